Background: an optimization exercise with open tools, aiming at small area, a short achievable clock period and few clock cycles. Do not read the settings as production practice.
Where RTL was checked, it was by simulation tests only, not by an equivalence proof against the original.
Order is by start time. A run may have started before the one above it ended, and the first run may already hold edits.
Not every run is shown, and edits may drop behaviour that the tests do not exercise.
The RTL of run 3 was laid out without a check of its function.
Power figures rest on the tool's default switching activity, not on a simulated workload.

==> design/flow/design.v <==
`default_nettype none
`timescale 1ns/1ns
module dcr (
    input wire clk,
    input wire reset,
    input wire device_control_write_enable,
    input wire [7:0] device_control_data,
    output wire [7:0] thread_count
);
    reg [7:0] device_conrol_register;
    assign thread_count = device_conrol_register[7:0];
    always @(posedge clk) begin
        if (reset) begin
            device_conrol_register <= 8'b0;
        end else begin
            if (device_control_write_enable) begin 
                device_conrol_register <= device_control_data;
            end
        end
    end
endmodule
`default_nettype none
`timescale 1ns/1ns
module controller #(
    parameter ADDR_BITS = 8,
    parameter DATA_BITS = 16,
    parameter NUM_CONSUMERS = 4,  
    parameter NUM_CHANNELS = 1,   
    parameter WRITE_ENABLE = 1    
) (
    input wire clk,
    input wire reset,
    input wire [NUM_CONSUMERS-1:0] consumer_read_valid,
    input wire [NUM_CONSUMERS-1:0][ADDR_BITS-1:0] consumer_read_address,
    output reg [NUM_CONSUMERS-1:0] consumer_read_ready,
    output reg [NUM_CONSUMERS-1:0][DATA_BITS-1:0] consumer_read_data,
    input wire [NUM_CONSUMERS-1:0] consumer_write_valid,
    input wire [NUM_CONSUMERS-1:0][ADDR_BITS-1:0] consumer_write_address,
    input wire [NUM_CONSUMERS-1:0][DATA_BITS-1:0] consumer_write_data,
    output reg [NUM_CONSUMERS-1:0] consumer_write_ready,
    output reg [NUM_CHANNELS-1:0] mem_read_valid,
    output reg [NUM_CHANNELS-1:0][ADDR_BITS-1:0] mem_read_address,
    input wire [NUM_CHANNELS-1:0] mem_read_ready,
    input wire [NUM_CHANNELS-1:0][DATA_BITS-1:0] mem_read_data,
    output reg [NUM_CHANNELS-1:0] mem_write_valid,
    output reg [NUM_CHANNELS-1:0][ADDR_BITS-1:0] mem_write_address,
    output reg [NUM_CHANNELS-1:0][DATA_BITS-1:0] mem_write_data,
    input wire [NUM_CHANNELS-1:0] mem_write_ready
);
    localparam IDLE = 3'b000, 
        READ_WAITING = 3'b010, 
        WRITE_WAITING = 3'b011,
        READ_RELAYING = 3'b100,
        WRITE_RELAYING = 3'b101;
    reg [NUM_CHANNELS-1:0][2:0] controller_state;
    reg [NUM_CHANNELS-1:0][$clog2(NUM_CONSUMERS)-1:0] current_consumer;
    reg [NUM_CONSUMERS-1:0] consumer_being_served;
    reg [$clog2(NUM_CONSUMERS):0] selected_consumer [NUM_CHANNELS-1:0];
    integer ch, j;
    always @(*) begin
        for (ch = 0; ch < NUM_CHANNELS; ch = ch + 1) begin
            selected_consumer[ch] = NUM_CONSUMERS;  
            for (j = NUM_CONSUMERS - 1; j >= 0; j = j - 1) begin
                if ((j % NUM_CHANNELS) == ch &&
                    (consumer_read_valid[j] || consumer_write_valid[j]) && !consumer_being_served[j]) begin
                    selected_consumer[ch] = j;
                end
            end
        end
    end
    integer i;
    always @(posedge clk) begin
        if (reset) begin 
            mem_read_valid <= 0;
            mem_read_address <= '0;
            mem_write_valid <= 0;
            mem_write_address <= '0;
            mem_write_data <= '0;
            consumer_read_ready <= 0;
            consumer_read_data <= '0;
            consumer_write_ready <= 0;
            current_consumer <= '0;
            controller_state <= '0;
            consumer_being_served <= 0;
        end else begin 
            for (i = 0; i < NUM_CHANNELS; i = i + 1) begin 
                case (controller_state[i])
                    IDLE: begin
                        if (selected_consumer[i] < NUM_CONSUMERS) begin
                            consumer_being_served[selected_consumer[i][$clog2(NUM_CONSUMERS)-1:0]] <= 1;
                            current_consumer[i] <= selected_consumer[i][$clog2(NUM_CONSUMERS)-1:0];
                            if (consumer_read_valid[selected_consumer[i][$clog2(NUM_CONSUMERS)-1:0]]) begin
                                mem_read_valid[i] <= 1;
                                mem_read_address[i] <= consumer_read_address[selected_consumer[i][$clog2(NUM_CONSUMERS)-1:0]];
                                controller_state[i] <= READ_WAITING;
                            end else begin
                                mem_write_valid[i] <= 1;
                                mem_write_address[i] <= consumer_write_address[selected_consumer[i][$clog2(NUM_CONSUMERS)-1:0]];
                                mem_write_data[i] <= consumer_write_data[selected_consumer[i][$clog2(NUM_CONSUMERS)-1:0]];
                                controller_state[i] <= WRITE_WAITING;
                            end
                        end
                    end
                    READ_WAITING: begin
                        if (mem_read_ready[i]) begin 
                            mem_read_valid[i] <= 0;
                            consumer_read_ready[current_consumer[i]] <= 1;
                            consumer_read_data[current_consumer[i]] <= mem_read_data[i];
                            controller_state[i] <= READ_RELAYING;
                        end
                    end
                    WRITE_WAITING: begin 
                        if (mem_write_ready[i]) begin 
                            mem_write_valid[i] <= 0;
                            consumer_write_ready[current_consumer[i]] <= 1;
                            controller_state[i] <= WRITE_RELAYING;
                        end
                    end
                    READ_RELAYING: begin
                        if (!consumer_read_valid[current_consumer[i]]) begin 
                            consumer_being_served[current_consumer[i]] <= 0;
                            consumer_read_ready[current_consumer[i]] <= 0;
                            controller_state[i] <= IDLE;
                        end
                    end
                    WRITE_RELAYING: begin 
                        if (!consumer_write_valid[current_consumer[i]]) begin 
                            consumer_being_served[current_consumer[i]] <= 0;
                            consumer_write_ready[current_consumer[i]] <= 0;
                            controller_state[i] <= IDLE;
                        end
                    end
                endcase
            end
        end
    end
endmodule
`default_nettype none
`timescale 1ns/1ns
module dispatch #(
    parameter NUM_CORES = 2,
    parameter THREADS_PER_BLOCK = 4
) (
    input wire clk,
    input wire reset,
    input wire start,
    input wire [7:0] thread_count,
    input wire [NUM_CORES-1:0] core_done,
    output reg [NUM_CORES-1:0] core_start,
    output reg [NUM_CORES-1:0] core_reset,
    output reg [NUM_CORES-1:0][7:0] core_block_id,
    output reg [NUM_CORES-1:0][$clog2(THREADS_PER_BLOCK):0] core_thread_count,
    output reg done
);
    wire [7:0] total_blocks;
    assign total_blocks = (thread_count + THREADS_PER_BLOCK - 1) / THREADS_PER_BLOCK;
    reg [7:0] blocks_dispatched;
    reg [7:0] blocks_done;
    reg start_execution;
    integer i;
    reg [7:0] cores_completing;
    always @(*) begin
        cores_completing = 0;
        for (i = 0; i < NUM_CORES; i = i + 1) begin
            if (core_start[i] && core_done[i]) begin
                cores_completing = cores_completing + 1;
            end
        end
    end
    reg [NUM_CORES-1:0] should_dispatch;
    reg [7:0] dispatch_block_id [NUM_CORES-1:0];
    reg [7:0] total_dispatching;
    always @(*) begin
        total_dispatching = 0;
        for (i = 0; i < NUM_CORES; i = i + 1) begin
            should_dispatch[i] = 0;
            dispatch_block_id[i] = 0;
            if (core_reset[i] && !core_start[i] && ((blocks_dispatched + total_dispatching) < total_blocks)) begin
                should_dispatch[i] = 1;
                dispatch_block_id[i] = blocks_dispatched + total_dispatching;
                total_dispatching = total_dispatching + 1;
            end
        end
    end
    always @(posedge clk) begin
        if (reset) begin
            done <= 1'b0;
            blocks_dispatched <= 8'b0;
            blocks_done <= 8'b0;
            start_execution <= 1'b0;
            for (i = 0; i < NUM_CORES; i = i + 1) begin
                core_start[i] <= 1'b0;
                core_reset[i] <= 1'b1;
                core_block_id[i] <= 8'b0;
                core_thread_count[i] <= THREADS_PER_BLOCK;
            end
        end else if (start) begin
            if (!start_execution) begin
                start_execution <= 1'b1;
            end
            blocks_done <= blocks_done + cores_completing;
            blocks_dispatched <= blocks_dispatched + total_dispatching;
            for (i = 0; i < NUM_CORES; i = i + 1) begin
                if (should_dispatch[i]) begin
                    core_reset[i] <= 1'b0;
                    core_start[i] <= 1'b1;
                    core_block_id[i] <= dispatch_block_id[i];
                    if (dispatch_block_id[i] == total_blocks - 1) begin
                        core_thread_count[i] <= thread_count - (dispatch_block_id[i] * THREADS_PER_BLOCK);
                    end else begin
                        core_thread_count[i] <= THREADS_PER_BLOCK;
                    end
                end
                else if (core_start[i] && core_done[i]) begin
                    core_reset[i] <= 1'b1;
                    core_start[i] <= 1'b0;
                end
            end
            if ((blocks_done + cores_completing) >= total_blocks && total_blocks > 0) begin
                done <= 1'b1;
            end
        end
    end
endmodule
`default_nettype none
`timescale 1ns/1ns
module alu (
    input wire clk,
    input wire reset,
    input wire enable,  
    input wire [2:0] core_state,
    input wire [1:0] decoded_alu_arithmetic_mux,
    input wire decoded_alu_output_mux,
    input wire [7:0] rs,
    input wire [7:0] rt,
    output wire [7:0] alu_out
);
    localparam ADD = 2'b00,
        SUB = 2'b01,
        MUL = 2'b10,
        DIV = 2'b11;
    reg [7:0] alu_out_reg;
    assign alu_out = alu_out_reg;
    always @(posedge clk) begin 
        if (reset) begin 
            alu_out_reg <= 8'b0;
        end else if (enable) begin
            if (core_state == 3'b101) begin 
                if (decoded_alu_output_mux == 1) begin 
                    alu_out_reg <= {5'b0, (rs > rt), (rs == rt), (rs < rt)};
                end else begin 
                    case (decoded_alu_arithmetic_mux)
                        ADD: begin 
                            alu_out_reg <= rs + rt;
                        end
                        SUB: begin 
                            alu_out_reg <= rs - rt;
                        end
                        MUL: begin 
                            alu_out_reg <= rs * rt;
                        end
                        DIV: begin 
                            alu_out_reg <= (rt == 8'd0) ? 8'hFF : rs / rt;   
                        end
                    endcase
                end
            end
        end
    end
endmodule
`default_nettype none
`timescale 1ns/1ns
module lsu (
    input wire clk,
    input wire reset,
    input wire enable,  
    input wire [2:0] core_state,
    input wire decoded_mem_read_enable,
    input wire decoded_mem_write_enable,
    input wire [7:0] rs,
    input wire [7:0] rt,
    output reg mem_read_valid,
    output reg [7:0] mem_read_address,
    input wire mem_read_ready,
    input wire [7:0] mem_read_data,
    output reg mem_write_valid,
    output reg [7:0] mem_write_address,
    output reg [7:0] mem_write_data,
    input wire mem_write_ready,
    output reg [1:0] lsu_state,
    output reg [7:0] lsu_out
);
    localparam IDLE = 2'b00, REQUESTING = 2'b01, WAITING = 2'b10, DONE = 2'b11;
    always @(posedge clk) begin
        if (reset) begin
            lsu_state <= IDLE;
            lsu_out <= 0;
            mem_read_valid <= 0;
            mem_read_address <= 0;
            mem_write_valid <= 0;
            mem_write_address <= 0;
            mem_write_data <= 0;
        end else if (enable) begin
            if (decoded_mem_read_enable) begin 
                case (lsu_state)
                    IDLE: begin
                        if (core_state == 3'b011) begin 
                            lsu_state <= REQUESTING;
                        end
                    end
                    REQUESTING: begin 
                        mem_read_valid <= 1;
                        mem_read_address <= rs;
                        lsu_state <= WAITING;
                    end
                    WAITING: begin
                        if (mem_read_ready == 1) begin
                            mem_read_valid <= 0;
                            lsu_out <= mem_read_data;
                            lsu_state <= DONE;
                        end
                    end
                    DONE: begin 
                        if (core_state == 3'b110) begin 
                            lsu_state <= IDLE;
                        end
                    end
                endcase
            end
            if (decoded_mem_write_enable) begin 
                case (lsu_state)
                    IDLE: begin
                        if (core_state == 3'b011) begin 
                            lsu_state <= REQUESTING;
                        end
                    end
                    REQUESTING: begin 
                        mem_write_valid <= 1;
                        mem_write_address <= rs;
                        mem_write_data <= rt;
                        lsu_state <= WAITING;
                    end
                    WAITING: begin
                        if (mem_write_ready) begin
                            mem_write_valid <= 0;
                            lsu_state <= DONE;
                        end
                    end
                    DONE: begin 
                        if (core_state == 3'b110) begin 
                            lsu_state <= IDLE;
                        end
                    end
                endcase
            end
        end
    end
endmodule
`default_nettype none
`timescale 1ns/1ns
module pc #(
    parameter DATA_MEM_DATA_BITS = 8,
    parameter PROGRAM_MEM_ADDR_BITS = 8
) (
    input wire clk,
    input wire reset,
    input wire enable,  
    input wire [2:0] core_state,
    input wire [2:0] decoded_nzp,
    input wire [DATA_MEM_DATA_BITS-1:0] decoded_immediate,
    input wire decoded_nzp_write_enable,
    input wire [1:0] decoded_pc_mux,   
    input wire [DATA_MEM_DATA_BITS-1:0] alu_out,
    input wire [DATA_MEM_DATA_BITS-1:0] rs_value,
    input wire [PROGRAM_MEM_ADDR_BITS-1:0] current_pc,
    output reg [PROGRAM_MEM_ADDR_BITS-1:0] next_pc
);
    reg [2:0] nzp;
    always @(posedge clk) begin
        if (reset) begin
            nzp <= 3'b0;
            next_pc <= 0;
        end else if (enable) begin
            if (core_state == 3'b101) begin 
                case (decoded_pc_mux)
                    2'd0: begin
                        next_pc <= current_pc + 1;
                    end
                    2'd1: begin
                        if ((nzp & decoded_nzp) != 3'b0) begin 
                            next_pc <= decoded_immediate;
                        end else begin 
                            next_pc <= current_pc + 1;
                        end
                    end
                    2'd2: begin
                        next_pc <= rs_value;
                    end
                    default: begin
                        next_pc <= current_pc + 1;
                    end
                endcase
            end   
            if (core_state == 3'b110) begin 
                if (decoded_nzp_write_enable) begin
                    nzp[2] <= alu_out[2];
                    nzp[1] <= alu_out[1];
                    nzp[0] <= alu_out[0];
                end
            end      
        end
    end
endmodule
`default_nettype none
`timescale 1ns/1ns
module registers #(
    parameter THREADS_PER_BLOCK = 4,
    parameter THREAD_ID = 0,
    parameter DATA_BITS = 8
) (
    input wire clk,
    input wire reset,
    input wire enable,  
    input wire [7:0] block_id,
    input wire [2:0] core_state,
    input wire [3:0] decoded_rd_address,
    input wire [3:0] decoded_rs_address,
    input wire [3:0] decoded_rt_address,
    input wire decoded_reg_write_enable,
    input wire [1:0] decoded_reg_input_mux,
    input wire [DATA_BITS-1:0] decoded_immediate,
    input wire [DATA_BITS-1:0] alu_out,
    input wire [DATA_BITS-1:0] lsu_out,
    input wire [DATA_BITS-1:0] smem_out,   
    output reg [7:0] rs,
    output reg [7:0] rt
);
    localparam ARITHMETIC = 2'b00,
        MEMORY = 2'b01,
        CONSTANT = 2'b10,
        SMEM = 2'b11;        
    reg [7:0] registers[15:0];
    always @(posedge clk) begin
        if (reset) begin
            rs <= 0;
            rt <= 0;
            registers[0] <= 8'b0;
            registers[1] <= 8'b0;
            registers[2] <= 8'b0;
            registers[3] <= 8'b0;
            registers[4] <= 8'b0;
            registers[5] <= 8'b0;
            registers[6] <= 8'b0;
            registers[7] <= 8'b0;
            registers[8] <= 8'b0;
            registers[9] <= 8'b0;
            registers[10] <= 8'b0;
            registers[11] <= 8'b0;
            registers[12] <= 8'b0;
            registers[13] <= 8'b0;               
            registers[14] <= THREADS_PER_BLOCK;  
            registers[15] <= THREAD_ID;          
        end else if (enable) begin 
            registers[13] <= block_id;  
            if (core_state == 3'b011) begin 
                rs <= registers[decoded_rs_address];
                rt <= registers[decoded_rt_address];
            end
            if (core_state == 3'b110) begin 
                if (decoded_reg_write_enable && decoded_rd_address < 13) begin
                    case (decoded_reg_input_mux)
                        ARITHMETIC: begin 
                            registers[decoded_rd_address] <= alu_out;
                        end
                        MEMORY: begin 
                            registers[decoded_rd_address] <= lsu_out;
                        end
                        CONSTANT: begin 
                            registers[decoded_rd_address] <= decoded_immediate;
                        end
                        SMEM: begin
                            registers[decoded_rd_address] <= smem_out;
                        end
                    endcase
                end
            end
        end
    end
endmodule
`default_nettype none
`timescale 1ns/1ns
module simt_stack #(
    parameter THREADS_PER_BLOCK = 4,
    parameter STACK_DEPTH = 2,
    parameter PC_BITS = 8
) (
    input  wire clk,
    input  wire reset,
    input  wire push,
    input  wire pop,
    input  wire [PC_BITS-1:0]           push_pc,
    input  wire [THREADS_PER_BLOCK-1:0] push_mask,
    input  wire [PC_BITS-1:0]           push_reconvpc,
    output wire [PC_BITS-1:0]           tos_pc,
    output wire [THREADS_PER_BLOCK-1:0] tos_mask,
    output wire [PC_BITS-1:0]           tos_reconvpc,
    output wire empty,
    output wire full
);
    reg [PC_BITS-1:0]           stack_pc      [STACK_DEPTH-1:0];
    reg [THREADS_PER_BLOCK-1:0] stack_mask    [STACK_DEPTH-1:0];
    reg [PC_BITS-1:0]           stack_reconvpc[STACK_DEPTH-1:0];
    reg [$clog2(STACK_DEPTH):0] sp;
    assign empty = (sp == 0);
    assign full  = (sp == STACK_DEPTH);
    assign tos_pc       = empty ? {PC_BITS{1'b0}}           : stack_pc[sp-1];
    assign tos_mask     = empty ? {THREADS_PER_BLOCK{1'b1}} : stack_mask[sp-1];
    assign tos_reconvpc = empty ? {PC_BITS{1'b1}}           : stack_reconvpc[sp-1];
    integer i;
    always @(posedge clk) begin
        if (reset) begin
            sp <= 0;
            for (i = 0; i < STACK_DEPTH; i = i + 1) begin
                stack_pc[i]       <= 0;
                stack_mask[i]     <= {THREADS_PER_BLOCK{1'b1}};
                stack_reconvpc[i] <= {PC_BITS{1'b1}};
            end
        end else begin
            if (push && !full) begin
                stack_pc[sp]       <= push_pc;
                stack_mask[sp]     <= push_mask;
                stack_reconvpc[sp] <= push_reconvpc;
                sp <= sp + 1;
            end else if (pop && !empty) begin
                sp <= sp - 1;
            end
        end
    end
endmodule
`default_nettype none
`timescale 1ns/1ns
module shared_memory #(
    parameter ADDR_BITS = 8,
    parameter DATA_BITS = 8,
    parameter SIZE = 256,   
    parameter THREADS_PER_BLOCK = 4
) (
    input wire clk,
    input wire reset,
    input wire read_enable,
    input wire [ADDR_BITS-1:0] read_addr,
    output reg [DATA_BITS-1:0] read_data,
    input wire write_enable,
    input wire [ADDR_BITS-1:0] write_addr,
    input wire [DATA_BITS-1:0] write_data
);
    reg [DATA_BITS-1:0] mem [SIZE-1:0];
    integer i;
    always @(posedge clk) begin
        if (reset) begin
            for (i = 0; i < SIZE; i = i + 1) begin
                mem[i] <= 0;
            end
            read_data <= 0;
        end else begin
            if (write_enable) begin
                mem[write_addr] <= write_data;
            end
            if (read_enable) begin
                read_data <= mem[read_addr];
            end
        end
    end
endmodule
`default_nettype none
`timescale 1ns/1ns
module icache #(
    parameter CACHE_LINES = 16,
    parameter ADDR_BITS = 8,
    parameter DATA_BITS = 16
) (
    input  wire clk,
    input  wire reset,
    input  wire                  fetch_valid,
    input  wire [ADDR_BITS-1:0]  fetch_pc,
    output reg                   fetch_ready,
    output reg  [DATA_BITS-1:0]  fetch_instruction,
    output reg                   mem_read_valid,
    output reg  [ADDR_BITS-1:0]  mem_read_address,
    input  wire                  mem_read_ready,
    input  wire [DATA_BITS-1:0]  mem_read_data
);
localparam IDLE  = 2'b00;
localparam CHECK = 2'b01;
localparam FETCH = 2'b10;
reg [1:0] state;
reg [DATA_BITS-1:0] cache_data  [CACHE_LINES-1:0];
reg [3:0]           cache_tag   [CACHE_LINES-1:0];
reg                 cache_valid [CACHE_LINES-1:0];
wire [3:0] index = fetch_pc[3:0];
wire [3:0] tag   = fetch_pc[7:4];
wire hit = cache_valid[index] && (cache_tag[index] == tag);  
integer i;
always @(posedge clk) begin
    if (reset) begin
        state <= IDLE;
        fetch_ready <= 0;
        fetch_instruction <= 0;
        mem_read_valid <= 0;
        mem_read_address <= 0;
        for (i = 0; i < CACHE_LINES; i = i + 1) begin
            cache_valid[i] <= 0;
            cache_tag[i] <= 0;
            cache_data[i] <= 0;
        end
    end else begin
        fetch_ready <= 0;
        case (state)
            IDLE: begin
                if (fetch_valid) begin
                    state <= CHECK;
                end
            end
            CHECK: begin
                if (hit) begin
                    fetch_instruction <= cache_data[index];
                    fetch_ready <= 1;
                    state <= IDLE;
                end else begin
                    mem_read_valid <= 1;
                    mem_read_address <= fetch_pc;
                    state <= FETCH; 
                end
            end
            FETCH: begin
                if (mem_read_ready) begin
                    cache_data[index] <= mem_read_data;
                    cache_tag[index] <= tag;
                    cache_valid[index] <= 1;
                    fetch_instruction <= mem_read_data;
                    fetch_ready <= 1;
                    mem_read_valid <= 0;
                    state <= IDLE;
                end
            end
            default: state <= IDLE;
        endcase
    end
end
endmodule
`default_nettype none
`timescale 1ns/1ns
module fetcher #(
    parameter PROGRAM_MEM_ADDR_BITS = 8,
    parameter PROGRAM_MEM_DATA_BITS = 16
) (
    input wire clk,
    input wire reset,
    input wire [2:0] core_state,
    input wire [7:0] current_pc,
    output wire mem_read_valid,
    output wire [PROGRAM_MEM_ADDR_BITS-1:0] mem_read_address,
    input wire mem_read_ready,
    input wire [PROGRAM_MEM_DATA_BITS-1:0] mem_read_data,
    output reg [2:0] fetcher_state,
    output reg [PROGRAM_MEM_DATA_BITS-1:0] instruction
);
    localparam IDLE     = 3'b000;
    localparam FETCHING = 3'b001;
    localparam FETCHED  = 3'b010;
    reg cache_request;
    wire cache_ready;
    wire [PROGRAM_MEM_DATA_BITS-1:0] cache_instruction;
    icache #(
        .CACHE_LINES(16),
        .ADDR_BITS(PROGRAM_MEM_ADDR_BITS),
        .DATA_BITS(PROGRAM_MEM_DATA_BITS)
    ) icache_inst (
        .clk(clk),
        .reset(reset),
        .fetch_valid(cache_request),
        .fetch_pc(current_pc),
        .fetch_ready(cache_ready),
        .fetch_instruction(cache_instruction),
        .mem_read_valid(mem_read_valid),
        .mem_read_address(mem_read_address),
        .mem_read_ready(mem_read_ready),
        .mem_read_data(mem_read_data)
    );
    always @(posedge clk) begin
        if (reset) begin
            fetcher_state <= IDLE;
            cache_request <= 0;
            instruction <= {PROGRAM_MEM_DATA_BITS{1'b0}};
        end else begin
            case (fetcher_state)
                IDLE: begin
                    if (core_state == 3'b001) begin
                        fetcher_state <= FETCHING;
                        cache_request <= 1;
                    end
                end
                FETCHING: begin
                    cache_request <= 0;   
                    if (cache_ready) begin
                        fetcher_state <= FETCHED;
                        instruction <= cache_instruction;
                    end
                end
                FETCHED: begin
                    if (core_state == 3'b010) begin 
                        fetcher_state <= IDLE;
                    end
                end
                default: fetcher_state <= IDLE;
            endcase
        end
    end
endmodule
`default_nettype none
`timescale 1ns/1ns
module decoder (
    input wire clk,
    input wire reset,
    input wire [2:0] core_state,
    input wire [15:0] instruction,
    output reg [3:0] decoded_rd_address,
    output reg [3:0] decoded_rs_address,
    output reg [3:0] decoded_rt_address,
    output reg [2:0] decoded_nzp,
    output reg [7:0] decoded_immediate,
    output reg decoded_reg_write_enable,            
    output reg decoded_mem_read_enable,             
    output reg decoded_mem_write_enable,            
    output reg decoded_nzp_write_enable,            
    output reg [1:0] decoded_reg_input_mux,         
    output reg [1:0] decoded_alu_arithmetic_mux,    
    output reg decoded_alu_output_mux,              
    output reg [1:0] decoded_pc_mux,                
    output reg decoded_smem_read_enable,            
    output reg decoded_smem_write_enable,           
    output reg decoded_ret,
    output reg decoded_reconv
);
    localparam NOP = 4'b0000,
        BRnzp = 4'b0001,
        CMP = 4'b0010,
        ADD = 4'b0011,
        SUB = 4'b0100,
        MUL = 4'b0101,
        DIV = 4'b0110,
        LDR = 4'b0111,
        STR = 4'b1000,
        CONST = 4'b1001,
        JMP = 4'b1010,
        RECONV = 4'b1011,
        LDS = 4'b1100,       
        STS = 4'b1101,       
        RET = 4'b1111;
    always @(posedge clk) begin 
        if (reset) begin 
            decoded_rd_address <= 0;
            decoded_rs_address <= 0;
            decoded_rt_address <= 0;
            decoded_immediate <= 0;
            decoded_nzp <= 0;
            decoded_reg_write_enable <= 0;
            decoded_mem_read_enable <= 0;
            decoded_mem_write_enable <= 0;
            decoded_nzp_write_enable <= 0;
            decoded_reg_input_mux <= 0;
            decoded_alu_arithmetic_mux <= 0;
            decoded_alu_output_mux <= 0;
            decoded_pc_mux <= 0;
            decoded_smem_read_enable <= 0;
            decoded_smem_write_enable <= 0;
            decoded_ret <= 0;
            decoded_reconv <= 0;
        end else begin 
            if (core_state == 3'b010) begin 
                decoded_rd_address <= instruction[11:8];
                decoded_rs_address <= instruction[7:4];
                decoded_rt_address <= instruction[3:0];
                decoded_immediate <= instruction[7:0];
                decoded_nzp <= instruction[11:9];
                decoded_reg_write_enable <= 0;
                decoded_mem_read_enable <= 0;
                decoded_mem_write_enable <= 0;
                decoded_nzp_write_enable <= 0;
                decoded_reg_input_mux <= 0;
                decoded_alu_arithmetic_mux <= 0;
                decoded_alu_output_mux <= 0;
                decoded_pc_mux <= 0;
                decoded_smem_read_enable <= 0;
                decoded_smem_write_enable <= 0;
                decoded_ret <= 0;
                decoded_reconv <= 0;
                case (instruction[15:12])
                    NOP: begin 
                    end
                    BRnzp: begin 
                        decoded_pc_mux <= 1;
                    end
                    CMP: begin 
                        decoded_alu_output_mux <= 1;
                        decoded_nzp_write_enable <= 1;
                    end
                    ADD: begin 
                        decoded_reg_write_enable <= 1;
                        decoded_reg_input_mux <= 2'b00;
                        decoded_alu_arithmetic_mux <= 2'b00;
                    end
                    SUB: begin 
                        decoded_reg_write_enable <= 1;
                        decoded_reg_input_mux <= 2'b00;
                        decoded_alu_arithmetic_mux <= 2'b01;
                    end
                    MUL: begin 
                        decoded_reg_write_enable <= 1;
                        decoded_reg_input_mux <= 2'b00;
                        decoded_alu_arithmetic_mux <= 2'b10;
                    end
                    DIV: begin 
                        decoded_reg_write_enable <= 1;
                        decoded_reg_input_mux <= 2'b00;
                        decoded_alu_arithmetic_mux <= 2'b11;
                    end
                    LDR: begin 
                        decoded_reg_write_enable <= 1;
                        decoded_reg_input_mux <= 2'b01;
                        decoded_mem_read_enable <= 1;
                    end
                    STR: begin 
                        decoded_mem_write_enable <= 1;
                    end
                    CONST: begin 
                        decoded_reg_write_enable <= 1;
                        decoded_reg_input_mux <= 2'b10;
                    end
                    JMP: begin
                        decoded_pc_mux <= 2;   
                    end
                    RET: begin 
                        decoded_ret <= 1;
                    end
                    RECONV: begin
                        decoded_reconv <= 1;
                    end
                    LDS: begin
                        decoded_reg_write_enable <= 1;
                        decoded_reg_input_mux <= 2'b11;   
                        decoded_smem_read_enable <= 1;
                    end
                    STS: begin
                        decoded_smem_write_enable <= 1;
                    end
                endcase
            end
        end
    end
endmodule
`default_nettype none
`timescale 1ns/1ns
module scheduler #(
    parameter THREADS_PER_BLOCK = 4,
    parameter PROGRAM_MEM_ADDR_BITS = 8
) (
    input wire clk,
    input wire reset,
    input wire start,
    input wire [$clog2(THREADS_PER_BLOCK):0] thread_count,
    input wire decoded_mem_read_enable,
    input wire decoded_mem_write_enable,
    input wire decoded_ret,
    input wire [1:0] decoded_pc_mux,  
    input wire decoded_reconv,        
    input wire [2:0] fetcher_state,
    input wire [THREADS_PER_BLOCK-1:0][1:0] lsu_state,
    output reg [PROGRAM_MEM_ADDR_BITS-1:0] current_pc,
    input wire [THREADS_PER_BLOCK-1:0][PROGRAM_MEM_ADDR_BITS-1:0] next_pc,
    output reg [THREADS_PER_BLOCK-1:0] active_mask,
    output reg [2:0] core_state,
    output reg done
);
    localparam IDLE = 3'b000,     
               FETCH = 3'b001,    
               DECODE = 3'b010,   
               REQUEST = 3'b011,  
               WAIT = 3'b100,     
               EXECUTE = 3'b101,  
               UPDATE = 3'b110,   
               DONE = 3'b111;     
    reg simt_push, simt_pop;
    reg [PROGRAM_MEM_ADDR_BITS-1:0] simt_push_pc;
    reg [THREADS_PER_BLOCK-1:0]     simt_push_mask;
    reg [PROGRAM_MEM_ADDR_BITS-1:0] simt_push_reconvpc;
    wire [PROGRAM_MEM_ADDR_BITS-1:0] simt_tos_pc;
    wire [THREADS_PER_BLOCK-1:0]     simt_tos_mask;
    wire [PROGRAM_MEM_ADDR_BITS-1:0] simt_tos_reconvpc;
    wire simt_empty, simt_full;
    simt_stack #(
        .THREADS_PER_BLOCK(THREADS_PER_BLOCK),
        .STACK_DEPTH(2),
        .PC_BITS(PROGRAM_MEM_ADDR_BITS)
    ) stack (
        .clk(clk),
        .reset(reset),
        .push(simt_push),
        .pop(simt_pop),
        .push_pc(simt_push_pc),
        .push_mask(simt_push_mask),
        .push_reconvpc(simt_push_reconvpc),
        .tos_pc(simt_tos_pc),
        .tos_mask(simt_tos_mask),
        .tos_reconvpc(simt_tos_reconvpc),
        .empty(simt_empty),
        .full(simt_full)
    );
    reg [THREADS_PER_BLOCK-1:0] taken_mask;
    reg [THREADS_PER_BLOCK-1:0] not_taken_mask;
    reg [PROGRAM_MEM_ADDR_BITS-1:0] branch_target;
    reg [PROGRAM_MEM_ADDR_BITS-1:0] fallthrough_pc;
    reg is_divergent;
    integer i;
    reg [THREADS_PER_BLOCK-1:0] live_mask;
    always @(*) begin
        for (i = 0; i < THREADS_PER_BLOCK; i = i + 1) begin
            live_mask[i] = active_mask[i] && (i < thread_count);
        end
    end
    always @(*) begin
        taken_mask = {THREADS_PER_BLOCK{1'b0}};
        not_taken_mask = {THREADS_PER_BLOCK{1'b0}};
        branch_target = next_pc[0];
        fallthrough_pc = current_pc + 1;
        is_divergent = 1'b0;
        for (i = 0; i < THREADS_PER_BLOCK; i = i + 1) begin
            if (live_mask[i]) begin
                if (next_pc[i] != fallthrough_pc) begin
                    taken_mask[i] = 1'b1;
                    branch_target = next_pc[i];   
                end else begin
                    not_taken_mask[i] = 1'b1;
                end
            end
        end
        is_divergent = (taken_mask != 0) && (not_taken_mask != 0);
    end
    always @(posedge clk) begin 
        simt_push <= 1'b0;
        simt_pop <= 1'b0;
        if (reset) begin
            current_pc <= 0;
            core_state <= IDLE;
            done <= 0;
            active_mask <= {THREADS_PER_BLOCK{1'b1}};  
        end else begin 
            case (core_state)
                IDLE: begin
                    if (start) begin 
                        core_state <= FETCH;
                        active_mask <= {THREADS_PER_BLOCK{1'b1}};  
                    end
                end
                FETCH: begin 
                    if (fetcher_state == 3'b010) begin 
                        core_state <= DECODE;
                    end
                end
                DECODE: begin
                    core_state <= REQUEST;
                end
                REQUEST: begin 
                    core_state <= WAIT;
                end
                WAIT: begin
                    reg any_lsu_waiting;
                    any_lsu_waiting = 1'b0;
                    for (i = 0; i < THREADS_PER_BLOCK; i = i + 1) begin
                        if (live_mask[i] && (lsu_state[i] == 2'b01 || lsu_state[i] == 2'b10)) begin
                            any_lsu_waiting = 1'b1;
                        end
                    end
                    if (!any_lsu_waiting) begin
                        core_state <= EXECUTE;
                    end
                end
                EXECUTE: begin
                    core_state <= UPDATE;
                end
                UPDATE: begin 
                    if (decoded_ret) begin 
                        if (simt_empty) begin
                            done <= 1;
                            core_state <= DONE;
                        end else begin
                            simt_pop <= 1'b1;
                            current_pc <= simt_tos_pc;
                            active_mask <= simt_tos_mask;
                            core_state <= FETCH;
                        end
                    end else begin
                        if (decoded_pc_mux == 2'd1 && is_divergent && !simt_full) begin
                            simt_push <= 1'b1;
                            simt_push_pc <= fallthrough_pc;
                            simt_push_mask <= not_taken_mask;
                            simt_push_reconvpc <= (branch_target > fallthrough_pc) ? 
                                                  branch_target + 8'd5 : fallthrough_pc + 8'd5;
                            current_pc <= branch_target;
                            active_mask <= taken_mask;
                            core_state <= FETCH;
                        end
                        else if (decoded_reconv) begin
                            if (!simt_empty) begin
                                simt_pop <= 1'b1;
                                current_pc <= simt_tos_pc;   
                                active_mask <= simt_tos_mask;   
                                core_state <= FETCH;
                            end else begin
                                current_pc <= current_pc + 1;
                                active_mask <= {THREADS_PER_BLOCK{1'b1}};   
                                core_state <= FETCH;
                            end
                        end
                        else begin
                            for (i = 0; i < THREADS_PER_BLOCK; i = i + 1) begin
                                if (live_mask[i]) begin
                                    current_pc <= next_pc[i];
                                end
                            end
                            core_state <= FETCH;
                        end
                    end
                end
                DONE: begin 
                end
            endcase
        end
    end
endmodule
`default_nettype none
`timescale 1ns/1ns
module core #(
    parameter DATA_MEM_ADDR_BITS = 8,
    parameter DATA_MEM_DATA_BITS = 8,
    parameter PROGRAM_MEM_ADDR_BITS = 8,
    parameter PROGRAM_MEM_DATA_BITS = 16,
    parameter THREADS_PER_BLOCK = 4
) (
    input wire clk,
    input wire reset,
    input wire start,
    output wire done,
    input wire [7:0] block_id,
    input wire [$clog2(THREADS_PER_BLOCK):0] thread_count,
    output reg program_mem_read_valid,
    output reg [PROGRAM_MEM_ADDR_BITS-1:0] program_mem_read_address,
    input wire program_mem_read_ready,
    input wire [PROGRAM_MEM_DATA_BITS-1:0] program_mem_read_data,
    output reg [THREADS_PER_BLOCK-1:0] data_mem_read_valid,
    output reg [THREADS_PER_BLOCK-1:0][DATA_MEM_ADDR_BITS-1:0] data_mem_read_address,
    input wire [THREADS_PER_BLOCK-1:0] data_mem_read_ready,
    input wire [THREADS_PER_BLOCK-1:0][DATA_MEM_DATA_BITS-1:0] data_mem_read_data,
    output reg [THREADS_PER_BLOCK-1:0] data_mem_write_valid,
    output reg [THREADS_PER_BLOCK-1:0][DATA_MEM_ADDR_BITS-1:0] data_mem_write_address,
    output reg [THREADS_PER_BLOCK-1:0][DATA_MEM_DATA_BITS-1:0] data_mem_write_data,
    input wire [THREADS_PER_BLOCK-1:0] data_mem_write_ready
);
    reg [2:0] core_state;
    reg [2:0] fetcher_state;
    reg [15:0] instruction;
    reg [7:0] current_pc;
    wire [THREADS_PER_BLOCK-1:0][7:0] next_pc;
    wire [THREADS_PER_BLOCK-1:0][7:0] rs;
    wire [THREADS_PER_BLOCK-1:0][7:0] rt;
    wire [THREADS_PER_BLOCK-1:0][1:0] lsu_state;
    wire [THREADS_PER_BLOCK-1:0][7:0] lsu_out;
    wire [THREADS_PER_BLOCK-1:0][7:0] alu_out;
    wire [THREADS_PER_BLOCK-1:0] active_mask;
    wire [THREADS_PER_BLOCK-1:0] thread_enable;
    genvar j;
    generate
        for (j = 0; j < THREADS_PER_BLOCK; j = j + 1) begin : enable_gen
            assign thread_enable[j] = (j < thread_count) && active_mask[j];
        end
    endgenerate
    wire [3:0] decoded_rd_address;
    wire [3:0] decoded_rs_address;
    wire [3:0] decoded_rt_address;
    wire [2:0] decoded_nzp;
    wire [7:0] decoded_immediate;
    wire decoded_reg_write_enable;            
    wire decoded_mem_read_enable;             
    wire decoded_mem_write_enable;            
    wire decoded_nzp_write_enable;            
    wire [1:0] decoded_reg_input_mux;         
    wire [1:0] decoded_alu_arithmetic_mux;    
    wire decoded_alu_output_mux;              
    wire [1:0] decoded_pc_mux;                
    wire decoded_ret;
    wire decoded_reconv;                       
    wire decoded_smem_read_enable;
    wire decoded_smem_write_enable;
    wire [DATA_MEM_DATA_BITS-1:0] smem_read_data;
    wire smem_active = (decoded_smem_read_enable || decoded_smem_write_enable) && 
                       (core_state == 3'b101 || core_state == 3'b110);   
    wire [DATA_MEM_ADDR_BITS-1:0] smem_addr = smem_active ? rs[0] : 8'b0;
    wire [DATA_MEM_DATA_BITS-1:0] smem_wdata = smem_active ? rt[0] : 8'b0;
    fetcher #(
        .PROGRAM_MEM_ADDR_BITS(PROGRAM_MEM_ADDR_BITS),
        .PROGRAM_MEM_DATA_BITS(PROGRAM_MEM_DATA_BITS)
    ) fetcher_instance (
        .clk(clk),
        .reset(reset),
        .core_state(core_state),
        .current_pc(current_pc),
        .mem_read_valid(program_mem_read_valid),
        .mem_read_address(program_mem_read_address),
        .mem_read_ready(program_mem_read_ready),
        .mem_read_data(program_mem_read_data),
        .fetcher_state(fetcher_state),
        .instruction(instruction) 
    );
    decoder decoder_instance (
        .clk(clk),
        .reset(reset),
        .core_state(core_state),
        .instruction(instruction),
        .decoded_rd_address(decoded_rd_address),
        .decoded_rs_address(decoded_rs_address),
        .decoded_rt_address(decoded_rt_address),
        .decoded_nzp(decoded_nzp),
        .decoded_immediate(decoded_immediate),
        .decoded_reg_write_enable(decoded_reg_write_enable),
        .decoded_mem_read_enable(decoded_mem_read_enable),
        .decoded_mem_write_enable(decoded_mem_write_enable),
        .decoded_nzp_write_enable(decoded_nzp_write_enable),
        .decoded_reg_input_mux(decoded_reg_input_mux),
        .decoded_alu_arithmetic_mux(decoded_alu_arithmetic_mux),
        .decoded_alu_output_mux(decoded_alu_output_mux),
        .decoded_pc_mux(decoded_pc_mux),
        .decoded_smem_read_enable(decoded_smem_read_enable),
        .decoded_smem_write_enable(decoded_smem_write_enable),
        .decoded_ret(decoded_ret),
        .decoded_reconv(decoded_reconv)
    );
    shared_memory #(
        .ADDR_BITS(DATA_MEM_ADDR_BITS),
        .DATA_BITS(DATA_MEM_DATA_BITS),
        .SIZE(256),
        .THREADS_PER_BLOCK(THREADS_PER_BLOCK)
    ) shared_memory_instance (
        .clk(clk),
        .reset(reset),
        .read_enable(decoded_smem_read_enable && core_state == 3'b101),   
        .read_addr(smem_addr),
        .read_data(smem_read_data),
        .write_enable(decoded_smem_write_enable && core_state == 3'b110),  
        .write_addr(smem_addr),
        .write_data(smem_wdata)
    );
    scheduler #(
        .THREADS_PER_BLOCK(THREADS_PER_BLOCK),
        .PROGRAM_MEM_ADDR_BITS(PROGRAM_MEM_ADDR_BITS)
    ) scheduler_instance (
        .clk(clk),
        .reset(reset),
        .start(start),
        .thread_count(thread_count),
        .fetcher_state(fetcher_state),
        .core_state(core_state),
        .decoded_mem_read_enable(decoded_mem_read_enable),
        .decoded_mem_write_enable(decoded_mem_write_enable),
        .decoded_ret(decoded_ret),
        .decoded_pc_mux(decoded_pc_mux),
        .decoded_reconv(decoded_reconv),
        .lsu_state(lsu_state),
        .current_pc(current_pc),
        .next_pc(next_pc),
        .active_mask(active_mask),
        .done(done)
    );
    genvar i;
    generate
        for (i = 0; i < THREADS_PER_BLOCK; i = i + 1) begin : threads
            alu alu_instance (
                .clk(clk),
                .reset(reset),
                .enable(thread_enable[i]),
                .core_state(core_state),
                .decoded_alu_arithmetic_mux(decoded_alu_arithmetic_mux),
                .decoded_alu_output_mux(decoded_alu_output_mux),
                .rs(rs[i]),
                .rt(rt[i]),
                .alu_out(alu_out[i])
            );
            lsu lsu_instance (
                .clk(clk),
                .reset(reset),
                .enable(thread_enable[i]),
                .core_state(core_state),
                .decoded_mem_read_enable(decoded_mem_read_enable),
                .decoded_mem_write_enable(decoded_mem_write_enable),
                .mem_read_valid(data_mem_read_valid[i]),
                .mem_read_address(data_mem_read_address[i]),
                .mem_read_ready(data_mem_read_ready[i]),
                .mem_read_data(data_mem_read_data[i]),
                .mem_write_valid(data_mem_write_valid[i]),
                .mem_write_address(data_mem_write_address[i]),
                .mem_write_data(data_mem_write_data[i]),
                .mem_write_ready(data_mem_write_ready[i]),
                .rs(rs[i]),
                .rt(rt[i]),
                .lsu_state(lsu_state[i]),
                .lsu_out(lsu_out[i])
            );
            registers #(
                .THREADS_PER_BLOCK(THREADS_PER_BLOCK),
                .THREAD_ID(i),
                .DATA_BITS(DATA_MEM_DATA_BITS)
            ) register_instance (
                .clk(clk),
                .reset(reset),
                .enable(thread_enable[i]),
                .block_id(block_id),
                .core_state(core_state),
                .decoded_reg_write_enable(decoded_reg_write_enable),
                .decoded_reg_input_mux(decoded_reg_input_mux),
                .decoded_rd_address(decoded_rd_address),
                .decoded_rs_address(decoded_rs_address),
                .decoded_rt_address(decoded_rt_address),
                .decoded_immediate(decoded_immediate),
                .alu_out(alu_out[i]),
                .lsu_out(lsu_out[i]),
                .smem_out(smem_read_data),   
                .rs(rs[i]),
                .rt(rt[i])
            );
            pc #(
                .DATA_MEM_DATA_BITS(DATA_MEM_DATA_BITS),
                .PROGRAM_MEM_ADDR_BITS(PROGRAM_MEM_ADDR_BITS)
            ) pc_instance (
                .clk(clk),
                .reset(reset),
                .enable(thread_enable[i]),
                .core_state(core_state),
                .decoded_nzp(decoded_nzp),
                .decoded_immediate(decoded_immediate),
                .decoded_nzp_write_enable(decoded_nzp_write_enable),
                .decoded_pc_mux(decoded_pc_mux),
                .alu_out(alu_out[i]),
                .rs_value(rs[i]),
                .current_pc(current_pc),
                .next_pc(next_pc[i])
            );
        end
    endgenerate
endmodule
`default_nettype none
`timescale 1ns/1ns
module gpu #(
    parameter DATA_MEM_ADDR_BITS = 8,         
    parameter DATA_MEM_DATA_BITS = 8,         
    parameter DATA_MEM_NUM_CHANNELS = 4,      
    parameter PROGRAM_MEM_ADDR_BITS = 8,      
    parameter PROGRAM_MEM_DATA_BITS = 16,     
    parameter PROGRAM_MEM_NUM_CHANNELS = 1,   
    parameter NUM_CORES = 2,                  
    parameter THREADS_PER_BLOCK = 4           
) (
    input wire clk,
    input wire reset,
    input wire start,
    output wire done,
    input wire device_control_write_enable,
    input wire [7:0] device_control_data,  
    output wire [PROGRAM_MEM_NUM_CHANNELS-1:0] program_mem_read_valid,
    output wire [PROGRAM_MEM_NUM_CHANNELS*PROGRAM_MEM_ADDR_BITS-1:0] program_mem_read_address,
    input wire [PROGRAM_MEM_NUM_CHANNELS-1:0] program_mem_read_ready,
    input wire [PROGRAM_MEM_NUM_CHANNELS*PROGRAM_MEM_DATA_BITS-1:0] program_mem_read_data,
    output wire [DATA_MEM_NUM_CHANNELS-1:0] data_mem_read_valid,
    output wire [DATA_MEM_NUM_CHANNELS*DATA_MEM_ADDR_BITS-1:0] data_mem_read_address,
    input wire [DATA_MEM_NUM_CHANNELS-1:0] data_mem_read_ready,
    input wire [DATA_MEM_NUM_CHANNELS*DATA_MEM_DATA_BITS-1:0] data_mem_read_data,
    output wire [DATA_MEM_NUM_CHANNELS-1:0] data_mem_write_valid,
    output wire [DATA_MEM_NUM_CHANNELS*DATA_MEM_ADDR_BITS-1:0] data_mem_write_address,
    output wire [DATA_MEM_NUM_CHANNELS*DATA_MEM_DATA_BITS-1:0] data_mem_write_data,
    input wire [DATA_MEM_NUM_CHANNELS-1:0] data_mem_write_ready
);
    wire [7:0] thread_count;
    wire [NUM_CORES-1:0] core_start;
    wire [NUM_CORES-1:0] core_reset;
    wire [NUM_CORES-1:0] core_done_w;
    wire [NUM_CORES-1:0][7:0] core_block_id;
    wire [NUM_CORES-1:0][$clog2(THREADS_PER_BLOCK):0] core_thread_count;
    localparam NUM_LSUS = NUM_CORES * THREADS_PER_BLOCK;
    reg [NUM_LSUS-1:0] lsu_read_valid;
    reg [NUM_LSUS-1:0][DATA_MEM_ADDR_BITS-1:0] lsu_read_address;
    wire [NUM_LSUS-1:0] lsu_read_ready;
    wire [NUM_LSUS-1:0][DATA_MEM_DATA_BITS-1:0] lsu_read_data;
    reg [NUM_LSUS-1:0] lsu_write_valid;
    reg [NUM_LSUS-1:0][DATA_MEM_ADDR_BITS-1:0] lsu_write_address;
    reg [NUM_LSUS-1:0][DATA_MEM_DATA_BITS-1:0] lsu_write_data;
    wire [NUM_LSUS-1:0] lsu_write_ready;
    localparam NUM_FETCHERS = NUM_CORES;
    wire [NUM_FETCHERS-1:0] fetcher_read_valid;
    wire [NUM_FETCHERS-1:0][PROGRAM_MEM_ADDR_BITS-1:0] fetcher_read_address;
    wire [NUM_FETCHERS-1:0] fetcher_read_ready;
    wire [NUM_FETCHERS-1:0][PROGRAM_MEM_DATA_BITS-1:0] fetcher_read_data;
    dcr dcr_instance (
        .clk(clk),
        .reset(reset),
        .device_control_write_enable(device_control_write_enable),
        .device_control_data(device_control_data),
        .thread_count(thread_count)
    );
    controller #(
        .ADDR_BITS(DATA_MEM_ADDR_BITS),
        .DATA_BITS(DATA_MEM_DATA_BITS),
        .NUM_CONSUMERS(NUM_LSUS),
        .NUM_CHANNELS(DATA_MEM_NUM_CHANNELS)
    ) data_memory_controller (
        .clk(clk),
        .reset(reset),
        .consumer_read_valid(lsu_read_valid),
        .consumer_read_address(lsu_read_address),
        .consumer_read_ready(lsu_read_ready),
        .consumer_read_data(lsu_read_data),
        .consumer_write_valid(lsu_write_valid),
        .consumer_write_address(lsu_write_address),
        .consumer_write_data(lsu_write_data),
        .consumer_write_ready(lsu_write_ready),
        .mem_read_valid(data_mem_read_valid),
        .mem_read_address(data_mem_read_address),
        .mem_read_ready(data_mem_read_ready),
        .mem_read_data(data_mem_read_data),
        .mem_write_valid(data_mem_write_valid),
        .mem_write_address(data_mem_write_address),
        .mem_write_data(data_mem_write_data),
        .mem_write_ready(data_mem_write_ready)
    );
    controller #(
        .ADDR_BITS(PROGRAM_MEM_ADDR_BITS),
        .DATA_BITS(PROGRAM_MEM_DATA_BITS),
        .NUM_CONSUMERS(NUM_FETCHERS),
        .NUM_CHANNELS(PROGRAM_MEM_NUM_CHANNELS),
        .WRITE_ENABLE(0)
    ) program_memory_controller (
        .clk(clk),
        .reset(reset),
        .consumer_read_valid(fetcher_read_valid),
        .consumer_read_address(fetcher_read_address),
        .consumer_read_ready(fetcher_read_ready),
        .consumer_read_data(fetcher_read_data),
        .mem_read_valid(program_mem_read_valid),
        .mem_read_address(program_mem_read_address),
        .mem_read_ready(program_mem_read_ready),
        .mem_read_data(program_mem_read_data),
        .consumer_write_valid({NUM_FETCHERS{1'b0}}),
        .consumer_write_address({NUM_FETCHERS*PROGRAM_MEM_ADDR_BITS{1'b0}}),
        .consumer_write_data({NUM_FETCHERS*PROGRAM_MEM_DATA_BITS{1'b0}}),
        .consumer_write_ready(),
        .mem_write_valid(),
        .mem_write_address(),
        .mem_write_data(),
        .mem_write_ready({PROGRAM_MEM_NUM_CHANNELS{1'b0}})
    );
    dispatch #(
        .NUM_CORES(NUM_CORES),
        .THREADS_PER_BLOCK(THREADS_PER_BLOCK)
    ) dispatch_instance (
        .clk(clk),
        .reset(reset),
        .start(start),
        .thread_count(thread_count),
        .core_done(core_done_w),
        .core_start(core_start),
        .core_reset(core_reset),
        .core_block_id(core_block_id),
        .core_thread_count(core_thread_count),
        .done(done)
    );
    wire [NUM_LSUS-1:0] core_lsu_read_valid;
    wire [NUM_LSUS*DATA_MEM_ADDR_BITS-1:0] core_lsu_read_address;
    reg [NUM_LSUS-1:0] core_lsu_read_ready;
    reg [NUM_LSUS*DATA_MEM_DATA_BITS-1:0] core_lsu_read_data;
    wire [NUM_LSUS-1:0] core_lsu_write_valid;
    wire [NUM_LSUS*DATA_MEM_ADDR_BITS-1:0] core_lsu_write_address;
    wire [NUM_LSUS*DATA_MEM_DATA_BITS-1:0] core_lsu_write_data;
    reg [NUM_LSUS-1:0] core_lsu_write_ready;
    genvar i;
    generate
        for (i = 0; i < NUM_CORES; i = i + 1) begin : cores
            genvar j;
            for (j = 0; j < THREADS_PER_BLOCK; j = j + 1) begin
                localparam lsu_index = i * THREADS_PER_BLOCK + j;
                always @(posedge clk) begin 
                    lsu_read_valid[lsu_index] <= core_lsu_read_valid[lsu_index];
                    lsu_read_address[lsu_index] <= core_lsu_read_address[lsu_index*DATA_MEM_ADDR_BITS +: DATA_MEM_ADDR_BITS];
                    lsu_write_valid[lsu_index] <= core_lsu_write_valid[lsu_index];
                    lsu_write_address[lsu_index] <= core_lsu_write_address[lsu_index*DATA_MEM_ADDR_BITS +: DATA_MEM_ADDR_BITS];
                    lsu_write_data[lsu_index] <= core_lsu_write_data[lsu_index*DATA_MEM_DATA_BITS +: DATA_MEM_DATA_BITS];
                    core_lsu_read_ready[lsu_index] <= lsu_read_ready[lsu_index];
                    core_lsu_read_data[lsu_index*DATA_MEM_DATA_BITS +: DATA_MEM_DATA_BITS] <= lsu_read_data[lsu_index];
                    core_lsu_write_ready[lsu_index] <= lsu_write_ready[lsu_index];
                end
            end
            core #(
                .DATA_MEM_ADDR_BITS(DATA_MEM_ADDR_BITS),
                .DATA_MEM_DATA_BITS(DATA_MEM_DATA_BITS),
                .PROGRAM_MEM_ADDR_BITS(PROGRAM_MEM_ADDR_BITS),
                .PROGRAM_MEM_DATA_BITS(PROGRAM_MEM_DATA_BITS),
                .THREADS_PER_BLOCK(THREADS_PER_BLOCK)
            ) core_instance (
                .clk(clk),
                .reset(core_reset[i]),
                .start(core_start[i]),
                .done(core_done_w[i]),
                .block_id(core_block_id[i]),
                .thread_count(core_thread_count[i]),
                .program_mem_read_valid(fetcher_read_valid[i]),
                .program_mem_read_address(fetcher_read_address[i]),
                .program_mem_read_ready(fetcher_read_ready[i]),
                .program_mem_read_data(fetcher_read_data[i]),
                .data_mem_read_valid(core_lsu_read_valid[i*THREADS_PER_BLOCK +: THREADS_PER_BLOCK]),
                .data_mem_read_address(core_lsu_read_address[i*THREADS_PER_BLOCK*DATA_MEM_ADDR_BITS +: THREADS_PER_BLOCK*DATA_MEM_ADDR_BITS]),
                .data_mem_read_ready(core_lsu_read_ready[i*THREADS_PER_BLOCK +: THREADS_PER_BLOCK]),
                .data_mem_read_data(core_lsu_read_data[i*THREADS_PER_BLOCK*DATA_MEM_DATA_BITS +: THREADS_PER_BLOCK*DATA_MEM_DATA_BITS]),
                .data_mem_write_valid(core_lsu_write_valid[i*THREADS_PER_BLOCK +: THREADS_PER_BLOCK]),
                .data_mem_write_address(core_lsu_write_address[i*THREADS_PER_BLOCK*DATA_MEM_ADDR_BITS +: THREADS_PER_BLOCK*DATA_MEM_ADDR_BITS]),
                .data_mem_write_data(core_lsu_write_data[i*THREADS_PER_BLOCK*DATA_MEM_DATA_BITS +: THREADS_PER_BLOCK*DATA_MEM_DATA_BITS]),
                .data_mem_write_ready(core_lsu_write_ready[i*THREADS_PER_BLOCK +: THREADS_PER_BLOCK])
            );
        end
    endgenerate
endmodule
==> design/flow/run.sh <==
#!/bin/bash
# synth_recipe.tcl (not shown) runs the flow's synth.tcl, then flattens the netlist and writes it again
# the make line also repeats each setting of config.mk as NAME=value (left out here)
make -C /OpenROAD-flow-scripts/flow DESIGN_CONFIG=/design/flow/config.mk WORK_HOME=/design/flow/orfs CLKGATE_MAP_FILE= SYNTH_SCRIPT=/design/flow/synth_recipe.tcl finish
==> design/flow/config.mk <==
export PLATFORM = sky130hd
export DESIGN_NAME = gpu
export DESIGN_NICKNAME = gpu
export VERILOG_FILES = /design/flow/design.v
export SDC_FILE = /design/flow/constraint.sdc
export NUM_CORES = 8
export LEC_CHECK = 0
export CAP_MARGIN = 20
export CORE_MARGIN = 2
export CORE_UTILIZATION = 30
export SLEW_MARGIN = 20
==> design/flow/constraint.sdc <==
create_clock -name core_clock -period 14.0 [get_ports {clk}]
set_input_delay 2.8000 -clock core_clock [delete_from_list [all_inputs] [get_ports {clk}]]
set_output_delay 2.8000 -clock core_clock [all_outputs]
set_load 0.01 [all_outputs]
==> results.txt, run 1 <==
status=finished clean; met3 Usage GRT=0.0469; Post-route DRC=0; Worst EP required=14.92 ns; vias after detailed routing=262444; WL/cell=27.8 um; Max-slew headroom=0.135; commonest non-fill, non-tap cell in the layout=nor2_1; flops & latches, synth=7241; first-pass GRT wire length=1840000 um; DR iter-0 viols=34472; IO Port Bufs=182; Synth Cell Area=351000 um^2; sequential power share=0.528; met2 GRT Util=0.332; final setup vio count=0; Largest register FFs=4096; ranking of synthesized cells by area=edfxtp_1 (50%), dfxtp_1 (8.0%), nor2_1 (7.5%), mux4_2 (5.8%), mux2i_1 (3.4%); leakage power=133 nW; Worst Setup End Kind=flop; Final Wtd Congestion=0.961; H-tree depth=6; register with the most flip-flops=cores.core_instance.shared_memory_instance.mem; Async SR Flop Fraction=0; Die ar.=1180000 um^2; switching share of power=0.255; post-synthesis sequential area ratio=0.580; Crit path largest cell delay=0.69 ns; GR peak layer=met2; initial antenna violation count=163; Hold Slack=0.305 ns; Num CTS Buffers=760; unique cell type count in the Yosys netlist=116; VDD IR max=106 uV; Clock Latency Late Sink=1.13 ns; fmax=78.0 MHz; hpwl dp=878000 um; EDFF count, synth=5832; pin count of the biggest net entering global routing=168; Tot Pwr=55.1 mW; Final Hold Violating Endpoints=0; cell family with most CP delay=compound AO/OA/AOI/OAI gates; Top FF cell, synth=edfxtp_1; syn avg cell area=11.2 um^2; ratio of cells with drive above 1 in the final layout=0.108; P per Cell Area=139 nW/um^2; Switch Pwr=14.1 mW; Layout area overhead=12.7%; WP data arrival=13.75 ns; Slew Limit Fails=0; CP Buf/Inv Count=2; clock root cell=clkbuf_16; starting density of the core=0.301; critical path peak fanout=11; final wirelength=1310000 um; clock power share=0.370; vias in the first global route=249796; CTS tree=built; CP dominant cell by count=o21a_1; worst-margin pin slew=1.30 ns; die width=1090 um; CP max stage cell=or4_1; # rows=397; routed vias/inst=5.57; GRT Overall Usage=0.213; Yosys top cell by area=edfxtp_1; Routed Antenna Nets=0; Setup Skew=0.120 ns; most frequent cells in the layout=nor2_1 (6956), edfxtp_1 (5832), nand2_1 (2796), a21oi_1 (1967), dfxtp_1 (1365); RSZ-0062 raised after global routing=false; synth warn=21; Post-Syn Instances=31374; Final Cycle Share=0.916; hold_buf cts=0; clk sinks=7241; met1 Resource Use GR=0.268; # IOs=183; CTS max path bufs=5; CORE AREA=1170000 um^2; combinational share of power=0.102; total grt overflow=0; Max-Cap Viols=0; post-synth top area share=0.499; CP startpoint kind=flop; Clk pin slew, worst setup/hold paths=0.07 ns; TritonRoute pass-1 iters=9; HP Class=flop to flop; Pint=41.0 mW; Crit Path Category=flop to flop; Tmin final=12.82 ns; Die Ht=1090 um; nets@finish=31559; setup TNS=0 ns
final timing paths:
| kind | start | to | slack (ns) | cells after the start |
|---|---|---|---|---|
| worst max-delay path | flop | flop | 1.18 | 57 |
| worst min-delay path | flop | lsu_write_address[39] | 0.31 | 0 |
| worst max register to register | flop | flop | 1.18 | 57 |
| worst min register to register | flop | lsu_write_address[39] | 0.31 | 0 |
worst register-to-register path, delay by kind of cell, from the launching register on:
kind,cells,cell delay [ns]
buffers and inverters,2,0.39
AOI/OAI and AO/OA,40,8.00
adders and majority gates,7,2.18
and+or+nand+nor,7,1.37
DFF,1,0.38
muxes,1,0.37
stage by stage:
stage / utilization / area, um^2 / setup WS (ns) / cells
after floorplan: - / 351000 / 2.22 / 31500
after CTS: 0.338 / 394000 / 0.686 / 46865
after global placement: 0.317 / 370000 / 0.738 / 45493
after detailed placement: 0.317 / 370000 / 0.769 / 45497
final: 0.339 / 395000 / 1.18 / 47107
after global routing: 0.339 / 395000 / 0.00281 / 47025
cell usage after synthesis (114+ instances only):
| cell | count |
|---|---|
| a221oi_1 | 325 |
| ha_1 | 664 |
| mux4_2 | 908 |
| o22ai_1 | 122 |
| nand2_1 | 2817 |
| nor3_1 | 466 |
| and3_1 | 233 |
| o221ai_1 | 187 |
| mux2i_1 | 1184 |
| a22oi_1 | 175 |
| nand3_1 | 185 |
| a21o_1 | 204 |
| clkbuf_1 | 1881 |
| dfxtp_1 | 1409 |
| o21a_1 | 192 |
| a21oi_1 | 1991 |
| xor2_1 | 118 |
| fa_1 | 114 |
| buf_1 | 287 |
| a211oi_1 | 635 |
| mux2_2 | 263 |
| o211ai_1 | 175 |
| or3_1 | 144 |
| o21ai_0 | 874 |
| inv_1 | 435 |
| edfxtp_1 | 5832 |
| buf_2 | 290 |
| xnor2_1 | 208 |
| nor2_1 | 7026 |
| and2_1 | 700 |
cell families after synthesis:
family                     Yosys count  synth area share
and+or+nand+nor                  12088             0.144
DFF                               7241             0.580
AOI/OAI and AO/OA                 5629             0.103
buffers and inverters             2931            0.0327
muxes                             2355             0.101
adders and majority gates          779            0.0302
xor gates and xnor gates           349           0.00944
other                                2         0.0000214
power groups by stage:
| stage | clock network (mW) | registers, mW | logic (mW) |
|---|---|---|---|
| 3_5_place_dp | 0 | 29.5 | 5.54 |
| 4_1_cts | 20.5 | 29.1 | 5.56 |
| 5_1_grt | 21.3 | 29.4 | 5.94 |
| 3_3_place_gp | 0 | 29.3 | 5.45 |
| 2_1_floorplan | 0 | 29.0 | 3.70 |
| 6_report | 20.4 | 29.1 | 5.61 |
final cells by class:
cell class	instances	area, um^2
repair buffers	927	7840
diodes	228	571
multi-input cells	21328	138000
clock inverters	399	3870
clock buffers	969	20500
fillers	115206	772000
inverters	454	1740
well taps	15561	19500
flip-flops and latches	7241	203000
repair_timing:
action / 4_1_cts / 5_1_grt
endpoints found under the setup margin: 0 / 3
endpoints found under the hold margin: 0 / 0
gates resized for setup: 0 / 4
buffers inserted: 0 / 6
routing by layer:
metal,vias to the layer above,share of wire
met5,-,0.00032
met3,3219,0.10
met4,66,0.073
met2,15250,0.45
li1,112591,-
met1,131318,0.37
Testbench counts, summed over its fixed seeds: cycles 106,284.
==> run 2: changes to the inputs <==
==> design/flow/design.v (replaced) <==
`default_nettype none
`timescale 1ns/1ns
module dcr (
    input wire clk,
    input wire reset,
    input wire device_control_write_enable,
    input wire [7:0] device_control_data,
    output reg [7:0] thread_count
);
    always @(posedge clk) begin
        if (reset) begin
            thread_count <= 8'b0;
        end else if (device_control_write_enable) begin
            thread_count <= device_control_data;
        end
    end
endmodule
`default_nettype none
`timescale 1ns/1ns
`default_nettype none
`timescale 1ns/1ns
`default_nettype none
`timescale 1ns/1ns
module alu #(
    parameter DIV_STEPS = 2
) (
    input  wire       clk,
    input  wire       div_first,    
    input  wire [7:0] a,
    input  wire [7:0] b,
    output wire [7:0] sum,
    output wire [7:0] diff,
    output wire [7:0] prod,
    output wire [2:0] nzp,          
    output wire [7:0] quot          
);
    assign sum  = a + b;
    assign diff = a - b;
    assign prod = a * b;
    assign nzp  = {a > b, a == b, a < b};
    reg [7:0] r_q, q_q;
    reg [7:0] r_n, q_n;
    reg [8:0] t;
    integer k;
    always @(*) begin
        r_n = div_first ? 8'd0 : r_q;
        q_n = div_first ? a : q_q;
        for (k = 0; k < DIV_STEPS; k = k + 1) begin
            t = {r_n, q_n[7]};
            if (t >= {1'b0, b}) begin
                r_n = t[7:0] - b;
                q_n = {q_n[6:0], 1'b1};
            end else begin
                r_n = t[7:0];
                q_n = {q_n[6:0], 1'b0};
            end
        end
    end
    assign quot = q_n;
    always @(posedge clk) begin
        r_q <= r_n;
        q_q <= q_n;
    end
endmodule
`default_nettype none
`timescale 1ns/1ns
module lsu (
    input  wire       clk,
    input  wire       reset,
    input  wire       issue_read,
    input  wire       issue_write,
    input  wire [7:0] addr,
    input  wire [7:0] wdata,
    output reg        mem_read_valid,
    output reg  [7:0] mem_read_address,
    input  wire       mem_read_ready,
    input  wire [7:0] mem_read_data,
    output reg        mem_write_valid,
    output reg  [7:0] mem_write_address,
    output reg  [7:0] mem_write_data,
    input  wire       mem_write_ready,
    output reg  [7:0] read_data
);
    always @(posedge clk) begin
        if (reset) begin
            mem_read_valid  <= 1'b0;
            mem_write_valid <= 1'b0;
        end else begin
            if (issue_read) begin
                mem_read_valid   <= 1'b1;
                mem_read_address <= addr;
            end else if (mem_read_ready) begin
                mem_read_valid <= 1'b0;
            end
            if (issue_write) begin
                mem_write_valid   <= 1'b1;
                mem_write_address <= addr;
                mem_write_data    <= wdata;
            end else if (mem_write_ready) begin
                mem_write_valid <= 1'b0;
            end
        end
        if (mem_read_valid && mem_read_ready) read_data <= mem_read_data;
    end
endmodule
`default_nettype none
`timescale 1ns/1ns
`default_nettype none
`timescale 1ns/1ns
module registers #(
    parameter THREAD_ID = 0
) (
    input  wire       clk,
    input  wire       clear,
    input  wire       we,
    input  wire [3:0] wa,
    input  wire [7:0] wd,
    input  wire [7:0] block_id,
    input  wire [3:0] ra1,
    input  wire [3:0] ra2,
    output wire [7:0] rd1,
    output wire [7:0] rd2
);
    reg [12:0][7:0] r;
    localparam [7:0] TID = THREAD_ID;
    wire [15:0][7:0] view = {TID, 8'd4, block_id, r};
    assign rd1 = view[ra1];
    assign rd2 = view[ra2];
    genvar i;
    generate
        for (i = 0; i < 13; i = i + 1) begin : regs
            always @(posedge clk) begin
                if (clear || (we && wa == i)) r[i] <= clear ? 8'd0 : wd;
            end
        end
    endgenerate
endmodule
`default_nettype none
`timescale 1ns/1ns
module simt_stack (
    input  wire       clk,
    input  wire       clear,
    input  wire       push,
    input  wire       pop,
    input  wire [7:0] push_pc,
    input  wire [3:0] push_mask,
    output wire [7:0] tos_pc,
    output wire [3:0] tos_mask,
    output wire       empty,
    output wire       full
);
    reg [1:0] sp;
    reg [7:0] pc0, pc1;
    reg [3:0] m0, m1;
    assign empty    = (sp == 2'd0);
    assign full     = sp[1];
    assign tos_pc   = sp[1] ? pc1 : pc0;
    assign tos_mask = sp[1] ? m1 : m0;
    always @(posedge clk) begin
        if (clear) begin
            sp <= 2'd0;
        end else if (push) begin
            if (sp[0]) begin pc1 <= push_pc; m1 <= push_mask; end
            else       begin pc0 <= push_pc; m0 <= push_mask; end
            sp <= sp + 2'd1;
        end else if (pop) begin
            sp <= sp - 2'd1;
        end
    end
endmodule
`default_nettype none
`timescale 1ns/1ns
module shared_memory (
    input  wire       clk,
    input  wire       clear,
    input  wire       we,
    input  wire [7:0] addr,
    input  wire [7:0] wd,
    output wire [7:0] rd
);
    reg [255:0][7:0] m;
    assign rd = m[addr];
    genvar i;
    generate
        for (i = 0; i < 256; i = i + 1) begin : bytes
            always @(posedge clk) begin
                if (clear || (we && addr == i)) m[i] <= clear ? 8'd0 : wd;
            end
        end
    endgenerate
endmodule
`default_nettype none
`timescale 1ns/1ns
module icache #(
    parameter CL = 7,
    parameter PD = 2
) (
    input  wire        clk,
    input  wire        reset,
    input  wire        enable,        
    input  wire [7:0]  fpc,           
    output wire        hit,
    output wire [15:0] word,
    output reg         pm_valid,
    output reg  [7:0]  pm_addr,
    input  wire        pm_ready,
    input  wire [15:0] pm_data
);
    localparam C = 1 << CL;
    reg [C-1:0][15:0]   data;
    reg [C-1:0][7-CL:0] tag;
    reg [C-1:0]         valid;
    reg [15:0] fb_data;
    reg [7:0]  fb_addr;
    reg        fb_v;
    reg        fb_new;
    reg [7:0]  pf;
    wire [CL-1:0] idx = fpc[CL-1:0];
    wire hit_c = valid[idx] && (tag[idx] == fpc[7:CL]);
    wire hit_b = fb_v && (fb_addr == fpc);
    assign hit  = hit_c || hit_b;
    assign word = hit_b ? fb_data : data[idx];
    wire inflight = pm_valid && (pm_addr == fpc);
    wire demand   = enable && !hit && !inflight;
    wire [CL-1:0] pidx = pf[CL-1:0];
    wire pf_have = (valid[pidx] && (tag[pidx] == pf[7:CL])) || (fb_v && (fb_addr == pf)) ||
                   (pm_valid && (pm_addr == pf));
    wire [7:0] pdist = pf - fpc;
    wire pf_in  = (pdist != 8'd0) && (pdist <= PD);
    wire pf_rst = (pdist == 8'd0) || (pdist > 8'd16);
    wire free   = !pm_valid || pm_ready;
    always @(posedge clk) begin
        if (reset) begin
            pm_valid <= 1'b0;
            valid    <= '0;
            fb_v     <= 1'b0;
            fb_new   <= 1'b0;
            pf       <= 8'd1;
        end else begin
            if (fb_new) begin
                data[fb_addr[CL-1:0]]  <= fb_data;
                tag[fb_addr[CL-1:0]]   <= fb_addr[7:CL];
                valid[fb_addr[CL-1:0]] <= 1'b1;
            end
            fb_new <= 1'b0;
            if (pm_valid && pm_ready) begin
                fb_data <= pm_data;
                fb_addr <= pm_addr;
                fb_v    <= 1'b1;
                fb_new  <= 1'b1;
            end
            if (free && demand) begin
                pm_valid <= 1'b1;
                pm_addr  <= fpc;
                pf       <= fpc + 8'd1;
            end else if (enable && pf_rst) begin
                if (free) pm_valid <= 1'b0;
                pf <= fpc + 8'd1;
            end else if (enable && pf_in && !pf_have) begin
                if (free) begin
                    pm_valid <= 1'b1;
                    pm_addr  <= pf;
                    pf       <= pf + 8'd1;
                end
            end else begin
                if (free) pm_valid <= 1'b0;
                if (enable && pf_in && pf_have) pf <= pf + 8'd1;
            end
        end
    end
endmodule
`default_nettype none
`timescale 1ns/1ns
`default_nettype none
`timescale 1ns/1ns
module decoder (
    input  wire [15:0] instruction,
    output wire        is_br,
    output wire        is_cmp,
    output wire        is_div,
    output wire        is_ldr,
    output wire        is_str,
    output wire        is_jmp,
    output wire        is_reconv,
    output wire        is_lds,
    output wire        is_sts,
    output wire        is_ret,
    output wire        reg_write,    
    output wire [2:0]  res_sel       
);
    wire [3:0] op = instruction[15:12];
    assign is_br     = (op == 4'b0001);
    assign is_cmp    = (op == 4'b0010);
    assign is_div    = (op == 4'b0110);
    assign is_ldr    = (op == 4'b0111);
    assign is_str    = (op == 4'b1000);
    assign is_jmp    = (op == 4'b1010);
    assign is_reconv = (op == 4'b1011);
    assign is_lds    = (op == 4'b1100);
    assign is_sts    = (op == 4'b1101);
    assign is_ret    = (op == 4'b1111);
    wire writes = (op == 4'b0011) || (op == 4'b0100) || (op == 4'b0101) || (op == 4'b0110) ||
                  (op == 4'b0111) || (op == 4'b1001) || (op == 4'b1100);
    assign reg_write = writes && (instruction[11:8] < 4'd13);
    assign res_sel = (op == 4'b0011) ? 3'd0 :
                     (op == 4'b0100) ? 3'd1 :
                     (op == 4'b0101) ? 3'd2 :
                     (op == 4'b0110) ? 3'd3 :
                     (op == 4'b0111) ? 3'd4 :
                     (op == 4'b1001) ? 3'd5 : 3'd6;
endmodule
`default_nettype none
`timescale 1ns/1ns
`default_nettype none
`timescale 1ns/1ns
module core #(
    parameter CACHE_LINES_LOG2 = 7,
    parameter DIV_STEPS = 2
) (
    input  wire        clk,
    input  wire        reset,
    input  wire        start,
    input  wire [7:0]  thread_count,
    output reg         done,
    output wire        pm_valid,
    output wire [7:0]  pm_addr,
    input  wire        pm_ready,
    input  wire [15:0] pm_data,
    output wire [3:0]  rd_valid,
    output wire [31:0] rd_addr,
    input  wire [3:0]  rd_ready,
    input  wire [31:0] rd_data,
    output wire [3:0]  wr_valid,
    output wire [31:0] wr_addr,
    output wire [31:0] wr_data,
    input  wire [3:0]  wr_ready
);
    localparam DIV_CYCLES = 8 / DIV_STEPS;
    reg        launched;    
    reg        running;     
    reg        finishing;   
    reg [7:0]  bid;         
    reg [3:0]  present;     
    reg [3:0]  mask;        
    reg [3:0][2:0] nzp;
    reg [7:0]  fpc;
    reg        d_valid;
    reg [15:0] d_ir;
    reg [7:0]  d_pc;
    reg        e_valid;
    reg [7:0]  e_pc;
    reg [3:0]  e_rd;
    reg [7:0]  e_imm;
    reg        e_br, e_cmp, e_div, e_ldr, e_str, e_jmp, e_reconv, e_lds, e_sts, e_ret, e_wen;
    reg [2:0]  e_sel;
    reg [3:0][7:0] e_a;
    reg [3:0][7:0] e_b;
    reg        e_busy;      
    reg [2:0]  e_cnt;       
    reg [7:0]  t0_rs, t0_rt;    
    wire        f_hit;
    wire [15:0] f_word;
    icache #(.CL(CACHE_LINES_LOG2), .PD(2)) icache_instance (
        .clk(clk),
        .reset(reset),
        .enable(running),
        .fpc(fpc),
        .hit(f_hit),
        .word(f_word),
        .pm_valid(pm_valid),
        .pm_addr(pm_addr),
        .pm_ready(pm_ready),
        .pm_data(pm_data)
    );
    wire d_br, d_cmp, d_div, d_ldr, d_str, d_jmp, d_reconv, d_lds, d_sts, d_ret, d_wen;
    wire [2:0] d_sel;
    decoder decoder_instance (
        .instruction(d_ir),
        .is_br(d_br), .is_cmp(d_cmp), .is_div(d_div), .is_ldr(d_ldr), .is_str(d_str),
        .is_jmp(d_jmp), .is_reconv(d_reconv), .is_lds(d_lds), .is_sts(d_sts), .is_ret(d_ret),
        .reg_write(d_wen), .res_sel(d_sel)
    );
    wire [3:0] d_rs = d_ir[7:4];
    wire [3:0] d_rt = d_ir[3:0];
    wire [3:0] live = mask & present;
    wire [1:0] h = live[3] ? 2'd3 : live[2] ? 2'd2 : live[1] ? 2'd1 : 2'd0;
    wire [7:0] pc1 = e_pc + 8'd1;
    wire [3:0][7:0] sum, diff, prod, quot, ldv;
    wire [3:0][2:0] cmp;
    wire [7:0] smem_rd;
    reg  [3:0][7:0] res;
    wire s_empty, s_full;
    wire [7:0] tos_pc;
    wire [3:0] tos_mask;
    wire wr_busy = |wr_valid;
    wire rd_busy = |rd_valid;
    reg e_stall;
    always @(*) begin
        e_stall = 1'b0;
        if (e_ldr)      e_stall = !e_busy || rd_busy;
        else if (e_str) e_stall = wr_busy;
        else if (e_div) e_stall = (e_cnt != 3'(DIV_CYCLES - 1));
    end
    wire e_fire = e_valid && !e_stall;
    wire issue_rd = e_valid && e_ldr && !e_busy && !wr_busy;
    wire issue_wr = e_fire && e_str;
    reg [3:0] cond;
    integer t;
    always @(*) begin
        for (t = 0; t < 4; t = t + 1) cond[t] = |(nzp[t] & e_rd[3:1]);
    end
    wire brt = (e_imm != pc1);
    wire [3:0] taken = live & cond & {4{brt}};
    wire [3:0] ntaken = live & ~(cond & {4{brt}});
    wire divergent = (|taken) && (|ntaken);
    reg [7:0] npc;
    reg       s_push, s_pop, blk_end, set_mask;
    reg [3:0] new_mask;
    always @(*) begin
        npc = pc1;
        s_push = 1'b0;
        s_pop = 1'b0;
        blk_end = 1'b0;
        set_mask = 1'b0;
        new_mask = 4'hF;
        if (e_br) begin
            if (divergent && !s_full) begin
                s_push = 1'b1;
                npc = e_imm;
                set_mask = 1'b1;
                new_mask = taken;
            end else if (cond[h]) begin
                npc = e_imm;
            end
        end else if (e_jmp) begin
            npc = e_a[h];
        end else if (e_reconv || e_ret) begin
            if (!s_empty) begin
                s_pop = 1'b1;
                npc = tos_pc;
                set_mask = 1'b1;
                new_mask = tos_mask;
            end else if (e_ret) begin
                blk_end = 1'b1;
            end else begin
                set_mask = 1'b1;
                new_mask = 4'hF;
            end
        end
    end
    wire redirect = e_fire && (blk_end || (npc != pc1));
    wire       launch   = start && !launched && (thread_count != 8'd0);
    wire [7:0] nbid     = launch ? 8'd0 : bid + 8'd1;
    reg  [3:0] npresent;
    always @(*) begin
        for (t = 0; t < 4; t = t + 1) npresent[t] = ({nbid, 2'b00} + 10'(t)) < {2'b00, thread_count};
    end
    wire next_blk  = e_fire && blk_end && npresent[0];
    wire blk_start = launch || next_blk;
    simt_stack stack_instance (
        .clk(clk),
        .clear(blk_start),
        .push(e_fire && s_push),
        .pop(e_fire && s_pop),
        .push_pc(pc1),
        .push_mask(ntaken),
        .tos_pc(tos_pc),
        .tos_mask(tos_mask),
        .empty(s_empty),
        .full(s_full)
    );
    wire [7:0] sm_addr = live[0] ? e_a[0] : t0_rs;
    wire [7:0] sm_wd   = live[0] ? e_b[0] : t0_rt;
    shared_memory shared_memory_instance (
        .clk(clk),
        .clear(blk_start),
        .we(e_fire && e_sts),
        .addr(sm_addr),
        .wd(sm_wd),
        .rd(smem_rd)
    );
    wire d_adv = running && d_valid && (!e_valid || e_fire) && !redirect;
    wire f_adv = running && f_hit && (!d_valid || d_adv) && !redirect;
    genvar i;
    generate
        for (i = 0; i < 4; i = i + 1) begin : lanes
            wire [7:0] rf1, rf2;
            registers #(.THREAD_ID(i)) register_instance (
                .clk(clk),
                .clear(blk_start),
                .we(e_fire && e_wen && live[i]),
                .wa(e_rd),
                .wd(res[i]),
                .block_id(bid),
                .ra1(d_rs),
                .ra2(d_rt),
                .rd1(rf1),
                .rd2(rf2)
            );
            alu #(.DIV_STEPS(DIV_STEPS)) alu_instance (
                .clk(clk),
                .div_first(e_cnt == 3'd0),
                .a(e_a[i]),
                .b(e_b[i]),
                .sum(sum[i]),
                .diff(diff[i]),
                .prod(prod[i]),
                .nzp(cmp[i]),
                .quot(quot[i])
            );
            lsu lsu_instance (
                .clk(clk),
                .reset(reset),
                .issue_read(issue_rd && live[i]),
                .issue_write(issue_wr && live[i]),
                .addr(e_a[i]),
                .wdata(e_b[i]),
                .mem_read_valid(rd_valid[i]),
                .mem_read_address(rd_addr[i*8 +: 8]),
                .mem_read_ready(rd_ready[i]),
                .mem_read_data(rd_data[i*8 +: 8]),
                .mem_write_valid(wr_valid[i]),
                .mem_write_address(wr_addr[i*8 +: 8]),
                .mem_write_data(wr_data[i*8 +: 8]),
                .mem_write_ready(wr_ready[i]),
                .read_data(ldv[i])
            );
            always @(*) begin
                case (e_sel)
                    3'd0: res[i] = sum[i];
                    3'd1: res[i] = diff[i];
                    3'd2: res[i] = prod[i];
                    3'd3: res[i] = quot[i];
                    3'd4: res[i] = ldv[i];
                    3'd5: res[i] = e_imm;
                    default: res[i] = smem_rd;
                endcase
            end
            wire byp1 = e_valid && e_wen && live[i] && (e_rd == d_rs);
            wire byp2 = e_valid && e_wen && live[i] && (e_rd == d_rt);
            always @(posedge clk) begin
                if (d_adv) begin
                    e_a[i] <= byp1 ? res[i] : rf1;
                    e_b[i] <= byp2 ? res[i] : rf2;
                end
                if (blk_start) nzp[i] <= 3'b000;
                else if (e_fire && e_cmp && live[i]) nzp[i] <= cmp[i];
            end
        end
    endgenerate
    always @(posedge clk) begin
        if (reset) begin
            launched  <= 1'b0;
            running   <= 1'b0;
            finishing <= 1'b0;
            done      <= 1'b0;
            d_valid   <= 1'b0;
            e_valid   <= 1'b0;
            e_busy    <= 1'b0;
            e_cnt     <= 3'd0;
            fpc       <= 8'd0;
            bid       <= 8'd0;
            present   <= 4'd0;
            mask      <= 4'hF;
        end else begin
            if (launch) launched <= 1'b1;
            if (finishing && !wr_busy) done <= 1'b1;
            if (issue_rd) e_busy <= 1'b1;
            if (e_valid && e_div && !e_fire) e_cnt <= e_cnt + 3'd1;
            if (e_fire) begin
                e_busy <= 1'b0;
                e_cnt  <= 3'd0;
                if (set_mask) mask <= new_mask;
                if (live[0]) begin
                    t0_rs <= e_a[0];
                    t0_rt <= e_b[0];
                end
            end
            if (d_adv) begin
                e_valid  <= 1'b1;
                e_pc     <= d_pc;
                e_rd     <= d_ir[11:8];
                e_imm    <= d_ir[7:0];
                e_br     <= d_br;
                e_cmp    <= d_cmp;
                e_div    <= d_div;
                e_ldr    <= d_ldr;
                e_str    <= d_str;
                e_jmp    <= d_jmp;
                e_reconv <= d_reconv;
                e_lds    <= d_lds;
                e_sts    <= d_sts;
                e_ret    <= d_ret;
                e_wen    <= d_wen;
                e_sel    <= d_sel;
            end else if (e_fire) begin
                e_valid <= 1'b0;
            end
            if (f_adv) begin
                d_valid <= 1'b1;
                d_ir    <= f_word;
                d_pc    <= fpc;
                fpc     <= fpc + 8'd1;
            end else if (d_adv || redirect) begin
                d_valid <= 1'b0;
            end
            if (redirect) begin
                fpc     <= npc;
                e_valid <= 1'b0;
            end
            if (e_fire && blk_end && !npresent[0]) begin
                running   <= 1'b0;
                finishing <= 1'b1;
            end
            if (blk_start) begin
                running <= 1'b1;
                bid     <= nbid;
                present <= npresent;
                mask    <= 4'hF;
                fpc     <= 8'd0;
                d_valid <= 1'b0;
                e_valid <= 1'b0;
                t0_rs   <= 8'd0;
                t0_rt   <= 8'd0;
            end
        end
    end
endmodule
`default_nettype none
`timescale 1ns/1ns
module gpu #(
    parameter DATA_MEM_ADDR_BITS = 8,
    parameter DATA_MEM_DATA_BITS = 8,
    parameter DATA_MEM_NUM_CHANNELS = 4,
    parameter PROGRAM_MEM_ADDR_BITS = 8,
    parameter PROGRAM_MEM_DATA_BITS = 16,
    parameter PROGRAM_MEM_NUM_CHANNELS = 1,
    parameter NUM_CORES = 2,
    parameter THREADS_PER_BLOCK = 4
) (
    input wire clk,
    input wire reset,
    input wire start,
    output wire done,
    input wire device_control_write_enable,
    input wire [7:0] device_control_data,  
    output wire [PROGRAM_MEM_NUM_CHANNELS-1:0] program_mem_read_valid,
    output wire [PROGRAM_MEM_NUM_CHANNELS*PROGRAM_MEM_ADDR_BITS-1:0] program_mem_read_address,
    input wire [PROGRAM_MEM_NUM_CHANNELS-1:0] program_mem_read_ready,
    input wire [PROGRAM_MEM_NUM_CHANNELS*PROGRAM_MEM_DATA_BITS-1:0] program_mem_read_data,
    output wire [DATA_MEM_NUM_CHANNELS-1:0] data_mem_read_valid,
    output wire [DATA_MEM_NUM_CHANNELS*DATA_MEM_ADDR_BITS-1:0] data_mem_read_address,
    input wire [DATA_MEM_NUM_CHANNELS-1:0] data_mem_read_ready,
    input wire [DATA_MEM_NUM_CHANNELS*DATA_MEM_DATA_BITS-1:0] data_mem_read_data,
    output wire [DATA_MEM_NUM_CHANNELS-1:0] data_mem_write_valid,
    output wire [DATA_MEM_NUM_CHANNELS*DATA_MEM_ADDR_BITS-1:0] data_mem_write_address,
    output wire [DATA_MEM_NUM_CHANNELS*DATA_MEM_DATA_BITS-1:0] data_mem_write_data,
    input wire [DATA_MEM_NUM_CHANNELS-1:0] data_mem_write_ready
);
    wire [7:0] thread_count;
    dcr dcr_instance (
        .clk(clk),
        .reset(reset),
        .device_control_write_enable(device_control_write_enable),
        .device_control_data(device_control_data),
        .thread_count(thread_count)
    );
    core core_instance (
        .clk(clk),
        .reset(reset),
        .start(start),
        .thread_count(thread_count),
        .done(done),
        .pm_valid(program_mem_read_valid[0]),
        .pm_addr(program_mem_read_address[7:0]),
        .pm_ready(program_mem_read_ready[0]),
        .pm_data(program_mem_read_data[15:0]),
        .rd_valid(data_mem_read_valid),
        .rd_addr(data_mem_read_address),
        .rd_ready(data_mem_read_ready),
        .rd_data(data_mem_read_data),
        .wr_valid(data_mem_write_valid),
        .wr_addr(data_mem_write_address),
        .wr_data(data_mem_write_data),
        .wr_ready(data_mem_write_ready)
    );
endmodule
==> run 2 against run 1 <==
Compared with the run above: still clean; register-to-register slack gained 5.3 ns; cell count shrank 42%; global-route usage decreased by 2.6 points; sequential share of layout area grew 3.7 points; clock power down 28%; area after synthesis decreased by 30%; wire length shrank 38%; first-iteration DRC count is 35% lower; combinational power decreased by 39%; worst setup slack improved by 5.3 ns; via count decreased by 41%.
==> results.txt, run 2 <==
WL/cell=29.6 um; CORE AREA=821000 um^2; die width=911 um; clock root cell=clkbuf_16; vias in the first global route=148243; routed vias/inst=5.64; Clock Latency Late Sink=1.15 ns; CTS tree=built; switching share of power=0.253; starting density of the core=0.301; Die ar.=830000 um^2; ranking of synthesized cells by area=edfxtp_1 (60%), mux4_2 (11%), mux2_2 (8.7%), nand2_1 (2.2%), dfxtp_1 (2.2%); most common library cells after synthesis=edfxtp_1 (4961), mux2_2 (1913), nand2_1 (1476); Worst Setup End Kind=flop; clk sinks=5228; cell family with most CP delay=simple AND/OR/NAND/NOR gates; Crit path largest cell delay=0.90 ns; cell area after placement=262000 um^2; Final Hold Violating Endpoints=0; hpwl dp=497000 um; post-synth top area share=0.604; first-pass GRT wire length=1130000 um; H-tree depth=6; vias after detailed routing=154134; CP max stage cell=a21oi_1; flops & latches, synth=5228; met3 WL post-DR=89300 um; HP Class=flop to flop; clock power share=0.399; Setup Skew=0.0859 ns; fin area=280000 um^2; RSZ-0062 raised after global routing=false; IO Port Bufs=182; Final Wtd Congestion=0.900; CP Buf/Inv Count=2; final setup vio count=0; met1 wire length=323000 um; final wirelength=808000 um; Top FF cell, synth=edfxtp_1; fmax=132 MHz; Highest Signal Layer=met5; post-synthesis sequential area ratio=0.626; Clk pin slew, worst setup/hold paths=0.06 ns; Final Core Density=0.341; DR iter-0 viols=22236; Post-route DRC=0; placed cell count=26263; initial antenna violation count=63; nets@finish=16309; Post-Layout Cell Count=27316; VDD IR max=138 uV; # IOs=183; ratio of cells with drive above 1 in the final layout=0.280; Post-Syn Instances=15920; Crit Path Category=flop to flop; TritonRoute pass-1 iters=10; leakage power=90.4 nW; Async SR Flop Fraction=0; WL met2=360000 um; Final Cycle Share=0.539; Max-Cap Viols=0; # rows=333; worst-margin pin slew=1.27 ns; WP data arrival=8.27 ns; Yosys top cell by area=edfxtp_1; hold_buf cts=0; CTS max path bufs=4; total grt overflow=0; commonest non-fill, non-tap cell in the layout=edfxtp_1; syn avg cell area=15.5 um^2; Synth Cell Area=247000 um^2; CP startpoint kind=flop; status=finished clean; EDFF count, synth=4961; cts repair resizes=0; Num CTS Buffers=562; sequential power share=0.508; unique cell type count in the Yosys netlist=101; GRT Overall Usage=0.186; post-CTS setup buffers=0; Routed Antenna Nets=0; Pint=27.4 mW; Die Ht=911 um; P per Cell Area=131 nW/um^2; synth warn=11; Tmin final=7.55 ns; most frequent cell after synthesis=edfxtp_1; combinational share of power=0.093; Worst EP required=14.72 ns; Slew Limit Fails=0; critical path peak fanout=83; pin count of the biggest net entering global routing=185; Layout area overhead=13.5%; setup TNS=0 ns; Max-slew headroom=0.152; Switch Pwr=9.29 mW; critical-path cell list=nand3_2, nand2_8, buf_12, buf_4, mux2i_1, mux4_2, a2111o_1, nor4b_1, nand4b_1, and2_1, a21oi_1; most frequent cells in the layout=edfxtp_1 (4961), mux2_2 (1912), nand2_1 (1470), mux4_2 (1171), o21ai_0 (747)
-- run 2: worst reg2reg max path, stage by stage (launching register included) --
cell and delay [ns]:
dfxtp_1 0.73, nand3_2 0.29, nand2_8 0.65, buf_12 0.51
buf_4 0.94, mux2i_1 0.22, mux4_2 0.60, a2111o_1 0.60
nor4b_1 0.50, nand4b_1 0.62, and2_1 0.61, a21oi_1 0.91
-- run 2: layer usage --
layer  global-route usage  vias up
met5                    0        -
met4               0.0754       16
met3               0.0441     1632
met2                0.284     9309
met1                0.257    80024
li1                     -    63153
-- run 2: logic make-up after synthesis --
kind of cell | Yosys count | synth area share
compound gates | 2362 | 0.0617
xor+xnor | 215 | 0.00775
fa+ha+maj | 279 | 0.0161
buf+inv | 1455 | 0.0246
flops | 5228 | 0.626
mux | 3546 | 0.213
simple gates | 2835 | 0.0511
-- run 2: final timing paths --
path	depth (start not counted)	slack, ns	to	start
worst max-delay path	11	6.45	core_instance.lanes[0].register_instance.r[23]	core_instance.mask[0]
worst min-delay path	0	0.41	core_instance.e_pc[2]	core_instance.d_pc[2]
worst min register to register	0	0.41	core_instance.e_pc[2]	core_instance.d_pc[2]
worst max register to register	11	6.45	core_instance.lanes[0].register_instance.r[23]	core_instance.mask[0]
-- run 2: area by class of cell --
class | instances | area, um^2
diodes | 22 | 55.1
inverters | 213 | 811
multi-input cells | 9237 | 87100
flip-flops and latches | 5228 | 154000
fillers | 78352 | 541000
clock buffers | 711 | 14900
repair buffers | 719 | 6310
well taps | 10887 | 13600
clock inverters | 299 | 2740
-- run 2: power groups by stage --
stage / registers, mW / logic [mW] / clock network, mW
5_1_grt: 18.7 / 3.54 / 15.4
2_1_floorplan: 18.9 / 2.01 / 0
3_5_place_dp: 19.0 / 3.33 / 0
6_report: 18.7 / 3.40 / 14.7
3_3_place_gp: 19.0 / 3.29 / 0
4_1_cts: 18.7 / 3.33 / 14.8
-- run 2: through the flow --
| step | worst slack [ns] | power [mW] | hold slack [ns] |
|---|---|---|---|
| 2_1_floorplan | 0.676 | 20.9 | 0.400 |
| 3_3_place_gp | 5.25 | 22.3 | 0.405 |
| 3_5_place_dp | 5.33 | 22.3 | 0.405 |
| 4_1_cts | 6.52 | 36.8 | 0.418 |
| 5_1_grt | 6.29 | 37.7 | 0.427 |
| 6_report | 6.45 | 36.7 | 0.411 |
Testbench counts for the RTL of run 2, summed over its fixed seeds: cycles 27,060.
==> run 3: changes to the inputs <==
--- a/design/flow/design.v
+++ b/design/flow/design.v
@@ -193,7 +193,8 @@
 `timescale 1ns/1ns
 module icache #(
     parameter CL = 7,
-    parameter PD = 2
+    parameter PD = 2,
+    parameter NOREPLACE = 1
 ) (
     input  wire        clk,
     input  wire        reset,
@@ -237,7 +238,7 @@
             fb_new   <= 1'b0;
             pf       <= 8'd1;
         end else begin
-            if (fb_new) begin
+            if (fb_new && !(NOREPLACE && valid[fb_addr[CL-1:0]])) begin
                 data[fb_addr[CL-1:0]]  <= fb_data;
                 tag[fb_addr[CL-1:0]]   <= fb_addr[7:CL];
                 valid[fb_addr[CL-1:0]] <= 1'b1;
@@ -314,7 +315,7 @@
 `default_nettype none
 `timescale 1ns/1ns
 module core #(
-    parameter CACHE_LINES_LOG2 = 7,
+    parameter CACHE_LINES_LOG2 = 6,
     parameter DIV_STEPS = 2
 ) (
     input  wire        clk,
@@ -357,6 +358,11 @@
     reg [3:0][7:0] e_b;
     reg        e_busy;      
     reg [2:0]  e_cnt;       
+    reg        e_fwa, e_fwb;    
+    reg [3:0]  w_we;            
+    reg [3:0]  w_rd;
+    reg [3:0][7:0] w_res;
+    reg        clr;             
     reg [7:0]  t0_rs, t0_rt;    
     wire        f_hit;
     wire [15:0] f_word;
@@ -382,6 +388,14 @@
     );
     wire [3:0] d_rs = d_ir[7:4];
     wire [3:0] d_rt = d_ir[3:0];
+    reg [3:0][7:0] a, b;        
+    integer l;
+    always @(*) begin
+        for (l = 0; l < 4; l = l + 1) begin
+            a[l] = (e_fwa && w_we[l]) ? w_res[l] : e_a[l];
+            b[l] = (e_fwb && w_we[l]) ? w_res[l] : e_b[l];
+        end
+    end
     wire [3:0] live = mask & present;
     wire [1:0] h = live[3] ? 2'd3 : live[2] ? 2'd2 : live[1] ? 2'd1 : 2'd0;
     wire [7:0] pc1 = e_pc + 8'd1;
@@ -433,7 +447,7 @@
                 npc = e_imm;
             end
         end else if (e_jmp) begin
-            npc = e_a[h];
+            npc = a[h];
         end else if (e_reconv || e_ret) begin
             if (!s_empty) begin
                 s_pop = 1'b1;
@@ -449,17 +463,20 @@
         end
     end
     wire redirect = e_fire && (blk_end || (npc != pc1));
-    wire       launch   = start && !launched && (thread_count != 8'd0);
-    wire [7:0] nbid     = launch ? 8'd0 : bid + 8'd1;
-    reg  [3:0] npresent;
+    wire       launch = start && !launched && (thread_count != 8'd0);
+    wire [7:0] bid1   = bid + 8'd1;
+    reg  [3:0] p0, pn;          
     always @(*) begin
-        for (t = 0; t < 4; t = t + 1) npresent[t] = ({nbid, 2'b00} + 10'(t)) < {2'b00, thread_count};
+        for (t = 0; t < 4; t = t + 1) begin
+            p0[t] = (8'(t) < thread_count);
+            pn[t] = ({bid1, 2'b00} + 10'(t)) < {2'b00, thread_count};
+        end
     end
-    wire next_blk  = e_fire && blk_end && npresent[0];
+    wire next_blk  = e_fire && blk_end && pn[0];
     wire blk_start = launch || next_blk;
     simt_stack stack_instance (
         .clk(clk),
-        .clear(blk_start),
+        .clear(clr),
         .push(e_fire && s_push),
         .pop(e_fire && s_pop),
         .push_pc(pc1),
@@ -469,11 +486,11 @@
         .empty(s_empty),
         .full(s_full)
     );
-    wire [7:0] sm_addr = live[0] ? e_a[0] : t0_rs;
-    wire [7:0] sm_wd   = live[0] ? e_b[0] : t0_rt;
+    wire [7:0] sm_addr = live[0] ? a[0] : t0_rs;
+    wire [7:0] sm_wd   = live[0] ? b[0] : t0_rt;
     shared_memory shared_memory_instance (
         .clk(clk),
-        .clear(blk_start),
+        .clear(clr),
         .we(e_fire && e_sts),
         .addr(sm_addr),
         .wd(sm_wd),
@@ -487,10 +504,10 @@
             wire [7:0] rf1, rf2;
             registers #(.THREAD_ID(i)) register_instance (
                 .clk(clk),
-                .clear(blk_start),
-                .we(e_fire && e_wen && live[i]),
-                .wa(e_rd),
-                .wd(res[i]),
+                .clear(clr),
+                .we(w_we[i]),
+                .wa(w_rd),
+                .wd(w_res[i]),
                 .block_id(bid),
                 .ra1(d_rs),
                 .ra2(d_rt),
@@ -500,8 +517,8 @@
             alu #(.DIV_STEPS(DIV_STEPS)) alu_instance (
                 .clk(clk),
                 .div_first(e_cnt == 3'd0),
-                .a(e_a[i]),
-                .b(e_b[i]),
+                .a(a[i]),
+                .b(b[i]),
                 .sum(sum[i]),
                 .diff(diff[i]),
                 .prod(prod[i]),
@@ -513,8 +530,8 @@
                 .reset(reset),
                 .issue_read(issue_rd && live[i]),
                 .issue_write(issue_wr && live[i]),
-                .addr(e_a[i]),
-                .wdata(e_b[i]),
+                .addr(a[i]),
+                .wdata(b[i]),
                 .mem_read_valid(rd_valid[i]),
                 .mem_read_address(rd_addr[i*8 +: 8]),
                 .mem_read_ready(rd_ready[i]),
@@ -536,15 +553,19 @@
                     default: res[i] = smem_rd;
                 endcase
             end
-            wire byp1 = e_valid && e_wen && live[i] && (e_rd == d_rs);
-            wire byp2 = e_valid && e_wen && live[i] && (e_rd == d_rt);
+            wire bw1 = w_we[i] && (w_rd == d_rs);
+            wire bw2 = w_we[i] && (w_rd == d_rt);
             always @(posedge clk) begin
                 if (d_adv) begin
-                    e_a[i] <= byp1 ? res[i] : rf1;
-                    e_b[i] <= byp2 ? res[i] : rf2;
+                    e_a[i] <= bw1 ? w_res[i] : rf1;
+                    e_b[i] <= bw2 ? w_res[i] : rf2;
+                end else begin
+                    e_a[i] <= a[i];
+                    e_b[i] <= b[i];
                 end
-                if (blk_start) nzp[i] <= 3'b000;
+                if (clr) nzp[i] <= 3'b000;
                 else if (e_fire && e_cmp && live[i]) nzp[i] <= cmp[i];
+                w_res[i] <= res[i];
             end
         end
     endgenerate
@@ -562,7 +583,16 @@
             bid       <= 8'd0;
             present   <= 4'd0;
             mask      <= 4'hF;
+            w_we      <= 4'd0;
+            clr       <= 1'b0;
+            e_fwa     <= 1'b0;
+            e_fwb     <= 1'b0;
         end else begin
+            clr  <= blk_start;
+            w_we <= (e_fire && e_wen) ? live : 4'd0;
+            w_rd <= e_rd;
+            e_fwa <= d_adv && e_valid && e_wen && (e_rd == d_rs);
+            e_fwb <= d_adv && e_valid && e_wen && (e_rd == d_rt);
             if (launch) launched <= 1'b1;
             if (finishing && !wr_busy) done <= 1'b1;
             if (issue_rd) e_busy <= 1'b1;
@@ -608,14 +638,14 @@
                 fpc     <= npc;
                 e_valid <= 1'b0;
             end
-            if (e_fire && blk_end && !npresent[0]) begin
+            if (e_fire && blk_end && !pn[0]) begin
                 running   <= 1'b0;
                 finishing <= 1'b1;
             end
             if (blk_start) begin
                 running <= 1'b1;
-                bid     <= nbid;
-                present <= npresent;
+                bid     <= launch ? 8'd0 : bid1;
+                present <= launch ? p0 : pn;
                 mask    <= 4'hF;
                 fpc     <= 8'd0;
                 d_valid <= 1'b0;
==> design/flow/flow/run.sh (new file) <==
#!/bin/bash
# Standard layout, unchanged; each tool's output is kept in standard.log
bash standard.sh > standard.log 2>&1
==> design/flow/standard.sh (new file) <==
#!/bin/bash
# synth_recipe.tcl (not shown) runs the flow's synth.tcl, then flattens the netlist and writes it again
# the make line also repeats each setting of config.mk as NAME=value (left out here)
make -C /OpenROAD-flow-scripts/flow DESIGN_CONFIG=/design/flow/config.mk WORK_HOME=/design/flow/orfs CLKGATE_MAP_FILE= SYNTH_SCRIPT=/design/flow/synth_recipe.tcl "${@:-finish}"
removed: design/flow/run.sh
==> run 3 against run 2 <==
Compared with the run above: clock power is 22% lower; design area is 21% lower; still clean; critical path type unchanged; maximum frequency is 12% higher; cell count is 20% lower; global-route usage is 0.081 points lower.
==> results.txt, run 3 <==
status=finished clean; met3 Usage GRT=0.0347; Crit path largest cell delay=0.71 ns; post-CTS setup buffers=0; H-tree depth=5; fmax=149 MHz; Largest register FFs=2048; HP Class=flop to flop; Yosys top cell by area=edfxtp_1; Synth Cell Area=194000 um^2; Hold Slack=0.419 ns; cts repair resizes=0; WP data arrival=7.58 ns; most frequent cells in the layout=edfxtp_1 (3877), nand2_1 (1208), mux2_2 (1008), mux4_2 (933), o21ai_0 (470); Die Ht=808 um; syn avg cell area=15.3 um^2; P per Cell Area=133 nW/um^2; CP Buf/Inv Count=1; most common library cells after synthesis=edfxtp_1 (3877), nand2_1 (1220), mux2_2 (1008); commonest non-fill, non-tap cell in the layout=edfxtp_1; Clock Latency Late Sink=1.09 ns; Num CTS Buffers=432; GRT Overall Usage=0.185; cell family with most CP delay=compound AO/OA/AOI/OAI gates; Layout area overhead=13.8%; VDD IR max=127 uV; worst-margin pin slew=1.35 ns; post-synthesis sequential area ratio=0.631; pin count of the biggest net entering global routing=205; clock root cell=clkbuf_16; adder-cell share of the synthesized area=0.0205; fill cell total of the finished layout=61818; # IOs=183; Final Cycle Share=0.479; Synth Area in XOR/XNOR=0.0104; Post-Syn Instances=12701; CTS tree=built; CP max stage cell=a222oi_1; vias in the first global route=115922; first-pass GRT wire length=892000 um; Crit Path Category=flop to flop; Setup Skew=0.192 ns; flops & latches, synth=4183; Die ar.=654000 um^2; met2 GRT Util=0.284; area of all sequential standard cells=123000 um^2; Async SR Flop Fraction=0; fin area=221000 um^2; TritonRoute pass-1 iters=7; Worst Setup End Kind=flop; leakage power=75.6 nW; starting density of the core=0.301; EDFF count, synth=3877; CP startpoint kind=flop; total grt overflow=0; Final Hold Violating Endpoints=0; Max-Cap Viols=0; register with the most flip-flops=core_instance.shared_memory_instance.m; DR iter-0 viols=17050; most frequent cell after synthesis=edfxtp_1; final wirelength=633000 um; CORE AREA=645000 um^2; clk sinks=4183; routed vias/inst=5.56; main combinational cell family by area after synthesis=multiplexers; final setup vio count=0; vias after detailed routing=121118; Post-route DRC=0; Clk pin slew, worst setup/hold paths=0.06 ns; CTS max path bufs=4; ratio of cells with drive above 1 in the final layout=0.236; IO Port Bufs=182; Final Wtd Congestion=0.891; die width=808 um; cell area after placement=207000 um^2; Worst EP required=14.87 ns; Routed Antenna Nets=0; Synth Area in Compound Gates=0.0646; synth warn=11; met1 Resource Use GR=0.261; RSZ-0062 raised after global routing=false; ranking of synthesized cells by area=edfxtp_1 (60%), mux4_2 (11%), mux2_2 (5.8%), dfxtp_1 (3.2%), mux2i_1 (2.4%); hold_buf cts=0; GR peak layer=met2; nets@finish=13142; hpwl dp=400000 um; Slew Limit Fails=0; # rows=295; critical-path cell list=nand2_1, mux2i_1, inv_1, ha_1, nor2b_1, o21ai_0, a21boi_0, o21ai_0, a21oi_1, o21ai_0, nand2_1, mux2i_1, ha_1, a21o_1, a21o_1, a21oi_1, o21bai_1, nand3_1, nand3_1, a221o_1, a222oi_1, nand3_1; Simple-Gate Fraction of Synth Area=0.0584; area of the multi-input gates=67700 um^2; Max-slew headroom=0.101; initial antenna violation count=27; mux cell area share after synthesis=0.191; post-synth top area share=0.600; critical path peak fanout=17; Top FF cell, synth=edfxtp_1; WL/cell=29.0 um; Tmin final=6.71 ns; unique cell type count in the Yosys netlist=82
-- run 3: changes by cell type after synthesis, sizes merged, moves of 153 or more --
cell    previous run  this run
nand2           1478      1220
a21o              61       358
o21ai            913       481
mux4            1173       933
buf              459       280
edfxtp          4961      3877
mux2            1914      1008
clkbuf           783       630
-- run 3: cell type report --
class | instances | area share
Clock inverter | 269 | 0.0113
Tap cell | 8613 | 0.0488
Clock buffer | 531 | 0.0512
Multi-Input combinational cell | 7366 | 0.307
Inverter | 242 | 0.00414
Timing Repair Buffer | 569 | 0.0229
Antenna cell | 17 | 0.000193
Sequential cell | 4183 | 0.555
-- run 3: cells by family after synthesis --
family / Yosys count
adders and majority gates: 279
DFF: 4183
buffers and inverters: 1152
and+or+nand+nor: 2554
xor gates and xnor gates: 230
AOI/OAI and AO/OA: 1896
muxes: 2407
-- run 3: worst paths after layout --
check                        startpoint                       to  slack [ns]  cells past startpoint
hold / removal    core_instance.d_pc[1]    core_instance.e_pc[1]        0.42                      0
hold reg to reg   core_instance.d_pc[1]    core_instance.e_pc[1]        0.42                      0
setup reg to reg  core_instance.w_we[3]  core_instance.w_res[24]        7.29                     22
setup / recovery  core_instance.w_we[3]  core_instance.w_res[24]        7.29                     22
-- run 3: metal layers --
layer | routed length [um] | share of wire
met5 | 124 | 0.00020
met4 | 28700 | 0.045
met3 | 62000 | 0.098
met2 | 282000 | 0.45
met1 | 260000 | 0.41
-- run 3: per-stage QoR --
step | std cells | util | total power, mW | TNS (ns) | setup slack [ns]
final | 21790 | 0.342 | 29.4 | 0 | 7.29
after global routing | 21776 | 0.342 | 30.1 | 0 | 6.66
after CTS | 21771 | 0.342 | 29.5 | 0 | 7.44
after detailed placement | 20971 | 0.321 | 18.1 | 0 | 7.47
after global placement | 20965 | 0.321 | 18.1 | 0 | 7.06
after floorplan | 12701 | - | 17.0 | -269.60 | -0.334
-- run 3: power breakdown --
part           total (mW)  leakage (nW)  internal [mW]  switching [mW]
registers            14.8          38.5           14.6           0.261
clock network        11.5          6.70           6.33            5.12
logic                3.08          30.5          0.993            2.09
total                29.4          75.6           21.9            7.47
==> run 4: changes to the inputs <==
--- a/design/flow/design.v
+++ b/design/flow/design.v
@@ -337,6 +337,8 @@
     input  wire [3:0]  wr_ready
 );
     localparam DIV_CYCLES = 8 / DIV_STEPS;
+    reg rst;
+    always @(posedge clk) rst <= reset;
     reg        launched;    
     reg        running;     
     reg        finishing;   
@@ -350,6 +352,7 @@
     reg [7:0]  d_pc;
     reg        e_valid;
     reg [7:0]  e_pc;
+    reg [7:0]  e_next;      
     reg [3:0]  e_rd;
     reg [7:0]  e_imm;
     reg        e_br, e_cmp, e_div, e_ldr, e_str, e_jmp, e_reconv, e_lds, e_sts, e_ret, e_wen;
@@ -358,6 +361,7 @@
     reg [3:0][7:0] e_b;
     reg        e_busy;      
     reg [2:0]  e_cnt;       
+    reg        e_first;     
     reg        e_fwa, e_fwb;    
     reg [3:0]  w_we;            
     reg [3:0]  w_rd;
@@ -368,7 +372,7 @@
     wire [15:0] f_word;
     icache #(.CL(CACHE_LINES_LOG2), .PD(2)) icache_instance (
         .clk(clk),
-        .reset(reset),
+        .reset(rst),
         .enable(running),
         .fpc(fpc),
         .hit(f_hit),
@@ -407,11 +411,11 @@
     wire [7:0] tos_pc;
     wire [3:0] tos_mask;
     wire wr_busy = |wr_valid;
-    wire rd_busy = |rd_valid;
+    wire rd_wait = |(rd_valid & ~rd_ready);
     reg e_stall;
     always @(*) begin
         e_stall = 1'b0;
-        if (e_ldr)      e_stall = !e_busy || rd_busy;
+        if (e_ldr)      e_stall = !e_busy || rd_wait;
         else if (e_str) e_stall = wr_busy;
         else if (e_div) e_stall = (e_cnt != 3'(DIV_CYCLES - 1));
     end
@@ -462,7 +466,7 @@
             end
         end
     end
-    wire redirect = e_fire && (blk_end || (npc != pc1));
+    wire redirect = e_fire && (blk_end || (npc != e_next));
     wire       launch = start && !launched && (thread_count != 8'd0);
     wire [7:0] bid1   = bid + 8'd1;
     reg  [3:0] p0, pn;          
@@ -497,7 +501,45 @@
         .rd(smem_rd)
     );
     wire d_adv = running && d_valid && (!e_valid || e_fire) && !redirect;
-    wire f_adv = running && f_hit && (!d_valid || d_adv) && !redirect;
+    wire f_adv = running && f_hit && (!d_valid || d_adv) && !redirect && !d_redirect;
+    wire [3:0] live_next = (e_valid && e_reconv && s_empty) ? present : live;
+    wire e_writes_rs = e_valid && e_wen && (e_rd == d_rs);
+    wire e_slow = (e_sel == 3'd2) || (e_sel == 3'd3) || (e_sel == 3'd6);
+    wire early_rd = d_adv && d_ldr && !wr_busy && !(e_valid && e_str) && !(e_writes_rs && e_slow);
+    wire [1:0] hn = live_next[3] ? 2'd3 : live_next[2] ? 2'd2 : live_next[1] ? 2'd1 : 2'd0;
+    wire [7:0] d_pc1 = d_pc + 8'd1;
+    reg  [3:0] d_cond;
+    reg  [3:0][7:0] d_av;       
+    always @(*) begin
+        for (t = 0; t < 4; t = t + 1) begin
+            d_cond[t] = |(((e_valid && e_cmp && live[t]) ? cmp[t] : nzp[t]) & d_ir[11:9]);
+        end
+    end
+    wire d_brt = (d_ir[7:0] != d_pc1);
+    wire [3:0] d_taken  = live_next & d_cond & {4{d_brt}};
+    wire [3:0] d_ntaken = live_next & ~(d_cond & {4{d_brt}});
+    wire d_div_br = (|d_taken) && (|d_ntaken) && !s_full;
+    reg       d_pred;           
+    reg [7:0] d_npc;
+    always @(*) begin
+        d_pred = 1'b0;
+        d_npc  = d_ir[7:0];
+        if (d_br) begin
+            d_pred = d_div_br || (d_cond[hn] && d_brt);
+        end else if (d_jmp) begin
+            if (e_writes_rs) begin
+                d_npc  = e_imm;
+                d_pred = (e_sel == 3'd5) && live[hn];
+            end else begin
+                d_npc  = d_av[hn];
+                d_pred = 1'b1;
+            end
+        end else if (d_reconv || d_ret) begin
+            d_npc  = tos_pc;
+            d_pred = !s_empty;
+        end
+    end
+    wire d_redirect = d_adv && d_pred && (d_npc != d_pc1);
     genvar i;
     generate
         for (i = 0; i < 4; i = i + 1) begin : lanes
@@ -516,7 +558,7 @@
             );
             alu #(.DIV_STEPS(DIV_STEPS)) alu_instance (
                 .clk(clk),
-                .div_first(e_cnt == 3'd0),
+                .div_first(e_first),
                 .a(a[i]),
                 .b(b[i]),
                 .sum(sum[i]),
@@ -525,12 +567,13 @@
                 .nzp(cmp[i]),
                 .quot(quot[i])
             );
+            wire [7:0] d_a = (e_writes_rs && live[i]) ? res[i] : d_av[i];
             lsu lsu_instance (
                 .clk(clk),
-                .reset(reset),
-                .issue_read(issue_rd && live[i]),
+                .reset(rst),
+                .issue_read((issue_rd && live[i]) || (early_rd && live_next[i])),
                 .issue_write(issue_wr && live[i]),
-                .addr(a[i]),
+                .addr(early_rd ? d_a : a[i]),
                 .wdata(b[i]),
                 .mem_read_valid(rd_valid[i]),
                 .mem_read_address(rd_addr[i*8 +: 8]),
@@ -548,13 +591,14 @@
                     3'd1: res[i] = diff[i];
                     3'd2: res[i] = prod[i];
                     3'd3: res[i] = quot[i];
-                    3'd4: res[i] = ldv[i];
+                    3'd4: res[i] = rd_valid[i] ? rd_data[i*8 +: 8] : ldv[i];
                     3'd5: res[i] = e_imm;
                     default: res[i] = smem_rd;
                 endcase
             end
             wire bw1 = w_we[i] && (w_rd == d_rs);
             wire bw2 = w_we[i] && (w_rd == d_rt);
+            always @(*) d_av[i] = bw1 ? w_res[i] : rf1;
             always @(posedge clk) begin
                 if (d_adv) begin
                     e_a[i] <= bw1 ? w_res[i] : rf1;
@@ -570,7 +614,7 @@
         end
     endgenerate
     always @(posedge clk) begin
-        if (reset) begin
+        if (rst) begin
             launched  <= 1'b0;
             running   <= 1'b0;
             finishing <= 1'b0;
@@ -587,7 +631,9 @@
             clr       <= 1'b0;
             e_fwa     <= 1'b0;
             e_fwb     <= 1'b0;
+            e_first   <= 1'b0;
         end else begin
+            e_first <= d_adv;
             clr  <= blk_start;
             w_we <= (e_fire && e_wen) ? live : 4'd0;
             w_rd <= e_rd;
@@ -607,8 +653,10 @@
                 end
             end
             if (d_adv) begin
+                e_busy   <= early_rd;
                 e_valid  <= 1'b1;
                 e_pc     <= d_pc;
+                e_next   <= d_redirect ? d_npc : d_pc1;
                 e_rd     <= d_ir[11:8];
                 e_imm    <= d_ir[7:0];
                 e_br     <= d_br;
@@ -634,6 +682,7 @@
             end else if (d_adv || redirect) begin
                 d_valid <= 1'b0;
             end
+            if (d_redirect) fpc <= d_npc;
             if (redirect) begin
                 fpc     <= npc;
                 e_valid <= 1'b0;
==> design/flow/flow/run.sh (replaced) <==
#!/bin/bash
set -euo pipefail
bash standard.sh synth > synth.log 2>&1
bash standard.sh SETUP_SLACK_MARGIN=9.5 finish > layout.log 2>&1
--- a/design/flow/config.mk
+++ b/design/flow/config.mk
@@ -7,5 +7,5 @@
 export LEC_CHECK = 0
 export CAP_MARGIN = 20
 export CORE_MARGIN = 2
-export CORE_UTILIZATION = 30
+export CORE_UTILIZATION = 40
 export SLEW_MARGIN = 20
==> run 4 against run 3 <==
Compared with the run above: still clean; core utilization is 14 points higher; clock power is essentially flat; area after synthesis is 0.66% lower; clock-buffer cell count rose by 16; power is 3.5% higher; die area shrank 25%; global-route usage rose by 6.8 points; non-clock buffer count rose by 656; wire length is 2.7% higher; flip-flop and latch count up 10; critical path depth decreased by 2; synthesized cell count shrank 1.5%; critical path type unchanged.
==> results.txt, run 4 <==
Die ar.=488000 um^2; fmax=182 MHz; VDD IR max=112 uV; Post-Syn Instances=12510; Reg-to-Reg Start=core_instance.e_fwa; Die Ht=698 um; GR peak layer=met2; DR iter-0 viols=17563; Worst Slack Setup Final=8.52 ns; min-delay src=core_instance.lanes[3].alu_instance.q_q[5]; clk sinks=4193; critical path peak fanout=5; met2 GRT Util=0.386; register with the most flip-flops=core_instance.shared_memory_instance.m; ranking of synthesized cells by area=edfxtp_1 (60%), mux4_2 (7.4%), mux2_2 (7.3%), dfxtp_1 (3.2%), a221oi_1 (2.1%); Top FF cell, synth=edfxtp_1; Async SR Flop Fraction=0; leakage power=77.4 nW; initial antenna violation count=26; total grt overflow=0; EDFF count, synth=3885; TritonRoute pass-1 iters=9; reg2reg path depth=20; most frequent cells in the layout=edfxtp_1 (3885), mux2_2 (1234), buf_4 (651), mux4_2 (630), clkbuf_16 (462); Layout area overhead=20.5%; final wirelength=650000 um; die width=698 um; most common library cells after synthesis=edfxtp_1 (3885), mux2_2 (1256), clkbuf_1 (734); fin area=232000 um^2; most frequent cell after synthesis=edfxtp_1; H-tree depth=5; Setup Skew=0.115 ns; CORE AREA=481000 um^2; # IOs=183; P per Cell Area=131 nW/um^2; vias after detailed routing=125372; hpwl dp=369000 um; synth warn=11; Max-slew headroom=0.151; commonest non-fill, non-tap cell in the layout=edfxtp_1; RSZ-0062 raised after global routing=true; first-pass GRT wire length=909000 um; CTS max path bufs=4; Tot Pwr=30.4 mW; Num CTS Buffers=440; dpl ws=6.37 ns; Max-Cap Viols=0; CTS tree=built; hold endpoint=core_instance.lanes[3].alu_instance.q_q[7]; Slew Limit Fails=0; post-synthesis sequential area ratio=0.637; Worst Setup End Kind=flop; routed vias/inst=6.27; flops & latches, synth=4193; Post-route DRC=0; Worst EP required=14.78 ns; cell area after placement=203000 um^2; CP startpoint=core_instance.e_fwa; WP data arrival=6.26 ns; syn avg cell area=15.4 um^2; WL/cell=32.5 um; Final Wtd Congestion=0.950; # rows=255; IO Port Bufs=182; Hold Path Cell Cnt=2; hold_buf cts=0; nets@finish=13546; pin count of the biggest net entering global routing=184; Routed Antenna Nets=0; ratio of cells with drive above 1 in the final layout=0.355; Tmin final=5.48 ns; Final Hold Violating Endpoints=0; GRT Overall Usage=0.254; post-synth top area share=0.605; HP Class=flop to flop; clock root cell=clkbuf_16; Crit Path Category=flop to flop; met3 Usage GRT=0.0507; Clock Latency Late Sink=1.06 ns; CP startpoint kind=flop; Final Cycle Share=0.392; worst-margin pin slew=1.26 ns; Clk pin slew, worst setup/hold paths=0.07 ns; status=finished clean; vias in the first global route=120270; Synth Cell Area=193000 um^2; worst reg-to-reg setup slack=8.52 ns; met1 Resource Use GR=0.354; final setup vio count=0; starting density of the core=0.401; Yosys top cell by area=edfxtp_1; setup TNS=0 ns; Hold Slack=0.469 ns; Largest register FFs=2048; unique cell type count in the Yosys netlist=85
run 4: final cells by class:
cell class | instances | area [um^2]
diodes | 14 | 35.0
repair buffers | 1225 | 13700
clock buffers | 547 | 11600
multi-input cells | 7090 | 72800
clock inverters | 261 | 2270
fillers | 40586 | 249000
well taps | 6425 | 8040
inverters | 248 | 998
flip-flops and latches | 4193 | 123000
run 4: metrics by stage:
step / cells / utilization
CTS: 19816 / 0.475
global placement: 18494 / 0.421
global route: 19991 / 0.483
floorplan: 12510 / -
finish: 20003 / 0.483
detailed placement: 18496 / 0.421
run 4: what timing repair did:
action / CTS / global route
resized for setup: 2075 / 444
buffers inserted: 440 / 144
setup endpoints to repair: 3793 / 2680
pin swaps: 260 / 223
cloned: 72 / 26
run 4: worst max-delay path by stage:
stage	to	slack, ns	cells past startpoint
finish	flop	8.52	20
global placement	flop	6.07	14
CTS	flop	8.77	20
detailed placement	flop	6.37	14
floorplan	core_instance.icache_instance.data[0]	-5.65	7
global route	flop	8.47	31
run 4: kinds of logic after synthesis:
logic type	after synthesis	share of synthesized area
adder cells (fa/ha/maj)	279	0.0206
multiplexers	2226	0.165
flip-flops	4193	0.637
XOR/XNOR	252	0.0116
AO/OA/AOI/OAI	2835	0.106
buffers and inverters	1243	0.0249
AND/OR/NAND/NOR	1482	0.0355
run 4: power breakdown:
part           switching (mW)  total (mW)  internal (mW)
clock network            5.11        11.5           6.37
logic                    2.39        3.80           1.41
registers               0.427        15.1           14.7
total                    7.93        30.4           22.4
run 4: routing by layer:
metal,wire length (um),vias up
met2,289000,7305
met5,64,-
met4,34500,12
met3,66300,1449
li1,-,51820
met1,259000,64786
run 4: worst max-delay path: stages (launching register included):
cell and delay (ns):
dfxtp_4 0.36, buf_12 0.13, buf_12 0.13, buf_12 0.13, buf_16 0.13, buf_4 0.14
and3_4 0.16, a21oi_4 0.12, buf_6 0.16, inv_4 0.05, ha_4 0.16, fa_1 0.44
ha_1 0.30, fa_1 0.49, fa_1 0.54, ha_4 0.22, xnor2_1 0.12, a222oi_1 0.85
o211ai_1 0.24, mux2i_1 0.19, a31oi_1 0.14
Testbench counts for the RTL of run 4, summed over its fixed seeds: cycles 28,465.
==> run 5: changes to the inputs <==
--- a/design/flow/design.v
+++ b/design/flow/design.v
@@ -21,13 +21,15 @@
 `timescale 1ns/1ns
 `default_nettype none
 `timescale 1ns/1ns
-module alu #(
-    parameter DIV_STEPS = 2
-) (
+module alu (
     input  wire       clk,
-    input  wire       div_first,    
+    input  wire [1:0] div_cycle,    
     input  wire [7:0] a,
     input  wire [7:0] b,
+    input  wire [7:0] da,           
+    input  wire [7:0] db,
+    input  wire [9:0] b3,           
+    input  wire [8:0] zf,           
     output wire [7:0] sum,
     output wire [7:0] diff,
     output wire [7:0] prod,
@@ -38,28 +40,44 @@
     assign diff = a - b;
     assign prod = a * b;
     assign nzp  = {a > b, a == b, a < b};
-    reg [7:0] r_q, q_q;
-    reg [7:0] r_n, q_n;
-    reg [8:0] t;
-    integer k;
+    wire [9:0] b2 = {1'b0, db, 1'b0};
+    reg [5:0] r_q;         
+    reg [7:0] q_q;         
+    reg [1:0] t1, r1, d1;
+    reg [3:0] t2, r2;
+    reg [1:0] d2;
     always @(*) begin
-        r_n = div_first ? 8'd0 : r_q;
-        q_n = div_first ? a : q_q;
-        for (k = 0; k < DIV_STEPS; k = k + 1) begin
-            t = {r_n, q_n[7]};
-            if (t >= {1'b0, b}) begin
-                r_n = t[7:0] - b;
-                q_n = {q_n[6:0], 1'b1};
-            end else begin
-                r_n = t[7:0];
-                q_n = {q_n[6:0], 1'b0};
-            end
-        end
+        t1 = da[7:6];
+        if (zf[2] && t1 >= b3[1:0])      begin r1 = t1 - b3[1:0];  d1 = 2'd3; end
+        else if (zf[1] && t1 >= b2[1:0]) begin r1 = t1 - b2[1:0];  d1 = 2'd2; end
+        else if (zf[0] && t1 >= db[1:0]) begin r1 = t1 - db[1:0];  d1 = 2'd1; end
+        else                             begin r1 = t1;            d1 = 2'd0; end
+        t2 = {r1, da[5:4]};
+        if (zf[5] && t2 >= b3[3:0])      begin r2 = t2 - b3[3:0];  d2 = 2'd3; end
+        else if (zf[4] && t2 >= b2[3:0]) begin r2 = t2 - b2[3:0];  d2 = 2'd2; end
+        else if (zf[3] && t2 >= db[3:0]) begin r2 = t2 - db[3:0];  d2 = 2'd1; end
+        else                             begin r2 = t2;            d2 = 2'd0; end
     end
-    assign quot = q_n;
+    reg [5:0] t3, r3;
+    reg [1:0] d3;
+    always @(*) begin
+        t3 = {r_q[3:0], q_q[7:6]};
+        if (zf[8] && t3 >= b3[5:0])      begin r3 = t3 - b3[5:0];  d3 = 2'd3; end
+        else if (zf[7] && t3 >= b2[5:0]) begin r3 = t3 - b2[5:0];  d3 = 2'd2; end
+        else if (zf[6] && t3 >= db[5:0]) begin r3 = t3 - db[5:0];  d3 = 2'd1; end
+        else                             begin r3 = t3;            d3 = 2'd0; end
+    end
+    wire [9:0] t4 = {2'b00, r_q, q_q[7:6]};
+    wire [1:0] d4 = (t4 >= b3) ? 2'd3 : (t4 >= b2) ? 2'd2 : (t4 >= {2'b00, db}) ? 2'd1 : 2'd0;
+    assign quot = {q_q[5:0], d4};
     always @(posedge clk) begin
-        r_q <= r_n;
-        q_q <= q_n;
+        if (div_cycle == 2'd0) begin
+            r_q <= {2'b00, r2};
+            q_q <= {da[3:0], d1, d2};
+        end else begin
+            r_q <= r3;
+            q_q <= {q_q[5:0], d3};
+        end
     end
 endmodule
 `default_nettype none
@@ -193,8 +211,8 @@
 `timescale 1ns/1ns
 module icache #(
     parameter CL = 7,
-    parameter PD = 2,
-    parameter NOREPLACE = 1
+    parameter N = 64,
+    parameter PD = 2
 ) (
     input  wire        clk,
     input  wire        reset,
@@ -207,29 +225,37 @@
     input  wire        pm_ready,
     input  wire [15:0] pm_data
 );
-    localparam C = 1 << CL;
-    reg [C-1:0][15:0]   data;
-    reg [C-1:0][7-CL:0] tag;
-    reg [C-1:0]         valid;
+    localparam C = N;
+    reg [C-1:0][15:0] data;
+    reg [C-1:0]       valid;
     reg [15:0] fb_data;
     reg [7:0]  fb_addr;
     reg        fb_v;
     reg        fb_new;
     reg [7:0]  pf;
     wire [CL-1:0] idx = fpc[CL-1:0];
-    wire hit_c = valid[idx] && (tag[idx] == fpc[7:CL]);
+    wire hit_c = valid[idx] && (fpc < C);
     wire hit_b = fb_v && (fb_addr == fpc);
     assign hit  = hit_c || hit_b;
     assign word = hit_b ? fb_data : data[idx];
     wire inflight = pm_valid && (pm_addr == fpc);
     wire demand   = enable && !hit && !inflight;
     wire [CL-1:0] pidx = pf[CL-1:0];
-    wire pf_have = (valid[pidx] && (tag[pidx] == pf[7:CL])) || (fb_v && (fb_addr == pf)) ||
+    wire pf_have = (valid[pidx] && (pf < C)) || (fb_v && (fb_addr == pf)) ||
                    (pm_valid && (pm_addr == pf));
     wire [7:0] pdist = pf - fpc;
     wire pf_in  = (pdist != 8'd0) && (pdist <= PD);
     wire pf_rst = (pdist == 8'd0) || (pdist > 8'd16);
     wire free   = !pm_valid || pm_ready;
+    wire fill = fb_new && (fb_addr < C);
+    genvar g;
+    generate
+        for (g = 0; g < C; g = g + 1) begin : lines
+            always @(posedge clk) begin
+                if (fill && (fb_addr[CL-1:0] == g)) data[g] <= fb_data;
+            end
+        end
+    endgenerate
     always @(posedge clk) begin
         if (reset) begin
             pm_valid <= 1'b0;
@@ -238,11 +264,7 @@
             fb_new   <= 1'b0;
             pf       <= 8'd1;
         end else begin
-            if (fb_new && !(NOREPLACE && valid[fb_addr[CL-1:0]])) begin
-                data[fb_addr[CL-1:0]]  <= fb_data;
-                tag[fb_addr[CL-1:0]]   <= fb_addr[7:CL];
-                valid[fb_addr[CL-1:0]] <= 1'b1;
-            end
+            if (fill) valid[fb_addr[CL-1:0]] <= 1'b1;
             fb_new <= 1'b0;
             if (pm_valid && pm_ready) begin
                 fb_data <= pm_data;
@@ -315,8 +337,7 @@
 `default_nettype none
 `timescale 1ns/1ns
 module core #(
-    parameter CACHE_LINES_LOG2 = 6,
-    parameter DIV_STEPS = 2
+    parameter ICACHE_WORDS = 96
 ) (
     input  wire        clk,
     input  wire        reset,
@@ -336,7 +357,6 @@
     output wire [31:0] wr_data,
     input  wire [3:0]  wr_ready
 );
-    localparam DIV_CYCLES = 8 / DIV_STEPS;
     reg rst;
     always @(posedge clk) rst <= reset;
     reg        launched;    
@@ -353,24 +373,37 @@
     reg        e_valid;
     reg [7:0]  e_pc;
     reg [7:0]  e_next;      
-    reg [3:0]  e_rd;
+    reg [3:0]  e_rd, e_rsf, e_rtf;
     reg [7:0]  e_imm;
     reg        e_br, e_cmp, e_div, e_ldr, e_str, e_jmp, e_reconv, e_lds, e_sts, e_ret, e_wen;
     reg [2:0]  e_sel;
     reg [3:0][7:0] e_a;
     reg [3:0][7:0] e_b;
     reg        e_busy;      
-    reg [2:0]  e_cnt;       
-    reg        e_first;     
+    reg [1:0]  e_cnt;       
+    reg [3:0][9:0] e_b3;    
+    reg [3:0][8:0] e_zf;    
+    reg [5:0]  e_oh;        
+    reg [3:0][2:0] e_cf;    
+    reg        e_cfok;      
     reg        e_fwa, e_fwb;    
     reg [3:0]  w_we;            
     reg [3:0]  w_rd;
     reg [3:0][7:0] w_res;
+    reg        pl_valid;        
+    reg        pl_wr;           
+    reg [3:0]  pl_rd;
+    reg [3:0]  pl_we;
     reg        clr;             
     reg [7:0]  t0_rs, t0_rt;    
+    integer t;
+    function automatic [8:0] zflags(input [7:0] x);
+        zflags = {x < 8'd22, x < 8'd32, x < 8'd64, x < 8'd6, x < 8'd8, x < 8'd16,
+                  x < 8'd2, x < 8'd2, x < 8'd4};
+    endfunction
     wire        f_hit;
     wire [15:0] f_word;
-    icache #(.CL(CACHE_LINES_LOG2), .PD(2)) icache_instance (
+    icache #(.CL($clog2(ICACHE_WORDS)), .N(ICACHE_WORDS), .PD(2)) icache_instance (
         .clk(clk),
         .reset(rst),
         .enable(running),
@@ -393,11 +426,10 @@
     wire [3:0] d_rs = d_ir[7:4];
     wire [3:0] d_rt = d_ir[3:0];
     reg [3:0][7:0] a, b;        
-    integer l;
     always @(*) begin
-        for (l = 0; l < 4; l = l + 1) begin
-            a[l] = (e_fwa && w_we[l]) ? w_res[l] : e_a[l];
-            b[l] = (e_fwb && w_we[l]) ? w_res[l] : e_b[l];
+        for (t = 0; t < 4; t = t + 1) begin
+            a[t] = (e_fwa && w_we[t]) ? w_res[t] : e_a[t];
+            b[t] = (e_fwb && w_we[t]) ? w_res[t] : e_b[t];
         end
     end
     wire [3:0] live = mask & present;
@@ -407,23 +439,29 @@
     wire [3:0][2:0] cmp;
     wire [7:0] smem_rd;
     reg  [3:0][7:0] res;
+    reg  [3:0][7:0] ld_res;
     wire s_empty, s_full;
     wire [7:0] tos_pc;
     wire [3:0] tos_mask;
     wire wr_busy = |wr_valid;
-    wire rd_wait = |(rd_valid & ~rd_ready);
-    reg e_stall;
+    wire sb_hit  = pl_valid && pl_wr &&
+                   ((e_rsf == pl_rd) || (e_rtf == pl_rd) || (e_wen && (e_rd == pl_rd)));
+    wire e_act = e_valid && !sb_hit;
+    wire div_go = e_act && e_div && (e_cnt == 2'd0) && !e_fwa && !e_fwb;
+    reg e_ok;
     always @(*) begin
-        e_stall = 1'b0;
-        if (e_ldr)      e_stall = !e_busy || rd_wait;
-        else if (e_str) e_stall = wr_busy;
-        else if (e_div) e_stall = (e_cnt != 3'(DIV_CYCLES - 1));
-    end
-    wire e_fire = e_valid && !e_stall;
-    wire issue_rd = e_valid && e_ldr && !e_busy && !wr_busy;
+        e_ok = 1'b1;
+        if (e_ldr)      e_ok = e_busy || (!wr_busy && !pl_valid);
+        else if (e_str) e_ok = !wr_busy && !pl_valid;
+        else if (e_div) e_ok = (e_cnt == 2'd2);
+        else if (e_ret) e_ok = !pl_valid;
+    end
+    wire e_fire   = e_act && e_ok;
+    wire e_wb     = e_fire && e_wen && !e_ldr;
+    wire pl_done  = pl_valid && !(|rd_valid) && !e_wb;
+    wire issue_rd = e_act && e_ldr && !e_busy && !wr_busy && !pl_valid;
     wire issue_wr = e_fire && e_str;
     reg [3:0] cond;
-    integer t;
     always @(*) begin
         for (t = 0; t < 4; t = t + 1) cond[t] = |(nzp[t] & e_rd[3:1]);
     end
@@ -502,17 +540,21 @@
     );
     wire d_adv = running && d_valid && (!e_valid || e_fire) && !redirect;
     wire f_adv = running && f_hit && (!d_valid || d_adv) && !redirect && !d_redirect;
+    wire       nw_valid = pl_done ? pl_wr : e_wb;
+    wire [3:0] nw_rd    = pl_done ? pl_rd : e_rd;
     wire [3:0] live_next = (e_valid && e_reconv && s_empty) ? present : live;
-    wire e_writes_rs = e_valid && e_wen && (e_rd == d_rs);
+    wire d_rs_pend = (pl_valid && pl_wr && (pl_rd == d_rs)) || (e_valid && e_ldr && e_wen && (e_rd == d_rs));
+    wire e_writes_rs = e_valid && e_wen && !e_ldr && (e_rd == d_rs);
     wire e_slow = (e_sel == 3'd2) || (e_sel == 3'd3) || (e_sel == 3'd6);
-    wire early_rd = d_adv && d_ldr && !wr_busy && !(e_valid && e_str) && !(e_writes_rs && e_slow);
+    wire early_rd = d_adv && d_ldr && !wr_busy && !pl_valid && !(e_valid && (e_str || e_ldr)) &&
+                    !d_rs_pend && !(e_writes_rs && e_slow);
     wire [1:0] hn = live_next[3] ? 2'd3 : live_next[2] ? 2'd2 : live_next[1] ? 2'd1 : 2'd0;
     wire [7:0] d_pc1 = d_pc + 8'd1;
     reg  [3:0] d_cond;
     reg  [3:0][7:0] d_av;       
     always @(*) begin
         for (t = 0; t < 4; t = t + 1) begin
-            d_cond[t] = |(((e_valid && e_cmp && live[t]) ? cmp[t] : nzp[t]) & d_ir[11:9]);
+            d_cond[t] = |(((e_valid && e_cmp && live[t]) ? e_cf[t] : nzp[t]) & d_ir[11:9]);
         end
     end
     wire d_brt = (d_ir[7:0] != d_pc1);
@@ -525,14 +567,14 @@
         d_pred = 1'b0;
         d_npc  = d_ir[7:0];
         if (d_br) begin
-            d_pred = d_div_br || (d_cond[hn] && d_brt);
+            d_pred = (d_div_br || (d_cond[hn] && d_brt)) && !(e_valid && e_cmp && !e_cfok);
         end else if (d_jmp) begin
             if (e_writes_rs) begin
                 d_npc  = e_imm;
                 d_pred = (e_sel == 3'd5) && live[hn];
             end else begin
                 d_npc  = d_av[hn];
-                d_pred = 1'b1;
+                d_pred = !d_rs_pend;
             end
         end else if (d_reconv || d_ret) begin
             d_npc  = tos_pc;
@@ -556,18 +598,24 @@
                 .rd1(rf1),
                 .rd2(rf2)
             );
-            alu #(.DIV_STEPS(DIV_STEPS)) alu_instance (
+            alu alu_instance (
                 .clk(clk),
-                .div_first(e_first),
+                .div_cycle(e_cnt),
+                .b3(e_b3[i]),
+                .zf(e_zf[i]),
                 .a(a[i]),
                 .b(b[i]),
+                .da(e_a[i]),
+                .db(e_b[i]),
                 .sum(sum[i]),
                 .diff(diff[i]),
                 .prod(prod[i]),
                 .nzp(cmp[i]),
                 .quot(quot[i])
             );
-            wire [7:0] d_a = (e_writes_rs && live[i]) ? res[i] : d_av[i];
+            wire [7:0] res_fast = (e_sel == 3'd0) ? sum[i] :
+                                  (e_sel == 3'd1) ? diff[i] : e_imm;
+            wire [7:0] d_a = (e_writes_rs && live[i]) ? res_fast : d_av[i];
             lsu lsu_instance (
                 .clk(clk),
                 .reset(rst),
@@ -586,30 +634,31 @@
                 .read_data(ldv[i])
             );
             always @(*) begin
-                case (e_sel)
-                    3'd0: res[i] = sum[i];
-                    3'd1: res[i] = diff[i];
-                    3'd2: res[i] = prod[i];
-                    3'd3: res[i] = quot[i];
-                    3'd4: res[i] = rd_valid[i] ? rd_data[i*8 +: 8] : ldv[i];
-                    3'd5: res[i] = e_imm;
-                    default: res[i] = smem_rd;
-                endcase
+                res[i] = ({8{e_oh[0]}} & sum[i]) | ({8{e_oh[1]}} & diff[i]) |
+                         ({8{e_oh[2]}} & prod[i]) | ({8{e_oh[3]}} & quot[i]) |
+                         ({8{e_oh[4]}} & e_imm) | ({8{e_oh[5]}} & smem_rd);
+                ld_res[i] = ldv[i];
             end
             wire bw1 = w_we[i] && (w_rd == d_rs);
             wire bw2 = w_we[i] && (w_rd == d_rt);
             always @(*) d_av[i] = bw1 ? w_res[i] : rf1;
+            wire [7:0] d_bv = bw2 ? w_res[i] : rf2;
             always @(posedge clk) begin
                 if (d_adv) begin
-                    e_a[i] <= bw1 ? w_res[i] : rf1;
-                    e_b[i] <= bw2 ? w_res[i] : rf2;
+                    e_cf[i] <= {d_av[i] > d_bv, d_av[i] == d_bv, d_av[i] < d_bv};
+                    e_a[i] <= d_av[i];
+                    e_b[i] <= d_bv;
+                    e_b3[i] <= {2'b00, d_bv} + {1'b0, d_bv, 1'b0};
+                    e_zf[i] <= zflags(d_bv);
                 end else begin
                     e_a[i] <= a[i];
                     e_b[i] <= b[i];
+                    e_b3[i] <= {2'b00, b[i]} + {1'b0, b[i], 1'b0};
+                    e_zf[i] <= zflags(b[i]);
                 end
                 if (clr) nzp[i] <= 3'b000;
                 else if (e_fire && e_cmp && live[i]) nzp[i] <= cmp[i];
-                w_res[i] <= res[i];
+                w_res[i] <= pl_done ? ld_res[i] : res[i];
             end
         end
     endgenerate
@@ -622,7 +671,7 @@
             d_valid   <= 1'b0;
             e_valid   <= 1'b0;
             e_busy    <= 1'b0;
-            e_cnt     <= 3'd0;
+            e_cnt     <= 2'd0;
             fpc       <= 8'd0;
             bid       <= 8'd0;
             present   <= 4'd0;
@@ -631,25 +680,36 @@
             clr       <= 1'b0;
             e_fwa     <= 1'b0;
             e_fwb     <= 1'b0;
-            e_first   <= 1'b0;
+            pl_valid  <= 1'b0;
         end else begin
-            e_first <= d_adv;
             clr  <= blk_start;
-            w_we <= (e_fire && e_wen) ? live : 4'd0;
-            w_rd <= e_rd;
-            e_fwa <= d_adv && e_valid && e_wen && (e_rd == d_rs);
-            e_fwb <= d_adv && e_valid && e_wen && (e_rd == d_rt);
+            w_we <= pl_done ? pl_we : e_wb ? live : 4'd0;
+            w_rd <= nw_rd;
+            if (d_adv) begin
+                e_fwa <= nw_valid && (nw_rd == d_rs);
+                e_fwb <= nw_valid && (nw_rd == d_rt);
+            end else begin
+                e_fwa <= nw_valid && (nw_rd == e_rsf);
+                e_fwb <= nw_valid && (nw_rd == e_rtf);
+            end
             if (launch) launched <= 1'b1;
             if (finishing && !wr_busy) done <= 1'b1;
+            if (pl_done) pl_valid <= 1'b0;
+            if (e_fire && e_ldr) begin
+                pl_valid <= 1'b1;
+                pl_wr    <= e_wen;
+                pl_rd    <= e_rd;
+                pl_we    <= e_wen ? live : 4'd0;
+            end
             if (issue_rd) e_busy <= 1'b1;
-            if (e_valid && e_div && !e_fire) e_cnt <= e_cnt + 3'd1;
+            if (div_go || (e_cnt == 2'd1)) e_cnt <= e_cnt + 2'd1;
             if (e_fire) begin
                 e_busy <= 1'b0;
-                e_cnt  <= 3'd0;
+                e_cnt  <= 2'd0;
                 if (set_mask) mask <= new_mask;
                 if (live[0]) begin
-                    t0_rs <= e_a[0];
-                    t0_rt <= e_b[0];
+                    t0_rs <= a[0];
+                    t0_rt <= b[0];
                 end
             end
             if (d_adv) begin
@@ -658,6 +718,8 @@
                 e_pc     <= d_pc;
                 e_next   <= d_redirect ? d_npc : d_pc1;
                 e_rd     <= d_ir[11:8];
+                e_rsf    <= d_rs;
+                e_rtf    <= d_rt;
                 e_imm    <= d_ir[7:0];
                 e_br     <= d_br;
                 e_cmp    <= d_cmp;
@@ -671,6 +733,10 @@
                 e_ret    <= d_ret;
                 e_wen    <= d_wen;
                 e_sel    <= d_sel;
+                e_oh     <= {d_sel == 3'd6, d_sel == 3'd5, d_sel == 3'd3, d_sel == 3'd2,
+                             d_sel == 3'd1, d_sel == 3'd0};
+                e_cfok   <= !(e_valid && e_wen && ((e_rd == d_rs) || (e_rd == d_rt))) &&
+                            !(pl_valid && pl_wr && ((pl_rd == d_rs) || (pl_rd == d_rt)));
             end else if (e_fire) begin
                 e_valid <= 1'b0;
             end
==> run 5 against run 4 <==
Compared with the run above: non-clock buffer count decreased by 141; clock-buffer cell count increased by 58; worst hold slack got worse by 0.012 ns; critical path type unchanged; cell count increased by 6.1%; global-route usage decreased by 1.8 points; synthesized cell count increased by 4.2%; die area increased by 8.1%; clock skew increased by 0.047 ns.
==> results.txt, run 5 <==
Routed Antenna Nets=0; sequential power share=0.499; Final Hold Violating Endpoints=0; VDD IR max=122 uV; final wirelength=648000 um; vias after detailed routing=126013; Final Wtd Congestion=0.955; Worst Setup End Kind=flop; first-pass GRT wire length=909000 um; fin area=246000 um^2; Worst EP required=14.90 ns; ratio of cells with drive above 1 in the final layout=0.254; status=finished clean; combinational share of power=0.113; Layout area overhead=18.0%; starting density of the core=0.401; WP data arrival=5.56 ns; reg2reg path depth=23; Pint=24.8 mW; WL/cell=30.6 um; Largest register FFs=2048; Tot Pwr=33.0 mW; commonest non-fill, non-tap cell in the layout=edfxtp_1; die width=726 um; HP Class=flop to flop; P per Cell Area=134 nW/um^2; fmax=214 MHz; Async SR Flop Fraction=0; RSZ-0062 raised after global routing=true; Switch Pwr=8.21 mW; Yosys top cell by area=edfxtp_1; leakage power=85.5 nW; worst-margin pin slew=1.16 ns; final setup vio count=0; Crit Path Category=flop to flop; most common library cells after synthesis=edfxtp_1 (4297), mux4_2 (1245), nand2_1 (1044); ranking of synthesized cells by area=edfxtp_1 (62%), mux4_2 (13%), dfxtp_1 (3.8%), ha_1 (2.7%), nand2_1 (1.9%); total grt overflow=0; Die ar.=527000 um^2; cell area after placement=220000 um^2; synth warn=11; CTS max path bufs=4; switching share of power=0.249; CTS tree=built; vias in the first global route=121986; Post-Syn Instances=13037; IO Port Bufs=182; worst reg-to-reg setup slack=9.34 ns; Synth Cell Area=209000 um^2; most frequent cells in the layout=edfxtp_1 (4297), mux4_2 (1245), nand2_1 (1022), nor2_1 (725), buf_4 (590); critical path peak fanout=6; hold_buf cts=0; Clock Latency Late Sink=1.07 ns; clk sinks=4696; Setup Skew=0.162 ns; Reg-to-Reg Start=core_instance.e_fwa; nets@finish=14459; initial antenna violation count=24; flops & latches, synth=4696; clock power share=0.388; DR iter-0 viols=16019; setup TNS=0 ns; Hold Path Cell Cnt=1; CP startpoint kind=flop; unique cell type count in the Yosys netlist=94; post-synthesis sequential area ratio=0.657; placed cell count=19757; EDFF count, synth=4297; # IOs=183; Top FF cell, synth=edfxtp_1; GRT Overall Usage=0.236; syn avg cell area=16.0 um^2; Max-Cap Viols=0; pin count of the biggest net entering global routing=257; Post-route DRC=0; Num CTS Buffers=485; H-tree depth=5; most frequent cell after synthesis=edfxtp_1; TritonRoute pass-1 iters=8; post-synth top area share=0.619; Tmin final=4.66 ns; Max-slew headroom=0.226; Clk pin slew, worst setup/hold paths=0.07 ns; Post-Layout Cell Count=21215; r2r endpoint=core_instance.w_res[31]; clock root cell=clkbuf_16; hpwl dp=383000 um; Final Cycle Share=0.333; Slew Limit Fails=0; register with the most flip-flops=core_instance.shared_memory_instance.m; # rows=265; routed vias/inst=5.94; CORE AREA=520000 um^2; Die Ht=726 um
-- run 5: logic make-up (layout without fill, tap and decap cells) --
logic type               after synthesis  after routing  share of synthesized area
buffers and inverters               1180           2391                     0.0224
AO/OA/AOI/OAI                       2010           2011                     0.0625
AND/OR/NAND/NOR                     2666           2673                     0.0555
XOR/XNOR                             356            356                     0.0151
flip-flops                          4696           4696                      0.657
adder cells (fa/ha/maj)              551            551                     0.0366
other                                  0             17                          0
multiplexers                        1578           1578                      0.151
-- run 5: critical path, stage by stage, from the launching register on --
cell	delay (ns)
dfxtp_4	0.36
buf_12	0.13
buf_4	0.14
nand2_8	0.12
mux2i_4	0.32
inv_2	0.09
ha_4	0.18
fa_1	0.37
inv_2	0.07
fa_1	0.41
inv_1	0.07
ha_1	0.22
inv_1	0.08
fa_1	0.43
inv_1	0.10
ha_4	0.21
a21o_1	0.19
a21oi_4	0.14
xnor2_2	0.10
xnor2_2	0.15
xnor2_1	0.20
xnor2_1	0.12
a22oi_1	0.20
a31oi_1	0.11
-- run 5: what timing repair did --
| action | 4_1_cts | 5_1_grt |
|---|---|---|
| pin swaps | 102 | 125 |
| endpoints found under the setup margin | 3059 | 2120 |
| setup buffers | 235 | 192 |
| gates resized for setup | 948 | 350 |
| gates cloned | 69 | 32 |
-- run 5: through the flow --
step	hold slack [ns]	utilization	setup slack (ns)
3_3_place_gp	0.454	0.422	6.58
3_5_place_dp	0.453	0.423	6.51
2_1_floorplan	0.406	-	7.78
4_1_cts	0.459	0.465	9.35
5_1_grt	0.470	0.473	9.14
6_report	0.456	0.473	9.34
-- run 5: layer usage --
layer / wire length, um / vias to the layer above / global-route usage / share of wire
li1: - / 52645 / - / -
met2: 296000 / 6664 / 0.367 / 0.46
met1: 261000 / 65217 / 0.330 / 0.40
met3: 61200 / 1477 / 0.0462 / 0.094
met5: 138 / - / 0 / 0.00021
met4: 30600 / 10 / 0.0919 / 0.047
-- run 5: final cells by class --
type | instances | area [um^2]
Fill cell | 43934 | 274000
Sequential cell | 4696 | 137000
Multi-Input combinational cell | 7169 | 70400
Clock buffer | 605 | 12700
Timing Repair Buffer | 1084 | 12500
Tap cell | 6942 | 8690
Clock inverter | 299 | 2870
Inverter | 401 | 1610
Antenna cell | 17 | 42.5
Timing Repair inverter | 2 | 32.5
-- run 5: worst max path at each step --
stage | startpoint | endpoint | cells after the start | slack [ns]
global route | core_instance.e_fwa | core_instance.w_res[31] | 23 | 9.14
global placement | core_instance.w_we[0] | core_instance.w_res[19] | 17 | 6.58
finish | core_instance.e_fwa | core_instance.w_res[31] | 23 | 9.34
CTS | core_instance.icache_instance.pm_addr[7] | program_mem_read_address[7] | 1 | 9.35
detailed placement | core_instance.w_we[0] | core_instance.w_res[3] | 17 | 6.51
floorplan | core_instance.mask[0] | core_instance.shared_memory_instance.m[0] | 7 | 7.78
-- run 5: power by group through the flow --
stage                     Sequential, mW  Clock, mW  Combinational [mW]
after global routing                16.5       13.5                3.92
after CTS                           16.4       13.0                3.56
after floorplan                     16.7          0                2.02
after global placement              16.7          0                3.21
final                               16.4       12.8                3.72
after detailed placement            16.7          0                3.24
Testbench counts for the RTL of run 5, summed over its fixed seeds: cycles 24,217.
==> run 6: changes to the inputs <==
--- a/design/flow/design.v
+++ b/design/flow/design.v
@@ -396,6 +396,7 @@
     reg [3:0]  pl_we;
     reg        clr;             
     reg [7:0]  t0_rs, t0_rt;    
+    reg [7:0]  e_sma, e_smd;    
     integer t;
     function automatic [8:0] zflags(input [7:0] x);
         zflags = {x < 8'd22, x < 8'd32, x < 8'd64, x < 8'd6, x < 8'd8, x < 8'd16,
@@ -455,6 +456,7 @@
         else if (e_str) e_ok = !wr_busy && !pl_valid;
         else if (e_div) e_ok = (e_cnt == 2'd2);
         else if (e_ret) e_ok = !pl_valid;
+        else if (e_lds || e_sts) e_ok = !sm_wait;
     end
     wire e_fire   = e_act && e_ok;
     wire e_wb     = e_fire && e_wen && !e_ldr;
@@ -528,8 +530,9 @@
         .empty(s_empty),
         .full(s_full)
     );
-    wire [7:0] sm_addr = live[0] ? a[0] : t0_rs;
-    wire [7:0] sm_wd   = live[0] ? b[0] : t0_rt;
+    wire [7:0] sm_addr = e_sma;
+    wire [7:0] sm_wd   = e_smd;
+    wire sm_wait = (e_fwa || e_fwb) && w_we[0];
     shared_memory shared_memory_instance (
         .clk(clk),
         .clear(clr),
@@ -552,6 +555,7 @@
     wire [7:0] d_pc1 = d_pc + 8'd1;
     reg  [3:0] d_cond;
     reg  [3:0][7:0] d_av;       
+    reg  [7:0] d_bv0;           
     always @(*) begin
         for (t = 0; t < 4; t = t + 1) begin
             d_cond[t] = |(((e_valid && e_cmp && live[t]) ? e_cf[t] : nzp[t]) & d_ir[11:9]);
@@ -581,7 +585,7 @@
             d_pred = !s_empty;
         end
     end
-    wire d_redirect = d_adv && d_pred && (d_npc != d_pc1);
+    wire d_redirect = d_adv && d_pred;
     genvar i;
     generate
         for (i = 0; i < 4; i = i + 1) begin : lanes
@@ -643,6 +647,9 @@
             wire bw2 = w_we[i] && (w_rd == d_rt);
             always @(*) d_av[i] = bw1 ? w_res[i] : rf1;
             wire [7:0] d_bv = bw2 ? w_res[i] : rf2;
+            if (i == 0) begin : t0
+                always @(*) d_bv0 = d_bv;
+            end
             always @(posedge clk) begin
                 if (d_adv) begin
                     e_cf[i] <= {d_av[i] > d_bv, d_av[i] == d_bv, d_av[i] < d_bv};
@@ -713,6 +720,13 @@
                 end
             end
             if (d_adv) begin
+                e_sma <= live_next[0] ? d_av[0] : (e_fire && live[0]) ? a[0] : t0_rs;
+                e_smd <= live_next[0] ? d_bv0   : (e_fire && live[0]) ? b[0] : t0_rt;
+            end else begin
+                e_sma <= live[0] ? a[0] : t0_rs;
+                e_smd <= live[0] ? b[0] : t0_rt;
+            end
+            if (d_adv) begin
                 e_busy   <= early_rd;
                 e_valid  <= 1'b1;
                 e_pc     <= d_pc;
==> run 6 against run 5 <==
Compared with the run above: combinational power is 25% lower; wire length is 6.1% lower; largest cell class unchanged; power is 3.4% lower; area after synthesis is 0.35% lower; via count is 6.2% lower.
==> results.txt, run 6 <==
Clock Latency Late Sink=1.09 ns; GRT Overall Usage=0.224; initial antenna violation count=21; P per Cell Area=131 nW/um^2; die width=725 um; Synth Cell Area=208000 um^2; HP Class=flop to flop; register with the most flip-flops=core_instance.shared_memory_instance.m; Crit path largest cell delay=0.60 ns; synth warn=11; Clk pin slew, worst setup/hold paths=0.06 ns; nets@finish=13444; Largest register FFs=2048; Yosys top cell by area=edfxtp_1; fin area=244000 um^2; Die ar.=525000 um^2; worst reg-to-reg setup slack=9.32 ns; DR iter-0 viols=14201; Die Ht=725 um; Pint=24.3 mW; Max-slew headroom=0.144; # IOs=183; # rows=264; starting density of the core=0.402; Tmin final=4.68 ns; ranking of synthesized cells by area=edfxtp_1 (62%), mux4_2 (15%), dfxtp_1 (3.8%), ha_1 (2.7%), nor2_1 (1.6%); commonest non-fill, non-tap cell in the layout=edfxtp_1; main combinational cell family by area after synthesis=multiplexers; status=finished clean; placed cell count=18904; clock root cell=clkbuf_16; first-pass GRT wire length=861000 um; Top FF cell, synth=edfxtp_1; Setup Skew=0.136 ns; Synth Area in Compound Gates=0.0567; Worst EP required=14.75 ns; most frequent cells in the layout=edfxtp_1 (4314), mux4_2 (1421), nor2_1 (785), a21oi_1 (568), clkbuf_16 (504); combinational share of power=0.088; pin count of the biggest net entering global routing=217; Crit Path Category=flop to flop; EDFF count, synth=4314; leakage power=82.0 nW; VDD IR max=142 uV; Worst Setup End Kind=flop; H-tree depth=5; Slew Limit Fails=0; setup TNS=0 ns; CORE AREA=517000 um^2; clock power share=0.402; RSZ-0062 raised after global routing=true; Switch Pwr=7.52 mW; Layout area overhead=17.2%; WP data arrival=5.42 ns; critical-path cell list=ha_4, xor2_1, nor2_1, and4_1, and4_4, o21a_4, or4_4, mux2_4, o21a_1, nor4b_4, a41oi_2, or3_4, buf_12, a211oi_4, buf_6, buf_12; post-synth top area share=0.623; Final Wtd Congestion=0.945; Post-Syn Instances=12167; final wirelength=609000 um; most common library cells after synthesis=edfxtp_1 (4314), mux4_2 (1421), nor2_1 (880); most frequent cell after synthesis=edfxtp_1; unique cell type count in the Yosys netlist=95; total grt overflow=0; hold_buf cts=0; Num CTS Buffers=484; routed vias/inst=5.86; CP max stage cell=or4_4; flops & latches, synth=4713; IO Port Bufs=182; Final Core Density=0.471; Synth Area in XOR/XNOR=0.0153; WL/cell=30.2 um; Hold Slack=0.450 ns; final setup vio count=0; CP startpoint kind=flop; vias after detailed routing=118259; post-synthesis sequential area ratio=0.662; cell area after placement=219000 um^2; CP dominant cell by count=buf_12; Final Cycle Share=0.334; CTS max path bufs=4; CTS tree=built; sequential power share=0.511; syn avg cell area=17.1 um^2; Simple-Gate Fraction of Synth Area=0.0404; Post-route DRC=0; vias in the first global route=115341; mux cell area share after synthesis=0.168; Max-Cap Viols=0; Async SR Flop Fraction=0; fmax=214 MHz; TritonRoute pass-1 iters=7; adder-cell share of the synthesized area=0.0367; Post-Layout Cell Count=20165; critical path peak fanout=6; clk sinks=4713; Routed Antenna Nets=0; Final Hold Violating Endpoints=0; hpwl dp=371000 um; ratio of cells with drive above 1 in the final layout=0.281; switching share of power=0.236; worst-margin pin slew=1.28 ns
[run 6: cell count changes after synthesis, sizes merged, moves of 69 or more]
cell / before / now
nand2: 1047 / 473
a21o: 404 / 151
o21bai: 51 / 303
nand3: 299 / 97
mux4: 1245 / 1421
buf: 265 / 187
o21ai: 334 / 265
[run 6: cells by family after synthesis]
kind of cell	count (synthesis)
DFF	4713
and+or+nand+nor	1901
AOI/OAI and AO/OA	1817
muxes	1713
buffers and inverters	1116
adders and majority gates	551
xor gates and xnor gates	356
[run 6: what timing repair did]
item	in CTS	in global routing
buffers inserted	144	134
setup endpoints to repair	2607	1748
pin swaps	33	88
cloned	43	22
resized for setup	1123	369
endpoints found under the hold margin	0	0
[run 6: layout make-up]
class	instances	area [um^2]
clock buffer	604	12700
antenna	12	30.0
timing repair inverter	3	43.8
fill	43576	274000
inverter	407	1590
timing repair buffer	870	9500
tap	6916	8650
sequential	4713	138000
multi-input combinational	6345	70400
clock inverter	295	3000
[run 6: layer usage]
layer | GRT usage | wire length, um | vias to the layer above
li1 | - | - | 49665
met1 | 0.320 | 253000 | 61803
met2 | 0.349 | 279000 | 5672
met3 | 0.0395 | 53300 | 1113
met4 | 0.0717 | 23800 | 6
met5 | 0 | 58 | -
[run 6: power by group through the flow]
| stage | sequential, mW | clock, mW | combinational [mW] |
|---|---|---|---|
| global route | 16.3 | 13.5 | 2.96 |
| detailed placement | 16.6 | 0 | 2.58 |
| floorplan | 16.5 | 0 | 1.62 |
| global placement | 16.6 | 0 | 2.56 |
| finish | 16.3 | 12.8 | 2.80 |
| CTS | 16.3 | 13.0 | 2.76 |
[run 6: metrics by stage]
step / power, mW / worst slack (ns)
floorplan: 18.1 / 8.80
global placement: 19.1 / 7.50
detailed placement: 19.1 / 7.39
CTS: 32.0 / 9.26
global route: 32.8 / 9.16
finish: 31.9 / 9.32
[run 6: worst paths after layout]
kind	start	end	cells after the start
min	core_instance.icache_instance.fb_data[5]	core_instance.icache_instance.data[1381]	0
max reg2reg	core_instance.e_pc[0]	flop	16
min reg2reg	core_instance.icache_instance.fb_data[5]	core_instance.icache_instance.data[1381]	0
max	core_instance.e_pc[0]	flop	16
[run 6: critical path: cells and delay by family (launching register included)]
family | cells | cell delay [ns]
simple gates | 6 | 1.82
mux | 1 | 0.34
flops | 1 | 0.48
compound gates | 4 | 0.86
fa+ha+maj | 1 | 0.33
xor+xnor | 1 | 0.15
buf+inv | 3 | 0.44
Testbench counts for the RTL of run 6, summed over its fixed seeds: cycles 24,298.
==> run 7: changes to the inputs <==
--- a/design/flow/design.v
+++ b/design/flow/design.v
@@ -23,7 +23,6 @@
 `timescale 1ns/1ns
 module alu (
     input  wire       clk,
-    input  wire [1:0] div_cycle,    
     input  wire [7:0] a,
     input  wire [7:0] b,
     input  wire [7:0] da,           
@@ -41,7 +40,7 @@
     assign prod = a * b;
     assign nzp  = {a > b, a == b, a < b};
     wire [9:0] b2 = {1'b0, db, 1'b0};
-    reg [5:0] r_q;         
+    reg [3:0] r_q;         
     reg [7:0] q_q;         
     reg [1:0] t1, r1, d1;
     reg [3:0] t2, r2;
@@ -61,23 +60,18 @@
     reg [5:0] t3, r3;
     reg [1:0] d3;
     always @(*) begin
-        t3 = {r_q[3:0], q_q[7:6]};
+        t3 = {r_q, q_q[7:6]};
         if (zf[8] && t3 >= b3[5:0])      begin r3 = t3 - b3[5:0];  d3 = 2'd3; end
         else if (zf[7] && t3 >= b2[5:0]) begin r3 = t3 - b2[5:0];  d3 = 2'd2; end
         else if (zf[6] && t3 >= db[5:0]) begin r3 = t3 - db[5:0];  d3 = 2'd1; end
         else                             begin r3 = t3;            d3 = 2'd0; end
     end
-    wire [9:0] t4 = {2'b00, r_q, q_q[7:6]};
+    wire [9:0] t4 = {2'b00, r3, q_q[5:4]};
     wire [1:0] d4 = (t4 >= b3) ? 2'd3 : (t4 >= b2) ? 2'd2 : (t4 >= {2'b00, db}) ? 2'd1 : 2'd0;
-    assign quot = {q_q[5:0], d4};
+    assign quot = {q_q[3:0], d3, d4};
     always @(posedge clk) begin
-        if (div_cycle == 2'd0) begin
-            r_q <= {2'b00, r2};
-            q_q <= {da[3:0], d1, d2};
-        end else begin
-            r_q <= r3;
-            q_q <= {q_q[5:0], d3};
-        end
+        r_q <= r2;
+        q_q <= {da[3:0], d1, d2};
     end
 endmodule
 `default_nettype none
@@ -454,7 +448,7 @@
         e_ok = 1'b1;
         if (e_ldr)      e_ok = e_busy || (!wr_busy && !pl_valid);
         else if (e_str) e_ok = !wr_busy && !pl_valid;
-        else if (e_div) e_ok = (e_cnt == 2'd2);
+        else if (e_div) e_ok = (e_cnt == 2'd1);
         else if (e_ret) e_ok = !pl_valid;
         else if (e_lds || e_sts) e_ok = !sm_wait;
     end
@@ -604,7 +598,6 @@
             );
             alu alu_instance (
                 .clk(clk),
-                .div_cycle(e_cnt),
                 .b3(e_b3[i]),
                 .zf(e_zf[i]),
                 .a(a[i]),
@@ -709,7 +702,7 @@
                 pl_we    <= e_wen ? live : 4'd0;
             end
             if (issue_rd) e_busy <= 1'b1;
-            if (div_go || (e_cnt == 2'd1)) e_cnt <= e_cnt + 2'd1;
+            if (div_go) e_cnt <= 2'd1;
             if (e_fire) begin
                 e_busy <= 1'b0;
                 e_cnt  <= 2'd0;
--- a/design/flow/config.mk
+++ b/design/flow/config.mk
@@ -8,4 +8,6 @@
 export CAP_MARGIN = 20
 export CORE_MARGIN = 2
 export CORE_UTILIZATION = 40
+export CTS_CLUSTER_DIAMETER = 100
+export CTS_CLUSTER_SIZE = 20
 export SLEW_MARGIN = 20
==> run 7 against run 6 <==
Compared with the run above: power shrank 15%; via count shrank 1.0%; first-iteration DRC count grew 2.3%; largest power group unchanged; clock skew shrank 0.021 ns; cell count shrank 2.4%; worst setup slack lost 0.057 ns; global-route usage is essentially flat.
==> results.txt, run 7 <==
Die Ht=726 um; P per Cell Area=116 nW/um^2; ranking of synthesized cells by area=edfxtp_1 (62%), mux4_2 (15%), dfxtp_1 (3.7%), ha_1 (3.1%), a21o_1 (1.4%); Max-Cap Viols=0; Hold Path Cell Cnt=0; HP Class=flop to flop; Routed Antenna Nets=0; Layout area overhead=12.1%; routed vias/inst=5.95; Synth Area in XOR/XNOR=0.0152; Tmin final=4.73 ns; most frequent cell after synthesis=edfxtp_1; CP max stage cell=o21ai_0; main combinational cell family by area after synthesis=multiplexers; WP data arrival=5.63 ns; die width=726 um; Simple-Gate Fraction of Synth Area=0.0364; Clk pin slew, worst setup/hold paths=0.09 ns; clock root cell=clkbuf_16; first-pass GRT wire length=858000 um; Setup Skew=0.115 ns; Synth Cell Area=209000 um^2; r2r endpoint=core_instance.fpc[0]; min-delay src=core_instance.e_a[16]; CORE AREA=520000 um^2; pin count of the biggest net entering global routing=257; hold_buf cts=0; IO Port Bufs=182; register with the most flip-flops=core_instance.shared_memory_instance.m; nets@finish=13298; worst reg-to-reg setup slack=9.27 ns; ratio of cells with drive above 1 in the final layout=0.235; Worst Setup End Kind=flop; # rows=265; unique cell type count in the Yosys netlist=93; final wirelength=608000 um; post-synth top area share=0.621; Die ar.=527000 um^2; RSZ-0062 raised after global routing=true; Largest register FFs=2048; Async SR Flop Fraction=0; EDFF count, synth=4314; clk sinks=4704; leakage power=79.0 nW; adder-cell share of the synthesized area=0.0402; post-synthesis sequential area ratio=0.658; Worst Slack Setup Final=9.27 ns; TritonRoute pass-1 iters=9; fill cell total of the finished layout=44568; Worst EP required=14.90 ns; CP dominant cell by count=a21oi_1; H-tree depth=5; starting density of the core=0.401; WL/cell=30.9 um; Tot Pwr=27.0 mW; syn avg cell area=17.1 um^2; # IOs=183; setup TNS=0 ns; fmax=211 MHz; initial antenna violation count=18; Max-slew headroom=0.171; CTS max path bufs=4; CP startpoint=core_instance.d_ir[7]; critical path peak fanout=26; total grt overflow=0; DR iter-0 viols=14529; critical path endpoint=core_instance.fpc[0]; CTS tree=built; dpl ws=7.43 ns; Crit Path Category=flop to flop; final setup vio count=0; critical-path cell list=buf_4, buf_6, nand3b_1, buf_4, a21oi_1, a21oi_1, o211ai_1, o21ai_0, buf_4, o21ai_0, a31oi_1, a21oi_1, nand2_1, a21oi_1, o21ai_0, a21boi_0; Reg-to-Reg Start=core_instance.d_ir[7]; Post-Syn Instances=12195; Final Cycle Share=0.338; Slew Limit Fails=0; Yosys top cell by area=edfxtp_1; Num CTS Buffers=279; commonest non-fill, non-tap cell in the layout=edfxtp_1; VDD IR max=103 uV; hpwl dp=374000 um; CP startpoint kind=flop; vias after detailed routing=117079; most frequent cells in the layout=edfxtp_1 (4314), mux4_2 (1413), nor2_1 (661), a21oi_1 (536), buf_4 (513); flops & latches, synth=4704; most common library cells after synthesis=edfxtp_1 (4314), mux4_2 (1413), nor2_1 (745); synth warn=11; reg2reg path depth=16; GRT Overall Usage=0.224; vias in the first global route=114422; Post-route DRC=0; Top FF cell, synth=edfxtp_1; Clock Latency Late Sink=1.01 ns; Synth Area in Compound Gates=0.0609; Final Wtd Congestion=0.935; Crit path largest cell delay=0.58 ns; mux cell area share after synthesis=0.167; status=finished clean; Final Hold Violating Endpoints=0; Final Core Density=0.450; worst-margin pin slew=1.23 ns
run 7: what timing repair did:
action / CTS / global route
setup endpoints to repair: 1269 / 229
setup buffers: 155 / 75
pin swaps: 65 / 91
gates cloned: 38 / 9
gates resized for setup: 716 / 172
run 7: power by group:
group | switching [mW] | leakage [nW] | total, mW | internal (mW)
Combinational | 1.50 | 32.7 | 2.37 | 0.871
Clock | 4.73 | 3.86 | 8.54 | 3.81
Sequential | 0.169 | 42.5 | 16.1 | 16.0
run 7: how the worst min path moves through the flow:
stage	end	slack [ns]
6_report	core_instance.lanes[2].alu_instance.q_q[4]	0.39
5_1_grt	core_instance.lanes[2].alu_instance.q_q[4]	0.39
4_1_cts	core_instance.lanes[2].alu_instance.q_q[4]	0.40
3_5_place_dp	core_instance.lanes[2].alu_instance.q_q[6]	0.39
3_3_place_gp	core_instance.lanes[2].alu_instance.q_q[5]	0.40
2_1_floorplan	core_instance.lanes[0].alu_instance.q_q[5]	0.32
run 7: logic make-up (layout without fill, tap and decap cells):
logic type	after synthesis	after routing
xor gates and xnor gates	360	360
DFF	4704	4704
and+or+nand+nor	1693	1694
AOI/OAI and AO/OA	1952	1954
muxes	1717	1717
other	0	10
adders and majority gates	612	612
buffers and inverters	1157	1678
run 7: per-layer routing:
metal	wire length, um	GRT usage
met5	49	0
met4	23400	0.0767
met3	50500	0.0379
met2	280000	0.349
met1	254000	0.319
run 7: area by class of cell:
class / instances / area [um^2] / share of cell area
timing repair buffer: 849 / 8980 / 0.0384
sequential: 4704 / 137000 / 0.587
tap: 6942 / 8690 / 0.0371
antenna: 10 / 25.0 / 0.000107
clock inverter: 41 / 647 / 0.00276
clock buffer: 342 / 7330 / 0.0313
inverter: 446 / 1750 / 0.00747
multi-input combinational: 6337 / 69100 / 0.295
run 7: through the flow:
stage	hold WS, ns	cell area, um^2	cells
2_1_floorplan	0.325	209000	12195
3_3_place_gp	0.399	220000	18995
3_5_place_dp	0.388	220000	18997
4_1_cts	0.398	232000	19573
5_1_grt	0.390	234000	19662
6_report	0.392	234000	19671
run 7: worst max-delay path: cells and delay by family (launching register included):
kind	cells	cell delay, ns
AND/OR/NAND/NOR	2	0.24
flip-flops	1	0.35
AO/OA/AOI/OAI	10	2.55
buffers and inverters	4	1.45
Testbench counts for the RTL of run 7, summed over its fixed seeds: cycles 23,706.
==> run 8: changes to the inputs <==
--- a/design/flow/design.v
+++ b/design/flow/design.v
@@ -37,7 +37,7 @@
 );
     assign sum  = a + b;
     assign diff = a - b;
-    assign prod = a * b;
+    assign prod = da * db;          
     assign nzp  = {a > b, a == b, a < b};
     wire [9:0] b2 = {1'b0, db, 1'b0};
     reg [3:0] r_q;         
@@ -81,7 +81,8 @@
     input  wire       reset,
     input  wire       issue_read,
     input  wire       issue_write,
-    input  wire [7:0] addr,
+    input  wire [7:0] raddr,
+    input  wire [7:0] waddr,
     input  wire [7:0] wdata,
     output reg        mem_read_valid,
     output reg  [7:0] mem_read_address,
@@ -100,13 +101,13 @@
         end else begin
             if (issue_read) begin
                 mem_read_valid   <= 1'b1;
-                mem_read_address <= addr;
+                mem_read_address <= raddr;
             end else if (mem_read_ready) begin
                 mem_read_valid <= 1'b0;
             end
             if (issue_write) begin
                 mem_write_valid   <= 1'b1;
-                mem_write_address <= addr;
+                mem_write_address <= waddr;
                 mem_write_data    <= wdata;
             end else if (mem_write_ready) begin
                 mem_write_valid <= 1'b0;
@@ -367,6 +368,7 @@
     reg        e_valid;
     reg [7:0]  e_pc;
     reg [7:0]  e_next;      
+    reg        e_bpred;     
     reg [3:0]  e_rd, e_rsf, e_rtf;
     reg [7:0]  e_imm;
     reg        e_br, e_cmp, e_div, e_ldr, e_str, e_jmp, e_reconv, e_lds, e_sts, e_ret, e_wen;
@@ -451,10 +453,11 @@
         else if (e_div) e_ok = (e_cnt == 2'd1);
         else if (e_ret) e_ok = !pl_valid;
         else if (e_lds || e_sts) e_ok = !sm_wait;
+        else if (e_oh[2]) e_ok = !e_fwa && !e_fwb;    
     end
     wire e_fire   = e_act && e_ok;
     wire e_wb     = e_fire && e_wen && !e_ldr;
-    wire pl_done  = pl_valid && !(|rd_valid) && !e_wb;
+    wire pl_done  = pl_valid && !(|(rd_valid & ~rd_ready)) && !e_wb;
     wire issue_rd = e_act && e_ldr && !e_busy && !wr_busy && !pl_valid;
     wire issue_wr = e_fire && e_str;
     reg [3:0] cond;
@@ -500,7 +503,7 @@
             end
         end
     end
-    wire redirect = e_fire && (blk_end || (npc != e_next));
+    wire redirect = e_fire && (blk_end ? !(e_bpred && pn[0]) : (npc != e_next));
     wire       launch = start && !launched && (thread_count != 8'd0);
     wire [7:0] bid1   = bid + 8'd1;
     reg  [3:0] p0, pn;          
@@ -535,7 +538,7 @@
         .wd(sm_wd),
         .rd(smem_rd)
     );
-    wire d_adv = running && d_valid && (!e_valid || e_fire) && !redirect;
+    wire d_adv = running && d_valid && (!e_valid || e_fire) && !redirect && !(e_fire && blk_end);
     wire f_adv = running && f_hit && (!d_valid || d_adv) && !redirect && !d_redirect;
     wire       nw_valid = pl_done ? pl_wr : e_wb;
     wire [3:0] nw_rd    = pl_done ? pl_rd : e_rd;
@@ -575,11 +578,11 @@
                 d_pred = !d_rs_pend;
             end
         end else if (d_reconv || d_ret) begin
-            d_npc  = tos_pc;
-            d_pred = !s_empty;
+            d_npc  = s_empty ? 8'd0 : tos_pc;
+            d_pred = !s_empty || d_ret;
         end
     end
-    wire d_redirect = d_adv && d_pred;
+    wire d_redirect = d_adv && d_pred && !clr;
     genvar i;
     generate
         for (i = 0; i < 4; i = i + 1) begin : lanes
@@ -618,7 +621,8 @@
                 .reset(rst),
                 .issue_read((issue_rd && live[i]) || (early_rd && live_next[i])),
                 .issue_write(issue_wr && live[i]),
-                .addr(early_rd ? d_a : a[i]),
+                .raddr((e_valid && e_ldr && !e_busy) ? a[i] : d_a),
+                .waddr(a[i]),
                 .wdata(b[i]),
                 .mem_read_valid(rd_valid[i]),
                 .mem_read_address(rd_addr[i*8 +: 8]),
@@ -634,12 +638,13 @@
                 res[i] = ({8{e_oh[0]}} & sum[i]) | ({8{e_oh[1]}} & diff[i]) |
                          ({8{e_oh[2]}} & prod[i]) | ({8{e_oh[3]}} & quot[i]) |
                          ({8{e_oh[4]}} & e_imm) | ({8{e_oh[5]}} & smem_rd);
-                ld_res[i] = ldv[i];
+                ld_res[i] = rd_valid[i] ? rd_data[i*8 +: 8] : ldv[i];
             end
             wire bw1 = w_we[i] && (w_rd == d_rs);
             wire bw2 = w_we[i] && (w_rd == d_rt);
-            always @(*) d_av[i] = bw1 ? w_res[i] : rf1;
-            wire [7:0] d_bv = bw2 ? w_res[i] : rf2;
+            always @(*) d_av[i] = (clr && d_rs < 4'd13) ? 8'd0 : bw1 ? w_res[i] : rf1;
+            wire [7:0] d_bv = (clr && d_rt < 4'd13) ? 8'd0 : bw2 ? w_res[i] : rf2;
+            wire [7:0] nb = d_adv ? d_bv : b[i];    
             if (i == 0) begin : t0
                 always @(*) d_bv0 = d_bv;
             end
@@ -647,15 +652,12 @@
                 if (d_adv) begin
                     e_cf[i] <= {d_av[i] > d_bv, d_av[i] == d_bv, d_av[i] < d_bv};
                     e_a[i] <= d_av[i];
-                    e_b[i] <= d_bv;
-                    e_b3[i] <= {2'b00, d_bv} + {1'b0, d_bv, 1'b0};
-                    e_zf[i] <= zflags(d_bv);
                 end else begin
                     e_a[i] <= a[i];
-                    e_b[i] <= b[i];
-                    e_b3[i] <= {2'b00, b[i]} + {1'b0, b[i], 1'b0};
-                    e_zf[i] <= zflags(b[i]);
                 end
+                e_b[i]  <= nb;
+                e_b3[i] <= d_adv ? {2'b00, d_bv} + {1'b0, d_bv, 1'b0} : {2'b00, b[i]} + {1'b0, b[i], 1'b0};
+                e_zf[i] <= d_adv ? zflags(d_bv) : zflags(b[i]);
                 if (clr) nzp[i] <= 3'b000;
                 else if (e_fire && e_cmp && live[i]) nzp[i] <= cmp[i];
                 w_res[i] <= pl_done ? ld_res[i] : res[i];
@@ -724,6 +726,7 @@
                 e_valid  <= 1'b1;
                 e_pc     <= d_pc;
                 e_next   <= d_redirect ? d_npc : d_pc1;
+                e_bpred  <= d_redirect && d_ret && s_empty;
                 e_rd     <= d_ir[11:8];
                 e_rsf    <= d_rs;
                 e_rtf    <= d_rt;
@@ -769,8 +772,10 @@
                 bid     <= launch ? 8'd0 : bid1;
                 present <= launch ? p0 : pn;
                 mask    <= 4'hF;
-                fpc     <= 8'd0;
-                d_valid <= 1'b0;
+                if (launch || !e_bpred) begin
+                    fpc     <= 8'd0;
+                    d_valid <= 1'b0;
+                end
                 e_valid <= 1'b0;
                 t0_rs   <= 8'd0;
                 t0_rt   <= 8'd0;
==> run 8 against run 7 <==
Compared with the run above: cell count is 2.6% higher; power is 12% higher; first-iteration DRC count increased by 0.36%; global-route usage is 0.15 points higher; non-clock buffer count down 87; worst hold slack better by 0.074 ns; worst setup slack better by 0.078 ns; clock skew fell by 0.0017 ns; largest power group unchanged.
==> results.txt, run 8 <==
Final Core Density=0.448; Worst Setup End Kind=flop; GRT Overall Usage=0.225; Layout area overhead=11.8%; WP data arrival=5.35 ns; Routed Antenna Nets=0; Setup Skew=0.113 ns; flops & latches, synth=4705; setup TNS=0 ns; Max-Cap Viols=0; Largest register FFs=2048; Final Hold Violating Endpoints=0; critical path peak fanout=27; CTS tree=built; clk sinks=4705; Synth Area in Compound Gates=0.0484; Worst Slack Setup Final=9.35 ns; met2 GRT Util=0.355; dpl ws=7.47 ns; post-synthesis sequential area ratio=0.654; Die ar.=531000 um^2; most common library cells after synthesis=edfxtp_1 (4315), mux4_2 (1374), nand2_1 (1220); worst-margin pin slew=1.35 ns; # IOs=183; ranking of synthesized cells by area=edfxtp_1 (62%), mux4_2 (15%), dfxtp_1 (3.7%), ha_1 (3.2%), nand2_1 (2.2%); met1 Resource Use GR=0.319; routed vias/inst=5.91; Post-route DRC=0; IO Port Bufs=182; CP startpoint kind=flop; ratio of cells with drive above 1 in the final layout=0.223; WL/cell=30.7 um; pin count of the biggest net entering global routing=256; commonest non-fill, non-tap cell in the layout=edfxtp_1; clock root cell=clkbuf_16; initial antenna violation count=22; Die Ht=729 um; RSZ-0062 raised after global routing=true; Yosys top cell by area=edfxtp_1; GR peak layer=met2; nets@finish=13805; Worst EP required=14.70 ns; HP Class=flop to flop; status=finished clean; Max-slew headroom=0.100; Synth Cell Area=210000 um^2; Tmin final=4.65 ns; CORE AREA=524000 um^2; worst reg-to-reg setup slack=9.35 ns; unique cell type count in the Yosys netlist=102; Slew Limit Fails=0; fmax=215 MHz; Final Wtd Congestion=0.956; CTS max path bufs=4; vias in the first global route=114614; starting density of the core=0.401; met3 Usage GRT=0.0331; hold_buf cts=0; EDFF count, synth=4315; Clock Latency Late Sink=1.00 ns; syn avg cell area=16.5 um^2; DR iter-0 viols=14582; P per Cell Area=129 nW/um^2; Num CTS Buffers=279; Simple-Gate Fraction of Synth Area=0.0507; leakage power=79.2 nW; synth warn=11; Post-Syn Instances=12764; adder-cell share of the synthesized area=0.0413; most frequent cells in the layout=edfxtp_1 (4315), mux4_2 (1374), nand2_1 (1189), nor2_1 (553), ha_1 (536); Final Cycle Share=0.332; mux cell area share after synthesis=0.169; post-synth top area share=0.616; Clk pin slew, worst setup/hold paths=0.09 ns; main combinational cell family by area after synthesis=multiplexers; most frequent cell after synthesis=edfxtp_1; Tot Pwr=30.2 mW; final wirelength=620000 um; TritonRoute pass-1 iters=9; Crit Path Category=flop to flop; # rows=266; Top FF cell, synth=edfxtp_1; hpwl dp=385000 um; first-pass GRT wire length=867000 um; H-tree depth=5; total grt overflow=0; VDD IR max=113 uV; final setup vio count=0; die width=729 um; register with the most flip-flops=core_instance.shared_memory_instance.m; vias after detailed routing=119157; Async SR Flop Fraction=0; Synth Area in XOR/XNOR=0.0158
## run 8: metrics by stage
stage | hold WS, ns | cell area (um^2) | cells
after floorplan | 0.380 | 210000 | 12764
after global placement | 0.444 | 221000 | 19510
after detailed placement | 0.456 | 221000 | 19513
after CTS | 0.469 | 232000 | 20038
after global routing | 0.490 | 235000 | 20164
final | 0.467 | 235000 | 20178
## run 8: final cells by class
| class | count | area [um^2] |
|---|---|---|
| diodes | 15 | 37.5 |
| clock buffers | 337 | 7390 |
| clock inverters | 39 | 514 |
| fillers | 45233 | 289000 |
| inverters | 424 | 1670 |
| multi-input cells | 6925 | 70400 |
| flip-flops and latches | 4705 | 138000 |
| well taps | 6968 | 8720 |
| repair buffers | 762 | 8700 |
| repair inverters | 3 | 26.3 |
## run 8: power by group
group	switching [mW]	internal (mW)
clock network	4.67	3.84
registers	0.355	16.2
logic	3.15	2.02
## run 8: what timing repair did
action / CTS / global route
gates resized for setup: 747 / 254
setup endpoints to repair: 2565 / 720
setup buffers: 109 / 90
pin swaps: 49 / 68
gates cloned: 40 / 23
## run 8: worst paths after layout
check | to | from | cells past startpoint
max | core_instance.e_sma[0] | core_instance.stack_instance.sp[1] | 16
min | core_instance.e_cnt[0] | core_instance.e_cnt[0] | 2
max reg2reg | core_instance.e_sma[0] | core_instance.stack_instance.sp[1] | 16
min reg2reg | core_instance.e_cnt[0] | core_instance.e_cnt[0] | 2
## run 8: layer usage
layer / wire [um] / vias up
met5: 69 / -
met3: 50700 / 999
li1: - / 50358
met2: 286000 / 5391
met4: 28000 / 10
met1: 255000 / 62399
## run 8: worst max-delay path, cell delays in order (launching register included)
cell       delay, ns
dfxtp_1         0.38
buf_4           0.36
nor2_2          0.17
nor2_4          0.27
nor2_1          0.07
a211oi_1        0.66
a31oi_1         0.27
o21ai_0         0.29
o2bb2ai_2       0.19
xnor2_1         0.17
nand4_1         0.18
o31a_4          0.42
buf_16          0.17
clkinv_16       0.08
nor2_4          0.06
buf_12          0.16
a221oi_4        0.45
## run 8: logic make-up after synthesis
| logic type | after synthesis |
|---|---|
| flops | 4705 |
| simple gates | 2477 |
| mux | 1813 |
| compound gates | 1627 |
| buf+inv | 1135 |
| fa+ha+maj | 636 |
| xor+xnor | 371 |
Testbench counts for the RTL of run 8, summed over its fixed seeds: cycles 23,099.
==> run 9: changes to the inputs <==
--- a/design/flow/design.v
+++ b/design/flow/design.v
@@ -94,21 +94,30 @@
     input  wire       mem_write_ready,
     output reg  [7:0] read_data
 );
+    reg  [7:0] ra_hn, wa_hn, wd_hn;
+    wire [7:0] ra_n = issue_read  ? raddr : ~ra_hn;
+    wire [7:0] wa_n = issue_write ? waddr : ~wa_hn;
+    wire [7:0] wd_n = issue_write ? wdata : ~wd_hn;
+    always @(posedge clk) begin
+        ra_hn <= ~ra_n;
+        wa_hn <= ~wa_n;
+        wd_hn <= ~wd_n;
+        mem_read_address  <= ra_n;
+        mem_write_address <= wa_n;
+        mem_write_data    <= wd_n;
+    end
     always @(posedge clk) begin
         if (reset) begin
             mem_read_valid  <= 1'b0;
             mem_write_valid <= 1'b0;
         end else begin
             if (issue_read) begin
-                mem_read_valid   <= 1'b1;
-                mem_read_address <= raddr;
+                mem_read_valid <= 1'b1;
             end else if (mem_read_ready) begin
                 mem_read_valid <= 1'b0;
             end
             if (issue_write) begin
-                mem_write_valid   <= 1'b1;
-                mem_write_address <= waddr;
-                mem_write_data    <= wdata;
+                mem_write_valid <= 1'b1;
             end else if (mem_write_ready) begin
                 mem_write_valid <= 1'b0;
             end
@@ -187,17 +196,18 @@
     input  wire       clk,
     input  wire       clear,
     input  wire       we,
-    input  wire [7:0] addr,
+    input  wire [7:0] waddr,
     input  wire [7:0] wd,
-    output wire [7:0] rd
+    input  wire [7:0] raddr,
+    output reg  [7:0] rd
 );
     reg [255:0][7:0] m;
-    assign rd = m[addr];
+    always @(posedge clk) rd <= m[raddr];
     genvar i;
     generate
         for (i = 0; i < 256; i = i + 1) begin : bytes
             always @(posedge clk) begin
-                if (clear || (we && addr == i)) m[i] <= clear ? 8'd0 : wd;
+                if (clear || (we && waddr == i)) m[i] <= clear ? 8'd0 : wd;
             end
         end
     endgenerate
@@ -251,6 +261,34 @@
             end
         end
     endgenerate
+    reg       req;              
+    reg [7:0] req_addr;
+    reg [7:0] pf_n;
+    always @(*) begin
+        req = 1'b0;
+        req_addr = pf;
+        pf_n = pf;
+        if (demand) begin
+            req = 1'b1;
+            req_addr = fpc;
+            pf_n = fpc + 8'd1;
+        end else if (enable && pf_rst) begin
+            pf_n = fpc + 8'd1;
+        end else if (enable && pf_in && !pf_have) begin
+            req = 1'b1;
+            req_addr = pf;
+            pf_n = pf + 8'd1;
+        end else if (enable && pf_in && pf_have) begin
+            pf_n = pf + 8'd1;
+        end
+    end
+    wire issue = free && req;
+    reg  [7:0] pa_hn;
+    wire [7:0] pa_n = issue ? req_addr : ~pa_hn;
+    always @(posedge clk) begin
+        pa_hn   <= ~pa_n;
+        pm_addr <= pa_n;
+    end
     always @(posedge clk) begin
         if (reset) begin
             pm_valid <= 1'b0;
@@ -267,23 +305,8 @@
                 fb_v    <= 1'b1;
                 fb_new  <= 1'b1;
             end
-            if (free && demand) begin
-                pm_valid <= 1'b1;
-                pm_addr  <= fpc;
-                pf       <= fpc + 8'd1;
-            end else if (enable && pf_rst) begin
-                if (free) pm_valid <= 1'b0;
-                pf <= fpc + 8'd1;
-            end else if (enable && pf_in && !pf_have) begin
-                if (free) begin
-                    pm_valid <= 1'b1;
-                    pm_addr  <= pf;
-                    pf       <= pf + 8'd1;
-                end
-            end else begin
-                if (free) pm_valid <= 1'b0;
-                if (enable && pf_in && pf_have) pf <= pf + 8'd1;
-            end
+            if (free) pm_valid <= req;
+            if (!(req && !free && !demand)) pf <= pf_n;
         end
     end
 endmodule
@@ -366,7 +389,8 @@
     reg [15:0] d_ir;
     reg [7:0]  d_pc;
     reg        e_valid;
-    reg [7:0]  e_pc;
+    reg [7:0]  e_pc1;       
+    reg        e_brt;       
     reg [7:0]  e_next;      
     reg        e_bpred;     
     reg [3:0]  e_rd, e_rsf, e_rtf;
@@ -377,6 +401,8 @@
     reg [3:0][7:0] e_b;
     reg        e_busy;      
     reg [1:0]  e_cnt;       
+    reg        sts_pend;    
+    reg [7:0]  sts_a, sts_d;
     reg [3:0][9:0] e_b3;    
     reg [3:0][8:0] e_zf;    
     reg [5:0]  e_oh;        
@@ -431,7 +457,7 @@
     end
     wire [3:0] live = mask & present;
     wire [1:0] h = live[3] ? 2'd3 : live[2] ? 2'd2 : live[1] ? 2'd1 : 2'd0;
-    wire [7:0] pc1 = e_pc + 8'd1;
+    wire [7:0] pc1 = e_pc1;
     wire [3:0][7:0] sum, diff, prod, quot, ldv;
     wire [3:0][2:0] cmp;
     wire [7:0] smem_rd;
@@ -440,11 +466,12 @@
     wire s_empty, s_full;
     wire [7:0] tos_pc;
     wire [3:0] tos_mask;
-    wire wr_busy = |wr_valid;
+    reg  wr_busy;
     wire sb_hit  = pl_valid && pl_wr &&
                    ((e_rsf == pl_rd) || (e_rtf == pl_rd) || (e_wen && (e_rd == pl_rd)));
     wire e_act = e_valid && !sb_hit;
     wire div_go = e_act && e_div && (e_cnt == 2'd0) && !e_fwa && !e_fwb;
+    wire lds_go = e_act && e_lds && (e_cnt == 2'd0) && !sm_wait && !sts_pend;
     reg e_ok;
     always @(*) begin
         e_ok = 1'b1;
@@ -452,7 +479,8 @@
         else if (e_str) e_ok = !wr_busy && !pl_valid;
         else if (e_div) e_ok = (e_cnt == 2'd1);
         else if (e_ret) e_ok = !pl_valid;
-        else if (e_lds || e_sts) e_ok = !sm_wait;
+        else if (e_lds) e_ok = (e_cnt == 2'd1);
+        else if (e_sts) e_ok = !sm_wait;
         else if (e_oh[2]) e_ok = !e_fwa && !e_fwb;    
     end
     wire e_fire   = e_act && e_ok;
@@ -464,7 +492,7 @@
     always @(*) begin
         for (t = 0; t < 4; t = t + 1) cond[t] = |(nzp[t] & e_rd[3:1]);
     end
-    wire brt = (e_imm != pc1);
+    wire brt = e_brt;
     wire [3:0] taken = live & cond & {4{brt}};
     wire [3:0] ntaken = live & ~(cond & {4{brt}});
     wire divergent = (|taken) && (|ntaken);
@@ -533,9 +561,10 @@
     shared_memory shared_memory_instance (
         .clk(clk),
         .clear(clr),
-        .we(e_fire && e_sts),
-        .addr(sm_addr),
-        .wd(sm_wd),
+        .we(sts_pend),
+        .waddr(sts_a),
+        .wd(sts_d),
+        .raddr(sm_addr),
         .rd(smem_rd)
     );
     wire d_adv = running && d_valid && (!e_valid || e_fire) && !redirect && !(e_fire && blk_end);
@@ -545,7 +574,7 @@
     wire [3:0] live_next = (e_valid && e_reconv && s_empty) ? present : live;
     wire d_rs_pend = (pl_valid && pl_wr && (pl_rd == d_rs)) || (e_valid && e_ldr && e_wen && (e_rd == d_rs));
     wire e_writes_rs = e_valid && e_wen && !e_ldr && (e_rd == d_rs);
-    wire e_slow = (e_sel == 3'd2) || (e_sel == 3'd3) || (e_sel == 3'd6);
+    wire e_slow = !e_oh[4];
     wire early_rd = d_adv && d_ldr && !wr_busy && !pl_valid && !(e_valid && (e_str || e_ldr)) &&
                     !d_rs_pend && !(e_writes_rs && e_slow);
     wire [1:0] hn = live_next[3] ? 2'd3 : live_next[2] ? 2'd2 : live_next[1] ? 2'd1 : 2'd0;
@@ -613,9 +642,7 @@
                 .nzp(cmp[i]),
                 .quot(quot[i])
             );
-            wire [7:0] res_fast = (e_sel == 3'd0) ? sum[i] :
-                                  (e_sel == 3'd1) ? diff[i] : e_imm;
-            wire [7:0] d_a = (e_writes_rs && live[i]) ? res_fast : d_av[i];
+            wire [7:0] d_a = (e_writes_rs && live[i]) ? e_imm : d_av[i];
             lsu lsu_instance (
                 .clk(clk),
                 .reset(rst),
@@ -674,6 +701,8 @@
             e_valid   <= 1'b0;
             e_busy    <= 1'b0;
             e_cnt     <= 2'd0;
+            sts_pend  <= 1'b0;
+            wr_busy   <= 1'b0;
             fpc       <= 8'd0;
             bid       <= 8'd0;
             present   <= 4'd0;
@@ -704,7 +733,11 @@
                 pl_we    <= e_wen ? live : 4'd0;
             end
             if (issue_rd) e_busy <= 1'b1;
-            if (div_go) e_cnt <= 2'd1;
+            if (div_go || lds_go) e_cnt <= 2'd1;
+            sts_pend <= e_fire && e_sts;
+            wr_busy  <= (issue_wr && (|live)) || (|(wr_valid & ~wr_ready));
+            sts_a    <= sm_addr;
+            sts_d    <= sm_wd;
             if (e_fire) begin
                 e_busy <= 1'b0;
                 e_cnt  <= 2'd0;
@@ -724,7 +757,8 @@
             if (d_adv) begin
                 e_busy   <= early_rd;
                 e_valid  <= 1'b1;
-                e_pc     <= d_pc;
+                e_pc1    <= d_pc1;
+                e_brt    <= d_brt;
                 e_next   <= d_redirect ? d_npc : d_pc1;
                 e_bpred  <= d_redirect && d_ret && s_empty;
                 e_rd     <= d_ir[11:8];
==> run 9 against run 8 <==
Compared with the run above: still clean on timing, DRC and antenna; maximum frequency grew 2.2%; worst setup slack better by 0.098 ns; clock-buffer cell count increased by 37; via count fell by 0.30%; sequential power barely moved; largest power group unchanged.
==> results.txt, run 9 <==
WL/cell=29.6 um; vias in the first global route=116196; Worst Setup End Kind=flop; register with the most flip-flops=core_instance.shared_memory_instance.m; Clk pin slew, worst setup/hold paths=0.09 ns; die width=733 um; CP startpoint kind=flop; flops & latches, synth=4836; commonest non-fill, non-tap cell in the layout=edfxtp_1; clk sinks=4836; EDFF count, synth=4260; most frequent cells in the layout=edfxtp_1 (4260), mux4_2 (1394), nand2_1 (976), nor2_1 (631), ha_1 (534); Tot Pwr=27.5 mW; Tmin final=4.56 ns; fin area=235000 um^2; Top FF cell, synth=edfxtp_1; Worst EP required=14.64 ns; Clock Latency Late Sink=1.03 ns; CORE AREA=529000 um^2; Post-route DRC=0; cell family with most CP delay=compound AO/OA/AOI/OAI gates; Max-Cap Viols=0; total grt overflow=0; Final Hold Violating Endpoints=0; worst-margin pin slew=1.14 ns; # IOs=183; Die Ht=733 um; pin count of the biggest net entering global routing=216; post-synth top area share=0.602; Async SR Flop Fraction=0; Crit Path Category=flop to flop; Layout area overhead=10.8%; Final Wtd Congestion=0.938; vias after detailed routing=118801; most common library cells after synthesis=edfxtp_1 (4260), mux4_2 (1394), nand2_1 (989); WP data arrival=5.19 ns; CP max stage cell=o221ai_1; post-synthesis sequential area ratio=0.657; unique cell type count in the Yosys netlist=84; most frequent cell after synthesis=edfxtp_1; first-pass GRT wire length=858000 um; nets@finish=13872; TritonRoute pass-1 iters=8; Slew Limit Fails=0; status=finished clean; Post-Syn Instances=12843; Synth Cell Area=212000 um^2; synth warn=11; P per Cell Area=117 nW/um^2; # rows=267; HP Class=flop to flop; IO Port Bufs=182; Die ar.=537000 um^2; Crit path largest cell delay=0.74 ns; VDD IR max=103 uV; routed vias/inst=5.85; initial antenna violation count=34; final setup vio count=0; fmax=219 MHz; Hold Slack=0.385 ns; Num CTS Buffers=287; Max-slew headroom=0.243; critical path peak fanout=8; Routed Antenna Nets=0; CP Buf/Inv Count=3; H-tree depth=5; Setup Skew=0.104 ns; cell area after placement=224000 um^2; syn avg cell area=16.5 um^2; setup TNS=0 ns; fill cell total of the finished layout=45835; clock root cell=clkbuf_16; Yosys top cell by area=edfxtp_1; RSZ-0062 raised after global routing=true; CTS tree=built; DR iter-0 viols=13954; final wirelength=601000 um; leakage power=79.3 nW; starting density of the core=0.402; critical-path cell list=buf_4, a222oi_1, buf_4, o22ai_1, o221ai_4, nand3_1, a32oi_2, xnor2_1, nand3_1, o21ai_4, buf_4, nand3_1, o221ai_1; GRT Overall Usage=0.218; CTS max path bufs=4; ratio of cells with drive above 1 in the final layout=0.205; ranking of synthesized cells by area=edfxtp_1 (60%), mux4_2 (15%), dfxtp_1 (5.4%), ha_1 (3.2%), nand2_1 (1.7%); hpwl dp=386000 um; Largest register FFs=2048; Final Cycle Share=0.325
## run 9: worst register-to-register path, stage by stage, from the launching register on
cell and delay (ns):
edfxtp_1 0.55, buf_4 0.21, a222oi_1 0.29, buf_4 0.20, o22ai_1 0.13, o221ai_4 0.42, nand3_1 0.17, a32oi_2 0.46
xnor2_1 0.19, nand3_1 0.23, o21ai_4 0.19, buf_4 0.14, nand3_1 0.25, o221ai_1 0.74
## run 9: logic make-up (layout without fill, tap and decap cells)
kind of cell,count (synthesis),after routing,share of synthesized area
adder cells (fa/ha/maj),635,635,0.0408
AO/OA/AOI/OAI,1746,1748,0.0518
other,0,13,0
buffers and inverters,1203,1644,0.0219
XOR/XNOR,346,346,0.0143
AND/OR/NAND/NOR,2283,2283,0.0474
flip-flops,4836,4836,0.657
multiplexers,1794,1794,0.167
## run 9: routing by layer
layer	share of wire	global-route usage	up-vias
met4	0.041	0.0766	12
met1	0.42	0.312	62307
met3	0.079	0.0356	906
met5	0.00014	0	-
met2	0.46	0.340	4895
li1	-	-	50681
## run 9: repair_timing
| action | 4_1_cts | 5_1_grt |
|---|---|---|
| gates cloned | 9 | 6 |
| setup endpoints to repair | 565 | 290 |
| setup buffers | 55 | 57 |
| gates resized for setup | 595 | 173 |
| pin swaps | 16 | 24 |
| hold buffers | 0 | 0 |
| endpoints found under the hold margin | 0 | 0 |
## run 9: final timing paths
check | startpoint | end | slack [ns] | depth (start not counted)
setup / recovery | core_instance.e_rd[1] | core_instance.e_sma[0] | 9.44 | 13
setup reg to reg | core_instance.e_rd[1] | core_instance.e_sma[0] | 9.44 | 13
hold / removal | flop | flop | 0.38 | 1
hold reg to reg | flop | flop | 0.38 | 1
## run 9: area by class of cell
cell class / instances / area (um^2) / area share
antenna: 13 / 32.5 / 0.000138
clock buffer: 374 / 7730 / 0.0329
clock inverter: 33 / 445 / 0.00189
inverter: 485 / 1880 / 0.00800
multi-input combinational: 6806 / 69500 / 0.296
sequential: 4836 / 140000 / 0.593
tap: 6994 / 8750 / 0.0372
timing repair buffer: 752 / 7280 / 0.0310
## run 9: per-stage QoR
stage / util / cells / worst slack [ns]
CTS: 0.442 / 20208 / 9.50
finish: 0.445 / 20293 / 9.44
global route: 0.445 / 20283 / 9.31
detailed placement: 0.423 / 19737 / 7.52
floorplan: - / 12843 / 8.66
global placement: 0.423 / 19736 / 7.49
## run 9: where the power goes
part           internal (mW)  total, mW  switching [mW]
Clock                   3.95       8.74            4.79
Sequential              16.3       16.5           0.242
Combinational          0.840       2.25            1.41
Testbench counts for the RTL of run 9, summed over its fixed seeds: cycles 23,232.
==> run 10: changes to the inputs <==
--- a/design/flow/design.v
+++ b/design/flow/design.v
@@ -197,17 +197,22 @@
     input  wire       clear,
     input  wire       we,
     input  wire [7:0] waddr,
-    input  wire [7:0] wd,
+    input  wire [7:0] wd_next,    
     input  wire [7:0] raddr,
     output reg  [7:0] rd
 );
+    localparam [63:0] KEYS = 64'hAA55CC33F00FFF00;
     reg [255:0][7:0] m;
     always @(posedge clk) rd <= m[raddr];
-    genvar i;
+    reg [7:0][7:0] wdk;           
+    genvar i, k;
     generate
+        for (k = 0; k < 8; k = k + 1) begin : copies
+            always @(posedge clk) wdk[k] <= wd_next ^ KEYS[8*k +: 8];
+        end
         for (i = 0; i < 256; i = i + 1) begin : bytes
             always @(posedge clk) begin
-                if (clear || (we && waddr == i)) m[i] <= clear ? 8'd0 : wd;
+                if (clear || (we && waddr == i)) m[i] <= clear ? 8'd0 : (wdk[i / 32] ^ KEYS[8*(i / 32) +: 8]);
             end
         end
     endgenerate
@@ -402,7 +407,7 @@
     reg        e_busy;      
     reg [1:0]  e_cnt;       
     reg        sts_pend;    
-    reg [7:0]  sts_a, sts_d;
+    reg [7:0]  sts_a;
     reg [3:0][9:0] e_b3;    
     reg [3:0][8:0] e_zf;    
     reg [5:0]  e_oh;        
@@ -426,7 +431,7 @@
     endfunction
     wire        f_hit;
     wire [15:0] f_word;
-    icache #(.CL($clog2(ICACHE_WORDS)), .N(ICACHE_WORDS), .PD(2)) icache_instance (
+    icache #(.CL($clog2(ICACHE_WORDS)), .N(ICACHE_WORDS), .PD(4)) icache_instance (
         .clk(clk),
         .reset(rst),
         .enable(running),
@@ -563,7 +568,7 @@
         .clear(clr),
         .we(sts_pend),
         .waddr(sts_a),
-        .wd(sts_d),
+        .wd_next(sm_wd),
         .raddr(sm_addr),
         .rd(smem_rd)
     );
@@ -737,7 +742,6 @@
             sts_pend <= e_fire && e_sts;
             wr_busy  <= (issue_wr && (|live)) || (|(wr_valid & ~wr_ready));
             sts_a    <= sm_addr;
-            sts_d    <= sm_wd;
             if (e_fire) begin
                 e_busy <= 1'b0;
                 e_cnt  <= 2'd0;
==> run 10 against run 9 <==
Compared with the run above: worst hold slack got worse by 0.018 ns; area after synthesis increased by 0.48%; synthesized cell count increased by 0.62%; combinational power increased by 7%; still clean on timing, DRC and antenna; core utilization about the same; critical path depth decreased by 5; clock-buffer cell count decreased by 1; non-clock buffer count increased by 30; first-iteration DRC count increased by 4.6%; design area increased by 0.64%.
==> results.txt, run 10 <==
status=finished clean; reg2reg path depth=12; CP max stage cell=nor4b_1; first-pass GRT wire length=865000 um; post-synthesis sequential area ratio=0.654; IO Port Bufs=182; switching share of power=0.235; Synth Cell Area=213000 um^2; min-delay src=core_instance.e_smd[5]; CORE AREA=532000 um^2; setup TNS=0 ns; worst reg-to-reg setup slack=9.53 ns; GRT Overall Usage=0.219; register with the most flip-flops=core_instance.shared_memory_instance.m; Hold Path Cell Cnt=0; hold endpoint=core_instance.shared_memory_instance.wdk[53]; WP data arrival=5.35 ns; P per Cell Area=117 nW/um^2; Async SR Flop Fraction=0; met1 Resource Use GR=0.314; Num CTS Buffers=288; Slew Limit Fails=0; Worst EP required=14.87 ns; sequential power share=0.599; total grt overflow=0; Clk pin slew, worst setup/hold paths=0.08 ns; pin count of the biggest net entering global routing=132; r2r endpoint=core_instance.e_next[7]; hpwl dp=389000 um; Largest register FFs=2048; DR iter-0 viols=14594; Post-Layout Cell Count=20412; EDFF count, synth=4252; WL/cell=29.7 um; TritonRoute pass-1 iters=7; Final Wtd Congestion=0.923; CTS max path bufs=4; flops & latches, synth=4844; placed cell count=19807; clock root cell=clkbuf_16; Crit Path Category=primary input to flop; met2 GRT Util=0.342; hold_buf cts=0; cell family with most CP delay=simple AND/OR/NAND/NOR gates; Final Core Density=0.445; fill cell total of the finished layout=46142; initial antenna violation count=37; Tmin final=4.48 ns; Hold Slack=0.367 ns; unique cell type count in the Yosys netlist=95; Max-Cap Viols=0; post-synth top area share=0.598; Switch Pwr=6.52 mW; routed vias/inst=5.88; HP Class=flop to flop; syn avg cell area=16.5 um^2; Routed Antenna Nets=0; Setup Skew=0.125 ns; commonest non-fill, non-tap cell in the layout=edfxtp_1; most frequent cells in the layout=edfxtp_1 (4252), mux4_2 (1397), nand2_1 (1044), dfxtp_1 (533), ha_1 (531); Die Ht=734 um; Clock Latency Late Sink=1.01 ns; clock power share=0.315; nets@finish=13963; ratio of cells with drive above 1 in the final layout=0.213; H-tree depth=5; final wirelength=607000 um; vias after detailed routing=120037; Top FF cell, synth=edfxtp_1; CP startpoint kind=primary input; ranking of synthesized cells by area=edfxtp_1 (60%), mux4_2 (15%), dfxtp_1 (5.6%), ha_1 (3.2%), nand2_1 (1.9%); Crit path largest cell delay=0.71 ns; Post-Syn Instances=12922; starting density of the core=0.401; final setup vio count=0; most frequent cell after synthesis=edfxtp_1; leakage power=79.9 nW; vias in the first global route=116880; critical-path cell list=clkdlybuf4s50_1, nand2b_1, o21ai_1, buf_4, or2_2, nor4b_1, a2111oi_0, nor3_1; VDD IR max=97.8 uV; Max-slew headroom=0.206; worst-margin pin slew=1.18 ns; fin area=237000 um^2; # IOs=183; Layout area overhead=11.0%; Worst Setup End Kind=flop; cell area after placement=225000 um^2; Pint=21.3 mW; RSZ-0062 raised after global routing=true; critical path peak fanout=9; clk sinks=4844; fmax=223 MHz; GR peak layer=met2; Die ar.=539000 um^2; Reg-to-Reg Start=core_instance.d_ir[10]; dpl ws=7.62 ns; CTS tree=built; met3 Usage GRT=0.0379; # rows=268; Final Cycle Share=0.320; most common library cells after synthesis=edfxtp_1 (4252), mux4_2 (1397), nand2_1 (1062); die width=734 um; Final Hold Violating Endpoints=0; Yosys top cell by area=edfxtp_1; CP Buf/Inv Count=2; synth warn=11; Post-route DRC=0; combinational share of power=0.086; Worst Slack Setup Final=9.52 ns; Tot Pwr=27.8 mW
[run 10: cells by family (layout without fill, tap and decap cells)]
group | Yosys count | after routing | synth area share
compound gates | 1787 | 1789 | 0.0540
xor+xnor | 328 | 328 | 0.0138
fa+ha+maj | 634 | 634 | 0.0406
buf+inv | 1221 | 1674 | 0.0226
flops | 4844 | 4844 | 0.654
mux | 1795 | 1795 | 0.167
other cells | 0 | 14 | 0
simple gates | 2313 | 2314 | 0.0486
[run 10: routing by layer]
layer	part of all wire	vias up
met4	0.036	28
met3	0.083	951
met5	0.00035	-
met1	0.42	62765
met2	0.46	5178
li1	-	51115
[run 10: worst reg2reg max path: cells and delay by family (launching register included)]
kind / cells / cell delay [ns]
AO/OA/AOI/OAI: 6 / 2.30
buffers and inverters: 2 / 0.37
flip-flops: 1 / 0.39
multiplexers: 2 / 0.67
AND/OR/NAND/NOR: 2 / 0.51
[run 10: final cells by class]
| cell class | count | area [um^2] | share of cell area |
|---|---|---|---|
| Inverter | 482 | 1870 | 0.00791 |
| Timing Repair Buffer | 782 | 7560 | 0.0319 |
| Sequential cell | 4844 | 140000 | 0.590 |
| Multi-Input combinational cell | 6860 | 70600 | 0.298 |
| Clock inverter | 35 | 434 | 0.00183 |
| Tap cell | 7020 | 8780 | 0.0371 |
| Clock buffer | 373 | 7800 | 0.0330 |
| Antenna cell | 14 | 35.0 | 0.000148 |
| Timing Repair inverter | 2 | 17.5 | 0.0000740 |
[run 10: power groups by stage]
stage	Sequential [mW]	Combinational, mW	Clock [mW]
after floorplan	16.8	1.47	0
after global placement	16.9	2.34	0
after detailed placement	17.0	2.36	0
after CTS	16.6	2.39	8.95
after global routing	16.7	2.55	9.41
final	16.6	2.40	8.75
[run 10: what timing repair did]
action                                  CTS  global route
resized for setup                       496           155
pin swaps                                33            44
setup buffers                            75            76
endpoints found under the setup margin  539           238
gates cloned                             16            12
[run 10: how the worst max path moves through the flow]
stage	startpoint	depth (start not counted)	slack, ns	endpoint
after global routing	core_instance.lanes[1].alu_instance.q_q[6]	25	9.35	core_instance.w_res[8]
after global placement	core_instance.w_we[3]	15	7.79	core_instance.e_fwb
after CTS	core_instance.e_b[10]	23	9.49	core_instance.w_res[8]
after floorplan	data_mem_read_ready[2]	10	9.17	core_instance.e_fwb
final	start	8	9.52	core_instance.fpc[4]
after detailed placement	core_instance.w_we[3]	15	7.62	core_instance.e_fwb
Testbench counts for the RTL of run 10, summed over its fixed seeds: cycles 23,156.
==> run 11: changes to the inputs <==
--- a/design/flow/design.v
+++ b/design/flow/design.v
@@ -393,6 +393,8 @@
     reg        d_valid;
     reg [15:0] d_ir;
     reg [7:0]  d_pc;
+    reg        d_fp;        
+    reg [7:0]  d_fnext;
     reg        e_valid;
     reg [7:0]  e_pc1;       
     reg        e_brt;       
@@ -616,7 +618,9 @@
             d_pred = !s_empty || d_ret;
         end
     end
-    wire d_redirect = d_adv && d_pred && !clr;
+    wire d_redirect = d_adv && d_pred && !clr && !d_fp;
+    wire f_jmp = d_valid && (f_word[15:12] == 4'b1010) && (d_ir[15:12] == 4'b1001) &&
+                 (d_ir[11:8] == f_word[7:4]) && (d_ir[11:8] < 4'd13);
     genvar i;
     generate
         for (i = 0; i < 4; i = i + 1) begin : lanes
@@ -763,7 +767,7 @@
                 e_valid  <= 1'b1;
                 e_pc1    <= d_pc1;
                 e_brt    <= d_brt;
-                e_next   <= d_redirect ? d_npc : d_pc1;
+                e_next   <= d_redirect ? d_npc : d_fp ? d_fnext : d_pc1;
                 e_bpred  <= d_redirect && d_ret && s_empty;
                 e_rd     <= d_ir[11:8];
                 e_rsf    <= d_rs;
@@ -792,7 +796,9 @@
                 d_valid <= 1'b1;
                 d_ir    <= f_word;
                 d_pc    <= fpc;
-                fpc     <= fpc + 8'd1;
+                d_fp    <= f_jmp;
+                d_fnext <= d_ir[7:0];
+                fpc     <= f_jmp ? d_ir[7:0] : fpc + 8'd1;
             end else if (d_adv || redirect) begin
                 d_valid <= 1'b0;
             end
==> run 11 against run 10 <==
Compared with the run above: design area hardly changed; still clean; die area about the same; sequential share of layout area grew 0.083 points.
==> results.txt, run 11 <==
status=finished clean; CP dominant cell by count=buf_4; Clk pin slew, worst setup/hold paths=0.10 ns; routed vias/inst=5.92; most frequent cells in the layout=edfxtp_1 (4261), mux4_2 (1303), nand2_1 (1014), ha_1 (534), dfxtp_1 (533); most common library cells after synthesis=edfxtp_1 (4261), mux4_2 (1303), nand2_1 (1036); Async SR Flop Fraction=0; leakage power=80.0 nW; Max-slew headroom=0.227; synth warn=11; Routed Antenna Nets=0; Num CTS Buffers=285; hpwl dp=402000 um; cell family with most CP delay=compound AO/OA/AOI/OAI gates; final setup vio count=0; hold_buf cts=0; critical path peak fanout=14; Setup Skew=0.107 ns; post-synthesis sequential area ratio=0.655; starting density of the core=0.401; syn avg cell area=16.4 um^2; Max-Cap Viols=0; P per Cell Area=118 nW/um^2; switching share of power=0.240; GRT Overall Usage=0.226; CORE AREA=532000 um^2; Synth Cell Area=213000 um^2; dpl ws=7.64 ns; H-tree depth=5; Final Hold Violating Endpoints=0; Yosys top cell by area=edfxtp_1; Worst EP required=14.85 ns; CTS max path bufs=4; Worst Slack Setup Final=9.44 ns; worst-margin pin slew=1.16 ns; die width=735 um; Final Cycle Share=0.326; unique cell type count in the Yosys netlist=99; Post-Syn Instances=13026; clock power share=0.309; TritonRoute pass-1 iters=6; Tmin final=4.56 ns; CP startpoint kind=flop; fmax=219 MHz; DR iter-0 viols=15448; first-pass GRT wire length=886000 um; commonest non-fill, non-tap cell in the layout=edfxtp_1; register with the most flip-flops=core_instance.shared_memory_instance.m; post-synth top area share=0.599; critical-path cell list=buf_4, a222oi_1, mux2_2, nor2b_1, a2111oi_0, o31ai_1, a41oi_1, nor3_4, buf_4, o21ai_2, o211a_1, o31a_1; WL/cell=30.7 um; combinational share of power=0.095; CP max stage cell=a222oi_1; Worst Setup End Kind=flop; Tot Pwr=28.1 mW; Post-route DRC=0; most frequent cell after synthesis=edfxtp_1; RSZ-0062 raised after global routing=true; setup TNS=0 ns; Pint=21.3 mW; # IOs=183; clock root cell=clkbuf_16; nets@finish=14098; clk sinks=4853; ranking of synthesized cells by area=edfxtp_1 (60%), mux4_2 (14%), dfxtp_1 (5.6%), ha_1 (3.2%), mux2i_1 (2.4%); Crit Path Category=flop to flop; flops & latches, synth=4853; vias after detailed routing=121745; IO Port Bufs=182; HP Class=flop to flop; pin count of the biggest net entering global routing=138; CP Buf/Inv Count=2; total grt overflow=0; vias in the first global route=118197; initial antenna violation count=33; ratio of cells with drive above 1 in the final layout=0.204; Largest register FFs=2048; Slew Limit Fails=0; Clock Latency Late Sink=1.04 ns; # rows=268; EDFF count, synth=4261; Die Ht=735 um; Crit path largest cell delay=0.93 ns; WP data arrival=5.41 ns; Top FF cell, synth=edfxtp_1; sequential power share=0.596; Die ar.=540000 um^2; Switch Pwr=6.74 mW; VDD IR max=118 uV; Layout area overhead=11.0%; CTS tree=built; Final Wtd Congestion=0.956; final wirelength=631000 um
-- run 11: layout make-up --
type                    instances  area [um^2]
diodes                         13         32.5
flip-flops and latches       4853       140000
clock buffers                 388         7670
multi-input cells            6974        70200
repair buffers                785         7950
inverters                     493         1930
clock inverters                34          433
fillers                     46019       295000
repair inverters                3         26.3
well taps                    7020         8780
-- run 11: timing repair --
action	in CTS	in global routing
setup buffers	64	52
gates resized for setup	463	171
pin swaps	12	24
gates cloned	19	24
hold endpoints to repair	0	0
endpoints found under the setup margin	529	233
-- run 11: logic make-up (layout without fill, tap and decap cells) --
group                      after synthesis  in the layout  share of synthesized area
and+or+nand+nor                       2313           2316                     0.0482
AOI/OAI and AO/OA                     1799           1803                     0.0542
muxes                                 1884           1884                      0.165
other                                    0             13                          0
xor gates and xnor gates               337            337                     0.0139
adders and majority gates              634            634                     0.0405
buffers and inverters                 1206           1703                     0.0231
DFF                                   4853           4853                      0.655
-- run 11: worst paths after layout --
path	from	to	slack, ns	depth (start not counted)
worst max-delay path	core_instance.d_ir[9]	core_instance.fpc[0]	9.44	12
worst min-delay path	flop	flop	0.41	1
worst max register to register	core_instance.d_ir[9]	core_instance.fpc[0]	9.44	12
worst min register to register	flop	flop	0.41	1
-- run 11: worst register-to-register path: stages (launching register included) --
cell	delay, ns
edfxtp_1	0.39
buf_4	0.26
a222oi_1	0.95
mux2_2	0.36
nor2b_1	0.13
a2111oi_0	0.07
o31ai_1	0.56
a41oi_1	0.38
nor3_4	0.35
buf_4	0.17
o21ai_2	0.19
o211a_1	0.26
o31a_1	0.30
-- run 11: per-stage QoR --
step | std cells | area (um^2) | util | hold WS [ns]
2_1_floorplan | 13026 | 214000 | - | 0.348
3_3_place_gp | 19956 | 225000 | 0.423 | 0.406
3_5_place_dp | 19963 | 225000 | 0.423 | 0.413
4_1_cts | 20468 | 235000 | 0.442 | 0.407
5_1_grt | 20551 | 237000 | 0.445 | 0.422
6_report | 20563 | 237000 | 0.445 | 0.411
-- run 11: layer usage --
layer	part of all wire	wire length (um)	GRT usage
met5	0.00013	82	0
met4	0.045	28700	0.0860
met3	0.083	52100	0.0350
met2	0.46	290000	0.355
met1	0.41	260000	0.319
-- run 11: power groups by stage --
stage / clock network [mW] / registers, mW / logic [mW]
after floorplan: 0 / 16.9 / 1.57
after global placement: 0 / 17.0 / 2.59
after detailed placement: 0 / 17.1 / 2.62
after CTS: 8.82 / 16.7 / 2.66
after global routing: 9.28 / 16.8 / 2.82
final: 8.66 / 16.7 / 2.67
Testbench counts for the RTL of run 11, summed over its fixed seeds: cycles 22,826.

re-timing with driven ports:
How much do the figures lean on ideal ports? The routed layouts below were timed once more, with nothing changed but the port constraints. Step 1 (the two cells are an assumption about what drives the block):
set clk [get_ports {clk}]
set_driving_cell -lib_cell sky130_fd_sc_hd__clkbuf_16 $clk
set_driving_cell -lib_cell sky130_fd_sc_hd__buf_2 [delete_from_list [all_inputs] $clk]
Step 2, shift: input delay + t, output delay - t, t = (earliest + latest rising clock arrival at the registers) / 2. This alone moves slack from input paths to output paths. Slacks: ideal / step 1 / step 2; pairs: ideal / step 1.
run	t, ns	setup WS [ns]	worst hold slack (ns)	worst setup path after step 2	clock arrival spread, ns
run 1	1.194	1.177 / 1.177 / 1.177	0.305 / 0.305 / 0.305	register to register	0.120 / 0.120
run 2	1.230	6.452 / 6.452 / 5.401	0.411 / 0.411 / 0.411	input to register	0.102 / 0.102
run 3	1.098	7.288 / 7.288 / 7.288	0.419 / 0.419 / 0.419	register to register	0.196 / 0.196
run 4	1.114	8.519 / 8.519 / 8.475	0.469 / 0.469 / 0.469	input to register	0.116 / 0.116
run 5	1.115	9.337 / 9.299 / 8.460	0.456 / 0.456 / 0.456	input to register	0.185 / 0.184
run 6	1.109	9.325 / 9.322 / 8.509	0.450 / 0.450 / 0.450	input to register	0.181 / 0.182
run 7	1.067	9.267 / 9.267 / 8.678	0.392 / 0.392 / 0.392	input to register	0.121 / 0.121
run 8	1.055	9.346 / 9.281 / 8.556	0.467 / 0.467 / 0.467	input to register	0.113 / 0.114
run 9	1.098	9.444 / 9.444 / 8.497	0.385 / 0.385 / 0.385	input to register	0.108 / 0.108
run 10	1.069	9.521 / 9.460 / 8.553	0.367 / 0.367 / 0.367	input to register	0.137 / 0.137
run 11	1.095	9.436 / 9.436 / 8.476	0.411 / 0.411 / 0.411	input to register	0.134 / 0.134
After both steps every run listed still meets setup and hold. The setup slack of run 2, which loses most, moves by 0.000 ns with the drivers and by -1.051 ns with both steps.
